Background: an optimization exercise with open tools, aiming at small area and a short achievable clock period. Do not read the settings as production practice. Where RTL was checked, it was by simulation tests only, not by an equivalence proof against the original. Runs are listed by start time; runs that overlapped did not see each other's results, and the first one shown may already differ from the original design. Not every run is shown, and edits may drop behaviour that the tests do not exercise. The RTL of runs 2 to 5 was laid out without a check of its function. Power and IR drop assume default switching activity.

--- flow/run.sh ---
#!/bin/bash
# synth_recipe.tcl (not shown) runs the flow's synth.tcl, then flattens the netlist and writes it again
# the make line also repeats each setting of config.mk as NAME=value (left out here)
make -C /OpenROAD-flow-scripts/flow DESIGN_CONFIG=/design/flow/config.mk WORK_HOME=/design/flow/orfs CLKGATE_MAP_FILE= SYNTH_SCRIPT=/design/flow/synth_recipe.tcl finish
--- flow/config.mk ---
export PLATFORM = sky130hd
export DESIGN_NAME = LEGLiteSingle
export DESIGN_NICKNAME = LEGLiteSingle
export VERILOG_FILES = /design/flow/design.v
export SDC_FILE = /design/flow/constraint.sdc
export NUM_CORES = 4
export LEC_CHECK = 0
export CAP_MARGIN = 20
export CORE_MARGIN = 2
export CORE_UTILIZATION = 40
export SLEW_MARGIN = 20
--- flow/constraint.sdc ---
create_clock -name core_clock -period 10.0 [get_ports {clock}]
set_input_delay 2.0000 -clock core_clock [delete_from_list [all_inputs] [get_ports {clock}]]
set_output_delay 2.0000 -clock core_clock [all_outputs]
set_load 0.01 [all_outputs]
--- flow/design.v ---
module DMemory_IO(
     output logic [15:0] rdata,   
     output logic [6:0] io_display,  
     input logic clock,   
     input logic [15:0] addr,    
     input logic [15:0] wdata,   
     input logic write,   
     input logic read,    
     input logic io_sw0,  
     input logic io_sw1   
     );
reg [15:0] memcell[0:127];  
always_comb
	begin
	if (read == 0) rdata = 0;
	else  
		begin
		if (addr >= 0 && addr < 256)
               rdata = memcell[addr[7:1]];
		else if (addr == 16'hfff0)
               rdata = {14'd0,io_sw1,io_sw0};
		else rdata = 0;  
		end
	end
always_ff @(posedge clock)
	if (write == 1 && addr == 16'hfffa)
         io_display <= wdata[6:0];
always_ff @(posedge clock)
     if (write == 1 && addr>= 0 && addr < 256)
          memcell[addr[7:1]] <= wdata;
endmodule
module RegFile(
     output logic [15:0] rdata1,   
     output logic [15:0] rdata2,   
     input logic clock,
     input logic [15:0] wdata,    
     input logic [2:0] waddr,    
     input logic [2:0] raddr1,   
     input logic [2:0] raddr2,   
     input logic write     
     );
reg [15:0] regcell[0:7];
always_ff @(posedge clock)
     if (write==1) regcell[waddr]<=wdata;
always_comb
     begin
     if (raddr1 == 7) 	rdata1 = 0;
     else rdata1 = regcell[raddr1];
     end
always_comb
     begin
     if (raddr2 == 7) 	rdata2 = 0;
     else rdata2 = regcell[raddr2];
     end
endmodule
module ALU(
     output logic [15:0] result,  
     output logic zero_result,  
     input logic [15:0] indata0,      
     input logic [15:0] indata1,      
     input logic [2:0] select        
     );
always_comb
	case(select)
	0: result = indata0 + indata1;
	1: result = indata0 - indata1;
	2: result = indata0;
	3: result = indata0 | indata1;
	4: result = indata0 & indata1;
	default: result = 0;
	endcase
always_comb  
	if (result == 0) 	zero_result = 1;
	else 			  	zero_result = 0;
endmodule
module MUX2(
     output logic [15:0] result,
     input logic [15:0] indata0,
     input logic [15:0] indata1,
     input logic select
     );
always_comb
	case(select)
	0: result = indata0;
	1: result = indata1;
	endcase
endmodule
module MUX4(
     output logic [15:0] result,
     input logic [15:0] indata0,
     input logic [15:0] indata1,
     input logic [15:0] indata2,
     input logic [15:0] indata3,
     input logic [1:0] select
     );
always_comb
	case(select)
	0: result = indata0;
	1: result = indata1;
	2: result = indata2;
	3: result = indata3;
	endcase
endmodule
module Control(
     output logic reg2loc,
     output logic uncondbranch,
     output logic branch,
     output logic memread,
     output logic memtoreg,
     output logic [2:0] alu_select,
     output logic memwrite,
     output logic alusrc,
     output logic regwrite,
     input logic [3:0] opcode
     );
always_comb
	case(opcode)
	0:			 
		begin
		reg2loc = 0;    
		branch = 0;     
    uncondbranch = 0;
		memread = 0;    
		memtoreg = 0;   
		alu_select = 0;  
		memwrite = 0;   
		alusrc = 0;     
		regwrite = 1;   
		end
	5:			 
		begin
		reg2loc = 0;    
		branch = 0;     
    uncondbranch = 0;
		memread = 1;    
		memtoreg = 1;   
		alu_select = 0;  
		memwrite = 0;   
		alusrc = 1;     
		regwrite = 1;   
		end
	6:			 
		begin
		reg2loc = 1;    
		branch = 0;     
    uncondbranch = 0;
		memread = 0;    
		memtoreg = 0;   
		alu_select = 0;  
		memwrite = 1;   
		alusrc = 1;     
		regwrite = 0;   
		end
	7:			 
		begin
		reg2loc = 1;    
		branch = 1;     
    uncondbranch = 0;
		memread = 0;    
		memtoreg = 0;   
		alu_select = 2;  
		memwrite = 0;   
		alusrc = 0;     
		regwrite = 0;   
		end
	8:			 
		begin
		reg2loc = 0;    
		branch = 0;     
    uncondbranch = 0;
		memread = 0;    
		memtoreg = 0;   
		alu_select = 0;  
		memwrite = 0;   
		alusrc = 1;     
		regwrite = 1;   
		end
	9:			 
		begin
		reg2loc = 0;    
		branch = 0;     
    uncondbranch = 0;
		memread = 0;    
		memtoreg = 0;   
		alu_select = 4;  
		memwrite = 0;   
		alusrc = 1;     
		regwrite = 1;   
		end
  default:
		begin
		reg2loc = 0;
		uncondbranch = 0;
		branch = 0;
		memread = 0;
		memtoreg = 0;
		alu_select = 0;
		memwrite = 0;
		alusrc = 0;
		regwrite = 0;
		end
	endcase
endmodule
module PCLogic(
     output logic [15:0] pc,   
     input logic clock,  
     input logic [15:0] signext,	 
     input logic uncondbranch,
     input logic branch,
     input logic alu_zero,
     input logic reset
     );
always_ff @(posedge clock)
	begin
	if (reset==1) pc <= 0;
  else if (branch == 1 && alu_zero == 1) pc <= pc + (signext << 1);
  else if(uncondbranch == 1) pc <= pc + (signext << 1);
	else pc <= pc+2;  
	end
endmodule
module LEGLiteSingle(
	iaddr,		 
	daddr,		 
	dwrite,		 
	dread,		 
	dwdata,		 
	alu_out,	 
	clock,
	idata,		 
	ddata,		 
	reset
	);
output [15:0] iaddr;
output [15:0] daddr;
output dwrite;
output dread;
output [15:0] dwdata;
output [15:0] alu_out;
input clock;
input [15:0] idata;  
input [15:0] ddata;
input reset;
wire reg2loc;
wire memread;
wire memtoreg;
wire[2:0] alu_select;
wire memwrite;
wire alusrc;
wire[15:0] pcout;  
wire[15:0] signext;
wire[15:0] alumuxout;
wire[15:0] iaddr;   
wire[15:0] readreg2;
wire[15:0] rdata1;
wire[15:0] rdata2;
wire[15:0] wdata;
wire[2:0] waddr;
assign alu_out = daddr;
assign dwdata = rdata2;
assign dwrite = memwrite;
assign dread = memread;
assign signext = {{10{idata[11]}}, idata[11:6]};
Control control(
	reg2loc,
	uncondbranch,
	branch,
	memread,
	memtoreg,
	alu_select,
	memwrite,
	alusrc,
	regwrite,
	{idata[15:12]}
	);
MUX2 regfilemux(
	readreg2,
	{{13'b0},idata [11:9]},
	{{13'b0},idata [2:0]},
	reg2loc
	);
RegFile regfile(
	rdata1,
	rdata2,
	clock,
	wdata,
	{idata[2:0]},
	{idata[5:3]},
	readreg2[2:0],
	regwrite
	);
MUX2 alumux(
	alumuxout,
	rdata2,
	signext,
	alusrc
	);
MUX2 datamux(
	wdata,
	daddr,
	ddata,
	memtoreg
	);
ALU alu(
	daddr,
	zero_result,
	rdata1,
	alumuxout,
	alu_select
	);
PCLogic PC(
	iaddr,
	clock,
	signext,
	uncondbranch,
	branch,
	zero_result,
	reset
	);
endmodule
==> summary.txt, run 1 <==
FF+latch area = 3934 sq um
clock sink count = 136
aggregate global-route resource usage = 0.2519
FILL cells = 1993
Setup crit start = idata[14]
Num CTS Buffers = 17
Synth top cells by count = 121 x edfxtp_1, 78 x nand2_1, 70 x nor2_1, 58 x mux2i_1, 38 x a21oi_1
mux cell area share after synthesis = 0.1534
CP Max Fanout = 12
die width = 154.6 um
PwrDens = 187.2 nW/um^2
hold_sp = PC.pc[1]
number of global-route vias before repair = 7512
Max Slew Vio Count = 0
first-pass GRT wire length = 44780 um
vias per inst = 5.773
syn nets = 906
clock skew = 0.007766 ns
post-synthesis sequential area ratio = 0.4338
RSZ-0062 raised after global routing = false
WP data required = 8.00 ns
R2R Path Start = regfile.regcell[6][2]
Avg Inst Size Synth = 10.81 sq um
post-DR wirelength/cell = 22.11 um
yosys warns = 9
simple-gate share of the synthesized area = 0.1423
CP max stage cell = clkdlybuf4s50_1
worst-skew pair later-pin latency = 0.43 ns
Placed Area = 11270 sq um
core area = 22430 sq um
Placer Congestion = 0.9861
final period utilization = 0.9558
Top FF cell, synth = edfxtp_1
Post-synth EDFFs = 121
die area = 23890 sq um
largest area contributor in the netlist = edfxtp_1
Yosys top cell area share = 0.4007
Die H = 154.6 um
compound-cell area share of the yosys netlist = 0.1472
hold slack final = 0.6293 ns
layout cells sized above 1 = 0.2423
post-layout instance area = 11970 sq um
top cells by area, synth = edfxtp_1 40%, mux4_2 6.5%, mux2i_1 6.4%, ha_1 4.3%, dfxtp_1 3.3%
port bufs = 98
critical path capture point type = output pin
HPWL Detailed = 22160 um
CP peak stage delay = 0.53 ns
DRT iter0 DRCs = 565
Root Driver = clkbuf_16
post-synthesis xor/xnor area fraction = 0.02801
initial antenna violation count = 0
worst IR drop on VDD = 0.0001174 V
largest net degree at the start of global routing = 26
CTS tree = yes
diode count = 0
Final min period = 9.558 ns
Layout area overhead = 32.01%
via count = 7793
Final nets = 1119
min-delay worst type = flop to flop
Final ANT Viol Nets = 0
cell family with most CP delay = compound AO/OA/AOI/OAI gates
main combinational cell family by area after synthesis = multiplexers
multi-input logic area = 4788 sq um
Initial Util = 0.4042
Crit Path Class = primary input to output pin
final setup fails = 0
DRT Wirelength = 29860 um
status = timing/DRC/antenna clean
grt ovf = 0
actual slew at the worst max-slew pin = 1.099 ns
clock transition at the registers of the reported paths = 0.07 ns
DRC = 0
Leak = 4.835 nW
CP arrival = 7.56 ns
H-tree depth = 4
synthesized area = 9067 sq um
CTS Hold Buffers Added = 0
crit path cell chain = clkdlybuf4s50_1, and3b_2, mux2_2, buf_4, mux4_2, a22oi_2, nand2_1, inv_1, ha_1, nand4_1, buf_4, or3_1, nor2_1, xnor2_1, ha_1, a211o_1, a21o_1, a211o_1, a21bo_2, and3_1, buf_4, a211o_1, dlymetal6s2s_1
Synth cell types = 79
Row Count = 55
Initial DRT Pass Iterations = 4
overall power = 2.241 mW
Hold Fails Final Rpt = 0
# IOs = 100
Post-Synth Adder-Cell Area = 0.04719
Slew HR = 0.2614
ys async rst share = 0
fmax = 104.6 MHz
Yosys reg bits = 136
maxcap violations = 0
most frequent cell after synthesis = edfxtp_1
clk buf depth = 2
count of buffer and inverter cells on the critical path = 6
crit path launch type = primary input
Synth Instances = 839
## sequential cells by signal (all words and copies together), names as in the netlist
signal	cells
PC.pc	15
regfile.regcell	121
## where the power goes
part / internal, mW / switching, mW / leakage (nW)
clock: 0.381 / 0.283 / 0.302
combinational: 0.414 / 0.453 / 3.32
sequential: 0.703 / 0.00704 / 1.21
## worst min-delay path: stages, from the launching register on
cell and delay [ns]:
dfxtp_1 0.35, ha_1 0.14, nor2b_1 0.11
## layout make-up
| cell class | instances | area share |
|---|---|---|
| sequential | 136 | 0.3286 |
| clock inverter | 14 | 0.01516 |
| multi-input combinational | 614 | 0.4000 |
| tap | 285 | 0.02979 |
| clock buffer | 18 | 0.03585 |
| timing repair buffer | 254 | 0.1815 |
| inverter | 29 | 0.009094 |
## kinds of logic (layout without fill, tap and decap cells)
family | count (synthesis) | count (layout)
simple gates | 261 | 261
flops | 136 | 136
other cells | 1 | 1
fa+ha+maj | 33 | 33
mux | 101 | 101
compound gates | 189 | 189
buf+inv | 89 | 315
xor+xnor | 29 | 29
## stage by stage
step                setup WS (ns)  TNS [ns]    util  std cells
floorplan                  0.2363         0       -        839
finish                     0.4416         0  0.5336       1350
global route              0.05051         0  0.5336       1350
detailed placement        -0.5589   -0.5589  0.5025       1317
global placement          -0.3764   -0.3764  0.5025       1317
CTS                       0.01136         0  0.5300       1349
## final timing paths
kind,end,slack [ns],cells past startpoint
setup reg to reg,PC.pc[15],2.68,29
setup / recovery,alu_out[15],0.44,23
hold reg to reg,PC.pc[1],0.63,2
hold / removal,PC.pc[1],0.63,2
## timing repair
item | in CTS | in global routing
gates resized for setup | 1 | 19
buffers inserted | 0 | 1
endpoints found under the setup margin | 1 | 5
pin swaps | 0 | 8
## cells in the final DEF (no fill, tap or decap), drive strengths merged, types with 16 or more instances in the layout
master,count
clkbuf,18
clkdlybuf4s50,94
buf,158
nand2,78
ha,31
nor3,23
inv,36
nor2,70
xnor2,16
a21oi,38
mux2i,58
mux4,28
o21ai,36
edfxtp,121
## layer usage
layer  track usage  up-vias  routed length [um]
met3       0.04259       52                1528
met1        0.3306     3850               13160
li1              -     3611                   -
met4       0.08995        0                 866
met2        0.4220      280               14300
met5             0        -                   0
==> run 2: changes to the inputs <==
==> flow/design.v (replaced) <==
module LEGLiteSingle(
	output [15:0] iaddr,    
	output [15:0] daddr,    
	output        dwrite,   
	output        dread,    
	output [15:0] dwdata,   
	output [15:0] alu_out,  
	input         clock,
	input  [15:0] idata,    
	input  [15:0] ddata,    
	input         reset
	);
wire [3:0] op = idata[15:12];
wire [2:0] rd = idata[2:0];
wire [2:0] rn = idata[5:3];
wire [2:0] rm = idata[11:9];
wire [15:0] imm = {{10{idata[11]}}, idata[11:6]};
wire is_add  = (op == 4'd0);
wire is_ld   = (op == 4'd5);
wire is_st   = (op == 4'd6);
wire is_cbz  = (op == 4'd7);
wire is_addi = (op == 4'd8);
wire is_andi = (op == 4'd9);
wire use_imm = is_ld | is_st | is_addi | is_andi;
wire regwrite = is_add | is_ld | is_addi | is_andi;
reg [15:0] r0, r1, r2, r3, r4, r5, r6;
function automatic [15:0] rdreg(input [2:0] a, input [15:0] q0, q1, q2, q3, q4, q5, q6);
	case (a)
	3'd0: rdreg = q0;
	3'd1: rdreg = q1;
	3'd2: rdreg = q2;
	3'd3: rdreg = q3;
	3'd4: rdreg = q4;
	3'd5: rdreg = q5;
	3'd6: rdreg = q6;
	default: rdreg = 16'd0;
	endcase
endfunction
wire [2:0] ra2 = (op[3:1] == 3'b011) ? rd : rm;
wire [15:0] rdata1 = rdreg(rn,  r0, r1, r2, r3, r4, r5, r6);
wire [15:0] rdata2 = rdreg(ra2, r0, r1, r2, r3, r4, r5, r6);
wire [15:0] opb = use_imm ? imm : rdata2;
wire [15:0] sum = rdata1 + opb;
wire [15:0] result = is_andi ? (rdata1 & imm) : is_cbz ? rdata1 : sum;
assign alu_out = result;
assign daddr   = result;
assign dwdata  = rdata2;
assign dread   = is_ld;
assign dwrite  = is_st;
wire [15:0] wdata = is_ld ? ddata : result;
always @(posedge clock) begin
	if (regwrite) begin
		case (rd)
		3'd0: r0 <= wdata;
		3'd1: r1 <= wdata;
		3'd2: r2 <= wdata;
		3'd3: r3 <= wdata;
		3'd4: r4 <= wdata;
		3'd5: r5 <= wdata;
		3'd6: r6 <= wdata;
		default: ;
		endcase
	end
end
reg [15:1] pc;
wire taken = is_cbz & (rdata1 == 16'd0);
wire [15:1] pc_inc = taken ? imm[14:0] : 15'd1;
always @(posedge clock) begin
	if (reset) pc <= 15'd0;
	else pc <= pc + pc_inc;
end
assign iaddr = {pc, 1'b0};
endmodule
==> run 2 against run 1 <==
Effect of this change:
- sequential power decreased by 8.5%
- fmax fell by 0.11%
- worst hold slack worse by 0.017 ns
- via count is 14% lower
- largest cell class unchanged
- largest power group is now sequential cells
==> summary.txt, run 2 <==
critical path capture point type = output pin (unchanged)
most frequent cell after synthesis = edfxtp_1 (unchanged)
crit path launch type = primary input (unchanged)
cts repair resizes = 0 (was 1)
core area = 19530 sq um (was 22430 sq um)
crit path cell chain = clkdlybuf4s50_1, and3b_1, nor2_1, a21oi_2, buf_12, mux2i_1, o22ai_1, a211o_1, mux2_2, fa_1, a211oi_1, nor2_1, a21oi_1, a211oi_1, xnor2_1, o22ai_1, clkdlybuf4s50_1 (was clkdlybuf4s50_1, and3b_2, mux2_2, buf_4, mux4_2, a22oi_2, nand2_1, inv_1, ha_1, nand4_1, buf_4, or3_1, nor2_1, xnor2_1, ha_1, a211o_1, a21o_1, a211o_1, a21bo_2, and3_1, buf_4, a211o_1, dlymetal6s2s_1)
ys async rst share = 0 (unchanged)
Num CTS Buffers = 17 (unchanged)
Row Count = 51 (was 55)
DRT iter0 DRCs = 675 (was 565)
HPWL Detailed = 19150 um (was 22160 um)
final setup fails = 0 (unchanged)
Initial Util = 0.4086 (was 0.4042)
yosys warns = 1 (was 9)
Yosys top cell area share = 0.4215 (was 0.4007)
Die H = 145.2 um (was 154.6 um)
Initial DRT Pass Iterations = 6 (was 4)
Root Driver = clkbuf_16 (unchanged)
final setup TNS = 0 ns (unchanged)
via count = 6707 (was 7793)
FF+latch area = 3664 sq um (was 3934 sq um)
die area = 21090 sq um (was 23890 sq um)
Final ANT Viol Nets = 0 (unchanged)
clock skew = 0.009167 ns (was 0.007766 ns)
DRT Wirelength = 26500 um (was 29860 um)
Crit Path Class = primary input to output pin (unchanged)
Layout area overhead = 23.57% (was 32.01%)
port bufs = 98 (unchanged)
Synth cell types = 66 (was 79)
status = timing/DRC/antenna clean (unchanged)
post-DR wirelength/cell = 23.94 um (was 22.11 um)
Post-synth EDFFs = 112 (was 121)
hold path cells = 2 (unchanged)
CP max stage cell = clkdlybuf4s50_1 (unchanged)
PwrDens = 186.7 nW/um^2 (was 187.2 nW/um^2)
post-CTS setup buffers = 0 (unchanged)
Slew HR = 0.2911 (was 0.2614)
Hold Fails Final Rpt = 0 (unchanged)
RSZ-0062 raised after global routing = false (unchanged)
largest net degree at the start of global routing = 25 (was 26)
CP Max Fanout = 14 (was 12)
Leak = 3.724 nW (was 4.835 nW)
largest area contributor in the netlist = edfxtp_1 (unchanged)
worst IR drop on VDD = 0.0001385 V (was 0.0001174 V)
# IOs = 100 (unchanged)
worst-skew pair later-pin latency = 0.42 ns (was 0.43 ns)
CP peak stage delay = 0.65 ns (was 0.53 ns)
Final nets = 894 (was 1119)
CTS Hold Buffers Added = 0 (unchanged)
overall power = 1.841 mW (was 2.241 mW)
clock sink count = 127 (was 136)
Avg Inst Size Synth = 10.90 sq um (was 10.81 sq um)
H-tree depth = 4 (unchanged)
aggregate global-route resource usage = 0.2508 (was 0.2519)
most frequent cells in the layout = 112 x edfxtp_1, 97 x clkdlybuf4s50_1, 60 x mux2i_1 (was 154 x buf_4, 121 x edfxtp_1, 94 x clkdlybuf4s50_1)
first-pass GRT wire length = 40010 um (was 44780 um)
vias per inst = 6.059 (was 5.773)
syn nets = 797 (was 906)
top cells by area, synth = edfxtp_1 42%, mux2i_1 7.5%, ha_1 4.5%, mux2_2 4.1%, dfxtp_1 3.8% (was edfxtp_1 40%, mux4_2 6.5%, mux2i_1 6.4%, ha_1 4.3%, dfxtp_1 3.3%)
Synth top cells by count = 112 x edfxtp_1, 60 x mux2i_1, 52 x nand2_1, 45 x nor2_1, 39 x a21oi_1 (was 121 x edfxtp_1, 78 x nand2_1, 70 x nor2_1, 58 x mux2i_1, 38 x a21oi_1)
CTS tree = yes (unchanged)
layout cells sized above 1 = 0.1271 (was 0.2423)
fmax = 104.5 MHz (was 104.6 MHz)
DRC = 0 (unchanged)
Top FF cell, synth = edfxtp_1 (unchanged)
Max Slew Vio Count = 0 (unchanged)
min-delay worst type = flop to flop (unchanged)
synthesized area = 7979 sq um (was 9067 sq um)
Placer Congestion = 0.8994 (was 0.9861)
CP arrival = 7.57 ns (was 7.56 ns)
actual slew at the worst max-slew pin = 1.059 ns (was 1.099 ns)
worst-case reg-to-reg path depth = 17 (was 29)
FILL cells = 1731 (was 1993)
post-synthesis sequential area ratio = 0.4592 (was 0.4338)
final period utilization = 0.9569 (was 0.9558)
clk buf depth = 2 (unchanged)
Synth Instances = 732 (was 839)
WP data required = 8.00 ns (about the same)
Yosys reg bits = 127 (was 136)
diode count = 0 (unchanged)
number of global-route vias before repair = 6652 (was 7512)
die width = 145.2 um (was 154.6 um)
most frequent standard cell in the layout excluding fill and tap cells = edfxtp_1 (was buf_4)
grt ovf = 0 (unchanged)
multi-input logic area = 3938 sq um (was 4788 sq um)
maxcap violations = 0 (unchanged)
Final min period = 9.569 ns (was 9.558 ns)
clock transition at the registers of the reported paths = 0.06 ns (was 0.07 ns)
initial antenna violation count = 0 (unchanged)
==> run 2: cell types whose count changed in the layout (fill, tap and decap cells not counted), moves of 14 or more <==
cell	change
a22oi_1	+14
buf_4	-125
mux2_2	+15
mux4_2	-24
nand2_1	-26
nor2_1	-25
o211ai_1	+14
o22ai_1	+14
==> run 2: critical path, delay by kind of cell <==
family	cells	cell delay, ns
buffers and inverters	3	1.52
adders and majority gates	1	0.49
AOI/OAI and AO/OA	7	2.03
muxes	2	0.53
and+or+nand+nor	3	0.84
xor gates and xnor gates	1	0.16
==> run 2: report_power, final <==
group	internal (mW)	total (mW)	leakage, nW	switching, mW
registers	0.643	0.650	1.13	0.00665
logic	0.241	0.553	2.29	0.311
clock network	0.395	0.639	0.300	0.244
==> run 2: layout make-up <==
class / count / area share
inverters: 28 / 0.01066
repair buffers: 128 / 0.1231
clock inverters: 15 / 0.01853
clock buffers: 17 / 0.04315
multi-input cells: 527 / 0.3994
well taps: 265 / 0.03363
flip-flops and latches: 127 / 0.3716
==> run 2: per-layer routing <==
layer  part of all wire  global-route usage  vias to the layer above
met2               0.49              0.4270                      329
met4              0.036              0.1010                        0
met3              0.075             0.05818                       71
met5                  0                   0                        -
li1                   -                   -                     2995
met1               0.40              0.3070                     3312
==> run 2: kinds of logic (layout without fill, tap and decap cells) <==
group / Yosys count / after routing / share of synthesized area
other: 1 / 1 / 0.0004700
buffers and inverters: 78 / 188 / 0.04987
xor gates and xnor gates: 21 / 21 / 0.02305
muxes: 95 / 95 / 0.1327
and+or+nand+nor: 178 / 178 / 0.1121
AOI/OAI and AO/OA: 201 / 201 / 0.1722
DFF: 127 / 127 / 0.4592
adders and majority gates: 31 / 31 / 0.05049
==> run 2: per-stage QoR <==
stage / cell area (sq um) / hold slack (ns) / utilization / instances / setup slack [ns]
after floorplan: 7979 / 0.6286 / - / 732 / 1.804
after global placement: 9251 / 0.5818 / 0.4738 / 1075 / 0.6972
after detailed placement: 9251 / 0.6079 / 0.4738 / 1075 / 0.5752
after CTS: 9859 / 0.6262 / 0.5049 / 1107 / 0.5425
after global routing: 9859 / 0.6540 / 0.5049 / 1107 / 0.2237
final: 9859 / 0.6120 / 0.5049 / 1107 / 0.4310
==> run 2: path summary, 6_finish.rpt <==
path / start / end / slack (ns)
worst max-delay path: idata[14] / daddr[12] / 0.43
worst min-delay path: pc[1] / pc[1] / 0.61
worst max register to register: r1[11] / pc[15] / 4.87
worst min register to register: pc[1] / pc[1] / 0.61
==> run 3: changes to the inputs <==
--- a/flow/design.v
+++ b/flow/design.v
@@ -26,14 +26,7 @@
 reg [15:0] r0, r1, r2, r3, r4, r5, r6;
 function automatic [15:0] rdreg(input [2:0] a, input [15:0] q0, q1, q2, q3, q4, q5, q6);
-	case (a)
-	3'd0: rdreg = q0;
-	3'd1: rdreg = q1;
-	3'd2: rdreg = q2;
-	3'd3: rdreg = q3;
-	3'd4: rdreg = q4;
-	3'd5: rdreg = q5;
-	3'd6: rdreg = q6;
-	default: rdreg = 16'd0;
-	endcase
+	rdreg = ({16{a == 3'd0}} & q0) | ({16{a == 3'd1}} & q1) | ({16{a == 3'd2}} & q2)
+	      | ({16{a == 3'd3}} & q3) | ({16{a == 3'd4}} & q4) | ({16{a == 3'd5}} & q5)
+	      | ({16{a == 3'd6}} & q6);
 endfunction
 wire [2:0] ra2 = (op[3:1] == 3'b011) ? rd : rm;
==> run 3 against run 2 <==
Effect of this change:
- synthesized cell count up 2.2%
- largest power group unchanged
- die area rose by 0.47%
- combinational power grew 0.7%
- sequential power about the same
- first-iteration DRC count is 13% lower
- sequential share of layout area hardly changed
- core utilization down 0.18 points
==> summary.txt, run 3 <==
worst-skew pair later-pin latency = 0.42 ns (about the same)
post-DR wirelength/cell = 23.20 um (was 23.94 um)
# IOs = 100 (unchanged)
largest net degree at the start of global routing = 37 (was 25)
number of global-route vias before repair = 6501 (was 6652)
die area = 21190 sq um (was 21090 sq um)
sw power = 0.5645 mW (was 0.5615 mW)
WP data required = 8.00 ns (about the same)
Initial Util = 0.4093 (was 0.4086)
HPWL Detailed = 18820 um (was 19150 um)
most frequent cell after synthesis = edfxtp_1 (unchanged)
Max Slew Vio Count = 0 (unchanged)
Num CTS Buffers = 17 (unchanged)
diode count = 0 (unchanged)
non-filler cells, final = 1123 (was 1107)
Yosys top cell area share = 0.4195 (was 0.4215)
Crit Path Class = primary input to output pin (unchanged)
aggregate global-route resource usage = 0.2440 (was 0.2508)
Avg Inst Size Synth = 10.72 sq um (was 10.90 sq um)
Leak = 3.682 nW (was 3.724 nW)
DRC = 0 (unchanged)
Synth Instances = 748 (was 732)
CTS tree = yes (unchanged)
CP arrival = 7.65 ns (was 7.57 ns)
DRT iter0 DRCs = 584 (was 675)
Final nets = 910 (was 894)
Post-synth EDFFs = 112 (unchanged)
largest area contributor in the netlist = edfxtp_1 (unchanged)
Root Driver = clkbuf_16 (unchanged)
worst-case reg-to-reg path depth = 15 (was 17)
fmax = 103.6 MHz (was 104.5 MHz)
crit path launch type = primary input (unchanged)
clock skew = 0.01196 ns (was 0.009167 ns)
actual slew at the worst max-slew pin = 1.046 ns (was 1.059 ns)
layout cells sized above 1 = 0.1364 (was 0.1271)
Layout Utilization = 0.5032 (was 0.5049)
DRT Wirelength = 26060 um (was 26500 um)
Placed Area = 9248 sq um (was 9251 sq um)
Initial DRT Pass Iterations = 7 (was 6)
final setup fails = 0 (unchanged)
top cells by area, synth = edfxtp_1 42%, ha_1 4.5%, mux2_2 4.4%, dfxtp_1 3.7%, mux2i_1 3.7% (was edfxtp_1 42%, mux2i_1 7.5%, ha_1 4.5%, mux2_2 4.1%, dfxtp_1 3.8%)
vias per inst = 5.917 (was 6.059)
Final ANT Viol Nets = 0 (unchanged)
clock sink count = 127 (unchanged)
Slew HR = 0.2965 (was 0.2911)
Row Count = 51 (unchanged)
critical path capture point type = output pin (unchanged)
RSZ-0062 raised after global routing = false (unchanged)
CTS Hold Buffers Added = 0 (unchanged)
Logic pwr share = 0.314 (was 0.300)
Layout area overhead = 22.94% (was 23.57%)
maxcap violations = 0 (unchanged)
syn nets = 813 (was 797)
hold path cells = 2 (unchanged)
reg2reg setup slack = 5.37 ns (was 4.87 ns)
die width = 145.6 um (was 145.2 um)
Placer Congestion = 0.9503 (was 0.8994)
H-tree depth = 4 (unchanged)
grt ovf = 0 (unchanged)
Flop pwr share = 0.367 (was 0.353)
Sw Share = 0.3185 (was 0.3050)
initial antenna violation count = 1 (was 0)
Synth top cells by count = 112 x edfxtp_1, 75 x nor2_1, 56 x nand2_1, 36 x a21oi_1, 31 x mux2_2 (was 112 x edfxtp_1, 60 x mux2i_1, 52 x nand2_1, 45 x nor2_1, 39 x a21oi_1)
post-synthesis sequential area ratio = 0.4569 (was 0.4592)
Yosys reg bits = 127 (unchanged)
final period utilization = 0.9651 (was 0.9569)
ys async rst share = 0 (unchanged)
most frequent cells in the layout = 112 x edfxtp_1, 97 x clkdlybuf4s50_1, 75 x nor2_1 (was 112 x edfxtp_1, 97 x clkdlybuf4s50_1, 60 x mux2i_1)
yosys warns = 1 (unchanged)
synthesized area = 8018 sq um (was 7979 sq um)
port bufs = 98 (unchanged)
Top FF cell, synth = edfxtp_1 (unchanged)
post-layout instance area = 9857 sq um (was 9859 sq um)
Final min period = 9.651 ns (was 9.569 ns)
core area = 19590 sq um (was 19530 sq um)
Synth cell types = 70 (was 66)
clock transition at the registers of the reported paths = 0.06 ns (about the same)
final setup TNS = 0 ns (unchanged)
Clock power frac = 0.319 (was 0.347)
Power Internal = 1.208 mW (was 1.280 mW)
PwrDens = 179.8 nW/um^2 (was 186.7 nW/um^2)
most frequent standard cell in the layout excluding fill and tap cells = edfxtp_1 (unchanged)
Die H = 145.6 um (was 145.2 um)
via count = 6645 (was 6707)
status = timing/DRC/antenna clean (unchanged)
min-delay worst type = flop to flop (unchanged)
Hold Fails Final Rpt = 0 (unchanged)
clk buf depth = 2 (unchanged)
worst IR drop on VDD = 0.0001389 V (was 0.0001385 V)
CP Max Fanout = 12 (was 14)
first-pass GRT wire length = 39100 um (was 40010 um)
DP Cell Count = 1084 (was 1075)
-- run 3: changes by cell type after synthesis, moves of 5 or more --
cell      delta
a22oi_1      -5
mux2_1       +8
nand2b_1    +10
o31ai_1      +5
o211ai_1    -10
mux4_2       +9
nor2_1      +30
nand3_1      +6
o22ai_1     -12
mux2i_1     -30
a211o_1      -6
inv_1        -5
-- run 3: path summary, 6_finish.rpt --
| check | start | to |
|---|---|---|
| hold reg to reg | pc[1] | pc[1] |
| hold / removal | pc[1] | pc[1] |
| setup reg to reg | r2[1] | r3[15] |
| setup / recovery | idata[13] | alu_out[15] |
-- run 3: area by class of cell --
cell class                      count  area, sq um
Clock buffer                       19        432.9
Clock inverter                     13        105.1
Fill cell                        1752         9733
Inverter                           23        86.33
Multi-Input combinational cell    546         4006
Sequential cell                   127         3664
Tap cell                          265        331.6
Timing Repair Buffer              130         1231
-- run 3: worst max-delay path, stage by stage --
cell	delay (ns)
clkdlybuf4s50_1	0.57
and3b_1	0.41
o31ai_1	0.92
a222oi_1	0.26
o21ai_0	0.22
nor2_1	0.09
nor2_1	0.20
ha_1	0.29
a211oi_1	0.39
nor3_1	0.15
nor2_1	0.18
a2111oi_0	0.15
o41ai_1	0.57
a21o_1	0.22
nand3_1	0.07
or3_1	0.33
nand2_1	0.10
clkdlybuf4s50_1	0.54
-- run 3: power groups by stage --
stage / combinational (mW) / sequential (mW) / clock [mW]
floorplan: 0.324 / 0.658 / 0
global placement: 0.540 / 0.660 / 0
detailed placement: 0.547 / 0.661 / 0
CTS: 0.550 / 0.649 / 0.573
global route: 0.595 / 0.651 / 0.598
finish: 0.557 / 0.650 / 0.566
-- run 3: logic make-up after synthesis --
family / count (synthesis) / share of synthesized area
AOI/OAI and AO/OA: 156 / 0.1314
xor gates and xnor gates: 24 / 0.02622
adders and majority gates: 31 / 0.05025
buffers and inverters: 75 / 0.04666
DFF: 127 / 0.4569
muxes: 83 / 0.1297
other: 1 / 0.0004677
and+or+nand+nor: 251 / 0.1584
-- run 3: per-stage QoR --
stage | total power [mW] | setup slack, ns | hold WS (ns)
after CTS | 1.772 | 0.2721 | 0.6358
after floorplan | 0.9819 | 1.694 | 0.6286
after global routing | 1.844 | 0.02540 | 0.6525
after detailed placement | 1.208 | 0.3295 | 0.6154
after global placement | 1.201 | 0.4460 | 0.6200
final | 1.772 | 0.3490 | 0.6331
-- run 3: repair_timing --
action / 4_1_cts / 5_1_grt
buffers inserted: 0 / 5
resized for setup: 0 / 1
endpoints found under the setup margin: 0 / 2
-- run 3: per-layer routing --
layer,share of wire,routed length [um],track usage
met1,0.42,11050,0.3235
met2,0.46,11880,0.3867
met3,0.098,2563,0.07022
met4,0.021,550,0.07990
met5,0.00046,12,0
==> run 4: changes to the inputs <==
--- a/flow/design.v
+++ b/flow/design.v
@@ -26,7 +26,14 @@
 reg [15:0] r0, r1, r2, r3, r4, r5, r6;
 function automatic [15:0] rdreg(input [2:0] a, input [15:0] q0, q1, q2, q3, q4, q5, q6);
-	rdreg = ({16{a == 3'd0}} & q0) | ({16{a == 3'd1}} & q1) | ({16{a == 3'd2}} & q2)
-	      | ({16{a == 3'd3}} & q3) | ({16{a == 3'd4}} & q4) | ({16{a == 3'd5}} & q5)
-	      | ({16{a == 3'd6}} & q6);
+	case (a)
+	3'd0: rdreg = q0;
+	3'd1: rdreg = q1;
+	3'd2: rdreg = q2;
+	3'd3: rdreg = q3;
+	3'd4: rdreg = q4;
+	3'd5: rdreg = q5;
+	3'd6: rdreg = q6;
+	default: rdreg = 16'd0;
+	endcase
 endfunction
 wire [2:0] ra2 = (op[3:1] == 3'b011) ? rd : rm;
==> flow/flow/run.sh (new file) <==
#!/bin/bash
# Standard ORFS layout, but port buffers use the small buf_1 cell instead of the
# delay buffer buffer_ports picks by default.
set -euo pipefail
bash standard.sh "BUFFER_PORTS_ARGS=-buffer_cell sky130_fd_sc_hd__buf_1" finish > standard.log 2>&1
==> flow/standard.sh (new file) <==
#!/bin/bash
# synth_recipe.tcl (not shown) runs the flow's synth.tcl, then flattens the netlist and writes it again
# the make line also repeats each setting of config.mk as NAME=value (left out here)
make -C /OpenROAD-flow-scripts/flow DESIGN_CONFIG=/design/flow/config.mk WORK_HOME=/design/flow/orfs CLKGATE_MAP_FILE= SYNTH_SCRIPT=/design/flow/synth_recipe.tcl "${@:-finish}"
--- a/flow/config.mk
+++ b/flow/config.mk
@@ -9,3 +9,4 @@
 export CORE_MARGIN = 2
 export CORE_UTILIZATION = 40
+export SETUP_SLACK_MARGIN = 3
 export SLEW_MARGIN = 20
removed: flow/run.sh
==> run 4 against run 3 <==
Effect of this change:
- still clean on timing, DRC and antenna
- count of clock-buffer cells in the layout increased by 1
- critical path depth up 1
- die area fell by 0.47%
- synthesized cell count fell by 2.1%
- via count is 3.1% higher
- sequential power barely moved
- combinational power grew 9.7%
- fmax increased by 25%
- sequential share of layout area shrank 1.8 points
- critical path type unchanged
- largest cell class unchanged
- largest power group unchanged
==> summary.txt, run 4 <==
initial antenna violation count = 0 (was 1)
status = timing/DRC/antenna clean (unchanged)
# IOs = 100 (unchanged)
RSZ-0062 raised after global routing = true (was false)
final setup fails = 0 (unchanged)
first-pass GRT wire length = 38830 um (was 39100 um)
DRC = 0 (unchanged)
largest area contributor in the netlist = edfxtp_1 (unchanged)
actual slew at the worst max-slew pin = 0.9595 ns (was 1.046 ns)
grt ovf = 0 (unchanged)
fmax = 129.2 MHz (was 103.6 MHz)
Synth Instances = 732 (was 748)
Final min period = 7.737 ns (was 9.651 ns)
worst IR drop on VDD = 0.0001351 V (was 0.0001389 V)
clock transition at the registers of the reported paths = 0.05 ns (was 0.06 ns)
Avg Inst Size Synth = 10.90 sq um (was 10.72 sq um)
Yosys reg bits = 127 (unchanged)
CTS Hold Buffers Added = 0 (unchanged)
R2R Path Start = r0[14] (was r2[1])
overall power = 1.859 mW (was 1.772 mW)
crit path launch type = primary input (unchanged)
Max Slew Vio Count = 0 (unchanged)
Hold Fails Final Rpt = 0 (unchanged)
ys async rst share = 0 (unchanged)
Placer Congestion = 0.9772 (was 0.9503)
core area = 19530 sq um (was 19590 sq um)
Row Count = 51 (unchanged)
Top FF cell, synth = edfxtp_1 (unchanged)
yosys warns = 1 (unchanged)
Final ANT Viol Nets = 0 (unchanged)
worst-skew pair later-pin latency = 0.44 ns (was 0.42 ns)
die width = 145.2 um (was 145.6 um)
CTS tree = yes (unchanged)
Reg-to-Reg End = pc[15] (was r3[15])
hold_sp = pc[1] (unchanged)
Num CTS Buffers = 17 (unchanged)
final setup TNS = 0 ns (unchanged)
WP data required = 8.00 ns (about the same)
layout cells sized above 1 = 0.2952 (was 0.1364)
Initial DRT Pass Iterations = 6 (was 7)
final period utilization = 0.7737 (was 0.9651)
Leak = 3.928 nW (was 3.682 nW)
Initial Util = 0.4086 (was 0.4093)
Post-synth EDFFs = 112 (unchanged)
PwrDens = 179.6 nW/um^2 (was 179.8 nW/um^2)
number of global-route vias before repair = 6581 (was 6501)
Hold Path End = pc[1] (unchanged)
post-DR wirelength/cell = 22.83 um (was 23.20 um)
vias per inst = 5.926 (was 5.917)
top cells by area, synth = edfxtp_1 42%, mux2i_1 7.5%, ha_1 4.5%, mux2_2 4.1%, dfxtp_1 3.8% (was edfxtp_1 42%, ha_1 4.5%, mux2_2 4.4%, dfxtp_1 3.7%, mux2i_1 3.7%)
worst-case reg-to-reg path depth = 18 (was 15)
most frequent cells in the layout = 112 x edfxtp_1, 66 x buf_1, 60 x buf_4 (was 112 x edfxtp_1, 97 x clkdlybuf4s50_1, 75 x nor2_1)
clk buf depth = 2 (unchanged)
aggregate global-route resource usage = 0.2444 (was 0.2440)
post-synthesis sequential area ratio = 0.4592 (was 0.4569)
Die H = 145.2 um (was 145.6 um)
DRT iter0 DRCs = 700 (was 584)
Synth cell types = 66 (was 70)
Crit Path Class = primary input to output pin (unchanged)
synthesized area = 7979 sq um (was 8018 sq um)
die area = 21090 sq um (was 21190 sq um)
CP arrival = 5.74 ns (was 7.65 ns)
HPWL Detailed = 17530 um (was 18820 um)
Layout area overhead = 29.67% (was 22.94%)
critical path capture point type = output pin (unchanged)
most frequent standard cell in the layout excluding fill and tap cells = edfxtp_1 (unchanged)
Root Driver = clkbuf_16 (unchanged)
DRT Wirelength = 26390 um (was 26060 um)
Synth top cells by count = 112 x edfxtp_1, 60 x mux2i_1, 52 x nand2_1, 45 x nor2_1, 39 x a21oi_1 (was 112 x edfxtp_1, 75 x nor2_1, 56 x nand2_1, 36 x a21oi_1, 31 x mux2_2)
FILL cells = 1743 (was 1752)
port bufs = 98 (unchanged)
diode count = 0 (unchanged)
maxcap violations = 0 (unchanged)
clock sink count = 127 (unchanged)
most frequent cell after synthesis = edfxtp_1 (unchanged)
Layout Utilization = 0.5299 (was 0.5032)
hold path cells = 2 (unchanged)
CP Max Fanout = 6 (was 12)
clock skew = 0.02774 ns (was 0.01196 ns)
min-delay worst type = flop to flop (unchanged)
Slew HR = 0.3536 (was 0.2965)
reg2reg setup slack = 5.12 ns (was 5.37 ns)
Final nets = 943 (was 910)
Yosys top cell area share = 0.4215 (was 0.4195)
largest net degree at the start of global routing = 31 (was 37)
H-tree depth = 4 (unchanged)
via count = 6851 (was 6645)
syn nets = 797 (was 813)
## run 4: cell count changes in the layout (fill, tap and decap cells not counted), sizes merged, moves of 8 or more
cell	before	now
buf	33	172
clkdlybuf4s50	97	0
mux2	41	30
mux2i	30	61
mux4	12	4
nand2b	13	3
nor2	75	45
o211ai	8	18
o22ai	4	16
## run 4: what timing repair did
item | 4_1_cts | 5_1_grt
endpoints found under the setup margin | 33 | 32
setup buffers | 45 | 13
resized for setup | 84 | 67
endpoints found under the hold margin | 0 | 0
cloned | 0 | 0
pin swaps | 29 | 36
## run 4: area by class of cell
class	instances	area, sq um	share of cell area
Multi-Input combinational cell	527	4523	0.4372
Tap cell	265	331.6	0.03205
Clock buffer	20	436.7	0.04221
Clock inverter	12	118.9	0.01149
Inverter	28	112.6	0.01088
Sequential cell	127	3664	0.3541
Timing Repair Buffer	177	1160	0.1121
## run 4: logic make-up (layout without fill, tap and decap cells)
| logic type | after synthesis | after routing | synth area share |
|---|---|---|---|
| AO/OA/AOI/OAI | 201 | 201 | 0.1722 |
| XOR/XNOR | 21 | 21 | 0.02305 |
| adder cells (fa/ha/maj) | 31 | 31 | 0.05049 |
| buffers and inverters | 78 | 237 | 0.04987 |
| flip-flops | 127 | 127 | 0.4592 |
| multiplexers | 95 | 95 | 0.1327 |
| other | 1 | 1 | 0.0004700 |
| AND/OR/NAND/NOR | 178 | 178 | 0.1121 |
## run 4: how the worst max path moves through the flow
stage | start | endpoint | slack, ns
after global routing | idata[15] | alu_out[8] | 2.13
after CTS | idata[15] | daddr[15] | 2.36
final | idata[15] | daddr[15] | 2.26
after floorplan | idata[13] | daddr[15] | 2.41
after detailed placement | idata[14] | daddr[15] | 1.32
after global placement | idata[14] | alu_out[15] | 1.38
## run 4: critical path, cell delays in order
cell	delay [ns]
buf_8	0.10
and3b_4	0.37
buf_6	0.13
nor2_4	0.03
a21oi_4	0.19
buf_6	0.17
buf_4	0.12
mux2i_1	0.19
o22ai_1	0.10
a211o_1	0.27
mux2_2	0.30
ha_2	0.39
nor2_1	0.07
o21ai_2	0.23
nand3b_1	0.16
and3_4	0.18
o31a_1	0.24
o31a_1	0.32
buf_2	0.16
## run 4: per-stage QoR
stage | area, sq um | setup WS (ns) | hold WS (ns) | cells
final | 10350 | 2.263 | 0.6226 | 1156
after global routing | 10350 | 2.130 | 0.6736 | 1156
after CTS | 9958 | 2.362 | 0.6315 | 1143
after detailed placement | 8745 | 1.322 | 0.6185 | 1066
after global placement | 8740 | 1.377 | 0.6025 | 1066
after floorplan | 8202 | 2.411 | 0.6286 | 732
## run 4: report_power, final
| part | switching, mW | leakage, nW | internal (mW) | total (mW) |
|---|---|---|---|---|
| logic | 0.347 | 2.53 | 0.264 | 0.611 |
| registers | 0.00698 | 1.13 | 0.643 | 0.650 |
| clock network | 0.235 | 0.265 | 0.363 | 0.598 |
| total | 0.589 | 3.93 | 1.27 | 1.86 |
## run 4: metal layers
metal,track usage,share of wire,up-vias
met3,0.05566,0.073,68
met2,0.3848,0.46,353
met5,0,0,-
met4,0.1074,0.039,0
li1,-,-,3101
met1,0.3227,0.43,3329
==> run 5: changes to the inputs <==
--- a/flow/config.mk
+++ b/flow/config.mk
@@ -9,4 +9,3 @@
 export CORE_MARGIN = 2
 export CORE_UTILIZATION = 40
-export SETUP_SLACK_MARGIN = 3
 export SLEW_MARGIN = 20
==> run 5 against run 4 <==
Effect of this change:
- global-route usage fell by 0.68 points
- worst hold slack got worse by 0.0051 ns
- combinational power fell by 27%
- routed wire length fell by 5.5%
- cell area fell by 10%
- core utilization fell by 5.5 points
- still clean on timing, DRC and antenna
- synthesized cell count did not move
==> summary.txt, run 5 <==
clk buf depth = 2 (unchanged)
fmax = 114.2 MHz (was 129.2 MHz)
CP max stage cell = nand3b_1 (was ha_2)
synthesized area = 7979 sq um (unchanged)
Layout area overhead = 16.12% (was 29.67%)
min-delay worst type = flop to flop (unchanged)
Placer Congestion = 0.9869 (was 0.9772)
Slew HR = 0.2904 (was 0.3536)
Crit Path Class = primary input to output pin (unchanged)
Layout Utilization = 0.4745 (was 0.5299)
Reg-to-Reg End = pc[15] (unchanged)
hold path cells = 2 (unchanged)
RSZ-0062 raised after global routing = false (was true)
Root Driver = clkbuf_16 (unchanged)
count of buffer and inverter cells on the critical path = 2 (was 5)
reg2reg setup slack = 4.90 ns (was 5.12 ns)
WP data required = 8.00 ns (about the same)
simple-gate share of the synthesized area = 0.1121 (unchanged)
Final ANT Viol Nets = 0 (unchanged)
largest net degree at the start of global routing = 32 (was 31)
mux cell area share after synthesis = 0.1327 (unchanged)
first-pass GRT wire length = 37870 um (was 38830 um)
Max Slew Vio Count = 0 (unchanged)
Hold Fails Final Rpt = 0 (unchanged)
Leak = 3.470 nW (was 3.928 nW)
Top FF cell, synth = edfxtp_1 (unchanged)
critical path capture point type = output pin (unchanged)
post-route setup slack = 1.240 ns (was 2.263 ns)
ys async rst share = 0 (unchanged)
crit path cell chain = buf_1, nand3b_1, nand3_1, o21a_1, nor2_1, a22o_1, a211o_1, mux2_2, ha_1, o21ai_0, o21a_1, o211ai_1, nand3b_1, and3_1, o31a_1, o31a_1, buf_1 (was buf_8, and3b_4, buf_6, nor2_4, a21oi_4, buf_6, buf_4, mux2i_1, o22ai_1, a211o_1, mux2_2, ha_2, nor2_1, o21ai_2, nand3b_1, and3_4, o31a_1, o31a_1, buf_2)
Avg Inst Size Synth = 10.90 sq um (unchanged)
Row Count = 51 (unchanged)
clock sink count = 127 (unchanged)
core area = 19530 sq um (unchanged)
post-synthesis xor/xnor area fraction = 0.02305 (unchanged)
Post-Synth Adder-Cell Area = 0.05049 (unchanged)
worst-skew pair later-pin latency = 0.43 ns (was 0.44 ns)
diode count = 0 (unchanged)
Die H = 145.2 um (unchanged)
main combinational cell family by area after synthesis = compound AO/OA/AOI/OAI gates (unchanged)
Final nets = 893 (was 943)
CP Max Fanout = 14 (was 6)
grt ovf = 0 (unchanged)
port bufs = 98 (unchanged)
via count = 6573 (was 6851)
DRT iter0 DRCs = 735 (was 700)
R2R Path Start = r0[2] (was r0[14])
worst slack, placed = 1.375 ns (was 1.322 ns)
Hold Path End = pc[1] (unchanged)
most frequent cells in the layout = 112 x edfxtp_1, 97 x buf_1, 60 x mux2i_1 (was 112 x edfxtp_1, 66 x buf_1, 60 x buf_4)
final setup TNS = 0 ns (unchanged)
Initial DRT Pass Iterations = 6 (unchanged)
CP arrival = 6.76 ns (was 5.74 ns)
HPWL Detailed = 17650 um (was 17530 um)
syn nets = 797 (unchanged)
DRC = 0 (unchanged)
most frequent cell after synthesis = edfxtp_1 (unchanged)
CTS tree = yes (unchanged)
Yosys top cell area share = 0.4215 (unchanged)
non-filler cells, final = 1106 (was 1156)
yosys warns = 1 (unchanged)
maxcap violations = 0 (unchanged)
worst-case reg-to-reg path depth = 18 (unchanged)
clock transition at the registers of the reported paths = 0.06 ns (was 0.05 ns)
post-DR wirelength/cell = 22.56 um (was 22.83 um)
FILL cells = 1856 (was 1743)
largest area contributor in the netlist = edfxtp_1 (unchanged)
layout cells sized above 1 = 0.1332 (was 0.2952)
vias per inst = 5.943 (was 5.926)
die width = 145.2 um (unchanged)
final setup fails = 0 (unchanged)
CP peak stage delay = 0.51 ns (was 0.39 ns)
# IOs = 100 (unchanged)
Yosys reg bits = 127 (unchanged)
cell family with most CP delay = compound AO/OA/AOI/OAI gates (unchanged)
DP Cell Count = 1074 (was 1066)
worst IR drop on VDD = 0.0001335 V (was 0.0001351 V)
actual slew at the worst max-slew pin = 1.035 ns (was 0.9595 ns)
aggregate global-route resource usage = 0.2375 (was 0.2444)
hold_sp = pc[1] (unchanged)
Synth top cells by count = 112 x edfxtp_1, 60 x mux2i_1, 52 x nand2_1, 45 x nor2_1, 39 x a21oi_1 (unchanged)
number of global-route vias before repair = 6303 (was 6581)
Synth Instances = 732 (unchanged)
cts repair resizes = 0 (was 84)
Synth cell types = 66 (unchanged)
initial antenna violation count = 0 (unchanged)
die area = 21090 sq um (unchanged)
post-synthesis sequential area ratio = 0.4592 (unchanged)
compound-cell area share of the yosys netlist = 0.1722 (unchanged)
Num CTS Buffers = 17 (unchanged)
PwrDens = 189.9 nW/um^2 (was 179.6 nW/um^2)
clock skew = 0.008225 ns (was 0.02774 ns)
Post-synth EDFFs = 112 (unchanged)
CTS Hold Buffers Added = 0 (unchanged)
top cells by area, synth = edfxtp_1 42%, mux2i_1 7.5%, ha_1 4.5%, mux2_2 4.1%, dfxtp_1 3.8% (unchanged)
crit path launch type = primary input (unchanged)
Final min period = 8.760 ns (was 7.737 ns)
status = timing/DRC/antenna clean (unchanged)
post-CTS setup buffers = 0 (was 45)
DRT Wirelength = 24950 um (was 26390 um)
H-tree depth = 4 (unchanged)
most frequent standard cell in the layout excluding fill and tap cells = edfxtp_1 (unchanged)
final period utilization = 0.8760 (was 0.7737)
Initial Util = 0.4086 (unchanged)
-- run 5: how the worst max path moves through the flow --
stage          startpoint     endpoint  slack [ns]  depth (start not counted)
2_1_floorplan   idata[14]    daddr[15]        1.80                         20
3_3_place_gp    idata[14]  alu_out[15]        1.38                         17
3_5_place_dp    idata[13]  alu_out[15]        1.38                         17
4_1_cts         idata[13]  alu_out[15]        1.35                         17
5_1_grt         idata[13]  alu_out[14]        0.95                         17
6_report        idata[13]  alu_out[15]        1.24                         17
-- run 5: final cells by class --
class                      count  area (sq um)  area share
clock buffer                  17         425.4     0.04591
clock inverter                15         196.4     0.02120
inverter                      28         105.1     0.01134
multi-input combinational    527          3956      0.4270
sequential                   127          3664      0.3954
tap                          265         331.6     0.03579
timing repair buffer         127         586.8     0.06334
-- run 5: metal layers --
metal  GRT usage  wire [um]  up-vias
met5           0          0        -
met4      0.1093        945        0
met3     0.05283       1860       62
met2      0.3815      11640      327
met1      0.3060      10500     3186
li1            -          -     2998
-- run 5: cells by family (layout without fill, tap and decap cells) --
group                      after synthesis  count (layout)
other                                    1               1
buffers and inverters                   78             187
and+or+nand+nor                        178             178
xor gates and xnor gates                21              21
adders and majority gates               31              31
muxes                                   95              95
DFF                                    127             127
AOI/OAI and AO/OA                      201             201
-- run 5: stage by stage --
stage	total power, mW	hold WS, ns	instance area, sq um
2_1_floorplan	0.9823	0.6286	7979
3_3_place_gp	1.100	0.5960	8637
3_5_place_dp	1.102	0.5984	8637
4_1_cts	1.760	0.6118	9259
5_1_grt	1.824	0.6780	9265
6_report	1.759	0.6175	9265
-- run 5: worst reg2reg max path: stages, from the launching register on --
cell and delay (ns):
edfxtp_1 0.38, nor2b_1 0.15, a2111oi_0 0.53, a221o_1 0.27
nand2_1 0.07, or4b_4 0.55, or2_2 0.37, or3_1 0.37
ha_1 0.22, inv_1 0.08, fa_1 0.20, nor2b_1 0.08
o31a_1 0.27, o41ai_1 0.45, o211ai_1 0.23, a31o_2 0.28
a21oi_1 0.17, nor2_1 0.06, mux2_4 0.28
-- run 5: where the power goes --
| group | internal (mW) | total [mW] | switching (mW) |
|---|---|---|---|
| registers | 0.643 | 0.649 | 0.00657 |
| clock network | 0.401 | 0.662 | 0.262 |
| logic | 0.154 | 0.447 | 0.293 |
==> run 6: changes to the inputs <==
==> flow/design.v (replaced) <==
module LEGLiteSingle(
	output [15:0] iaddr,    
	output [15:0] daddr,    
	output        dwrite,   
	output        dread,    
	output [15:0] dwdata,   
	output [15:0] alu_out,  
	input         clock,
	input  [15:0] idata,    
	input  [15:0] ddata,    
	input         reset
	);
wire [3:0] op = idata[15:12];
wire [2:0] rd = idata[2:0];
wire [2:0] rn = idata[5:3];
wire [2:0] rm = idata[11:9];
wire [15:0] imm = {{10{idata[11]}}, idata[11:6]};
wire is_add  = (op == 4'd0);
wire is_ld   = (op == 4'd5);
wire is_st   = (op == 4'd6);
wire is_cbz  = (op == 4'd7);
wire is_addi = (op == 4'd8);
wire is_andi = (op == 4'd9);
wire use_imm = is_ld | is_st | is_addi | is_andi;
wire regwrite = is_add | is_ld | is_addi | is_andi;
reg [15:0] r [0:6];
wire st_or_cbz = (op[3:1] == 3'b011);
wire [6:0] sel1, sel2;
genvar k;
generate
	for (k = 0; k < 7; k = k + 1) begin : g_sel
		assign sel1[k] = (rn == k);
		assign sel2[k] = st_or_cbz ? (~op[0] & (rd == k)) : (rm == k);
	end
endgenerate
reg [15:0] rdata1, rdata2;
integer i;
always @(*) begin
	rdata1 = 16'd0;
	rdata2 = 16'd0;
	for (i = 0; i < 7; i = i + 1) begin
		rdata1 = rdata1 | ({16{sel1[i]}} & r[i]);
		rdata2 = rdata2 | ({16{sel2[i]}} & r[i]);
	end
end
wire [15:0] opb = use_imm ? imm : rdata2;
wire [15:0] sum = rdata1 + opb;
wire [15:0] result = is_andi ? (rdata1 & imm) : sum;
assign alu_out = result;
assign daddr   = result;
assign dwdata  = rdata2;
assign dread   = is_ld;
assign dwrite  = is_st;
wire [15:0] wdata = is_ld ? ddata : result;
always @(posedge clock) begin
	for (i = 0; i < 7; i = i + 1)
		if (regwrite && rd == i) r[i] <= wdata;
end
reg [15:1] pc;
wire taken = is_cbz & (rdata1 == 16'd0);
wire [15:1] pc_inc = taken ? imm[14:0] : 15'd1;
always @(posedge clock) begin
	if (reset) pc <= 15'd0;
	else pc <= pc + pc_inc;
end
assign iaddr = {pc, 1'b0};
endmodule
--- a/flow/config.mk
+++ b/flow/config.mk
@@ -6,4 +6,5 @@
 export NUM_CORES = 4
 export LEC_CHECK = 0
+export ABC_AREA = 1
 export CAP_MARGIN = 20
 export CORE_MARGIN = 2
==> run 6 against run 5 <==
Effect of this change:
- synthesized area down 1.9%
- count of clock-buffer cells in the layout unchanged
- setup slack better by 0.69 ns
- clock skew up 0.0021 ns
- largest cell class is now registers
- critical path depth up 5
- cell count up 20%
- cell area down 4.5%
- power down 7.6%
==> summary.txt, run 6 <==
status = timing/DRC/antenna clean (unchanged)
Die H = 143.9 um (was 145.2 um)
Synth Instances = 974 (was 732)
hold_sp = pc[1] (unchanged)
crit path cell chain = buf_1, nand3_1, nand3_1, nand2_1, inv_1, nor2_1, a221oi_1, nand2_1, nand2_1, o21ai_0, ha_1, fa_1, nand3_1, nand3_1, nand3_1, nand3_1, nand2_1, nand2_1, a21oi_1, nor2_1, o21ai_0, buf_1 (was buf_1, nand3b_1, nand3_1, o21a_1, nor2_1, a22o_1, a211o_1, mux2_2, ha_1, o21ai_0, o21a_1, o211ai_1, nand3b_1, and3_1, o31a_1, o31a_1, buf_1)
CP Max Fanout = 13 (was 14)
largest registers = r: 112 flops, pc: 15 flops
CP arrival = 6.07 ns (was 6.76 ns)
DRT iter0 DRCs = 680 (was 735)
Initial DRT Pass Iterations = 8 (was 6)
Synth cell types = 42 (was 66)
Yosys top cell area share = 0.4299 (was 0.4215)
worst slack, placed = 1.995 ns (was 1.375 ns)
post-synthesis sequential area ratio = 0.4683 (was 0.4592)
core area = 19330 sq um (was 19530 sq um)
Layout area overhead = 13.05% (was 16.12%)
Hold Fails Final Rpt = 0 (unchanged)
overall power = 1.624 mW (was 1.759 mW)
FILL cells = 1936 (was 1856)
clk buf depth = 2 (unchanged)
Root Driver = clkbuf_16 (unchanged)
Final nets = 1117 (was 893)
Leak = 3.788 nW (was 3.470 nW)
cts repair resizes = 0 (unchanged)
Placer Congestion = 0.9698 (was 0.9869)
mux cell area share after synthesis = 0 (was 0.1327)
post-synthesis xor/xnor area fraction = 0.004478 (was 0.02305)
Max Slew Vio Count = 0 (unchanged)
RSZ-0062 raised after global routing = false (unchanged)
cell mode on critical path = nand3_1
Num CTS Buffers = 17 (unchanged)
most frequent cells in the layout = 279 x nand2_1, 112 x edfxtp_1, 103 x inv_1 (was 112 x edfxtp_1, 97 x buf_1, 60 x mux2i_1)
Layout Utilization = 0.4575 (was 0.4745)
Yosys reg bits = 127 (unchanged)
clock transition at the registers of the reported paths = 0.06 ns (about the same)
WP data required = 8.00 ns (about the same)
Final ANT Viol Nets = 0 (unchanged)
Crit Path Class = primary input to output pin (unchanged)
final period utilization = 0.8075 (was 0.8760)
Synth top cells by count = 279 x nand2_1, 112 x edfxtp_1, 103 x inv_1, 88 x nor2_1, 67 x nand3_1 (was 112 x edfxtp_1, 60 x mux2i_1, 52 x nand2_1, 45 x nor2_1, 39 x a21oi_1)
number of global-route vias before repair = 6612 (was 6303)
CTS tree = yes (unchanged)
clock sink count = 127 (unchanged)
# IOs = 100 (unchanged)
hold slack final = 0.6074 ns (was 0.6175 ns)
PwrDens = 183.7 nW/um^2 (was 189.9 nW/um^2)
clock skew = 0.01028 ns (was 0.008225 ns)
DRC = 0 (unchanged)
Initial Util = 0.4046 (was 0.4086)
synthesized area = 7824 sq um (was 7979 sq um)
Largest Register = r
post-route setup slack = 1.925 ns (was 1.240 ns)
first-pass GRT wire length = 37830 um (was 37870 um)
via count = 7285 (was 6573)
HPWL Detailed = 18800 um (was 17650 um)
aggregate global-route resource usage = 0.2504 (was 0.2375)
most frequent cell after synthesis = nand2_1 (was edfxtp_1)
fmax = 123.8 MHz (was 114.2 MHz)
layout cells sized above 1 = 0.05634 (was 0.1332)
R2R Path Start = r[1][9] (was r0[2])
max FFs per register = 112
top cells by area, synth = edfxtp_1 43%, nand2_1 13%, inv_1 4.9%, ha_1 4.6%, nand3_1 4.3% (was edfxtp_1 42%, mux2i_1 7.5%, ha_1 4.5%, mux2_2 4.1%, dfxtp_1 3.8%)
DRT Wirelength = 25830 um (was 24950 um)
worst IR drop on VDD = 0.0001048 V (was 0.0001335 V)
hold path cells = 3 (was 2)
post-DR wirelength/cell = 19.42 um (was 22.56 um)
final setup fails = 0 (unchanged)
min-delay worst type = flop to flop (unchanged)
most frequent standard cell in the layout excluding fill and tap cells = nand2_1 (was edfxtp_1)
largest area contributor in the netlist = edfxtp_1 (unchanged)
DP Cell Count = 1298 (was 1074)
ys async rst share = 0 (unchanged)
H-tree depth = 4 (unchanged)
CTS Hold Buffers Added = 0 (unchanged)
CP peak stage delay = 0.44 ns (was 0.51 ns)
port bufs = 98 (unchanged)
CP max stage cell = nand2_1 (was nand3b_1)
crit path launch type = primary input (unchanged)
initial antenna violation count = 0 (unchanged)
post-layout instance area = 8845 sq um (was 9265 sq um)
non-filler cells, final = 1330 (was 1106)
main combinational cell family by area after synthesis = simple AND/OR/NAND/NOR gates (was compound AO/OA/AOI/OAI gates)
Placed Area = 8305 sq um (was 8637 sq um)
Final min period = 8.075 ns (was 8.760 ns)
post-CTS setup buffers = 0 (unchanged)
Top FF cell, synth = edfxtp_1 (unchanged)
Setup crit start = idata[14] (was idata[13])
Post-Synth Adder-Cell Area = 0.05150 (was 0.05049)
actual slew at the worst max-slew pin = 1.083 ns (was 1.035 ns)
die width = 143.9 um (was 145.2 um)
critical path capture point type = output pin (unchanged)
worst-case reg-to-reg path depth = 18 (unchanged)
maxcap violations = 0 (unchanged)
die area = 20690 sq um (was 21090 sq um)
compound-cell area share of the yosys netlist = 0.1191 (was 0.1722)
yosys warns = 2 (was 1)
Slew HR = 0.2778 (was 0.2904)
vias per inst = 5.477 (was 5.943)
largest net degree at the start of global routing = 32 (unchanged)
Avg Inst Size Synth = 8.033 sq um (was 10.90 sq um)
Post-synth EDFFs = 112 (unchanged)
grt ovf = 0 (unchanged)
final setup TNS = 0 ns (unchanged)
diode count = 0 (unchanged)
worst-skew pair later-pin latency = 0.43 ns (about the same)
Row Count = 51 (unchanged)
syn nets = 1039 (was 797)
simple-gate share of the synthesized area = 0.2660 (was 0.1121)
-- run 6: changes by cell type in the layout (fill, tap and decap cells not counted), moves of 23 or more --
cell	delta
o21ai_0	+26
buf_4	-23
mux2_2	-29
nand3_1	+54
nand2_1	+227
mux2i_1	-60
nand4_1	+39
nor2_1	+48
inv_1	+75
-- run 6: power by group --
part	internal (mW)	total (mW)	switching (mW)
Sequential	0.640	0.647	0.00639
Combinational	0.108	0.412	0.304
Clock	0.318	0.566	0.248
Total	1.07	1.62	0.558
-- run 6: worst max-delay path: cells and delay by family --
| family | cells | cell delay, ns |
|---|---|---|
| compound gates | 4 | 0.86 |
| fa+ha+maj | 2 | 0.68 |
| buf+inv | 3 | 0.65 |
| simple gates | 13 | 1.89 |
-- run 6: kinds of logic after synthesis --
logic type | after synthesis
adders and majority gates | 31
and+or+nand+nor | 491
other | 1
AOI/OAI and AO/OA | 157
DFF | 127
buffers and inverters | 163
xor gates and xnor gates | 4
-- run 6: routing by layer --
metal | up-vias | global-route usage | share of wire
met1 | 3339 | 0.3345 | 0.42
met5 | - | 0 | 0
li1 | 3459 | - | -
met3 | 83 | 0.06531 | 0.087
met4 | 0 | 0.1331 | 0.052
met2 | 404 | 0.3722 | 0.44
-- run 6: final timing paths --
| path | to | slack (ns) |
|---|---|---|
| setup / recovery | daddr[14] | 1.93 |
| hold / removal | pc[1] | 0.61 |
| setup reg to reg | r[0][14] | 6.36 |
| hold reg to reg | pc[1] | 0.61 |
-- run 6: area by class of cell --
cell class	instances	area [sq um]	share of cell area
inverter	118	442.9	0.05008
timing repair buffer	104	412.9	0.04668
clock buffer	17	425.4	0.04810
sequential	127	3664	0.4142
tap	265	331.6	0.03749
clock inverter	15	113.9	0.01287
multi-input combinational	684	3455	0.3906
==> run 7: changes to the inputs <==
==> flow/design.v (replaced) <==
module leg_decode(
	input  [15:0] idata,
	output [6:0]  sel1,      
	output [6:0]  sel2,      
	output [6:0]  we,        
	output        use_imm,
	output        reg_b,     
	output        is_andi,
	output        is_ld,
	output        is_st,
	output        is_cbz
	);
wire [3:0] op = idata[15:12];
wire [2:0] rd = idata[2:0];
wire [2:0] rn = idata[5:3];
wire [2:0] rm = idata[11:9];
wire is_add  = (op == 4'd0);
wire is_addi = (op == 4'd8);
assign is_ld   = (op == 4'd5);
assign is_st   = (op == 4'd6);
assign is_cbz  = (op == 4'd7);
assign is_andi = (op == 4'd9);
assign use_imm = is_ld | is_st | is_addi | is_andi;
wire regwrite  = is_add | is_ld | is_addi | is_andi;
assign reg_b   = ~use_imm & ~is_cbz;
wire rt_port   = (op[3:1] == 3'b011);
genvar k;
generate
	for (k = 0; k < 7; k = k + 1) begin : g_sel
		assign sel1[k] = (rn == k);
		assign sel2[k] = rt_port ? (rd == k) : (rm == k);
		assign we[k]   = regwrite & (rd == k);
	end
endgenerate
endmodule
module leg_rd1(input [6:0] s, input [6:0] d, output y);
assign y = |(s & d);
endmodule
module leg_rd2(input [6:0] s, input [6:0] d, input imm, input use_imm, input reg_b, output y, output b);
assign y = |(s & d);
assign b = (use_imm & imm) | (reg_b & y);
endmodule
module leg_gn(input a, input b, input andi, output gn);
assign gn = ~(a & b & ~andi);
endmodule
module leg_tn(input a, input b, output tn);
assign tn = ~(a | b);
endmodule
module leg_x(input a, input b, input andi, output x);
assign x = andi ? (a & b) : (a ^ b);
endmodule
module leg_blk_p(input gh, input ph, input gl, input pl, output gn, output pn);
assign gn = ~(gh | (ph & gl));
assign pn = ~(ph & pl);
endmodule
module leg_blk_n(input ghn, input phn, input gln, input pln, output g, output p);
assign g = ~(ghn & (phn | gln));
assign p = ~(phn | pln);
endmodule
module leg_gry_p(input gh, input ph, input gl, output gn);
assign gn = ~(gh | (ph & gl));
endmodule
module leg_gry_n(input ghn, input phn, input gln, output g);
assign g = ~(ghn & (phn | gln));
endmodule
module leg_inv(input a, output y);
assign y = ~a;
endmodule
module leg_sum_p(input x, input c, output y);
assign y = x ^ c;
endmodule
module leg_sum_n(input x, input cn, output y);
assign y = ~(x ^ cn);
endmodule
module leg_wmux(input ld, input d, input r, output y);
assign y = ld ? d : r;
endmodule
module leg_zero(input [15:0] a, output z);
assign z = ~|a;
endmodule
module leg_pcnext(input [15:1] pc, input [5:0] imm, input taken, input reset, output [15:1] next);
wire [15:1] inc = taken ? {{9{imm[5]}}, imm} : 15'd1;
wire [15:1] sum = pc + inc;
assign next = reset ? 15'd0 : sum;
endmodule
module leg_alu(input [15:0] ra, input [15:0] rb, input andi, output [15:0] y);
wire G1, G2, P3, G4, P5, G6, P7, G8, P9, G10, P11, G12, P13, G14, P15, G16, P17, G18, P19, G20, P21, G22, P23, G24, P25, G26, P27, v28, G29, G30, G31, P32, G33, P34, G35, P36, G37, P38, G39, P40, G41, P42, G43, P44, G45, P46, G47, P48, G49, P50, G51, P52, G53, v54, G55, G56, G57, G58, P59, G60, P61, G62, P63, G64, P65, G66, P67, G68, P69, G70, P71, G72, G73, v74, G75, v76, G77, G78, G79, G80;
wire [15:0] gn, tn, x;
genvar i;
generate
	for (i = 0; i < 16; i = i + 1) begin : g_pg
		leg_gn u_gn(.a(ra[i]), .b(rb[i]), .andi(andi), .gn(gn[i]));
		leg_tn u_tn(.a(ra[i]), .b(rb[i]), .tn(tn[i]));
		leg_x u_x(.a(ra[i]), .b(rb[i]), .andi(andi), .x(x[i]));
	end
endgenerate
leg_gry_n u_G1(.ghn(gn[1]), .phn(tn[1]), .gln(gn[0]), .g(G1));
leg_blk_n u_G2(.ghn(gn[2]), .phn(tn[2]), .gln(gn[1]), .pln(tn[1]), .g(G2), .p(P3));
leg_blk_n u_G4(.ghn(gn[3]), .phn(tn[3]), .gln(gn[2]), .pln(tn[2]), .g(G4), .p(P5));
leg_blk_n u_G6(.ghn(gn[4]), .phn(tn[4]), .gln(gn[3]), .pln(tn[3]), .g(G6), .p(P7));
leg_blk_n u_G8(.ghn(gn[5]), .phn(tn[5]), .gln(gn[4]), .pln(tn[4]), .g(G8), .p(P9));
leg_blk_n u_G10(.ghn(gn[6]), .phn(tn[6]), .gln(gn[5]), .pln(tn[5]), .g(G10), .p(P11));
leg_blk_n u_G12(.ghn(gn[7]), .phn(tn[7]), .gln(gn[6]), .pln(tn[6]), .g(G12), .p(P13));
leg_blk_n u_G14(.ghn(gn[8]), .phn(tn[8]), .gln(gn[7]), .pln(tn[7]), .g(G14), .p(P15));
leg_blk_n u_G16(.ghn(gn[9]), .phn(tn[9]), .gln(gn[8]), .pln(tn[8]), .g(G16), .p(P17));
leg_blk_n u_G18(.ghn(gn[10]), .phn(tn[10]), .gln(gn[9]), .pln(tn[9]), .g(G18), .p(P19));
leg_blk_n u_G20(.ghn(gn[11]), .phn(tn[11]), .gln(gn[10]), .pln(tn[10]), .g(G20), .p(P21));
leg_blk_n u_G22(.ghn(gn[12]), .phn(tn[12]), .gln(gn[11]), .pln(tn[11]), .g(G22), .p(P23));
leg_blk_n u_G24(.ghn(gn[13]), .phn(tn[13]), .gln(gn[12]), .pln(tn[12]), .g(G24), .p(P25));
leg_blk_n u_G26(.ghn(gn[14]), .phn(tn[14]), .gln(gn[13]), .pln(tn[13]), .g(G26), .p(P27));
leg_inv u_v28(.a(gn[0]), .y(v28));
leg_gry_p u_G29(.gh(G2), .ph(P3), .gl(v28), .gn(G29));
leg_gry_p u_G30(.gh(G4), .ph(P5), .gl(G1), .gn(G30));
leg_blk_p u_G31(.gh(G6), .ph(P7), .gl(G2), .pl(P3), .gn(G31), .pn(P32));
leg_blk_p u_G33(.gh(G8), .ph(P9), .gl(G4), .pl(P5), .gn(G33), .pn(P34));
leg_blk_p u_G35(.gh(G10), .ph(P11), .gl(G6), .pl(P7), .gn(G35), .pn(P36));
leg_blk_p u_G37(.gh(G12), .ph(P13), .gl(G8), .pl(P9), .gn(G37), .pn(P38));
leg_blk_p u_G39(.gh(G14), .ph(P15), .gl(G10), .pl(P11), .gn(G39), .pn(P40));
leg_blk_p u_G41(.gh(G16), .ph(P17), .gl(G12), .pl(P13), .gn(G41), .pn(P42));
leg_blk_p u_G43(.gh(G18), .ph(P19), .gl(G14), .pl(P15), .gn(G43), .pn(P44));
leg_blk_p u_G45(.gh(G20), .ph(P21), .gl(G16), .pl(P17), .gn(G45), .pn(P46));
leg_blk_p u_G47(.gh(G22), .ph(P23), .gl(G18), .pl(P19), .gn(G47), .pn(P48));
leg_blk_p u_G49(.gh(G24), .ph(P25), .gl(G20), .pl(P21), .gn(G49), .pn(P50));
leg_blk_p u_G51(.gh(G26), .ph(P27), .gl(G22), .pl(P23), .gn(G51), .pn(P52));
leg_gry_n u_G53(.ghn(G31), .phn(P32), .gln(gn[0]), .g(G53));
leg_inv u_v54(.a(G1), .y(v54));
leg_gry_n u_G55(.ghn(G33), .phn(P34), .gln(v54), .g(G55));
leg_gry_n u_G56(.ghn(G35), .phn(P36), .gln(G29), .g(G56));
leg_gry_n u_G57(.ghn(G37), .phn(P38), .gln(G30), .g(G57));
leg_blk_n u_G58(.ghn(G39), .phn(P40), .gln(G31), .pln(P32), .g(G58), .p(P59));
leg_blk_n u_G60(.ghn(G41), .phn(P42), .gln(G33), .pln(P34), .g(G60), .p(P61));
leg_blk_n u_G62(.ghn(G43), .phn(P44), .gln(G35), .pln(P36), .g(G62), .p(P63));
leg_blk_n u_G64(.ghn(G45), .phn(P46), .gln(G37), .pln(P38), .g(G64), .p(P65));
leg_blk_n u_G66(.ghn(G47), .phn(P48), .gln(G39), .pln(P40), .g(G66), .p(P67));
leg_blk_n u_G68(.ghn(G49), .phn(P50), .gln(G41), .pln(P42), .g(G68), .p(P69));
leg_blk_n u_G70(.ghn(G51), .phn(P52), .gln(G43), .pln(P44), .g(G70), .p(P71));
leg_gry_p u_G72(.gh(G58), .ph(P59), .gl(v28), .gn(G72));
leg_gry_p u_G73(.gh(G60), .ph(P61), .gl(G1), .gn(G73));
leg_inv u_v74(.a(G29), .y(v74));
leg_gry_p u_G75(.gh(G62), .ph(P63), .gl(v74), .gn(G75));
leg_inv u_v76(.a(G30), .y(v76));
leg_gry_p u_G77(.gh(G64), .ph(P65), .gl(v76), .gn(G77));
leg_gry_p u_G78(.gh(G66), .ph(P67), .gl(G53), .gn(G78));
leg_gry_p u_G79(.gh(G68), .ph(P69), .gl(G55), .gn(G79));
leg_gry_p u_G80(.gh(G70), .ph(P71), .gl(G56), .gn(G80));
assign y[0] = x[0];
leg_sum_n u_s1(.x(x[1]), .cn(gn[0]), .y(y[1]));
leg_sum_p u_s2(.x(x[2]), .c(G1), .y(y[2]));
leg_sum_n u_s3(.x(x[3]), .cn(G29), .y(y[3]));
leg_sum_n u_s4(.x(x[4]), .cn(G30), .y(y[4]));
leg_sum_p u_s5(.x(x[5]), .c(G53), .y(y[5]));
leg_sum_p u_s6(.x(x[6]), .c(G55), .y(y[6]));
leg_sum_p u_s7(.x(x[7]), .c(G56), .y(y[7]));
leg_sum_p u_s8(.x(x[8]), .c(G57), .y(y[8]));
leg_sum_n u_s9(.x(x[9]), .cn(G72), .y(y[9]));
leg_sum_n u_s10(.x(x[10]), .cn(G73), .y(y[10]));
leg_sum_n u_s11(.x(x[11]), .cn(G75), .y(y[11]));
leg_sum_n u_s12(.x(x[12]), .cn(G77), .y(y[12]));
leg_sum_n u_s13(.x(x[13]), .cn(G78), .y(y[13]));
leg_sum_n u_s14(.x(x[14]), .cn(G79), .y(y[14]));
leg_sum_n u_s15(.x(x[15]), .cn(G80), .y(y[15]));
endmodule
module LEGLiteSingle(
	output [15:0] iaddr,    
	output [15:0] daddr,    
	output        dwrite,   
	output        dread,    
	output [15:0] dwdata,   
	output [15:0] alu_out,  
	input         clock,
	input  [15:0] idata,    
	input  [15:0] ddata,    
	input         reset
	);
wire [6:0] sel1, sel2, we;
wire use_imm, reg_b, is_andi, is_ld, is_st, is_cbz;
leg_decode u_dec(.idata(idata), .sel1(sel1), .sel2(sel2), .we(we), .use_imm(use_imm), .reg_b(reg_b),
	.is_andi(is_andi), .is_ld(is_ld), .is_st(is_st), .is_cbz(is_cbz));
reg [15:0] r0, r1, r2, r3, r4, r5, r6;
wire [15:0] imm = {{10{idata[11]}}, idata[11:6]};
wire [15:0] rdata1, rdata2, opb, result, wdata;
genvar i;
generate
	for (i = 0; i < 16; i = i + 1) begin : g_bit
		wire [6:0] d = {r6[i], r5[i], r4[i], r3[i], r2[i], r1[i], r0[i]};
		leg_rd1 u_rd1(.s(sel1), .d(d), .y(rdata1[i]));
		leg_rd2 u_rd2(.s(sel2), .d(d), .imm(imm[i]), .use_imm(use_imm), .reg_b(reg_b), .y(rdata2[i]), .b(opb[i]));
		leg_wmux u_wm(.ld(is_ld), .d(ddata[i]), .r(result[i]), .y(wdata[i]));
	end
endgenerate
leg_alu u_alu(.ra(rdata1), .rb(opb), .andi(is_andi), .y(result));
assign alu_out = result;
assign daddr   = result;
assign dwdata  = rdata2;
assign dread   = is_ld;
assign dwrite  = is_st;
always @(posedge clock) begin
	if (we[0]) r0 <= wdata;
	if (we[1]) r1 <= wdata;
	if (we[2]) r2 <= wdata;
	if (we[3]) r3 <= wdata;
	if (we[4]) r4 <= wdata;
	if (we[5]) r5 <= wdata;
	if (we[6]) r6 <= wdata;
end
reg [15:1] pc;
wire zero;
wire [15:1] pc_next;
leg_zero u_zero(.a(rdata1), .z(zero));
leg_pcnext u_pc(.pc(pc), .imm(idata[11:6]), .taken(is_cbz & zero), .reset(reset), .next(pc_next));
always @(posedge clock) pc <= pc_next;
assign iaddr = {pc, 1'b0};
endmodule
==> flow/flow/run.sh (replaced) <==
#!/bin/bash
# The standard ORFS layout with these changes:
#  - port buffers are buf_1 instead of the delay cell buffer_ports picks;
#  - after floorplan, logic cells that synthesis upsized are set back to their
#    smallest size (flow/downsize.tcl), so that repair upsizes only what
#    timing needs;
#  - clock tree from clkbuf_8 without dummy loads.
# ORFS writes each step's log under orfs/logs/; make's own output goes to
# standard.log.
set -euo pipefail
HERE=$(pwd)
bash standard.sh \
  "BUFFER_PORTS_ARGS=-buffer_cell sky130_fd_sc_hd__buf_1" \
  "POST_FLOORPLAN_TCL=$HERE/flow/downsize.tcl" \
  "CTS_ARGS=-sink_clustering_enable -repair_clock_nets -buf_list sky130_fd_sc_hd__clkbuf_8 -dont_use_dummy_load" \
  finish > standard.log 2>&1
==> flow/flow/downsize.tcl (new file) <==
# Resize every logic cell that synthesis upsized back to its smallest drive
# strength; later repair steps upsize only what timing needs.
set n_down 0
foreach inst [[ord::get_db_block] getInsts] {
  set m [[$inst getMaster] getName]
  if {[string match "*df*" $m] || [string match "*conb*" $m] || [string match "*tap*" $m]} { continue }
  if {![regexp {^(sky130_fd_sc_hd__[a-z0-9]+)_([0-9]+)$} $m -> base drive]} { continue }
  foreach d {0 1 2} {
    if {$d >= $drive} { break }
    set cand ${base}_$d
    set lc [get_lib_cells -quiet */$cand]
    if {$lc == ""} { continue }
    if {[get_property $lc dont_use]} { continue }
    replace_cell [$inst getName] $cand
    incr n_down
    break
  }
}
puts "downsize: $n_down cells downsized"
--- a/flow/config.mk
+++ b/flow/config.mk
@@ -6,7 +6,8 @@
 export NUM_CORES = 4
 export LEC_CHECK = 0
-export ABC_AREA = 1
 export CAP_MARGIN = 20
 export CORE_MARGIN = 2
 export CORE_UTILIZATION = 40
+export SETUP_SLACK_MARGIN = 3
 export SLEW_MARGIN = 20
+export SYNTH_HIERARCHICAL = 1
==> run 7 against run 6 <==
Effect of this change:
- still clean
- count of clock-buffer cells in the layout unchanged
- sequential power up 0.9%
- clock power down 44%
- setup slack better by 1.2 ns
- synthesized cell count down 36%
- power down 13%
- critical path depth down 6
- synthesized area down 3.8%
- largest power group unchanged
==> summary.txt, run 7 <==
Slew HR = 0.2826 (was 0.2778)
Crit Path Class = primary input to output pin (unchanged)
yosys warns = 7 (was 2)
min-delay worst type = flop to flop (unchanged)
post-DR wirelength/cell = 23.04 um (was 19.42 um)
fmax = 145.7 MHz (was 123.8 MHz)
vias per inst = 6.300 (was 5.477)
Synth top cells by count = 112 x edfxtp_1, 65 x a22oi_1, 59 x nor2_1, 36 x nand3_1 (was 279 x nand2_1, 112 x edfxtp_1, 103 x inv_1, 88 x nor2_1, 67 x nand3_1)
reg2reg setup slack = 5.56 ns (was 6.36 ns)
die area = 19940 sq um (was 20690 sq um)
FILL cells = 1717 (was 1936)
DRT iter0 DRCs = 625 (was 680)
Placed Area = 7961 sq um (was 8305 sq um)
Die H = 141.2 um (was 143.9 um)
worst IR drop on VDD = 0.0001135 V (was 0.0001048 V)
crit path cell chain = buf_8, nand3b_1, buf_6, nand4b_1, o21ai_4, buf_4, a222oi_1, nand3_1, a22o_1, nor2_2, nor2_1, a21oi_2, o21ai_1, a21oi_2, xnor2_2, buf_2 (was buf_1, nand3_1, nand3_1, nand2_1, inv_1, nor2_1, a221oi_1, nand2_1, nand2_1, o21ai_0, ha_1, fa_1, nand3_1, nand3_1, nand3_1, nand3_1, nand2_1, nand2_1, a21oi_1, nor2_1, o21ai_0, buf_1)
aggregate global-route resource usage = 0.2279 (was 0.2504)
Reg-to-Reg End = pc[12] (was r[0][14])
Row Count = 50 (was 51)
Avg Inst Size Synth = 12.03 sq um (was 8.033 sq um)
number of global-route vias before repair = 6186 (was 6612)
Final ANT Viol Nets = 0 (unchanged)
largest net degree at the start of global routing = 32 (unchanged)
# IOs = 100 (unchanged)
CP Max Fanout = 7 (was 13)
H-tree depth = 4 (unchanged)
syn nets = 684 (was 1039)
CP peak stage delay = 0.36 ns (was 0.44 ns)
Initial DRT Pass Iterations = 6 (was 8)
Synth Instances = 626 (was 974)
critical path capture point type = output pin (unchanged)
maxcap violations = 0 (unchanged)
most frequent cells in the layout = 112 x edfxtp_1, 76 x buf_1, 65 x a22oi_1 (was 279 x nand2_1, 112 x edfxtp_1, 103 x inv_1)
CP arrival = 4.86 ns (was 6.07 ns)
final period utilization = 0.6864 (was 0.8075)
grt ovf = 0 (unchanged)
largest area contributor in the netlist = edfxtp_1 (unchanged)
actual slew at the worst max-slew pin = 1.072 ns (was 1.083 ns)
clock sink count = 127 (unchanged)
R2R Path Start = r0[1] (was r[1][9])
hold_sp = pc[10] (was pc[1])
met2 WL = 11250 um (was 11310 um)
uppermost layer routed = met4 (unchanged)
CTS Hold Buffers Added = 0 (unchanged)
WP data required = 8.00 ns (about the same)
overall power = 1.407 mW (was 1.624 mW)
Placer Congestion = 0.9412 (was 0.9698)
clock skew = 0.02340 ns (was 0.01028 ns)
cell family with most CP delay = compound AO/OA/AOI/OAI gates (was simple AND/OR/NAND/NOR gates)
Leak = 3.037 nW (was 3.788 nW)
Top FF cell, synth = edfxtp_1 (unchanged)
FF+latch area = 3664 sq um (unchanged)
initial antenna violation count = 0 (unchanged)
core area = 18580 sq um (was 19330 sq um)
count of buffer and inverter cells on the critical path = 4 (was 3)
Hold Path End = pc[10] (was pc[1])
diode count = 0 (unchanged)
RSZ-0062 raised after global routing = true (was false)
most frequent cell after synthesis = edfxtp_1 (was nand2_1)
synthesized area = 7530 sq um (was 7824 sq um)
post-synthesis sequential area ratio = 0.4865 (was 0.4683)
first-pass GRT wire length = 34390 um (was 37830 um)
die width = 141.2 um (was 143.9 um)
port bufs = 98 (unchanged)
final setup TNS = 0 ns (unchanged)
Root Driver = clkbuf_8 (was clkbuf_16)
final setup fails = 0 (unchanged)
Post-synth EDFFs = 112 (unchanged)
Final nets = 815 (was 1117)
Yosys reg bits = 127 (unchanged)
top cells by area, synth = edfxtp_1 45%, a22oi_1 6.5%, mux2_4 6.4%, a222oi_1 4.3%, dfxtp_1 4.0% (was edfxtp_1 43%, nand2_1 13%, inv_1 4.9%, ha_1 4.6%, nand3_1 4.3%)
ys async rst share = 0 (unchanged)
Hold Fails Final Rpt = 0 (unchanged)
post-layout instance area = 8598 sq um (was 8845 sq um)
Synth cell types = 58 (was 42)
HPWL Detailed = 15170 um (was 18800 um)
clk buf depth = 2 (unchanged)
status = timing/DRC/antenna clean (unchanged)
metal3 WL = 1818 um (was 2246 um)
cell mode on critical path = a21oi_2 (was nand3_1)
Final min period = 6.864 ns (was 8.075 ns)
most frequent standard cell in the layout excluding fill and tap cells = edfxtp_1 (was nand2_1)
Max Slew Vio Count = 0 (unchanged)
Layout area overhead = 14.19% (was 13.05%)
crit path launch type = primary input (unchanged)
hold path cells = 2 (was 3)
Metal-1 WL = 9153 um (was 10940 um)
worst-case reg-to-reg path depth = 12 (was 18)
CTS tree = yes (unchanged)
multi-input logic area = 3675 sq um (was 3455 sq um)
Num CTS Buffers = 17 (unchanged)
PwrDens = 163.6 nW/um^2 (was 183.7 nW/um^2)
DRC = 0 (unchanged)
DRT Wirelength = 22790 um (was 25830 um)
via count = 6231 (was 7285)
worst-skew pair later-pin latency = 0.46 ns (was 0.43 ns)
Initial Util = 0.4053 (was 0.4046)
clock transition at the registers of the reported paths = 0.06 ns (about the same)
CP max stage cell = a222oi_1 (was nand2_1)
layout cells sized above 1 = 0.1828 (was 0.05634)
Yosys top cell area share = 0.4467 (was 0.4299)
-- run 7: layout make-up --
cell class                      count  area share
Multi-Input combinational cell    468      0.4274
Tap cell                          234     0.03405
Clock buffer                       17     0.02721
Sequential cell                   127      0.4261
Timing Repair Buffer              136     0.08222
Inverter                            7    0.003056
-- run 7: worst max-delay path by stage --
| stage | cells past startpoint | start | to |
|---|---|---|---|
| 6_report | 16 | idata[15] | daddr[15] |
| 5_1_grt | 16 | idata[15] | alu_out[15] |
| 4_1_cts | 16 | idata[15] | alu_out[12] |
| 3_5_place_dp | 13 | idata[14] | alu_out[14] |
| 3_3_place_gp | 13 | idata[14] | alu_out[14] |
| 2_1_floorplan | 13 | idata[0] | daddr[14] |
-- run 7: metrics by stage --
step / hold slack [ns] / instances / utilization / worst slack (ns)
after floorplan: 0.5712 / 626 / - / 3.071
after CTS: 0.5906 / 982 / 0.4508 / 3.000
after detailed placement: 0.5756 / 956 / 0.4285 / 2.091
after global routing: 0.6263 / 989 / 0.4628 / 2.931
after global placement: 0.5401 / 956 / 0.4285 / 2.294
final: 0.5922 / 989 / 0.4628 / 3.136
-- run 7: worst min-delay path: cells and delay by family, from the launching register on --
| family | cells | cell delay [ns] |
|---|---|---|
| muxes | 1 | 0.12 |
| DFF | 1 | 0.35 |
| and+or+nand+nor | 1 | 0.09 |
-- run 7: kinds of logic after synthesis --
kind of cell             count (synthesis)  synth area share
AO/OA/AOI/OAI                          190            0.2080
multiplexers                            43           0.07910
XOR/XNOR                                22           0.02559
flip-flops                             127            0.4865
AND/OR/NAND/NOR                        188            0.1346
buffers and inverters                   31           0.02476
other                                    1         0.0004980
adder cells (fa/ha/maj)                 24           0.04088
-- run 7: per-module statistics from Yosys, one instance, submodules excluded, a selection --
module / cell area [sq um] / flops+latches / times used / cells inside
leg_blk_n: 12.51 / 0 / 20 / 2
leg_blk_p: 12.51 / 0 / 11 / 2
leg_decode: 354.1 / 0 / 1 / 53
leg_gry_n: 5.005 / 0 / 5 / 1
leg_rd1: 30.03 / 0 / 16 / 4
leg_rd2: 38.79 / 0 / 16 / 5
leg_tn: 3.754 / 0 / 14 / 1
leg_wmux: 15.01 / 0 / 16 / 1
leg_x: 27.53 / 0 / 16 / 2
-- run 7: repair_timing --
item	4_1_cts	5_1_grt
pin swaps	19	33
endpoints found under the setup margin	30	26
setup buffers	9	7
resized for setup	42	69
-- run 7: power by group --
group          internal, mW  leakage, nW  switching, mW  total [mW]
Sequential            0.647         1.14        0.00665       0.653
Clock                 0.149        0.122          0.169       0.318
Combinational         0.155         1.78          0.281       0.436
-- run 7: layer usage --
layer,global-route usage,vias to the layer above
met1,0.2845,3071
met4,0.08474,0
met5,0,-
met2,0.3917,308
li1,-,2797
met3,0.04552,55
==> run 8: changes to the inputs <==
--- a/flow/design.v
+++ b/flow/design.v
@@ -4,7 +4,8 @@
 	output [6:0]  sel2,      
 	output [6:0]  we,        
-	output        use_imm,
+	output        imm_b,     
 	output        reg_b,     
 	output        is_andi,
+	output        not_andi,
 	output        is_ld,
 	output        is_st,
@@ -21,5 +22,7 @@
 assign is_cbz  = (op == 4'd7);
 assign is_andi = (op == 4'd9);
-assign use_imm = is_ld | is_st | is_addi | is_andi;
+wire use_imm   = is_ld | is_st | is_addi | is_andi;
+assign imm_b   = is_ld | is_st | is_addi;
+assign not_andi = ~is_andi;
 wire regwrite  = is_add | is_ld | is_addi | is_andi;
 assign reg_b   = ~use_imm & ~is_cbz;
@@ -37,16 +40,16 @@
 assign y = |(s & d);
 endmodule
-module leg_rd2(input [6:0] s, input [6:0] d, input imm, input use_imm, input reg_b, output y, output b);
+module leg_rd2(input [6:0] s, input [6:0] d, input imm, input imm_b, input reg_b, input a, input m, output y, output b);
 assign y = |(s & d);
-assign b = (use_imm & imm) | (reg_b & y);
-endmodule
-module leg_gn(input a, input b, input andi, output gn);
-assign gn = ~(a & b & ~andi);
+assign b = (imm_b & imm) | (reg_b & y) | (a & m);
+endmodule
+module leg_gn(input a, input b, input nandi, output gn);
+assign gn = ~(a & b & nandi);
 endmodule
 module leg_tn(input a, input b, output tn);
 assign tn = ~(a | b);
 endmodule
-module leg_x(input a, input b, input andi, output x);
-assign x = andi ? (a & b) : (a ^ b);
+module leg_x(input a, input b, output x);
+assign x = a ^ b;
 endmodule
 module leg_blk_p(input gh, input ph, input gl, input pl, output gn, output pn);
@@ -80,9 +83,24 @@
 endmodule
 module leg_pcnext(input [15:1] pc, input [5:0] imm, input taken, input reset, output [15:1] next);
-wire [15:1] inc = taken ? {{9{imm[5]}}, imm} : 15'd1;
-wire [15:1] sum = pc + inc;
-assign next = reset ? 15'd0 : sum;
-endmodule
-module leg_alu(input [15:0] ra, input [15:0] rb, input andi, output [15:0] y);
+wire [5:0] step = taken ? imm : 6'd1;
+wire [6:0] lo = {1'b0, pc[6:1]} + {1'b0, step};
+wire neg = taken & imm[5];
+wire up = lo[6] & ~neg;
+wire dn = ~lo[6] & neg;
+wire [8:0] hi = pc[15:7];
+wire [8:0] all1, all0, hin;
+assign all1[0] = 1'b1;
+assign all0[0] = 1'b1;
+genvar k;
+generate
+	for (k = 1; k < 9; k = k + 1) begin : g_chain
+		assign all1[k] = all1[k-1] & hi[k-1];
+		assign all0[k] = all0[k-1] & ~hi[k-1];
+	end
+endgenerate
+assign hin = hi ^ (({9{up}} & all1) | ({9{dn}} & all0));
+assign next = reset ? 15'd0 : {hin, lo[5:0]};
+endmodule
+module leg_alu(input [15:0] ra, input [15:0] rb, input nandi, output [15:0] y);
 wire G1, G2, P3, G4, P5, G6, P7, G8, P9, G10, P11, G12, P13, G14, P15, G16, P17, G18, P19, G20, P21, G22, P23, G24, P25, G26, P27, v28, G29, G30, G31, P32, G33, P34, G35, P36, G37, P38, G39, P40, G41, P42, G43, P44, G45, P46, G47, P48, G49, P50, G51, P52, G53, v54, G55, G56, G57, G58, P59, G60, P61, G62, P63, G64, P65, G66, P67, G68, P69, G70, P71, G72, G73, v74, G75, v76, G77, G78, G79, G80;
 wire [15:0] gn, tn, x;
@@ -90,7 +108,7 @@
 generate
 	for (i = 0; i < 16; i = i + 1) begin : g_pg
-		leg_gn u_gn(.a(ra[i]), .b(rb[i]), .andi(andi), .gn(gn[i]));
+		leg_gn u_gn(.a(ra[i]), .b(rb[i]), .nandi(nandi), .gn(gn[i]));
 		leg_tn u_tn(.a(ra[i]), .b(rb[i]), .tn(tn[i]));
-		leg_x u_x(.a(ra[i]), .b(rb[i]), .andi(andi), .x(x[i]));
+		leg_x u_x(.a(ra[i]), .b(rb[i]), .x(x[i]));
 	end
 endgenerate
@@ -174,9 +192,11 @@
 	);
 wire [6:0] sel1, sel2, we;
-wire use_imm, reg_b, is_andi, is_ld, is_st, is_cbz;
-leg_decode u_dec(.idata(idata), .sel1(sel1), .sel2(sel2), .we(we), .use_imm(use_imm), .reg_b(reg_b),
-	.is_andi(is_andi), .is_ld(is_ld), .is_st(is_st), .is_cbz(is_cbz));
+wire imm_b, reg_b, is_andi, not_andi, is_ld, is_st, is_cbz;
+leg_decode u_dec(.idata(idata), .sel1(sel1), .sel2(sel2), .we(we), .imm_b(imm_b), .reg_b(reg_b),
+	.is_andi(is_andi), .not_andi(not_andi), .is_ld(is_ld), .is_st(is_st), .is_cbz(is_cbz));
 reg [15:0] r0, r1, r2, r3, r4, r5, r6;
 wire [15:0] imm = {{10{idata[11]}}, idata[11:6]};
+wire [5:0] m6 = {6{is_andi}} & ~idata[11:6];
+wire [15:0] m = {{10{m6[5]}}, m6};
 wire [15:0] rdata1, rdata2, opb, result, wdata;
 genvar i;
@@ -185,9 +205,10 @@
 		wire [6:0] d = {r6[i], r5[i], r4[i], r3[i], r2[i], r1[i], r0[i]};
 		leg_rd1 u_rd1(.s(sel1), .d(d), .y(rdata1[i]));
-		leg_rd2 u_rd2(.s(sel2), .d(d), .imm(imm[i]), .use_imm(use_imm), .reg_b(reg_b), .y(rdata2[i]), .b(opb[i]));
+		leg_rd2 u_rd2(.s(sel2), .d(d), .imm(imm[i]), .imm_b(imm_b), .reg_b(reg_b),
+			.a(rdata1[i]), .m(m[i]), .y(rdata2[i]), .b(opb[i]));
 		leg_wmux u_wm(.ld(is_ld), .d(ddata[i]), .r(result[i]), .y(wdata[i]));
 	end
 endgenerate
-leg_alu u_alu(.ra(rdata1), .rb(opb), .andi(is_andi), .y(result));
+leg_alu u_alu(.ra(rdata1), .rb(opb), .nandi(not_andi), .y(result));
 assign alu_out = result;
 assign daddr   = result;
==> run 8 against run 7 <==
Effect of this change:
- fmax grew 0.12%
- largest cell class is now registers
- still clean
- clock power down 3%
- non-clock buffer count fell by 3
- critical path type unchanged
- highest routed layer unchanged
==> summary.txt, run 8 <==
Root Driver = clkbuf_8 (unchanged)
Synth cell types = 59 (was 58)
Final min period = 6.855 ns (was 6.864 ns)
CP arrival = 4.86 ns (about the same)
syn nets = 666 (was 684)
CTS Hold Buffers Added = 0 (unchanged)
Final ANT Viol Nets = 0 (unchanged)
worst slack, placed = 2.128 ns (was 2.091 ns)
post-synthesis sequential area ratio = 0.5032 (was 0.4865)
min-delay worst type = flop to flop (unchanged)
first-pass GRT wire length = 34740 um (was 34390 um)
WP data required = 8.00 ns (about the same)
Avg Inst Size Synth = 11.71 sq um (was 12.03 sq um)
vias per inst = 6.285 (was 6.300)
DRT Wirelength = 23180 um (was 22790 um)
clock sink count = 127 (unchanged)
largest area contributor in the netlist = edfxtp_1 (unchanged)
met3 usage = 0.05594 (was 0.04552)
Hold Fails Final Rpt = 0 (unchanged)
layout cells sized above 1 = 0.1700 (was 0.1828)
final setup fails = 0 (unchanged)
Synth top cells by count = 112 x edfxtp_1, 64 x a22oi_1, 58 x nor2_1, 50 x nand3_1, 32 x a222oi_1 (was 112 x edfxtp_1, 65 x a22oi_1, 59 x nor2_1, 36 x nand3_1)
clk buf depth = 2 (unchanged)
via count = 6134 (was 6231)
CTS tree = yes (unchanged)
GRT Max-Usage Layer = met2 (unchanged)
critical path capture point type = output pin (unchanged)
crit path launch type = primary input (unchanged)
final period utilization = 0.6855 (was 0.6864)
Layout Utilization = 0.4633 (was 0.4628)
met2 GRT Util = 0.3832 (was 0.3917)
H-tree depth = 4 (unchanged)
actual slew at the worst max-slew pin = 0.8010 ns (was 1.072 ns)
Slew HR = 0.4660 (was 0.2826)
Post-synth EDFFs = 112 (unchanged)
most frequent cells in the layout = 112 x edfxtp_1, 79 x buf_1, 64 x a22oi_1 (was 112 x edfxtp_1, 76 x buf_1, 65 x a22oi_1)
final setup TNS = 0 ns (unchanged)
most frequent cell after synthesis = edfxtp_1 (unchanged)
RSZ-0062 raised after global routing = false (was true)
Yosys reg bits = 127 (unchanged)
DRC = 0 (unchanged)
Final nets = 793 (was 815)
worst IR drop on VDD = 0.0001104 V (was 0.0001135 V)
met1 usage = 0.2933 (was 0.2845)
number of global-route vias before repair = 6134 (was 6186)
clock transition at the registers of the reported paths = 0.07 ns (was 0.06 ns)
Max Slew Vio Count = 0 (unchanged)
die width = 138.9 um (was 141.2 um)
CP Max Fanout = 16 (was 7)
grt ovf = 0 (unchanged)
most frequent standard cell in the layout excluding fill and tap cells = edfxtp_1 (unchanged)
Crit Path Class = primary input to output pin (unchanged)
# IOs = 100 (unchanged)
Layout area overhead = 13.92% (was 14.19%)
yosys warns = 7 (unchanged)
Yosys top cell area share = 0.4619 (was 0.4467)
aggregate global-route resource usage = 0.2370 (was 0.2279)
Synth Instances = 622 (was 626)
largest net degree at the start of global routing = 21 (was 32)
Top FF cell, synth = edfxtp_1 (unchanged)
maxcap violations = 0 (unchanged)
non-filler cells, final = 976 (was 989)
core area = 17900 sq um (was 18580 sq um)
fmax = 145.9 MHz (was 145.7 MHz)
port bufs = 98 (unchanged)
top cells by area, synth = edfxtp_1 46%, a22oi_1 6.6%, a222oi_1 4.4%, dfxtp_1 4.1%, nand3_1 3.4% (was edfxtp_1 45%, a22oi_1 6.5%, mux2_4 6.4%, a222oi_1 4.3%, dfxtp_1 4.0%)
ys async rst share = 0 (unchanged)
DRT iter0 DRCs = 701 (was 625)
die area = 19300 sq um (was 19940 sq um)
Die H = 138.9 um (was 141.2 um)
diode count = 0 (unchanged)
post-DR wirelength/cell = 23.75 um (was 23.04 um)
Initial Util = 0.4067 (was 0.4053)
post-route setup slack = 3.145 ns (was 3.136 ns)
Num CTS Buffers = 17 (unchanged)
initial antenna violation count = 0 (unchanged)
PwrDens = 166.0 nW/um^2 (was 163.6 nW/um^2)
synthesized area = 7281 sq um (was 7530 sq um)
worst-skew pair later-pin latency = 0.44 ns (was 0.46 ns)
Leak = 2.962 nW (was 3.037 nW)
HPWL Detailed = 15460 um (was 15170 um)
Placer Congestion = 0.9594 (was 0.9412)
Initial DRT Pass Iterations = 7 (was 6)
status = timing/DRC/antenna clean (unchanged)
DP Cell Count = 947 (was 956)
clock skew = 0.02837 ns (was 0.02340 ns)
Row Count = 49 (was 50)
run 8: changes by cell type after synthesis, sizes merged, moves of 5 or more:
cell    change
mux2       -20
nand3b     -16
xor2       +16
a21o       +14
ha         -14
nand3      +14
and2b       +6
mux2i       -5
nor3        +5
nor3b       +5
run 8: area by class of cell:
type | instances | area [sq um]
inverters | 11 | 41.29
multi-input cells | 459 | 3407
repair buffers | 133 | 661.9
clock buffers | 17 | 234.0
fillers | 1706 | 9608
well taps | 229 | 286.5
flip-flops and latches | 127 | 3664
run 8: final timing paths:
check                  from  endpoint  slack [ns]  depth (start not counted)
setup / recovery  idata[15]  daddr[9]        3.14                         16
hold / removal       pc[15]    pc[15]        0.55                          2
setup reg to reg      r0[4]    pc[15]        5.05                         19
hold reg to reg      pc[15]    pc[15]        0.55                          2
run 8: what timing repair did:
| action | in CTS | in global routing |
|---|---|---|
| setup buffers | 1 | 11 |
| setup endpoints to repair | 28 | 22 |
| hold endpoints to repair | 0 | 0 |
| resized for setup | 28 | 57 |
| pin swaps | 3 | 21 |
run 8: cell families (layout without fill, tap and decap cells):
| logic type | after synthesis | after routing | synth area share |
|---|---|---|---|
| other cells | 1 | 1 | 0.0005151 |
| buf+inv | 36 | 161 | 0.02939 |
| compound gates | 197 | 197 | 0.2229 |
| xor+xnor | 38 | 38 | 0.04571 |
| fa+ha+maj | 10 | 10 | 0.01822 |
| mux | 18 | 18 | 0.03575 |
| simple gates | 195 | 195 | 0.1444 |
| flops | 127 | 127 | 0.5032 |
run 8: worst max-delay path, stage by stage:
cell	delay [ns]
buf_2	0.14
nand3b_1	0.16
buf_4	0.18
nand4b_1	0.09
o21ai_1	0.07
buf_4	0.22
a222oi_1	0.32
nand3_1	0.20
a21o_1	0.26
nor2_2	0.18
o21ai_1	0.13
a21oi_2	0.18
o21ai_0	0.15
a21oi_2	0.22
xnor2_2	0.17
buf_1	0.17
run 8: where the power goes:
| part | internal, mW | leakage (nW) | switching, mW |
|---|---|---|---|
| combinational | 0.138 | 1.70 | 0.276 |
| sequential | 0.646 | 1.13 | 0.00686 |
| clock | 0.149 | 0.122 | 0.161 |
| total | 0.932 | 2.96 | 0.444 |
run 8: stage by stage:
| stage | hold slack, ns | instance area [sq um] | power (mW) |
|---|---|---|---|
| 2_1_floorplan | 0.5643 | 7306 | 0.9794 |
| 3_3_place_gp | 0.5312 | 7731 | 1.032 |
| 3_5_place_dp | 0.5452 | 7731 | 1.036 |
| 4_1_cts | 0.5536 | 8058 | 1.351 |
| 5_1_grt | 0.5866 | 8294 | 1.441 |
| 6_report | 0.5486 | 8294 | 1.377 |
run 8: modules after synthesis (local to each module, per instance), a selection:
module / flip-flops and latches / cell area (sq um) / times used / cells inside
leg_wmux: 0 / 15.01 / 16 / 1
leg_pcnext: 0 / 631.9 / 1 / 91
leg_alu: 0 / 7.507 / 1 / 1
leg_gn: 0 / 5.005 / 15 / 1
leg_sum_n: 0 / 8.758 / 10 / 1
LEGLiteSingle: 127 / 3854 / 1 / 152
leg_rd2: 0 / 46.29 / 16 / 6
leg_inv: 0 / 3.754 / 4 / 1
leg_zero: 0 / 33.78 / 1 / 5
run 8: metal layers:
metal  vias to the layer above  routed length, um  part of all wire
met5                         -                  0                 0
li1                       2743                  -                 -
met3                        94               1997             0.086
met2                       356              10940              0.47
met1                      2941               9044              0.39
met4                         0               1199             0.052
==> run 9: changes to the inputs <==
--- a/flow/design.v
+++ b/flow/design.v
@@ -76,6 +76,6 @@
 assign y = ~(x ^ cn);
 endmodule
-module leg_wmux(input ld, input d, input r, output y);
-assign y = ld ? d : r;
+module leg_wmux(input ld, input nld, input d, input r, output y);
+assign y = (ld & d) | (nld & r);
 endmodule
 module leg_zero(input [15:0] a, output z);
@@ -200,4 +200,5 @@
 wire [15:0] m = {{10{m6[5]}}, m6};
 wire [15:0] rdata1, rdata2, opb, result, wdata;
+wire not_ld = ~is_ld;
 genvar i;
 generate
@@ -207,5 +208,5 @@
 		leg_rd2 u_rd2(.s(sel2), .d(d), .imm(imm[i]), .imm_b(imm_b), .reg_b(reg_b),
 			.a(rdata1[i]), .m(m[i]), .y(rdata2[i]), .b(opb[i]));
-		leg_wmux u_wm(.ld(is_ld), .d(ddata[i]), .r(result[i]), .y(wdata[i]));
+		leg_wmux u_wm(.ld(is_ld), .nld(not_ld), .d(ddata[i]), .r(result[i]), .y(wdata[i]));
 	end
 endgenerate
--- a/flow/flow/run.sh
+++ b/flow/flow/run.sh
@@ -5,5 +5,5 @@
 #    smallest size (flow/downsize.tcl), so that repair upsizes only what
 #    timing needs;
-#  - clock tree from clkbuf_8 without dummy loads.
+#  - clock tree from clkbuf_4 in clusters at most 30 um across, without dummy loads.
 # ORFS writes each step's log under orfs/logs/; make's own output goes to
 # standard.log.
@@ -13,4 +13,4 @@
   "BUFFER_PORTS_ARGS=-buffer_cell sky130_fd_sc_hd__buf_1" \
   "POST_FLOORPLAN_TCL=$HERE/flow/downsize.tcl" \
-  "CTS_ARGS=-sink_clustering_enable -repair_clock_nets -buf_list sky130_fd_sc_hd__clkbuf_8 -dont_use_dummy_load" \
+  "CTS_ARGS=-sink_clustering_enable -repair_clock_nets -buf_list sky130_fd_sc_hd__clkbuf_4 -dont_use_dummy_load -sink_clustering_max_diameter 30" \
   finish > standard.log 2>&1
==> run 9 against run 8 <==
Effect of this change:
- power fell by 4.9%
- setup slack got worse by 0.051 ns
- combinational power rose by 4%
- core utilization fell by 0.053 points
- sequential share of layout area rose by 0.36 points
- fmax fell by 0.74%
- clock power fell by 26%
- critical path type unchanged
- critical path depth fell by 1
- synthesized cell count rose by 0.16%
- register-to-register slack improved by 0.09 ns
==> summary.txt, run 9 <==
DRC = 0 (unchanged)
vias per inst = 6.323 (was 6.285)
Row Count = 49 (unchanged)
Setup crit start = idata[15] (unchanged)
post-synthesis sequential area ratio = 0.5099 (was 0.5032)
min-delay worst type = flop to flop (unchanged)
Avg Inst Size Synth = 11.53 sq um (was 11.71 sq um)
Initial DRT Pass Iterations = 6 (was 7)
crit path cell chain = buf_2, and3b_2, nand3b_1, o41ai_2, buf_4, a222oi_1, nand3_1, a21o_1, nor2_1, o21ai_1, a21oi_1, o21ai_1, a21oi_2, xnor2_2, buf_1 (was buf_2, nand3b_1, buf_4, nand4b_1, o21ai_1, buf_4, a222oi_1, nand3_1, a21o_1, nor2_2, o21ai_1, a21oi_2, o21ai_0, a21oi_2, xnor2_2, buf_1)
Crit Path Class = primary input to output pin (unchanged)
Yosys top cell area share = 0.4681 (was 0.4619)
hold_sp = pc[15] (unchanged)
Hold Fails Final Rpt = 0 (unchanged)
core area = 17780 sq um (was 17900 sq um)
actual slew at the worst max-slew pin = 0.8094 ns (was 0.8010 ns)
WP data required = 8.00 ns (about the same)
final period utilization = 0.6907 (was 0.6855)
initial antenna violation count = 0 (unchanged)
status = timing/DRC/antenna clean (unchanged)
post-DR wirelength/cell = 23.27 um (was 23.75 um)
worst-skew pair later-pin latency = 0.53 ns (was 0.44 ns)
die width = 138.0 um (was 138.9 um)
Final ANT Viol Nets = 0 (unchanged)
DRT iter0 DRCs = 788 (was 701)
fmax = 144.8 MHz (was 145.9 MHz)
Layout area overhead = 14.52% (was 13.92%)
post-route setup slack = 3.093 ns (was 3.145 ns)
Top FF cell, synth = edfxtp_1 (unchanged)
clock skew = 0.03025 ns (was 0.02837 ns)
HPWL Detailed = 15070 um (was 15460 um)
worst IR drop on VDD = 0.00009437 V (was 0.0001104 V)
largest net degree at the start of global routing = 21 (unchanged)
worst slack, placed = 2.244 ns (was 2.128 ns)
met1 usage = 0.3035 (was 0.2933)
met3 usage = 0.06062 (was 0.05594)
Initial Util = 0.4041 (was 0.4067)
DRT Wirelength = 22890 um (was 23180 um)
RSZ-0062 raised after global routing = true (was false)
FF+latch area = 3664 sq um (unchanged)
layout cells sized above 1 = 0.1788 (was 0.1700)
Max Slew Vio Count = 0 (unchanged)
R2R Path Start = r0[7] (was r0[4])
grt ovf = 0 (unchanged)
PwrDens = 159.2 nW/um^2 (was 166.0 nW/um^2)
yosys warns = 7 (unchanged)
Slew HR = 0.4598 (was 0.4660)
Yosys reg bits = 127 (unchanged)
die area = 19050 sq um (was 19300 sq um)
GRT Max-Usage Layer = met2 (unchanged)
syn nets = 667 (was 666)
Synth top cells by count = 112 x edfxtp_1, 64 x a22oi_1, 58 x nor2_1, 50 x nand3_1 (was 112 x edfxtp_1, 64 x a22oi_1, 58 x nor2_1, 50 x nand3_1, 32 x a222oi_1)
clk buf depth = 2 (unchanged)
CTS tree = yes (unchanged)
maxcap violations = 0 (unchanged)
Num CTS Buffers = 17 (unchanged)
largest area contributor in the netlist = edfxtp_1 (unchanged)
synthesized area = 7184 sq um (was 7281 sq um)
final setup fails = 0 (unchanged)
Root Driver = clkbuf_4 (was clkbuf_8)
diode count = 0 (unchanged)
port bufs = 98 (unchanged)
clock transition at the registers of the reported paths = 0.10 ns (was 0.07 ns)
clock sink count = 127 (unchanged)
multi-input logic area = 3386 sq um (was 3407 sq um)
post-layout instance area = 8228 sq um (was 8294 sq um)
Post-synth EDFFs = 112 (unchanged)
Leak = 2.990 nW (was 2.962 nW)
FILL cells = 1680 (was 1706)
top cells by area, synth = edfxtp_1 47%, a22oi_1 6.7%, a222oi_1 4.5%, dfxtp_1 4.2%, a22o_1 3.9% (was edfxtp_1 46%, a22oi_1 6.6%, a222oi_1 4.4%, dfxtp_1 4.1%, nand3_1 3.4%)
Final nets = 801 (was 793)
hold slack final = 0.5482 ns (was 0.5486 ns)
CP Max Fanout = 16 (unchanged)
aggregate global-route resource usage = 0.2306 (was 0.2370)
Synth Instances = 623 (was 622)
final setup TNS = 0 ns (unchanged)
# IOs = 100 (unchanged)
critical path capture point type = output pin (unchanged)
CP peak stage delay = 0.36 ns (was 0.32 ns)
number of global-route vias before repair = 6019 (was 6134)
Final min period = 6.907 ns (was 6.855 ns)
CP arrival = 4.91 ns (was 4.86 ns)
Placer Congestion = 0.9228 (was 0.9594)
crit path launch type = primary input (unchanged)
CTS Hold Buffers Added = 0 (unchanged)
Layout Utilization = 0.4628 (was 0.4633)
Synth cell types = 58 (was 59)
met2 GRT Util = 0.3658 (was 0.3832)
first-pass GRT wire length = 33820 um (was 34740 um)
ys async rst share = 0 (unchanged)
Die H = 138.0 um (was 138.9 um)
CP max stage cell = a222oi_1 (unchanged)
cell mode on critical path = o21ai_1
H-tree depth = 4 (unchanged)
most frequent standard cell in the layout excluding fill and tap cells = edfxtp_1 (unchanged)
via count = 6222 (was 6134)
most frequent cell after synthesis = edfxtp_1 (unchanged)
Placed Area = 7706 sq um (was 7731 sq um)
most frequent cells in the layout = 112 x edfxtp_1, 78 x buf_1, 64 x a22oi_1 (was 112 x edfxtp_1, 79 x buf_1, 64 x a22oi_1)
==> run 9: report_power, final <==
part           switching [mW]  leakage, nW  internal [mW]  total, mW
logic                   0.282         1.78          0.148      0.430
clock network           0.151       0.0782         0.0774      0.229
registers             0.00667         1.14          0.644      0.651
total                   0.440         2.99          0.869       1.31
==> run 9: per-layer routing <==
metal / share of wire / wire (um)
met2: 0.46 / 10510
met3: 0.10 / 2378
met5: 0 / 0
met1: 0.40 / 9193
met4: 0.036 / 813
==> run 9: timing repair <==
item                                    CTS  global route
gates resized for setup                  31            58
gates cloned                              0             0
endpoints found under the setup margin   28            24
pin swaps                                 8            24
setup buffers                             7            11
==> run 9: stage by stage <==
step / power [mW] / cells
detailed placement: 1.039 / 949
finish: 1.310 / 984
CTS: 1.279 / 973
floorplan: 0.9608 / 623
global route: 1.375 / 984
global placement: 1.035 / 949
==> run 9: path summary, 6_finish.rpt <==
check	end	slack, ns	depth (start not counted)
max	alu_out[13]	3.09	15
min	pc[15]	0.55	2
max reg2reg	pc[15]	5.14	18
min reg2reg	pc[15]	0.55	2
==> run 9: per-module statistics from Yosys, one instance, submodules excluded, a selection <==
module | times used | cells | flops+latches
leg_x | 16 | 1 | 0
leg_blk_p | 11 | 2 | 0
leg_gry_p | 9 | 1 | 0
leg_zero | 1 | 5 | 0
leg_inv | 4 | 1 | 0
leg_blk_n | 20 | 2 | 0
leg_wmux | 16 | 1 | 0
leg_sum_n | 10 | 1 | 0
leg_decode | 1 | 57 | 0
leg_rd2 | 16 | 6 | 0
leg_rd1 | 16 | 4 | 0
leg_tn | 14 | 1 | 0
leg_alu | 1 | 1 | 0
==> run 9: cell families (layout without fill, tap and decap cells) <==
logic type | count (synthesis) | after routing | share of synthesized area
compound gates | 213 | 213 | 0.2454
simple gates | 195 | 195 | 0.1463
flops | 127 | 127 | 0.5099
xor+xnor | 38 | 38 | 0.04633
buf+inv | 37 | 169 | 0.03030
fa+ha+maj | 10 | 10 | 0.01846
mux | 2 | 2 | 0.002787
other cells | 1 | 1 | 0.0005220
==> run 9: cell type report <==
type | instances | area share
inverter | 12 | 0.005474
multi-input combinational | 459 | 0.4115
tap | 229 | 0.03482
sequential | 127 | 0.4453
clock buffer | 17 | 0.01551
timing repair buffer | 140 | 0.08744
==> run 9: worst max-delay path, delay by kind of cell <==
kind | cells | cell delay, ns
compound gates | 7 | 1.36
xor+xnor | 1 | 0.16
buf+inv | 3 | 0.57
simple gates | 4 | 0.80
==> run 10: changes to the inputs <==
==> flow/flow/run.sh (replaced) <==
#!/bin/bash
# The standard ORFS layout with these changes:
#  - port buffers are buf_1 instead of the delay cell buffer_ports picks;
#  - after floorplan, logic cells that synthesis upsized are set back to their
#    smallest size (flow/downsize.tcl), so that repair upsizes only what
#    timing needs;
#  - clock tree from clkbuf_8 without dummy loads.
# ORFS writes each step's log under orfs/logs/; make's own output goes to
# standard.log.
set -euo pipefail
HERE=$(pwd)
bash standard.sh \
  "BUFFER_PORTS_ARGS=-buffer_cell sky130_fd_sc_hd__buf_1" \
  "POST_FLOORPLAN_TCL=$HERE/flow/downsize.tcl" \
  "CTS_ARGS=-sink_clustering_enable -repair_clock_nets -buf_list sky130_fd_sc_hd__clkbuf_8 -dont_use_dummy_load" \
  finish > standard.log 2>&1
--- a/flow/config.mk
+++ b/flow/config.mk
@@ -9,5 +9,5 @@
 export CORE_MARGIN = 2
 export CORE_UTILIZATION = 40
-export SETUP_SLACK_MARGIN = 3
+export SETUP_SLACK_MARGIN = 3.2
 export SLEW_MARGIN = 20
 export SYNTH_HIERARCHICAL = 1
==> run 10 against run 9 <==
Effect of this change:
- still clean on timing, DRC and antenna
- register-to-register slack barely moved
- global-route usage rose by 0.84 points
- core utilization rose by 4.1 points
- synthesized cell count is the same
- synthesized area unchanged
- routed wire length rose by 4.8%
- combinational power increased by 16%
- sequential power about the same
- sequential share of layout area fell by 3.6 points
- largest power group unchanged
- highest routed layer unchanged
==> summary.txt, run 10 <==
Metal-1 WL = 9520 um (was 9193 um)
Avg Inst Size Synth = 11.53 sq um (unchanged)
largest net degree at the start of global routing = 21 (unchanged)
met2 WL = 11190 um (was 10510 um)
DRT iter0 DRCs = 824 (was 788)
non-filler cells, final = 1031 (was 984)
Synth Instances = 623 (unchanged)
most frequent cell after synthesis = edfxtp_1 (unchanged)
Power Internal = 0.9881 mW (was 0.8695 mW)
Sw Share = 0.3230 (was 0.3362)
Final ANT Viol Nets = 0 (unchanged)
WP data required = 8.00 ns (about the same)
Initial DRT Pass Iterations = 8 (was 6)
DRC = 0 (unchanged)
Synth top cells by count = 112 x edfxtp_1, 64 x a22oi_1, 58 x nor2_1, 50 x nand3_1 (unchanged)
Root Driver = clkbuf_8 (was clkbuf_4)
core area = 17780 sq um (unchanged)
Placer Congestion = 0.9228 (unchanged)
final setup TNS = 0 ns (unchanged)
top cells by area, synth = edfxtp_1 47%, a22oi_1 6.7%, a222oi_1 4.5%, dfxtp_1 4.2%, a22o_1 3.9% (unchanged)
Initial Util = 0.4041 (unchanged)
crit path launch type = primary input (unchanged)
post-layout instance area = 8962 sq um (was 8228 sq um)
vias per inst = 6.240 (was 6.323)
worst IR drop on VDD = 0.00009579 V (was 0.00009437 V)
grt ovf = 0 (unchanged)
CP arrival = 4.82 ns (was 4.91 ns)
Num CTS Buffers = 17 (unchanged)
Clock power frac = 0.212 (was 0.175)
Placed Area = 7706 sq um (unchanged)
actual slew at the worst max-slew pin = 0.8062 ns (was 0.8094 ns)
hold slack final = 0.5432 ns (was 0.5482 ns)
FILL cells = 1619 (was 1680)
R2R Path Start = r0[6] (was r0[7])
Leak = 3.355 nW (was 2.990 nW)
die area = 19050 sq um (unchanged)
Reg-to-Reg End = pc[15] (unchanged)
DRT Wirelength = 23990 um (was 22890 um)
post-synthesis sequential area ratio = 0.5099 (unchanged)
most frequent standard cell in the layout excluding fill and tap cells = edfxtp_1 (unchanged)
ys async rst share = 0 (unchanged)
metal3 WL = 2461 um (was 2378 um)
diode count = 0 (unchanged)
final period utilization = 0.6816 (was 0.6907)
Crit Path Class = primary input to output pin (unchanged)
number of global-route vias before repair = 6330 (was 6019)
worst-skew pair later-pin latency = 0.44 ns (was 0.53 ns)
Yosys reg bits = 127 (unchanged)
Die H = 138.0 um (unchanged)
largest area contributor in the netlist = edfxtp_1 (unchanged)
die width = 138.0 um (unchanged)
uppermost layer routed = met4 (unchanged)
clock skew = 0.02414 ns (was 0.03025 ns)
via count = 6433 (was 6222)
syn nets = 667 (unchanged)
H-tree depth = 4 (unchanged)
hold_sp = pc[15] (unchanged)
Top FF cell, synth = edfxtp_1 (unchanged)
port bufs = 98 (unchanged)
Post-synth EDFFs = 112 (unchanged)
sw power = 0.4715 mW (was 0.4404 mW)
critical path capture point type = output pin (unchanged)
overall power = 1.460 mW (was 1.310 mW)
worst-case reg-to-reg path depth = 19 (was 18)
DP Cell Count = 949 (unchanged)
# IOs = 100 (unchanged)
most frequent cells in the layout = 112 x edfxtp_1, 72 x buf_1, 64 x buf_4 (was 112 x edfxtp_1, 78 x buf_1, 64 x a22oi_1)
layout cells sized above 1 = 0.2631 (was 0.1788)
reg2reg setup slack = 5.13 ns (was 5.14 ns)
yosys warns = 7 (unchanged)
clk buf depth = 2 (unchanged)
RSZ-0062 raised after global routing = true (unchanged)
hold path cells = 2 (unchanged)
Logic pwr share = 0.341 (was 0.329)
Hold Path End = pc[15] (unchanged)
Hold Fails Final Rpt = 0 (unchanged)
Row Count = 49 (unchanged)
first-pass GRT wire length = 35250 um (was 33820 um)
initial antenna violation count = 0 (unchanged)
aggregate global-route resource usage = 0.2390 (was 0.2306)
status = timing/DRC/antenna clean (unchanged)
min-delay worst type = flop to flop (unchanged)
Flop pwr share = 0.447 (was 0.497)
HPWL Detailed = 15070 um (unchanged)
PwrDens = 162.9 nW/um^2 (was 159.2 nW/um^2)
Final min period = 6.816 ns (was 6.907 ns)
clock transition at the registers of the reported paths = 0.07 ns (was 0.10 ns)
Slew HR = 0.4626 (was 0.4598)
CP Max Fanout = 6 (was 16)
Final nets = 848 (was 801)
post-DR wirelength/cell = 23.26 um (was 23.27 um)
final setup fails = 0 (unchanged)
maxcap violations = 0 (unchanged)
fmax = 146.7 MHz (was 144.8 MHz)
Synth cell types = 58 (unchanged)
Yosys top cell area share = 0.4681 (unchanged)
Max Slew Vio Count = 0 (unchanged)
CTS tree = yes (unchanged)
clock sink count = 127 (unchanged)
synthesized area = 7184 sq um (unchanged)
FF+latch area = 3664 sq um (unchanged)
Layout area overhead = 24.75% (was 14.52%)
multi-input logic area = 3537 sq um (was 3386 sq um)
run 10: cell count changes in the layout (fill, tap and decap cells not counted), moves of 7 or more:
cell,delta
o21ai_0,-7
buf_4,+25
clkbuf_8,+17
buf_2,+9
clkbuf_4,-17
buf_6,+21
run 10: through the flow:
stage | utilization | setup WS (ns)
finish | 0.5041 | 3.184
global route | 0.5041 | 3.080
detailed placement | 0.4334 | 2.244
CTS | 0.4809 | 3.208
global placement | 0.4334 | 2.410
floorplan | - | 3.222
run 10: how the worst max path moves through the flow:
stage,startpoint,slack [ns],end
final,idata[15],3.18,alu_out[12]
after floorplan,idata[15],3.22,daddr[14]
after global placement,idata[13],2.41,alu_out[14]
after detailed placement,idata[14],2.24,daddr[14]
after CTS,idata[15],3.21,dwdata[6]
after global routing,idata[15],3.08,alu_out[13]
run 10: layout make-up:
class,count,area share
multi-input cells,459,0.3947
well taps,229,0.03197
flip-flops and latches,127,0.4088
repair buffers,187,0.1335
inverters,12,0.005026
clock buffers,17,0.02611
run 10: per-module statistics from Yosys, one instance, submodules excluded, excerpt:
module / flip-flops and latches / cell area [sq um] / cells inside
LEGLiteSingle: 127 / 3857 / 153
leg_decode: 0 / 386.6 / 57
leg_rd2: 0 / 46.29 / 6
leg_zero: 0 / 33.78 / 5
leg_x: 0 / 8.758 / 1
leg_gry_n: 0 / 5.005 / 1
leg_gn: 0 / 5.005 / 1
leg_inv: 0 / 3.754 / 1
run 10: routing by layer:
metal  vias up  track usage
met4         0      0.09506
li1       2863            -
met1      3090       0.3150
met3        77      0.05542
met2       403       0.3838
met5         -            0
run 10: power groups by stage:
stage / clock (mW) / combinational [mW] / sequential, mW
final: 0.309 / 0.498 / 0.652
after global routing: 0.339 / 0.534 / 0.653
after CTS: 0.316 / 0.445 / 0.651
after detailed placement: 0 / 0.376 / 0.663
after global placement: 0 / 0.373 / 0.662
after floorplan: 0 / 0.302 / 0.661
run 10: critical path, cell delays in order:
cell       delay (ns)
buf_8            0.10
nand3b_1         0.21
buf_6            0.17
nand4b_1         0.14
o21ai_4          0.15
clkbuf_16        0.19
a222oi_1         0.34
nand3_1          0.18
a21o_1           0.27
nor2_4           0.15
o21ai_0          0.13
a21oi_1          0.13
o21ai_0          0.11
a21oi_2          0.19
xnor2_2          0.18
clkbuf_2         0.18
run 10: logic make-up (layout without fill, tap and decap cells):
family,after synthesis,count (layout),share of synthesized area
flops,127,127,0.5099
mux,2,2,0.002787
fa+ha+maj,10,10,0.01846
simple gates,195,195,0.1463
other cells,1,1,0.0005220
compound gates,213,213,0.2454
buf+inv,37,216,0.03030
xor+xnor,38,38,0.04633
run 10: repair_timing:
item	in CTS	in global routing
cloned	0	2
setup buffers	49	14
hold buffers	0	0
pin swaps	37	55
gates resized for setup	81	83
setup endpoints to repair	28	32
==> run 11: changes to the inputs <==
--- a/flow/flow/run.sh
+++ b/flow/flow/run.sh
@@ -5,5 +5,5 @@
 #    smallest size (flow/downsize.tcl), so that repair upsizes only what
 #    timing needs;
-#  - clock tree from clkbuf_8 without dummy loads.
+#  - clock tree from clkbuf_4 in clusters at most 30 um across, without dummy loads.
 # ORFS writes each step's log under orfs/logs/; make's own output goes to
 # standard.log.
@@ -13,4 +13,4 @@
   "BUFFER_PORTS_ARGS=-buffer_cell sky130_fd_sc_hd__buf_1" \
   "POST_FLOORPLAN_TCL=$HERE/flow/downsize.tcl" \
-  "CTS_ARGS=-sink_clustering_enable -repair_clock_nets -buf_list sky130_fd_sc_hd__clkbuf_8 -dont_use_dummy_load" \
+  "CTS_ARGS=-sink_clustering_enable -repair_clock_nets -buf_list sky130_fd_sc_hd__clkbuf_4 -dont_use_dummy_load -sink_clustering_max_diameter 30" \
   finish > standard.log 2>&1
--- a/flow/config.mk
+++ b/flow/config.mk
@@ -9,5 +9,5 @@
 export CORE_MARGIN = 2
 export CORE_UTILIZATION = 40
-export SETUP_SLACK_MARGIN = 3.2
+export SETUP_SLACK_MARGIN = 2.8
 export SLEW_MARGIN = 20
 export SYNTH_HIERARCHICAL = 1
==> run 11 against run 10 <==
Effect of this change:
- critical path depth unchanged
- non-clock buffer count decreased by 59
- synthesized cell count unchanged
- flip-flop and latch count unchanged
- critical endpoint is now daddr[15]
==> summary.txt, run 11 <==
number of global-route vias before repair = 5979 (was 6330)
most frequent cell after synthesis = edfxtp_1 (unchanged)
Yosys reg bits = 127 (unchanged)
diode count = 0 (unchanged)
Top FF cell, synth = edfxtp_1 (unchanged)
CP arrival = 5.02 ns (was 4.82 ns)
mux cell area share after synthesis = 0.002786 (unchanged)
clock sink count = 127 (unchanged)
largest area contributor in the netlist = edfxtp_1 (unchanged)
Layout area overhead = 11.70% (was 24.75%)
grt ovf = 0 (unchanged)
post-synthesis xor/xnor area fraction = 0.04633 (unchanged)
Crit Path Class = primary input to output pin (unchanged)
# IOs = 100 (unchanged)
ys async rst share = 0 (unchanged)
simple-gate share of the synthesized area = 0.1463 (unchanged)
most frequent cells in the layout = 112 x edfxtp_1, 88 x buf_1, 64 x a22oi_1 (was 112 x edfxtp_1, 72 x buf_1, 64 x buf_4)
Setup crit start = idata[15] (unchanged)
WP data required = 8.00 ns (about the same)
vias per inst = 6.370 (was 6.240)
GRT Max-Usage Layer = met2 (unchanged)
final setup TNS = 0 ns (unchanged)
Final nets = 789 (was 848)
Max Slew Vio Count = 0 (unchanged)
final period utilization = 0.7017 (was 0.6816)
Placer Congestion = 0.9228 (unchanged)
Post-synth EDFFs = 112 (unchanged)
Avg Inst Size Synth = 11.53 sq um (unchanged)
post-route setup slack = 2.983 ns (was 3.184 ns)
DRC = 0 (unchanged)
CP peak stage delay = 0.29 ns (was 0.34 ns)
RSZ-0062 raised after global routing = true (unchanged)
layout cells sized above 1 = 0.1279 (was 0.2631)
CTS tree = yes (unchanged)
DRT iter0 DRCs = 804 (was 824)
yosys warns = 7 (unchanged)
Num CTS Buffers = 17 (unchanged)
worst slack, placed = 2.244 ns (unchanged)
Post-Synth Adder-Cell Area = 0.01846 (unchanged)
crit path launch type = primary input (unchanged)
aggregate global-route resource usage = 0.2297 (was 0.2390)
CP Max Fanout = 10 (was 6)
Synth top cells by count = 112 x edfxtp_1, 64 x a22oi_1, 58 x nor2_1, 50 x nand3_1 (unchanged)
Initial Util = 0.4041 (unchanged)
met3 usage = 0.06062 (was 0.05542)
post-synthesis sequential area ratio = 0.5099 (unchanged)
min-delay worst type = flop to flop (unchanged)
status = timing/DRC/antenna clean (unchanged)
Slew HR = 0.4679 (was 0.4626)
DP Cell Count = 949 (unchanged)
Reg-to-Reg End = pc[15] (unchanged)
Final min period = 7.017 ns (was 6.816 ns)
maxcap violations = 0 (unchanged)
top cells by area, synth = edfxtp_1 47%, a22oi_1 6.7%, a222oi_1 4.5%, dfxtp_1 4.2%, a22o_1 3.9% (unchanged)
met2 GRT Util = 0.3640 (was 0.3838)
Synth cell types = 58 (unchanged)
met1 usage = 0.3024 (was 0.3150)
CP max stage cell = a222oi_1 (unchanged)
clock skew = 0.03022 ns (was 0.02414 ns)
compound-cell area share of the yosys netlist = 0.2454 (unchanged)
critical path capture point type = output pin (unchanged)
largest net degree at the start of global routing = 21 (unchanged)
die width = 138.0 um (unchanged)
most frequent standard cell in the layout excluding fill and tap cells = edfxtp_1 (unchanged)
core area = 17780 sq um (unchanged)
HPWL Detailed = 15070 um (unchanged)
first-pass GRT wire length = 33660 um (was 35250 um)
Row Count = 49 (unchanged)
crit path cell chain = buf_2, nand3b_1, buf_4, nand4b_1, o21ai_4, buf_4, a222oi_1, nand3_1, a21o_1, nor2_1, o21ai_0, a21oi_1, o21ai_0, a21oi_2, xnor2_2, buf_1 (was buf_8, nand3b_1, buf_6, nand4b_1, o21ai_4, clkbuf_16, a222oi_1, nand3_1, a21o_1, nor2_4, o21ai_0, a21oi_1, o21ai_0, a21oi_2, xnor2_2, clkbuf_2)
via count = 6192 (was 6433)
Root Driver = clkbuf_4 (was clkbuf_8)
fmax = 142.5 MHz (was 146.7 MHz)
post-DR wirelength/cell = 23.20 um (was 23.26 um)
syn nets = 667 (unchanged)
synthesized area = 7184 sq um (unchanged)
worst-skew pair later-pin latency = 0.53 ns (was 0.44 ns)
clk buf depth = 2 (unchanged)
PwrDens = 159.6 nW/um^2 (was 162.9 nW/um^2)
worst IR drop on VDD = 0.00009265 V (was 0.00009579 V)
Critical path destination = daddr[15] (was alu_out[12])
reg2reg setup slack = 5.17 ns (was 5.13 ns)
final setup fails = 0 (unchanged)
Initial DRT Pass Iterations = 9 (was 8)
Yosys top cell area share = 0.4681 (unchanged)
port bufs = 98 (unchanged)
die area = 19050 sq um (unchanged)
Synth Instances = 623 (unchanged)
worst-case reg-to-reg path depth = 18 (was 19)
initial antenna violation count = 0 (unchanged)
clock transition at the registers of the reported paths = 0.10 ns (was 0.07 ns)
non-filler cells, final = 972 (was 1031)
Final ANT Viol Nets = 0 (unchanged)
Die H = 138.0 um (unchanged)
Hold Fails Final Rpt = 0 (unchanged)
main combinational cell family by area after synthesis = compound AO/OA/AOI/OAI gates (unchanged)
DRT Wirelength = 22560 um (was 23990 um)
actual slew at the worst max-slew pin = 0.7981 ns (was 0.8062 ns)
H-tree depth = 4 (unchanged)
R2R Path Start = r0[1] (was r0[6])
Leak = 2.885 nW (was 3.355 nW)
## run 11: cell count changes in the layout (fill, tap and decap cells not counted), sizes merged
cell    delta
buf       -63
clkbuf     +4
## run 11: cells by family after synthesis
family | after synthesis
AOI/OAI and AO/OA | 213
muxes | 2
adders and majority gates | 10
and+or+nand+nor | 195
buffers and inverters | 37
DFF | 127
other | 1
xor gates and xnor gates | 38
## run 11: critical path, delay by kind of cell
kind / cells / cell delay [ns]
xor+xnor: 1 / 0.16
simple gates: 4 / 0.69
compound gates: 7 / 1.46
buf+inv: 4 / 0.69
## run 11: repair_timing
item                                    in CTS  in global routing
endpoints found under the setup margin      26                 22
hold buffers                                 0                  0
buffers inserted                             4                  2
gates resized for setup                      7                 37
pin swaps                                    2                  3
gates cloned                                 0                  0
hold endpoints to repair                     0                  0
## run 11: stage by stage
stage	hold WS, ns	power [mW]	cell area (sq um)	utilization
6_report	0.5482	1.280	8025	0.4514
5_1_grt	0.5952	1.346	8025	0.4514
3_3_place_gp	0.5251	1.035	7706	0.4334
4_1_cts	0.5544	1.266	7894	0.4440
2_1_floorplan	0.5643	0.9606	7204	-
3_5_place_dp	0.5367	1.039	7706	0.4334
## run 11: per-module statistics from Yosys (local to each module, per instance), excerpt
module	area, sq um	cells	flip-flops and latches	times used
leg_wmux	8.758	1	0	16
leg_gry_p	8.758	1	0	9
leg_pcnext	631.9	91	0	1
leg_gn	5.005	1	0	15
leg_sum_n	8.758	1	0	10
leg_alu	7.507	1	0	1
leg_x	8.758	1	0	16
leg_blk_p	12.51	2	0	11
leg_zero	33.78	5	0	1
leg_rd2	46.29	6	0	16
## run 11: power by group
part	internal, mW	switching (mW)	total, mW
Sequential	0.644	0.00664	0.651
Combinational	0.131	0.270	0.401
Clock	0.0774	0.151	0.229
Total	0.853	0.428	1.28
## run 11: how the worst min path moves through the flow
| stage | startpoint | to | slack (ns) | cells after the start |
|---|---|---|---|---|
| 2_1_floorplan | pc[15] | pc[15] | 0.56 | 2 |
| 3_3_place_gp | pc[15] | pc[15] | 0.53 | 2 |
| 3_5_place_dp | pc[15] | pc[15] | 0.54 | 2 |
| 4_1_cts | pc[15] | pc[15] | 0.55 | 2 |
| 5_1_grt | pc[13] | pc[13] | 0.60 | 2 |
| 6_report | pc[15] | pc[15] | 0.55 | 2 |
## run 11: area by class of cell
type,count,area (sq um)
fillers,1691,9754
repair buffers,128,605.6
well taps,229,286.5
clock buffers,17,127.6
flip-flops and latches,127,3664
inverters,12,45.04
multi-input cells,459,3297
## run 11: routing by layer
metal  share of wire  vias to the layer above
met3            0.10                       64
met2            0.46                      393
met4           0.031                        0
li1                -                     2755
met5               0                        -
met1            0.41                     2980
==> run 12: changes to the inputs <==
==> flow/flow/run.sh (replaced) <==
#!/bin/bash
# The standard ORFS layout with these changes:
#  - port buffers are buf_1 instead of the delay cell buffer_ports picks;
#  - after floorplan, logic cells that synthesis upsized are set back to their
#    smallest size (flow/downsize.tcl), so that repair upsizes only what
#    timing needs;
#  - clock tree from clkbuf_4 in clusters at most 30 um across, without dummy loads;
set -euo pipefail
HERE=$(pwd)
ARGS=(
  "BUFFER_PORTS_ARGS=-buffer_cell sky130_fd_sc_hd__buf_1"
  "POST_FLOORPLAN_TCL=$HERE/flow/downsize.tcl"
  "CTS_ARGS=-sink_clustering_enable -repair_clock_nets -buf_list sky130_fd_sc_hd__clkbuf_4 -dont_use_dummy_load -sink_clustering_max_diameter 30"
)
bash standard.sh "${ARGS[@]}" cts > standard_cts.log 2>&1
bash standard.sh "${ARGS[@]}" SETUP_SLACK_MARGIN=2.6 finish > standard_finish.log 2>&1
--- a/flow/config.mk
+++ b/flow/config.mk
@@ -9,5 +9,5 @@
 export CORE_MARGIN = 2
 export CORE_UTILIZATION = 40
-export SETUP_SLACK_MARGIN = 2.8
+export SETUP_SLACK_MARGIN = 3
 export SLEW_MARGIN = 20
 export SYNTH_HIERARCHICAL = 1
==> run 12 against run 11 <==
Effect of this change:
- still clean on timing, DRC and antenna
- sequential share of layout area increased by 0.21 points
- critical path depth unchanged
- flip-flop and latch count unchanged
- critical endpoint is now alu_out[10]
==> summary.txt, run 12 <==
Synth top cells by count = 112 x edfxtp_1, 64 x a22oi_1, 58 x nor2_1, 50 x nand3_1 (unchanged)
Final min period = 7.033 ns (was 7.017 ns)
port bufs = 98 (unchanged)
HPWL Detailed = 15070 um (unchanged)
largest net degree at the start of global routing = 21 (unchanged)
Yosys reg bits = 127 (unchanged)
post-DR wirelength/cell = 23.22 um (was 23.20 um)
CP Max Fanout = 10 (unchanged)
most frequent standard cell in the layout excluding fill and tap cells = edfxtp_1 (unchanged)
Layout area overhead = 11.20% (was 11.70%)
clock sink count = 127 (unchanged)
reg2reg setup slack = 5.15 ns (was 5.17 ns)
crit path cell chain = buf_2, nand3b_1, buf_4, nand4b_1, o21ai_4, buf_4, a222oi_1, nand3_1, a21o_1, nor2_1, o21ai_0, a21oi_1, o21ai_0, a21oi_2, xnor2_1, buf_2 (was buf_2, nand3b_1, buf_4, nand4b_1, o21ai_4, buf_4, a222oi_1, nand3_1, a21o_1, nor2_1, o21ai_0, a21oi_1, o21ai_0, a21oi_2, xnor2_2, buf_1)
crit path launch type = primary input (unchanged)
worst IR drop on VDD = 0.00009291 V (was 0.00009265 V)
DRT Wirelength = 22600 um (was 22560 um)
synthesized area = 7184 sq um (unchanged)
maxcap violations = 0 (unchanged)
clk buf depth = 2 (unchanged)
syn nets = 667 (unchanged)
aggregate global-route resource usage = 0.2306 (was 0.2297)
core area = 17780 sq um (unchanged)
min-delay worst type = flop to flop (unchanged)
Synth cell types = 58 (unchanged)
# IOs = 100 (unchanged)
count of buffer and inverter cells on the critical path = 4 (unchanged)
largest area contributor in the netlist = edfxtp_1 (unchanged)
grt ovf = 0 (unchanged)
final setup fails = 0 (unchanged)
fmax = 142.2 MHz (was 142.5 MHz)
Crit Path Class = primary input to output pin (unchanged)
CTS tree = yes (unchanged)
Leak = 2.863 nW (was 2.885 nW)
non-filler cells, final = 973 (was 972)
post-synthesis sequential area ratio = 0.5099 (unchanged)
via count = 6147 (was 6192)
Initial DRT Pass Iterations = 10 (was 9)
DP Cell Count = 949 (unchanged)
diode count = 0 (unchanged)
die area = 19050 sq um (unchanged)
Row Count = 49 (unchanged)
Slew HR = 0.4606 (was 0.4679)
Num CTS Buffers = 17 (unchanged)
CTS Hold Buffers Added = 0 (unchanged)
Final nets = 790 (was 789)
layout cells sized above 1 = 0.1142 (was 0.1279)
Final ANT Viol Nets = 0 (unchanged)
Top FF cell, synth = edfxtp_1 (unchanged)
DRC = 0 (unchanged)
final period utilization = 0.7033 (was 0.7017)
clock transition at the registers of the reported paths = 0.10 ns (about the same)
Die H = 138.0 um (unchanged)
DRT iter0 DRCs = 794 (was 804)
Post-synth EDFFs = 112 (unchanged)
top cells by area, synth = edfxtp_1 47%, a22oi_1 6.7%, a222oi_1 4.5%, dfxtp_1 4.2%, a22o_1 3.9% (unchanged)
yosys warns = 7 (unchanged)
number of global-route vias before repair = 6019 (was 5979)
Initial Util = 0.4041 (unchanged)
Root Driver = clkbuf_4 (unchanged)
most frequent cell after synthesis = edfxtp_1 (unchanged)
Synth Instances = 623 (unchanged)
most frequent cells in the layout = 112 x edfxtp_1, 88 x buf_1, 64 x a22oi_1 (unchanged)
FILL cells = 1698 (was 1691)
clock skew = 0.03107 ns (was 0.03022 ns)
actual slew at the worst max-slew pin = 0.8083 ns (was 0.7981 ns)
CP max stage cell = a222oi_1 (unchanged)
cell family with most CP delay = compound AO/OA/AOI/OAI gates (unchanged)
Max Slew Vio Count = 0 (unchanged)
status = timing/DRC/antenna clean (unchanged)
final setup TNS = 0 ns (unchanged)
CP arrival = 5.03 ns (was 5.02 ns)
worst-skew pair later-pin latency = 0.53 ns (about the same)
H-tree depth = 4 (unchanged)
die width = 138.0 um (unchanged)
Hold Fails Final Rpt = 0 (unchanged)
PwrDens = 159.7 nW/um^2 (was 159.6 nW/um^2)
CP peak stage delay = 0.33 ns (was 0.29 ns)
Avg Inst Size Synth = 11.53 sq um (unchanged)
WP data required = 8.00 ns (about the same)
first-pass GRT wire length = 33820 um (was 33660 um)
initial antenna violation count = 0 (unchanged)
RSZ-0062 raised after global routing = false (was true)
Placer Congestion = 0.9228 (unchanged)
critical path capture point type = output pin (unchanged)
Yosys top cell area share = 0.4681 (unchanged)
ys async rst share = 0 (unchanged)
vias per inst = 6.318 (was 6.370)
==> run 12: repair_timing <==
item | in CTS | in global routing
gates resized for setup | 31 | 0
setup buffers | 7 | 0
setup endpoints to repair | 28 | 0
==> run 12: per-layer routing <==
metal | global-route usage | share of wire | vias to the layer above
li1 | - | - | 2752
met2 | 0.3658 | 0.46 | 363
met1 | 0.3035 | 0.40 | 2971
met4 | 0.09076 | 0.031 | 0
met5 | 0 | 0 | -
met3 | 0.06062 | 0.11 | 61
==> run 12: report_power, final <==
| part | switching, mW | leakage (nW) | internal [mW] |
|---|---|---|---|
| registers | 0.00661 | 1.14 | 0.644 |
| logic | 0.269 | 1.65 | 0.128 |
| clock network | 0.151 | 0.0782 | 0.0774 |
==> run 12: Yosys stat by module (local to each module, per instance), excerpt <==
module / flops+latches / cells inside / area [sq um] / times used
LEGLiteSingle: 127 / 153 / 3857 / 1
leg_pcnext: 0 / 91 / 631.9 / 1
leg_decode: 0 / 57 / 386.6 / 1
leg_rd2: 0 / 6 / 46.29 / 16
leg_zero: 0 / 5 / 33.78 / 1
leg_rd1: 0 / 4 / 30.03 / 16
leg_blk_p: 0 / 2 / 12.51 / 11
leg_wmux: 0 / 1 / 8.758 / 16
leg_sum_p: 0 / 1 / 8.758 / 5
leg_sum_n: 0 / 1 / 8.758 / 10
leg_gry_p: 0 / 1 / 8.758 / 9
leg_x: 0 / 1 / 8.758 / 16
leg_alu: 0 / 1 / 7.507 / 1
leg_gn: 0 / 1 / 5.005 / 15
leg_tn: 0 / 1 / 3.754 / 14
leg_inv: 0 / 1 / 3.754 / 4
==> run 12: cell type report <==
type | instances | area [sq um] | area share
clock buffer | 17 | 127.6 | 0.01597
inverter | 12 | 45.04 | 0.005638
multi-input combinational | 459 | 3253 | 0.4072
sequential | 127 | 3664 | 0.4586
tap | 229 | 286.5 | 0.03587
timing repair buffer | 129 | 613.1 | 0.07674
==> run 12: through the flow <==
step,cell area [sq um],worst slack [ns],hold slack [ns],power (mW),util
2_1_floorplan,7209,3.010,0.5643,0.9608,-
3_3_place_gp,7706,2.410,0.5251,1.035,0.4334
3_5_place_dp,7706,2.244,0.5367,1.039,0.4334
4_1_cts,7989,3.001,0.5544,1.279,0.4493
5_1_grt,7989,2.652,0.5952,1.341,0.4493
6_report,7989,2.967,0.5482,1.276,0.4493
==> run 12: worst register-to-register path, delay by kind of cell (launching register included) <==
kind	cells	cell delay, ns
adders and majority gates	3	0.62
AOI/OAI and AO/OA	4	0.95
buffers and inverters	1	0.08
and+or+nand+nor	10	2.66
DFF	1	0.40
==> run 12: logic make-up (layout without fill, tap and decap cells) <==
group	Yosys count	in the layout	synth area share
multiplexers	2	2	0.002787
flip-flops	127	127	0.5099
AO/OA/AOI/OAI	213	213	0.2454
adder cells (fa/ha/maj)	10	10	0.01846
buffers and inverters	37	158	0.03030
AND/OR/NAND/NOR	195	195	0.1463
other	1	1	0.0005220
XOR/XNOR	38	38	0.04633
==> run 12: final timing paths <==
kind / start / to / cells past startpoint
setup / recovery: idata[15] / alu_out[10] / 16
hold / removal: pc[15] / pc[15] / 2
setup reg to reg: r0[1] / pc[15] / 18
hold reg to reg: pc[15] / pc[15] / 2
==> run 13: changes to the inputs <==
--- a/flow/design.v
+++ b/flow/design.v
@@ -40,6 +40,20 @@
 assign y = |(s & d);
 endmodule
+module leg_aoi22(input a1, input a2, input b1, input b2, output y);
+assign y = ~((a1 & a2) | (b1 & b2));
+endmodule
+module leg_nand2(input a, input b, output y);
+assign y = ~(a & b);
+endmodule
+module leg_nand4(input a, input b, input c, input d, output y);
+assign y = ~(a & b & c & d);
+endmodule
 module leg_rd2(input [6:0] s, input [6:0] d, input imm, input imm_b, input reg_b, input a, input m, output y, output b);
-assign y = |(s & d);
+wire n0, n1, n2, n3;
+leg_aoi22 u_a0(.a1(s[0]), .a2(d[0]), .b1(s[1]), .b2(d[1]), .y(n0));
+leg_aoi22 u_a1(.a1(s[2]), .a2(d[2]), .b1(s[3]), .b2(d[3]), .y(n1));
+leg_aoi22 u_a2(.a1(s[4]), .a2(d[4]), .b1(s[5]), .b2(d[5]), .y(n2));
+leg_nand2 u_a3(.a(s[6]), .b(d[6]), .y(n3));
+leg_nand4 u_o(.a(n0), .b(n1), .c(n2), .d(n3), .y(y));
 assign b = (imm_b & imm) | (reg_b & y) | (a & m);
 endmodule
==> flow/flow/run.sh (replaced) <==
#!/bin/bash
# The standard ORFS layout with these changes:
#  - port buffers are buf_1 instead of the delay cell buffer_ports picks;
#  - after floorplan, logic cells that synthesis upsized are set back to their
#    smallest size (flow/downsize.tcl), so that repair upsizes only what
#    timing needs;
#  - clock tree from clkbuf_4 in clusters at most 30 um across, without dummy loads.
# ORFS writes each step's log under orfs/logs/; make's own output goes to
# standard.log.
set -euo pipefail
HERE=$(pwd)
bash standard.sh \
  "BUFFER_PORTS_ARGS=-buffer_cell sky130_fd_sc_hd__buf_1" \
  "POST_FLOORPLAN_TCL=$HERE/flow/downsize.tcl" \
  "CTS_ARGS=-sink_clustering_enable -repair_clock_nets -buf_list sky130_fd_sc_hd__clkbuf_4 -dont_use_dummy_load -sink_clustering_max_diameter 30" \
  finish > standard.log 2>&1
--- a/flow/config.mk
+++ b/flow/config.mk
@@ -9,5 +9,5 @@
 export CORE_MARGIN = 2
 export CORE_UTILIZATION = 40
-export SETUP_SLACK_MARGIN = 3
+export SETUP_SLACK_MARGIN = 2.8
 export SLEW_MARGIN = 20
 export SYNTH_HIERARCHICAL = 1
==> run 13 against run 12 <==
Effect of this change:
- largest power group unchanged
- synthesized area rose by 3.3%
- core utilization is 0.33 points lower
- count of clock-buffer cells in the layout stayed put
- critical path depth is 2 higher
- via count is 2.1% higher
- still clean
- power rose by 1.6%
- fmax fell by 0.41%
==> summary.txt, run 13 <==
port bufs = 98 (unchanged)
status = timing/DRC/antenna clean (unchanged)
number of global-route vias before repair = 6085 (was 6019)
clock skew = 0.03419 ns (was 0.03107 ns)
Initial DRT Pass Iterations = 9 (was 10)
CP arrival = 5.06 ns (was 5.03 ns)
Max Slew Vio Count = 0 (unchanged)
grt ovf = 0 (unchanged)
CTS Hold Buffers Added = 0 (unchanged)
Avg Inst Size Synth = 11.62 sq um (was 11.53 sq um)
HPWL Detailed = 15210 um (was 15070 um)
Root Driver = clkbuf_4 (unchanged)
ys async rst share = 0 (unchanged)
diode count = 0 (unchanged)
Leak = 2.852 nW (was 2.863 nW)
worst-skew pair later-pin latency = 0.55 ns (was 0.53 ns)
via count = 6278 (was 6147)
Final ANT Viol Nets = 0 (unchanged)
hold_sp = pc[15] (unchanged)
core area = 18090 sq um (was 17780 sq um)
DRT iter0 DRCs = 875 (was 794)
Layout Utilization = 0.4461 (was 0.4493)
most frequent cells in the layout = 112 x edfxtp_1, 85 x buf_1, 80 x a22oi_1 (was 112 x edfxtp_1, 88 x buf_1, 64 x a22oi_1)
Reg-to-Reg End = pc[15] (unchanged)
WP data required = 8.00 ns (about the same)
Top FF cell, synth = edfxtp_1 (unchanged)
worst IR drop on VDD = 0.0001516 V (was 0.00009291 V)
actual slew at the worst max-slew pin = 0.7787 ns (was 0.8083 ns)
Initial Util = 0.4105 (was 0.4041)
aggregate global-route resource usage = 0.2266 (was 0.2306)
Hold Path End = pc[15] (unchanged)
critical path capture point type = output pin (unchanged)
cell family with most CP delay = compound AO/OA/AOI/OAI gates (unchanged)
initial antenna violation count = 0 (unchanged)
Slew HR = 0.4808 (was 0.4606)
clock sink count = 127 (unchanged)
# IOs = 100 (unchanged)
Crit Path Class = primary input to output pin (unchanged)
post-synthesis sequential area ratio = 0.4934 (was 0.5099)
R2R Path Start = r0[10] (was r0[1])
Synth cell types = 59 (was 58)
Row Count = 49 (unchanged)
count of buffer and inverter cells on the critical path = 6 (was 4)
most frequent standard cell in the layout excluding fill and tap cells = edfxtp_1 (unchanged)
Num CTS Buffers = 17 (unchanged)
reg2reg setup slack = 5.19 ns (was 5.15 ns)
top cells by area, synth = edfxtp_1 45%, a22oi_2 8.1%, a222oi_1 4.3%, dfxtp_1 4.0%, a22oi_1 3.2% (was edfxtp_1 47%, a22oi_1 6.7%, a222oi_1 4.5%, dfxtp_1 4.2%, a22o_1 3.9%)
Yosys top cell area share = 0.4530 (was 0.4681)
CP max stage cell = a222oi_1 (unchanged)
post-DR wirelength/cell = 23.11 um (was 23.22 um)
final period utilization = 0.7062 (was 0.7033)
Hold Fails Final Rpt = 0 (unchanged)
maxcap violations = 0 (unchanged)
die area = 19670 sq um (was 19050 sq um)
PwrDens = 160.6 nW/um^2 (was 159.7 nW/um^2)
DP Cell Count = 962 (was 949)
DRT Wirelength = 22880 um (was 22600 um)
non-filler cells, final = 990 (was 973)
vias per inst = 6.341 (was 6.318)
Layout area overhead = 8.662% (was 11.20%)
Final min period = 7.062 ns (was 7.033 ns)
CTS tree = yes (unchanged)
final setup TNS = 0 ns (unchanged)
Placer Congestion = 0.9873 (was 0.9228)
layout cells sized above 1 = 0.1314 (was 0.1142)
largest net degree at the start of global routing = 21 (unchanged)
Synth Instances = 639 (was 623)
Placed Area = 7686 sq um (was 7706 sq um)
crit path cell chain = clkbuf_2, nand3b_1, buf_4, nand4b_1, o21ai_4, buf_12, buf_4, a22oi_1, nand4_1, a222oi_1, inv_1, nor2_1, nor2_1, a21oi_1, o21ai_0, a21oi_1, xnor2_1, buf_1 (was buf_2, nand3b_1, buf_4, nand4b_1, o21ai_4, buf_4, a222oi_1, nand3_1, a21o_1, nor2_1, o21ai_0, a21oi_1, o21ai_0, a21oi_2, xnor2_1, buf_2)
DRC = 0 (unchanged)
Yosys reg bits = 127 (unchanged)
largest area contributor in the netlist = edfxtp_1 (unchanged)
Final nets = 807 (was 790)
die width = 140.2 um (was 138.0 um)
overall power = 1.296 mW (was 1.276 mW)
synthesized area = 7425 sq um (was 7184 sq um)
crit path launch type = primary input (unchanged)
min-delay worst type = flop to flop (unchanged)
H-tree depth = 4 (unchanged)
Post-synth EDFFs = 112 (unchanged)
RSZ-0062 raised after global routing = false (unchanged)
most frequent cell after synthesis = edfxtp_1 (unchanged)
CP Max Fanout = 13 (was 10)
CP peak stage delay = 0.29 ns (was 0.33 ns)
clock transition at the registers of the reported paths = 0.10 ns (about the same)
final setup fails = 0 (unchanged)
Synth top cells by count = 112 x edfxtp_1, 58 x nor2_1, 48 x a22oi_2, 35 x nand2_1, 34 x nand3_1 (was 112 x edfxtp_1, 64 x a22oi_1, 58 x nor2_1, 50 x nand3_1)
syn nets = 683 (was 667)
clk buf depth = 2 (unchanged)
first-pass GRT wire length = 33850 um (was 33820 um)
hold path cells = 2 (unchanged)
Die H = 140.2 um (was 138.0 um)
post-layout instance area = 8068 sq um (was 7989 sq um)
worst-case reg-to-reg path depth = 18 (unchanged)
yosys warns = 7 (unchanged)
fmax = 141.6 MHz (was 142.2 MHz)
run 13: stage by stage:
stage | worst slack, ns | hold slack (ns)
final | 2.938 | 0.5665
after CTS | 2.814 | 0.5652
after global placement | 2.477 | 0.5261
after global routing | 2.786 | 0.6100
after floorplan | 2.896 | 0.5643
after detailed placement | 2.353 | 0.5463
run 13: worst max path at each step:
| stage | startpoint | endpoint | slack, ns | cells past startpoint |
|---|---|---|---|---|
| after floorplan | idata[15] | daddr[14] | 2.90 | 14 |
| after global placement | idata[15] | daddr[14] | 2.48 | 14 |
| after detailed placement | idata[14] | daddr[14] | 2.35 | 14 |
| after CTS | idata[15] | daddr[15] | 2.81 | 16 |
| after global routing | idata[15] | alu_out[15] | 2.79 | 17 |
| final | idata[15] | daddr[13] | 2.94 | 18 |
run 13: kinds of logic (layout without fill, tap and decap cells):
family	count (synthesis)	in the layout	share of synthesized area
compound gates	197	197	0.2509
mux	2	2	0.002696
buf+inv	53	175	0.03741
simple gates	211	211	0.1523
xor+xnor	38	38	0.04483
fa+ha+maj	10	10	0.01786
other cells	1	1	0.0005051
flops	127	127	0.4934
run 13: worst min-delay path: cells and delay by family (launching register included):
kind	cells	cell delay (ns)
flip-flops	1	0.37
AND/OR/NAND/NOR	1	0.04
AO/OA/AOI/OAI	1	0.13
run 13: where the power goes:
group	switching [mW]	internal [mW]	leakage, nW	total (mW)
logic	0.278	0.131	1.64	0.409
registers	0.00686	0.644	1.14	0.651
clock network	0.159	0.0774	0.0782	0.236
total	0.444	0.852	2.85	1.30
run 13: layout make-up:
cell class | instances | area, sq um
well taps | 229 | 286.5
repair buffers | 130 | 648.1
multi-input cells | 459 | 3237
inverters | 28 | 105.1
fillers | 1690 | 10020
clock buffers | 17 | 127.6
flip-flops and latches | 127 | 3664
run 13: layer usage:
| metal | vias up | wire length (um) | track usage |
|---|---|---|---|
| met5 | - | 0 | 0 |
| met4 | 0 | 734 | 0.09888 |
| met3 | 70 | 2258 | 0.05299 |
| met2 | 434 | 10870 | 0.3764 |
| met1 | 2991 | 9019 | 0.2833 |
| li1 | 2783 | - | - |
run 13: repair_timing:
item | 4_1_cts | 5_1_grt
pin swaps | 1 | 13
hold endpoints to repair | 0 | 0
gates resized for setup | 13 | 37
buffers inserted | 3 | 8
setup endpoints to repair | 24 | 22
run 13: per-module statistics from Yosys, one instance, submodules excluded, excerpt:
module | times used | area (sq um) | cells
LEGLiteSingle | 1 | 3857 | 153
leg_aoi22 | 48 | 12.51 | 1
leg_blk_n | 20 | 12.51 | 2
leg_blk_p | 11 | 12.51 | 2
leg_inv | 4 | 3.754 | 1
leg_nand2 | 16 | 3.754 | 1
leg_nand4 | 16 | 6.256 | 1
leg_rd2 | 16 | 13.76 | 2
leg_sum_n | 10 | 8.758 | 1
leg_sum_p | 5 | 8.758 | 1
leg_tn | 14 | 3.754 | 1
leg_wmux | 16 | 8.758 | 1
leg_x | 16 | 8.758 | 1
leg_zero | 1 | 33.78 | 5
==> run 14: changes to the inputs <==
==> flow/flow/run.sh (replaced) <==
#!/bin/bash
# The standard ORFS layout with these changes:
#  - port buffers are buf_1 instead of the delay cell buffer_ports picks;
#  - after floorplan, logic cells that synthesis upsized are set back to their
#    smallest size (flow/downsize.tcl), so that repair upsizes only what
#    timing needs;
#  - clock tree from clkbuf_4 in clusters at most 30 um across, without dummy loads;
set -euo pipefail
HERE=$(pwd)
ARGS=(
  "BUFFER_PORTS_ARGS=-buffer_cell sky130_fd_sc_hd__buf_1"
  "POST_FLOORPLAN_TCL=$HERE/flow/downsize.tcl"
  "CTS_ARGS=-sink_clustering_enable -repair_clock_nets -buf_list sky130_fd_sc_hd__clkbuf_4 -dont_use_dummy_load -sink_clustering_max_diameter 30"
)
bash standard.sh "${ARGS[@]}" cts > standard_cts.log 2>&1
bash standard.sh "${ARGS[@]}" SETUP_SLACK_MARGIN=2.6 finish > standard_finish.log 2>&1
--- a/flow/config.mk
+++ b/flow/config.mk
@@ -9,5 +9,5 @@
 export CORE_MARGIN = 2
 export CORE_UTILIZATION = 40
-export SETUP_SLACK_MARGIN = 2.8
+export SETUP_SLACK_MARGIN = 3
 export SLEW_MARGIN = 20
 export SYNTH_HIERARCHICAL = 1
==> run 14 against run 13 <==
Effect of this change:
- still clean on timing, DRC and antenna
- sequential power about the same
- count of clock-buffer cells in the layout is the same
- register-to-register slack better by 0.04 ns
- clock skew grew 0.0020 ns
- worst hold slack lost 0.017 ns
- global-route usage up 0.78 points
- die area unchanged
==> summary.txt, run 14 <==
status = timing/DRC/antenna clean (unchanged)
actual slew at the worst max-slew pin = 0.7932 ns (was 0.7787 ns)
Reg-to-Reg End = pc[15] (unchanged)
aggregate global-route resource usage = 0.2344 (was 0.2266)
Layout area overhead = 6.673% (was 8.662%)
die width = 140.2 um (unchanged)
Initial Util = 0.4105 (unchanged)
Yosys top cell area share = 0.4530 (unchanged)
fmax = 140.5 MHz (was 141.6 MHz)
Leak = 2.776 nW (was 2.852 nW)
worst-case reg-to-reg path depth = 18 (unchanged)
Yosys reg bits = 127 (unchanged)
largest area contributor in the netlist = edfxtp_1 (unchanged)
Top FF cell, synth = edfxtp_1 (unchanged)
Row Count = 49 (unchanged)
reg2reg setup slack = 5.23 ns (was 5.19 ns)
PwrDens = 161.6 nW/um^2 (was 160.6 nW/um^2)
Synth Instances = 639 (unchanged)
Synth cell types = 59 (unchanged)
Root Driver = clkbuf_4 (unchanged)
syn nets = 683 (unchanged)
final setup TNS = 0 ns (unchanged)
first-pass GRT wire length = 35100 um (was 33850 um)
number of global-route vias before repair = 6280 (was 6085)
hold path cells = 2 (unchanged)
grt ovf = 0 (unchanged)
Final nets = 799 (was 807)
yosys warns = 7 (unchanged)
clock transition at the registers of the reported paths = 0.09 ns (was 0.10 ns)
most frequent standard cell in the layout excluding fill and tap cells = edfxtp_1 (unchanged)
Crit Path Class = primary input to output pin (unchanged)
Hold Fails Final Rpt = 0 (unchanged)
min-delay worst type = flop to flop (unchanged)
maxcap violations = 0 (unchanged)
Initial DRT Pass Iterations = 8 (was 9)
diode count = 0 (unchanged)
CTS Hold Buffers Added = 0 (unchanged)
clock sink count = 127 (unchanged)
final setup fails = 0 (unchanged)
ys async rst share = 0 (unchanged)
worst IR drop on VDD = 0.0001248 V (was 0.0001516 V)
DRT iter0 DRCs = 970 (was 875)
final period utilization = 0.7117 (was 0.7062)
Post-synth EDFFs = 112 (unchanged)
DRT Wirelength = 22880 um (about the same)
post-route setup slack = 2.883 ns (was 2.938 ns)
post-DR wirelength/cell = 23.30 um (was 23.11 um)
R2R Path Start = r0[1] (was r0[10])
WP data required = 8.00 ns (about the same)
top cells by area, synth = edfxtp_1 45%, a22oi_2 8.1%, a222oi_1 4.3%, dfxtp_1 4.0%, a22oi_1 3.2% (unchanged)
port bufs = 98 (unchanged)
worst-skew pair later-pin latency = 0.56 ns (was 0.55 ns)
clk buf depth = 2 (unchanged)
Layout Utilization = 0.4379 (was 0.4461)
post-synthesis sequential area ratio = 0.4934 (unchanged)
via count = 6289 (was 6278)
Max Slew Vio Count = 0 (unchanged)
most frequent cells in the layout = 112 x edfxtp_1, 88 x buf_1, 80 x a22oi_1 (was 112 x edfxtp_1, 85 x buf_1, 80 x a22oi_1)
largest net degree at the start of global routing = 21 (unchanged)
CP Max Fanout = 16 (was 13)
Final ANT Viol Nets = 0 (unchanged)
DRC = 0 (unchanged)
Placer Congestion = 0.9720 (was 0.9873)
Hold Path End = pc[15] (unchanged)
initial antenna violation count = 0 (unchanged)
vias per inst = 6.404 (was 6.341)
CTS tree = yes (unchanged)
most frequent cell after synthesis = edfxtp_1 (unchanged)
# IOs = 100 (unchanged)
crit path launch type = primary input (unchanged)
layout cells sized above 1 = 0.1036 (was 0.1314)
synthesized area = 7425 sq um (unchanged)
CP arrival = 5.12 ns (was 5.06 ns)
hold_sp = pc[15] (unchanged)
Slew HR = 0.4712 (was 0.4808)
Final min period = 7.117 ns (was 7.062 ns)
Synth top cells by count = 112 x edfxtp_1, 58 x nor2_1, 48 x a22oi_2, 35 x nand2_1, 34 x nand3_1 (unchanged)
clock skew = 0.03620 ns (was 0.03419 ns)
core area = 18090 sq um (unchanged)
die area = 19670 sq um (unchanged)
RSZ-0062 raised after global routing = false (unchanged)
HPWL Detailed = 15210 um (about the same)
Setup crit start = idata[15] (unchanged)
critical path capture point type = output pin (unchanged)
Num CTS Buffers = 17 (unchanged)
Die H = 140.2 um (unchanged)
Avg Inst Size Synth = 11.62 sq um (unchanged)
H-tree depth = 4 (unchanged)
worst slack, placed = 2.403 ns (was 2.353 ns)
-- run 14: cell counts after synthesis --
No cell type changed its count.
-- run 14: what timing repair did --
action / 4_1_cts / 5_1_grt
gates resized for setup: 35 / 0
buffers inserted: 2 / 0
endpoints found under the setup margin: 28 / 0
-- run 14: metrics by stage --
step	hold WS [ns]	instance area [sq um]	power (mW)	instances
final	0.5495	7920	1.280	982
after global routing	0.5830	7920	1.337	982
after CTS	0.5531	7920	1.281	982
after detailed placement	0.5397	7687	1.036	963
after global placement	0.5310	7687	1.029	963
after floorplan	0.5643	7508	0.9698	639
-- run 14: report_power, final --
group	switching (mW)	leakage [nW]	internal [mW]	total, mW
Combinational	0.270	1.56	0.120	0.390
Clock	0.162	0.0782	0.0773	0.239
Sequential	0.00691	1.14	0.644	0.651
-- run 14: cells by family after synthesis --
group,after synthesis,synth area share
AOI/OAI and AO/OA,197,0.2509
DFF,127,0.4934
and+or+nand+nor,211,0.1523
xor gates and xnor gates,38,0.04483
muxes,2,0.002696
adders and majority gates,10,0.01786
buffers and inverters,53,0.03741
other,1,0.0005051
-- run 14: per-module statistics from Yosys, one instance, submodules excluded, a selection --
module | area (sq um) | flip-flops and latches | times used
leg_decode | 386.6 | 0 | 1
leg_rd2 | 13.76 | 0 | 16
leg_blk_n | 12.51 | 0 | 20
leg_aoi22 | 12.51 | 0 | 48
leg_blk_p | 12.51 | 0 | 11
leg_sum_p | 8.758 | 0 | 5
leg_sum_n | 8.758 | 0 | 10
leg_gry_p | 8.758 | 0 | 9
leg_x | 8.758 | 0 | 16
leg_nand2 | 3.754 | 0 | 16
leg_inv | 3.754 | 0 | 4
-- run 14: worst max path at each step --
stage	depth (start not counted)	endpoint
6_report	17	alu_out[14]
5_1_grt	16	daddr[5]
4_1_cts	17	alu_out[14]
3_5_place_dp	13	alu_out[14]
3_3_place_gp	13	alu_out[15]
2_1_floorplan	14	daddr[15]
-- run 14: worst max-delay path, stage by stage --
cell	delay [ns]
buf_2	0.15
nand3b_1	0.17
buf_4	0.18
nand3_1	0.10
o31ai_2	0.07
buf_4	0.23
a22oi_1	0.24
nand4_1	0.19
a222oi_1	0.25
inv_1	0.13
nor2_1	0.22
o21ai_0	0.19
a21oi_1	0.22
o21ai_1	0.14
a21oi_1	0.25
xnor2_2	0.19
buf_1	0.19
-- run 14: per-layer routing --
metal,routed length (um),part of all wire,global-route usage
met3,2268,0.099,0.05333
met1,9182,0.40,0.3010
met2,10550,0.46,0.3813
met5,0,0,0
met4,880,0.038,0.1015
-- run 14: area by class of cell --
| type | instances | area, sq um |
|---|---|---|
| flip-flops and latches | 127 | 3664 |
| multi-input cells | 459 | 3177 |
| well taps | 229 | 286.5 |
| repair buffers | 122 | 560.5 |
| clock buffers | 17 | 127.6 |
| inverters | 28 | 105.1 |
| fillers | 1715 | 10170 |
==> run 15: changes to the inputs <==
--- a/flow/design.v
+++ b/flow/design.v
@@ -1,11 +1,17 @@
+module leg_immb(input [3:0] op, output y);    
+assign y = (op == 4'd5) | (op == 4'd6) | (op == 4'd8);
+endmodule
+module leg_regb(input [3:0] op, output y);    
+assign y = ~((op == 4'd5) | (op == 4'd6) | (op == 4'd7) | (op == 4'd8) | (op == 4'd9));
+endmodule
 module leg_decode(
 	input  [15:0] idata,
 	output [6:0]  sel1,      
-	output [6:0]  sel2,      
+	output [6:0]  selb,      
+	output [6:0]  selt,      
 	output [6:0]  we,        
 	output        imm_b,     
 	output        reg_b,     
 	output        is_andi,
-	output        not_andi,
 	output        is_ld,
 	output        is_st,
@@ -22,20 +28,18 @@
 assign is_cbz  = (op == 4'd7);
 assign is_andi = (op == 4'd9);
-wire use_imm   = is_ld | is_st | is_addi | is_andi;
-assign imm_b   = is_ld | is_st | is_addi;
-assign not_andi = ~is_andi;
+leg_immb u_immb(.op(op), .y(imm_b));
+leg_regb u_regb(.op(op), .y(reg_b));
 wire regwrite  = is_add | is_ld | is_addi | is_andi;
-assign reg_b   = ~use_imm & ~is_cbz;
-wire rt_port   = (op[3:1] == 3'b011);
 genvar k;
 generate
 	for (k = 0; k < 7; k = k + 1) begin : g_sel
 		assign sel1[k] = (rn == k);
-		assign sel2[k] = rt_port ? (rd == k) : (rm == k);
+		assign selb[k] = (rm == k);
+		assign selt[k] = (rd == k);
 		assign we[k]   = regwrite & (rd == k);
 	end
 endgenerate
 endmodule
-module leg_rd1(input [6:0] s, input [6:0] d, output y);
+module leg_rd(input [6:0] s, input [6:0] d, output y);
 assign y = |(s & d);
 endmodule
@@ -49,21 +53,21 @@
 assign y = ~(a & b & c & d);
 endmodule
-module leg_rd2(input [6:0] s, input [6:0] d, input imm, input imm_b, input reg_b, input a, input m, output y, output b);
-wire n0, n1, n2, n3;
+module leg_rdb(input [6:0] s, input [6:0] d, input reg_b, input imm, input imm_b, output y);
+wire n0, n1, n2, n3, r;
 leg_aoi22 u_a0(.a1(s[0]), .a2(d[0]), .b1(s[1]), .b2(d[1]), .y(n0));
 leg_aoi22 u_a1(.a1(s[2]), .a2(d[2]), .b1(s[3]), .b2(d[3]), .y(n1));
 leg_aoi22 u_a2(.a1(s[4]), .a2(d[4]), .b1(s[5]), .b2(d[5]), .y(n2));
 leg_nand2 u_a3(.a(s[6]), .b(d[6]), .y(n3));
-leg_nand4 u_o(.a(n0), .b(n1), .c(n2), .d(n3), .y(y));
-assign b = (imm_b & imm) | (reg_b & y) | (a & m);
-endmodule
-module leg_gn(input a, input b, input nandi, output gn);
-assign gn = ~(a & b & nandi);
+leg_nand4 u_o(.a(n0), .b(n1), .c(n2), .d(n3), .y(r));
+assign y = (r & reg_b) | (imm & imm_b);
+endmodule
+module leg_gn(input a, input b, output gn);
+assign gn = ~(a & b);
 endmodule
 module leg_tn(input a, input b, output tn);
 assign tn = ~(a | b);
 endmodule
-module leg_x(input a, input b, output x);
-assign x = a ^ b;
+module leg_x(input a, input b, input m, output x);
+assign x = a ^ (b | (a & m));
 endmodule
 module leg_blk_p(input gh, input ph, input gl, input pl, output gn, output pn);
@@ -90,6 +94,6 @@
 assign y = ~(x ^ cn);
 endmodule
-module leg_wmux(input ld, input nld, input d, input r, output y);
-assign y = (ld & d) | (nld & r);
+module leg_wmux(input ld, input d, input r, output y);
+assign y = ld ? d : r;
 endmodule
 module leg_zero(input [15:0] a, output z);
@@ -116,5 +120,5 @@
 assign next = reset ? 15'd0 : {hin, lo[5:0]};
 endmodule
-module leg_alu(input [15:0] ra, input [15:0] rb, input nandi, output [15:0] y);
+module leg_alu(input [15:0] ra, input [15:0] rb, input [15:0] m, output [15:0] y);
 wire G1, G2, P3, G4, P5, G6, P7, G8, P9, G10, P11, G12, P13, G14, P15, G16, P17, G18, P19, G20, P21, G22, P23, G24, P25, G26, P27, v28, G29, G30, G31, P32, G33, P34, G35, P36, G37, P38, G39, P40, G41, P42, G43, P44, G45, P46, G47, P48, G49, P50, G51, P52, G53, v54, G55, G56, G57, G58, P59, G60, P61, G62, P63, G64, P65, G66, P67, G68, P69, G70, P71, G72, G73, v74, G75, v76, G77, G78, G79, G80;
 wire [15:0] gn, tn, x;
@@ -122,7 +126,7 @@
 generate
 	for (i = 0; i < 16; i = i + 1) begin : g_pg
-		leg_gn u_gn(.a(ra[i]), .b(rb[i]), .nandi(nandi), .gn(gn[i]));
+		leg_gn u_gn(.a(ra[i]), .b(rb[i]), .gn(gn[i]));
 		leg_tn u_tn(.a(ra[i]), .b(rb[i]), .tn(tn[i]));
-		leg_x u_x(.a(ra[i]), .b(rb[i]), .x(x[i]));
+		leg_x u_x(.a(ra[i]), .b(rb[i]), .m(m[i]), .x(x[i]));
 	end
 endgenerate
@@ -205,28 +209,27 @@
 	input         reset
 	);
-wire [6:0] sel1, sel2, we;
-wire imm_b, reg_b, is_andi, not_andi, is_ld, is_st, is_cbz;
-leg_decode u_dec(.idata(idata), .sel1(sel1), .sel2(sel2), .we(we), .imm_b(imm_b), .reg_b(reg_b),
-	.is_andi(is_andi), .not_andi(not_andi), .is_ld(is_ld), .is_st(is_st), .is_cbz(is_cbz));
+wire [6:0] sel1, selb, selt, we;
+wire imm_b, reg_b, is_andi, is_ld, is_st, is_cbz;
+leg_decode u_dec(.idata(idata), .sel1(sel1), .selb(selb), .selt(selt), .we(we), .imm_b(imm_b), .reg_b(reg_b),
+	.is_andi(is_andi), .is_ld(is_ld), .is_st(is_st), .is_cbz(is_cbz));
 reg [15:0] r0, r1, r2, r3, r4, r5, r6;
 wire [15:0] imm = {{10{idata[11]}}, idata[11:6]};
 wire [5:0] m6 = {6{is_andi}} & ~idata[11:6];
 wire [15:0] m = {{10{m6[5]}}, m6};
-wire [15:0] rdata1, rdata2, opb, result, wdata;
-wire not_ld = ~is_ld;
+wire [15:0] rdata1, rdatat, opb, result, wdata;
 genvar i;
 generate
 	for (i = 0; i < 16; i = i + 1) begin : g_bit
 		wire [6:0] d = {r6[i], r5[i], r4[i], r3[i], r2[i], r1[i], r0[i]};
-		leg_rd1 u_rd1(.s(sel1), .d(d), .y(rdata1[i]));
-		leg_rd2 u_rd2(.s(sel2), .d(d), .imm(imm[i]), .imm_b(imm_b), .reg_b(reg_b),
-			.a(rdata1[i]), .m(m[i]), .y(rdata2[i]), .b(opb[i]));
-		leg_wmux u_wm(.ld(is_ld), .nld(not_ld), .d(ddata[i]), .r(result[i]), .y(wdata[i]));
-	end
-endgenerate
-leg_alu u_alu(.ra(rdata1), .rb(opb), .nandi(not_andi), .y(result));
+		leg_rd u_rd1(.s(sel1), .d(d), .y(rdata1[i]));
+		leg_rdb u_rdb(.s(selb), .d(d), .reg_b(reg_b), .imm(imm[i]), .imm_b(imm_b), .y(opb[i]));
+		leg_rd u_rdt(.s(selt), .d(d), .y(rdatat[i]));
+		leg_wmux u_wm(.ld(is_ld), .d(ddata[i]), .r(result[i]), .y(wdata[i]));
+	end
+endgenerate
+leg_alu u_alu(.ra(rdata1), .rb(opb), .m(m), .y(result));
 assign alu_out = result;
 assign daddr   = result;
-assign dwdata  = rdata2;
+assign dwdata  = rdatat;
 assign dread   = is_ld;
 assign dwrite  = is_st;
==> flow/flow/run.sh (replaced) <==
#!/bin/bash
# The standard ORFS layout with these changes:
#  - port buffers are buf_1 instead of the delay cell buffer_ports picks;
#  - after floorplan, logic cells that synthesis upsized are set back to their
#    smallest size (flow/downsize.tcl), so that repair upsizes only what
#    timing needs;
#  - clock tree from clkbuf_4 in clusters at most 20 um across, without dummy loads;
set -euo pipefail
HERE=$(pwd)
ARGS=(
  "BUFFER_PORTS_ARGS=-buffer_cell sky130_fd_sc_hd__buf_1"
  "POST_FLOORPLAN_TCL=$HERE/flow/downsize.tcl"
  "CTS_ARGS=-sink_clustering_enable -repair_clock_nets -buf_list sky130_fd_sc_hd__clkbuf_4 -dont_use_dummy_load -sink_clustering_max_diameter 20"
)
bash standard.sh "${ARGS[@]}" cts > standard_cts.log 2>&1
bash standard.sh "${ARGS[@]}" SETUP_SLACK_MARGIN=3.3 finish > standard_finish.log 2>&1
--- a/flow/config.mk
+++ b/flow/config.mk
@@ -9,5 +9,5 @@
 export CORE_MARGIN = 2
 export CORE_UTILIZATION = 40
-export SETUP_SLACK_MARGIN = 3
+export SETUP_SLACK_MARGIN = 3.6
 export SLEW_MARGIN = 20
 export SYNTH_HIERARCHICAL = 1
==> run 15 against run 14 <==
Effect of this change:
- critical path depth down 3
- highest routed layer unchanged
- largest power group unchanged
- fmax is 9.3% higher
- cell count increased by 10%
- non-clock buffer count is 9 higher
- still clean on timing, DRC and antenna
- worst hold slack got worse by 0.0021 ns
- setup slack improved by 0.61 ns
==> summary.txt, run 15 <==
status = timing/DRC/antenna clean (unchanged)
largest area contributor in the netlist = edfxtp_1 (unchanged)
worst IR drop on VDD = 0.00009708 V (was 0.0001248 V)
clock skew = 0.04792 ns (was 0.03620 ns)
Initial Util = 0.4089 (was 0.4105)
H-tree depth = 4 (unchanged)
crit path cell chain = buf_4, buf_8, nor3b_4, buf_6, a22oi_1, nand4_1, a22o_1, nor2_2, nor2_1, nand2_1, nor2_1, a21oi_2, xnor2_2, buf_2 (was buf_2, nand3b_1, buf_4, nand3_1, o31ai_2, buf_4, a22oi_1, nand4_1, a222oi_1, inv_1, nor2_1, o21ai_0, a21oi_1, o21ai_1, a21oi_1, xnor2_2, buf_1)
post-DR wirelength/cell = 23.79 um (was 23.30 um)
via count = 6858 (was 6289)
top cells by area, synth = edfxtp_1 42%, a22oi_2 7.5%, a22oi_1 6.0%, a222oi_1 4.0%, dfxtp_1 3.8% (was edfxtp_1 45%, a22oi_2 8.1%, a222oi_1 4.3%, dfxtp_1 4.0%, a22oi_1 3.2%)
Row Count = 51 (was 49)
PwrDens = 144.3 nW/um^2 (was 161.6 nW/um^2)
min-delay worst type = flop to flop (unchanged)
Top FF cell, synth = edfxtp_1 (unchanged)
largest net degree at the start of global routing = 19 (was 21)
CP arrival = 4.51 ns (was 5.12 ns)
Synth Instances = 693 (was 639)
hold slack final = 0.5474 ns (was 0.5495 ns)
Placer Congestion = 0.9221 (was 0.9720)
Flop pwr share = 0.503 (was 0.508)
core area = 19530 sq um (was 18090 sq um)
clock transition at the registers of the reported paths = 0.09 ns (about the same)
Sw Share = 0.3398 (was 0.3427)
Root Driver = clkbuf_4 (unchanged)
Power Internal = 0.8420 mW (was 0.8412 mW)
Hold Fails Final Rpt = 0 (unchanged)
Max Slew Vio Count = 0 (unchanged)
met3 usage = 0.05597 (was 0.05333)
DRT iter0 DRCs = 908 (was 970)
Final min period = 6.512 ns (was 7.117 ns)
Synth cell types = 56 (was 59)
most frequent standard cell in the layout excluding fill and tap cells = edfxtp_1 (unchanged)
critical path capture point type = output pin (unchanged)
clock sink count = 127 (unchanged)
final setup fails = 0 (unchanged)
layout cells sized above 1 = 0.1785 (was 0.1036)
# IOs = 100 (unchanged)
CP Max Fanout = 8 (was 16)
Post-synth EDFFs = 112 (unchanged)
final period utilization = 0.6512 (was 0.7117)
Synth top cells by count = 112 x edfxtp_1, 64 x a22oi_1, 54 x nor2_1, 49 x nand2_1, 48 x a22oi_2 (was 112 x edfxtp_1, 58 x nor2_1, 48 x a22oi_2, 35 x nand2_1, 34 x nand3_1)
RSZ-0062 raised after global routing = false (unchanged)
Yosys top cell area share = 0.4212 (was 0.4530)
Final nets = 864 (was 799)
Logic pwr share = 0.313 (was 0.305)
CP peak stage delay = 0.32 ns (was 0.25 ns)
initial antenna violation count = 2 (was 0)
actual slew at the worst max-slew pin = 1.124 ns (was 0.7932 ns)
Die H = 145.3 um (was 140.2 um)
synthesized area = 7985 sq um (was 7425 sq um)
final setup TNS = 0 ns (unchanged)
post-synthesis sequential area ratio = 0.4588 (was 0.4934)
syn nets = 737 (was 683)
maxcap violations = 0 (unchanged)
DRT Wirelength = 25820 um (was 22880 um)
Leak = 2.952 nW (was 2.776 nW)
Layout area overhead = 10.69% (was 6.673%)
die area = 21110 sq um (was 19670 sq um)
met1 usage = 0.3108 (was 0.3010)
aggregate global-route resource usage = 0.2404 (was 0.2344)
Slew HR = 0.2496 (was 0.4712)
WP data required = 8.00 ns (about the same)
Clock power frac = 0.184 (was 0.187)
CTS Hold Buffers Added = 0 (unchanged)
grt ovf = 0 (unchanged)
sw power = 0.4334 mW (was 0.4386 mW)
most frequent cells in the layout = 112 x edfxtp_1, 111 x a22oi_1, 84 x buf_1 (was 112 x edfxtp_1, 88 x buf_1, 80 x a22oi_1)
ys async rst share = 0 (unchanged)
crit path launch type = primary input (unchanged)
reg2reg setup slack = 5.33 ns (was 5.23 ns)
met2 GRT Util = 0.3751 (was 0.3813)
Final ANT Viol Nets = 0 (unchanged)
DRC = 0 (unchanged)
port bufs = 98 (unchanged)
fmax = 153.6 MHz (was 140.5 MHz)
Num CTS Buffers = 17 (unchanged)
vias per inst = 6.321 (was 6.404)
GRT Max-Usage Layer = met2 (unchanged)
yosys warns = 7 (unchanged)
Initial DRT Pass Iterations = 8 (unchanged)
first-pass GRT wire length = 38830 um (was 35100 um)
cell mode on critical path = nor2_1
die width = 145.3 um (was 140.2 um)
CTS tree = yes (unchanged)
worst-skew pair later-pin latency = 0.53 ns (was 0.56 ns)
CP max stage cell = nor3b_4 (was a222oi_1)
number of global-route vias before repair = 6653 (was 6280)
most frequent cell after synthesis = edfxtp_1 (unchanged)
clk buf depth = 2 (unchanged)
Avg Inst Size Synth = 11.52 sq um (was 11.62 sq um)
Yosys reg bits = 127 (unchanged)
HPWL Detailed = 17070 um (was 15210 um)
Crit Path Class = primary input to output pin (unchanged)
==> run 15: cell count changes after synthesis, moves of 4 or more <==
cell	before	now
xor2_1	24	8
inv_1	28	10
nor3_1	7	13
a22oi_1	32	64
mux2i_1	2	18
nand2b_1	6	23
nor2_1	58	54
mux2_4	0	16
nand3b_1	5	0
nand2_1	35	49
==> run 15: what timing repair did <==
action / in CTS / in global routing
gates resized for setup: 110 / 0
endpoints found under the setup margin: 33 / 0
buffers inserted: 14 / 0
==> run 15: per-module statistics from Yosys (local to each module, per instance), a selection <==
module | flip-flops and latches | area, sq um | cells inside | copies in the design
leg_pcnext | 0 | 631.9 | 91 | 1
leg_sum_p | 0 | 8.758 | 1 | 5
leg_gn | 0 | 3.754 | 1 | 15
leg_wmux | 0 | 15.01 | 1 | 16
leg_nand4 | 0 | 6.256 | 1 | 16
leg_regb | 0 | 22.52 | 4 | 1
leg_gry_n | 0 | 5.005 | 1 | 5
LEGLiteSingle | 127 | 3854 | 152 | 1
leg_alu | 0 | 7.507 | 1 | 1
leg_sum_n | 0 | 8.758 | 1 | 10
==> run 15: critical path: cells and delay by family <==
kind | cells | cell delay (ns)
AO/OA/AOI/OAI | 3 | 0.45
XOR/XNOR | 1 | 0.29
buffers and inverters | 4 | 0.66
AND/OR/NAND/NOR | 6 | 1.10
==> run 15: path summary, 6_finish.rpt <==
kind	start	end	cells past startpoint
hold reg to reg	pc[15]	pc[15]	2
setup / recovery	idata[11]	alu_out[9]	14
hold / removal	pc[15]	pc[15]	2
setup reg to reg	r0[5]	pc[15]	18
==> run 15: through the flow <==
stage	total power, mW	cell area (sq um)	instances	worst slack [ns]	utilization
6_report	1.275	8838	1085	3.488	0.4526
3_5_place_dp	0.9992	8260	1050	2.561	0.4230
3_3_place_gp	0.9993	8248	1050	2.571	0.4224
5_1_grt	1.334	8838	1085	3.329	0.4526
4_1_cts	1.276	8828	1083	3.582	0.4521
2_1_floorplan	0.9415	8050	693	3.606	-
==> run 15: layout make-up <==
type,instances,area [sq um]
fillers,1854,10690
multi-input cells,533,4014
flip-flops and latches,127,3664
repair buffers,131,659.4
well taps,265,331.6
clock buffers,17,127.6
inverters,10,37.54
diodes,2,5.005
==> run 15: logic make-up after synthesis <==
family          synth area share
compound gates            0.2576
xor+xnor                 0.02413
fa+ha+maj                0.01661
buf+inv                  0.02460
flops                     0.4588
mux                      0.05265
other cells            0.0004696
simple gates              0.1652
==> run 15: power groups by stage <==
stage	Sequential (mW)	Clock, mW	Combinational [mW]
6_report	0.641	0.235	0.400
5_1_grt	0.642	0.263	0.429
3_3_place_gp	0.653	0	0.346
2_1_floorplan	0.651	0	0.290
3_5_place_dp	0.653	0	0.346
4_1_cts	0.641	0.242	0.393
==> run 15: per-layer routing <==
metal	share of wire	up-vias	wire [um]
met5	0	-	0
met4	0.054	0	1403
met3	0.096	102	2472
met2	0.45	464	11550
met1	0.40	3235	10380
li1	-	3057	-

static timing again, ports no longer ideal:
The flow's constraints put no driver on any port. The routed layouts listed below were extracted and timed again, unchanged, in two steps.
Step 1 (the two cells are an assumption about what drives the block):
set clk [get_ports {clock}]
set_driving_cell -lib_cell sky130_fd_sc_hd__clkbuf_16 $clk
set_driving_cell -lib_cell sky130_fd_sc_hd__buf_2 [delete_from_list [all_inputs] $clk]
Step 2 times the ports against the registers' clock, not the clock port: input delays grow and output delays shrink by t, the midpoint of the rising clock arrivals with the driver on.
a / b / c = ideal ports / drivers / drivers and shift; a / b = the first two.
| run | t (ns) | setup slack, ns | hold WS [ns] |
|---|---|---|---|
| run 1 | 0.470 | 0.442 / 0.420 / 0.075 | 0.629 / 0.629 / 0.629 |
| run 2 | 0.460 | 0.431 / 0.385 / 0.385 | 0.612 / 0.612 / 0.612 |
| run 3 | 0.458 | 0.349 / 0.319 / 0.319 | 0.633 / 0.633 / 0.633 |
| run 4 | 0.472 | 2.263 / 2.219 / 2.219 | 0.623 / 0.623 / 0.623 |
| run 5 | 0.472 | 1.240 / 1.192 / 1.192 | 0.618 / 0.618 / 0.618 |
| run 6 | 0.473 | 1.925 / 1.904 / 1.904 | 0.607 / 0.607 / 0.607 |
| run 7 | 0.482 | 3.136 / 3.095 / 3.095 | 0.592 / 0.592 / 0.592 |
| run 8 | 0.467 | 3.145 / 3.124 / 2.943 | 0.549 / 0.549 / 0.549 |
| run 9 | 0.557 | 3.093 / 3.070 / 3.047 | 0.548 / 0.548 / 0.548 |
| run 10 | 0.463 | 3.184 / 3.140 / 3.043 | 0.543 / 0.543 / 0.543 |
| run 11 | 0.554 | 2.983 / 2.959 / 2.959 | 0.548 / 0.548 / 0.548 |
| run 12 | 0.554 | 2.967 / 2.946 / 2.946 | 0.548 / 0.548 / 0.548 |
| run 13 | 0.565 | 2.938 / 2.913 / 2.913 | 0.566 / 0.566 / 0.566 |
| run 14 | 0.573 | 2.883 / 2.862 / 2.862 | 0.550 / 0.550 / 0.550 |
| run 15 | 0.550 | 3.488 / 3.463 / 3.135 | 0.547 / 0.547 / 0.547 |
After both steps setup and hold are still met in every run listed. For run 1, which loses most, drivers alone change the setup slack by -0.022 ns; drivers and shift together by -0.367 ns.
